Source: an optimization exercise on an open RTL-to-GDS flow (aim: small area and a short achievable clock period). Production flows keep margins and buffers that such runs may drop.
Function was checked by simulation only, so behaviour that the tests miss may differ from the original.
Runs are listed by start time; runs that overlapped did not see each other's results, and the first one shown may already differ from the original design.
The series may have gaps, and a smaller design here may also do less where the tests do not look.
Power and IR drop assume default switching activity.

==> flow/design.v <==
module mul
    #(parameter Nbits = 8)
    (
    input [Nbits - 1:0] multiplier_u,
    input [Nbits - 1:0] multiplicand_u,
    output [2*Nbits-1:0] mult_out_u
    );
    assign mult_out_u = multiplier_u*multiplicand_u;
endmodule
module mac #(
    parameter Nbits = 8
) (
    input clk,
    input reset,
    input [Nbits-1:0] multiplier,
    input [Nbits-1:0] multiplicand,
    output reg [2*Nbits-1:0] accumulator_out
);
    wire [2*Nbits-1:0] oprod, omux;
    mul #(
        .Nbits(Nbits)
    ) multi (
        .multiplier_u(multiplier),
        .multiplicand_u(multiplicand),
        .mult_out_u(oprod)
    );
    assign omux = reset ? 0 : accumulator_out;
    always @(posedge clk) begin
        accumulator_out <= omux + oprod;
    end
endmodule
module scalar_product_mac #(
    parameter Ndata = 4,
    Nbits = 8
) (
    input [Nbits*Ndata-1:0] A,
    input [Nbits*Ndata-1:0] B,
    input clk,
    input reset,
    output reg [2*Nbits-1:0] out
);
    reg [Nbits*Ndata-1:0] A_reg, B_reg;
    reg [4:0] index;
    reg [Nbits-1:0] multiplier;
    reg [Nbits-1:0] multiplicand;
    wire [2*Nbits-1:0] mac_acc;
    mac #(.Nbits(Nbits)) mac_inst (
    .clk(clk),
    .reset(reset),
    .multiplier(multiplier),
    .multiplicand(multiplicand),
    .accumulator_out(mac_acc)
    );
    always @(posedge clk) begin
        if(reset) begin
            A_reg <= A;
            B_reg <= B;
            multiplier <= 0;
            multiplicand <=0;
            index <= 0;
        end else if (index <= Ndata) begin
            multiplier <= A_reg[Nbits-1:0];
            multiplicand <= B_reg[Nbits-1:0];
            A_reg <= A_reg >> Nbits;
            B_reg <= B_reg >> Nbits;
            index <= index +1;
        end else begin
            out <= mac_acc;
        end
    end
endmodule
module mult_mat_vec_mac #(
    parameter Mdata = 8,
    Ndata = 8,
    Nbits = 8
) (
    input [Mdata*Ndata*Nbits-1:0] M,
    input [Ndata*Nbits-1:0] X,
    input clk,
    input reset,
    output [Mdata*(2*Nbits)-1:0] out
);
    genvar i;
    for (i = 0; i < Mdata; i = i + 1) begin
        scalar_product_mac #(
            .Ndata(Ndata),
            .Nbits(Nbits)
        ) sp (
            .A(M[(i+1)*Ndata*Nbits-1:i*Ndata*Nbits]),
            .B(X[Ndata*Nbits-1:0]),
            .clk(clk),
            .reset(reset),
            .out(out[(i+1)*2*Nbits-1:i*2*Nbits])
        );
    end
endmodule
==> flow/run.sh <==
#!/bin/bash
# synth_recipe.tcl (not shown) runs the flow's synth.tcl, then flattens the netlist and writes it again
# the make line also repeats each setting of config.mk as NAME=value (left out here)
make -C /OpenROAD-flow-scripts/flow DESIGN_CONFIG=/design/flow/config.mk WORK_HOME=/design/flow/orfs CLKGATE_MAP_FILE= SYNTH_SCRIPT=/design/flow/synth_recipe.tcl finish
==> flow/config.mk <==
export PLATFORM = sky130hd
export DESIGN_NAME = mult_mat_vec_mac
export DESIGN_NICKNAME = mult_mat_vec_mac
export VERILOG_FILES = /design/flow/design.v
export SDC_FILE = /design/flow/constraint.sdc
export NUM_CORES = 4
export LEC_CHECK = 0
export CAP_MARGIN = 20
export CORE_MARGIN = 2
export CORE_UTILIZATION = 40
export PLACE_DENSITY = 0.6
export SLEW_MARGIN = 20
==> flow/constraint.sdc <==
create_clock -name core_clock -period 5.0 [get_ports {clk}]
set_input_delay 1.0000 -clock core_clock [delete_from_list [all_inputs] [get_ports {clk}]]
set_output_delay 1.0000 -clock core_clock [all_outputs]
set_load 0.01 [all_outputs]
==> results.ini, run 1 <==
[synth]
synth.area.top_cells = sky130_fd_sc_hd__edfxtp_1 (46%), sky130_fd_sc_hd__fa_1 (11%), sky130_fd_sc_hd__dfxtp_1 (7.9%), sky130_fd_sc_hd__mux2_2 (6.8%), sky130_fd_sc_hd__inv_1 (5.9%)
count_of_flip_flops_with_a_built_in_enable_after_synthesis = 1152
yosys_warnings = 2
synth_nets = 7339
yosys.cell_types.count = 66
ys_seq_elements = 1448
synth_sequential_area_ratio_pct = 54.3
synthDominantCellAreaShare_pct = 46.3
synth_cells = 6065
async_flop_share_pct = 0
post_synth_top_cells = sky130_fd_sc_hd__inv_1 (1178), sky130_fd_sc_hd__edfxtp_1 (1152), sky130_fd_sc_hd__o21ai_0 (476)
yosys_most_used_dff = sky130_fd_sc_hd__edfxtp_1
synthMostInstantiatedCell = sky130_fd_sc_hd__inv_1
syn_avg_cell_area_um2 = 12.3
netlist.top_cell.by_area = sky130_fd_sc_hd__edfxtp_1
post_synth_instance_area_um2 = 74700

[layout]
num-nets-final = 8131
finish.instance_area_um2 = 91100
post_layout_nonfiller_instances = 9491
post_route_cells_drive_above_1_share_pct = 12.7
layout-area-overhead-vs-synth_pct = 22.0

[setup_path]
reg2reg_from = genblk1[5].sp.multiplier[6]$_SDFFE_PP0P_
critical_path_buf_inv_count = 3
cpLargestDelayFamily = adder cells
critPathLaunch = genblk1[5].sp.multiplier[6]$_SDFFE_PP0P_
worst-setup-path-type = flip-flop to flip-flop
cp.arrival_ns = 5.24
critical_path.cell_chain = nand2_1, fa_1, inv_1, fa_1, fa_1, inv_1, fa_1, inv_2, ha_4, or4_1, o21ai_1, a31oi_2, or4b_1, nand4b_1
cp_slowest_stage_delay_ns = 0.58
critical_path.startpoint_type = flip-flop
critical_path_cell_count = 14
endpoint_kind = flip-flop
required_ns = 5.74
timing.rr.end = genblk1[5].sp.mac_inst.accumulator_out[12]$_DFF_P_
critPathMaxFanout = 9
cp_common_cell = sky130_fd_sc_hd__fa_1
endpoint_of_the_most_critical_setup_path = genblk1[5].sp.mac_inst.accumulator_out[12]$_DFF_P_
rr_worst_depth = 14
max_stage_delay_cell_worst_path = sky130_fd_sc_hd__dfxtp_1
setup.reg_to_reg.worst_slack_ns = 0.51

[floorplan]
dieHeight_um = 436
initial_utilization_pct = 40.3
core-area_um2 = 185000
boundaryPins = 706
dieWidth_um = 436
rows = 158
floorplan.die_area_um2 = 190000

[detailed_routing]
antenna_left = 0
drt_pre_antenna_iters = 7
via_per_inst = 4.72
num_vias = 44800
drtIter0Drc = 2657
routed_wire_length_per_instance_um = 19.9
routed_wl_um = 189000
drc = 0

[job]
cap_violations = 0

[cts]
cts-resized-gates = 0
worst_skew_pair.late_latency_ns = 0.82
cts_setup_buffers = 0
h-tree-depth = 4
clk_pin_slew_worst_paths_ns = 0.07
cts-root-buf = sky130_fd_sc_hd__clkbuf_16
clock_tree_from_tritoncts = yes
clockBufferDepth = 3
numClockSinks = 1448
cts-buffers-inserted = 163
ctsHoldBuffers = 0

[pwr]
power_w = 0.0335
leakagePower_nw = 39.5
power_density_nw_per_um2 = 368
vdd.ir_drop.worst_mv = 0.274

[global_routing]
grt_overflow = 0
pin_count_of_the_biggest_net_entering_global_routing = 234
wire_length_of_the_first_global_routing_pass_um = 290000
grt.total_usage_pct = 20.0
first_global_vias = 46400
grt_antenna_before_repair = 26

[sta]
fmax_mhz = 223
worst_slew_pin_slew_ns = 0.988
worst_slew_margin_rel_pct = 34.1
finalWorstSetupSlack_ns = 0.506
timing.clock.skew_ns = 0.0392
hold_viol_final = 0
period_needed_ns = 4.49
fin_crit_sh_pct = 89.9
rsz0062_at_grt = no
setup_tns_ns = 0
report.final.setup_viol = 0
final-max-slew-violation-count = 0

[place]
globalplace.congestion = 0.871
dp_cells = 9172
portBuffers = 705
detailedPlace.worstSlack_ns = -0.118
dp_hpwl_um = 140000
placedInstanceArea_um2 = 85500

[min_path]
holdCritPathClass = flip-flop to flip-flop

[outcome]
run_status = complete, no violations

[stage by stage]
stage	util (%)	hold WS, ns
finish	49.1	0.423
global route	49.1	0.426
CTS	49.1	0.425
detailed placement	46.1	0.412
global placement	46.1	0.407
floorplan	-	0.401
[cells by family after synthesis]
family	after synthesis	synth area share [%]
flip-flops	1448	54.3
multiplexers	579	8.52
buffers and inverters	1392	7.16
adder cells (fa/ha/maj)	696	15.7
XOR/XNOR	106	1.30
AO/OA/AOI/OAI	681	5.11
AND/OR/NAND/NOR	1163	7.96
[where the power goes]
| part | internal [W] | switching (W) | total (W) | leakage [nW] |
|---|---|---|---|---|
| registers | 0.0145 | 0.000937 | 0.0154 | 14.9 |
| clock network | 0.00713 | 0.00507 | 0.0122 | 2.64 |
| logic | 0.00288 | 0.00301 | 0.00589 | 22.0 |
| total | 0.0245 | 0.00902 | 0.0335 | 39.5 |
[cell usage in the layout, fill, tap and decap left out, types with 14 or more instances in the layout]
cell / count
sky130_fd_sc_hd__a21o_1: 18
sky130_fd_sc_hd__fa_1: 398
sky130_fd_sc_hd__buf_12: 17
sky130_fd_sc_hd__o21ai_0: 473
sky130_fd_sc_hd__a21oi_1: 57
sky130_fd_sc_hd__xnor2_1: 78
sky130_fd_sc_hd__o211ai_1: 15
sky130_fd_sc_hd__nor2b_1: 70
sky130_fd_sc_hd__inv_1: 1177
sky130_fd_sc_hd__edfxtp_1: 1152
sky130_fd_sc_hd__dfxtp_1: 296
sky130_fd_sc_hd__nor2_1: 216
sky130_fd_sc_hd__and2_1: 362
sky130_fd_sc_hd__mux2i_1: 130
sky130_fd_sc_hd__ha_4: 14
sky130_fd_sc_hd__xor2_1: 25
sky130_fd_sc_hd__clkbuf_16: 169
sky130_fd_sc_hd__clkinv_2: 21
sky130_fd_sc_hd__nand2b_1: 76
sky130_fd_sc_hd__diode_2: 15
sky130_fd_sc_hd__nand2_1: 319
sky130_fd_sc_hd__buf_4: 119
sky130_fd_sc_hd__clkinv_1: 25
sky130_fd_sc_hd__clkbuf_1: 39
sky130_fd_sc_hd__mux2_2: 449
sky130_fd_sc_hd__clkdlybuf4s50_1: 704
sky130_fd_sc_hd__ha_1: 282
sky130_fd_sc_hd__nor3_1: 23
sky130_fd_sc_hd__bufinv_16: 14
sky130_fd_sc_hd__nand3_1: 22
sky130_fd_sc_hd__o21a_1: 20
[metal layers]
layer | wire [um] | track usage [%] | up-vias | share of wire (%)
met3 | 6100 | 2.61 | 257 | 3.2
li1 | - | - | 21700 | -
met2 | 94100 | 34.0 | 765 | 50
met4 | 5030 | 6.28 | 0 | 2.7
met5 | 0 | 0 | - | 0
met1 | 83500 | 26.5 | 22100 | 44
[how the worst min path moves through the flow]
| stage | end | slack [ns] | cells past startpoint | start |
|---|---|---|---|---|
| 2_1_floorplan | genblk1[0].sp.out[0]$_DFFE_PP_ | 0.40 | 0 | genblk1[0].sp.mac_inst.accumulator_out[0]$_DFF_P_ |
| 3_3_place_gp | genblk1[4].sp.out[8]$_DFFE_PP_ | 0.41 | 0 | genblk1[4].sp.mac_inst.accumulator_out[8]$_DFF_P_ |
| 3_5_place_dp | genblk1[5].sp.out[15]$_DFFE_PP_ | 0.41 | 0 | genblk1[5].sp.mac_inst.accumulator_out[15]$_DFF_P_ |
| 4_1_cts | genblk1[4].sp.out[2]$_DFFE_PP_ | 0.43 | 0 | genblk1[4].sp.mac_inst.accumulator_out[2]$_DFF_P_ |
| 5_1_grt | genblk1[4].sp.out[2]$_DFFE_PP_ | 0.43 | 0 | genblk1[4].sp.mac_inst.accumulator_out[2]$_DFF_P_ |
| 6_report | genblk1[4].sp.out[2]$_DFFE_PP_ | 0.42 | 0 | genblk1[4].sp.mac_inst.accumulator_out[2]$_DFF_P_ |
[final cells by class]
| type | count | area [um2] |
|---|---|---|
| inverters | 1178 | 4420 |
| clock buffers | 218 | 4510 |
| repair buffers | 841 | 8300 |
| flip-flops and latches | 1448 | 40500 |
| multi-input cells | 3225 | 29200 |
| clock inverters | 86 | 972 |
| fillers | 16600 | 94400 |
| well taps | 2480 | 3100 |
| diodes | 15 | 37.5 |
==> run 2, diff against run 1 <==
==> flow/design.v (replaced) <==
module mult_mat_vec_mac #(
    parameter Mdata = 8,
    Ndata = 8,
    Nbits = 8
) (
    input [Mdata*Ndata*Nbits-1:0] M,
    input [Ndata*Nbits-1:0] X,
    input clk,
    input reset,
    output reg [Mdata*(2*Nbits)-1:0] out
);
    reg [511:0] mr;
    reg [63:0] xr;
    reg [35:0] yr;
    reg [8:0] ph;
    reg [87:0] sr, cr;
    wire [7:0] bo;
    wire [87:0] so, co;
    integer e, k, p;
    always @(posedge clk) begin
        for (e = 0; e < 64; e = e + 1) begin
            for (k = 0; k < 7; k = k + 1)
                mr[e*8+k] <= reset ? M[e*8+k] : mr[e*8+k+1];
            mr[e*8+7] <= M[e*8+7];
        end
        if (reset) begin
            xr <= X;
            for (p = 0; p < 4; p = p + 1)
                yr[p*9 +: 9] <= {1'b0, X[(2*p)*8 +: 8]} + {1'b0, X[(2*p+1)*8 +: 8]};
        end
        ph <= reset ? 9'b1 : {ph[7:0], 1'b0};
        sr <= reset ? 88'b0 : so;
        cr <= reset ? 88'b0 : co;
    end
    genvar i, b;
    for (i = 0; i < 8; i = i + 1) begin : row
        wire [7:0] mb;
        for (b = 0; b < 8; b = b + 1) begin : sel
            assign mb[b] = mr[(i*8+b)*8];
        end
        mv_row r (
            .m(mb), .x(xr), .y(yr),
            .s(sr[i*11 +: 11]), .c(cr[i*11 +: 11]),
            .bo(bo[i]), .so(so[i*11 +: 11]), .co(co[i*11 +: 11])
        );
        for (b = 0; b < 8; b = b + 1) begin : lo
            always @(posedge clk)
                if (ph[b]) out[i*16+b] <= bo[i];
        end
        always @(posedge clk)
            if (ph[8]) out[i*16+8 +: 8] <= sr[i*11 +: 8] + cr[i*11 +: 8];
    end
endmodule
module mv_row (
  input  [7:0] m,
  input  [63:0] x,
  input  [35:0] y,
  input  [10:0] s,
  input  [10:0] c,
  output bo,
  output [10:0] so,
  output [10:0] co
);
  wire sa0 = m[0] & ~m[1];
  wire sb0 = ~m[0] & m[1];
  wire sy0 = m[0] & m[1];
  wire [8:0] pp0 = ({9{sa0}} & {1'b0, x[7:0]}) | ({9{sb0}} & {1'b0, x[15:8]}) | ({9{sy0}} & y[8:0]);
  wire sa1 = m[2] & ~m[3];
  wire sb1 = ~m[2] & m[3];
  wire sy1 = m[2] & m[3];
  wire [8:0] pp1 = ({9{sa1}} & {1'b0, x[23:16]}) | ({9{sb1}} & {1'b0, x[31:24]}) | ({9{sy1}} & y[17:9]);
  wire sa2 = m[4] & ~m[5];
  wire sb2 = ~m[4] & m[5];
  wire sy2 = m[4] & m[5];
  wire [8:0] pp2 = ({9{sa2}} & {1'b0, x[39:32]}) | ({9{sb2}} & {1'b0, x[47:40]}) | ({9{sy2}} & y[26:18]);
  wire sa3 = m[6] & ~m[7];
  wire sb3 = ~m[6] & m[7];
  wire sy3 = m[6] & m[7];
  wire [8:0] pp3 = ({9{sa3}} & {1'b0, x[55:48]}) | ({9{sb3}} & {1'b0, x[63:56]}) | ({9{sy3}} & y[35:27]);
  wire t1 = c[0] ^ s[0] ^ pp0[0];
  wire t2 = (c[0] & s[0]) | (c[0] & pp0[0]) | (s[0] & pp0[0]);
  wire t3 = pp1[0] ^ pp2[0] ^ pp3[0];
  wire t4 = (pp1[0] & pp2[0]) | (pp1[0] & pp3[0]) | (pp2[0] & pp3[0]);
  wire t5 = t1 ^ t3;
  wire t6 = t1 & t3;
  wire t7 = c[1] ^ s[1] ^ pp0[1];
  wire t8 = (c[1] & s[1]) | (c[1] & pp0[1]) | (s[1] & pp0[1]);
  wire t9 = pp1[1] ^ pp2[1] ^ pp3[1];
  wire t10 = (pp1[1] & pp2[1]) | (pp1[1] & pp3[1]) | (pp2[1] & pp3[1]);
  wire t11 = t2 ^ t4 ^ t7;
  wire t12 = (t2 & t4) | (t2 & t7) | (t4 & t7);
  wire t13 = t9 ^ t11 ^ t6;
  wire t14 = (t9 & t11) | (t9 & t6) | (t11 & t6);
  wire t15 = c[2] ^ s[2] ^ pp0[2];
  wire t16 = (c[2] & s[2]) | (c[2] & pp0[2]) | (s[2] & pp0[2]);
  wire t17 = pp1[2] ^ pp2[2] ^ pp3[2];
  wire t18 = (pp1[2] & pp2[2]) | (pp1[2] & pp3[2]) | (pp2[2] & pp3[2]);
  wire t19 = t10 ^ t15 ^ t17;
  wire t20 = (t10 & t15) | (t10 & t17) | (t15 & t17);
  wire t21 = t8 ^ t12 ^ t19;
  wire t22 = (t8 & t12) | (t8 & t19) | (t12 & t19);
  wire t23 = c[3] ^ s[3] ^ pp0[3];
  wire t24 = (c[3] & s[3]) | (c[3] & pp0[3]) | (s[3] & pp0[3]);
  wire t25 = pp1[3] ^ pp2[3] ^ pp3[3];
  wire t26 = (pp1[3] & pp2[3]) | (pp1[3] & pp3[3]) | (pp2[3] & pp3[3]);
  wire t27 = t16 ^ t18 ^ t23;
  wire t28 = (t16 & t18) | (t16 & t23) | (t18 & t23);
  wire t29 = t25 ^ t20 ^ t27;
  wire t30 = (t25 & t20) | (t25 & t27) | (t20 & t27);
  wire t31 = c[4] ^ s[4] ^ pp0[4];
  wire t32 = (c[4] & s[4]) | (c[4] & pp0[4]) | (s[4] & pp0[4]);
  wire t33 = pp1[4] ^ pp2[4] ^ pp3[4];
  wire t34 = (pp1[4] & pp2[4]) | (pp1[4] & pp3[4]) | (pp2[4] & pp3[4]);
  wire t35 = t24 ^ t26 ^ t31;
  wire t36 = (t24 & t26) | (t24 & t31) | (t26 & t31);
  wire t37 = t33 ^ t28 ^ t35;
  wire t38 = (t33 & t28) | (t33 & t35) | (t28 & t35);
  wire t39 = c[5] ^ s[5] ^ pp0[5];
  wire t40 = (c[5] & s[5]) | (c[5] & pp0[5]) | (s[5] & pp0[5]);
  wire t41 = pp1[5] ^ pp2[5] ^ pp3[5];
  wire t42 = (pp1[5] & pp2[5]) | (pp1[5] & pp3[5]) | (pp2[5] & pp3[5]);
  wire t43 = t32 ^ t34 ^ t39;
  wire t44 = (t32 & t34) | (t32 & t39) | (t34 & t39);
  wire t45 = t41 ^ t36 ^ t43;
  wire t46 = (t41 & t36) | (t41 & t43) | (t36 & t43);
  wire t47 = c[6] ^ s[6] ^ pp0[6];
  wire t48 = (c[6] & s[6]) | (c[6] & pp0[6]) | (s[6] & pp0[6]);
  wire t49 = pp1[6] ^ pp2[6] ^ pp3[6];
  wire t50 = (pp1[6] & pp2[6]) | (pp1[6] & pp3[6]) | (pp2[6] & pp3[6]);
  wire t51 = t40 ^ t42 ^ t47;
  wire t52 = (t40 & t42) | (t40 & t47) | (t42 & t47);
  wire t53 = t49 ^ t44 ^ t51;
  wire t54 = (t49 & t44) | (t49 & t51) | (t44 & t51);
  wire t55 = c[7] ^ s[7] ^ pp0[7];
  wire t56 = (c[7] & s[7]) | (c[7] & pp0[7]) | (s[7] & pp0[7]);
  wire t57 = pp1[7] ^ pp2[7] ^ pp3[7];
  wire t58 = (pp1[7] & pp2[7]) | (pp1[7] & pp3[7]) | (pp2[7] & pp3[7]);
  wire t59 = t48 ^ t50 ^ t55;
  wire t60 = (t48 & t50) | (t48 & t55) | (t50 & t55);
  wire t61 = t57 ^ t52 ^ t59;
  wire t62 = (t57 & t52) | (t57 & t59) | (t52 & t59);
  wire t63 = c[8] ^ s[8] ^ pp0[8];
  wire t64 = (c[8] & s[8]) | (c[8] & pp0[8]) | (s[8] & pp0[8]);
  wire t65 = pp1[8] ^ pp2[8] ^ pp3[8];
  wire t66 = (pp1[8] & pp2[8]) | (pp1[8] & pp3[8]) | (pp2[8] & pp3[8]);
  wire t67 = t56 ^ t58 ^ t63;
  wire t68 = (t56 & t58) | (t56 & t63) | (t58 & t63);
  wire t69 = t65 ^ t60 ^ t67;
  wire t70 = (t65 & t60) | (t65 & t67) | (t60 & t67);
  wire t71 = c[9] ^ s[9] ^ t64;
  wire t72 = (c[9] & s[9]) | (c[9] & t64) | (s[9] & t64);
  wire t73 = t66 ^ t68 ^ t71;
  wire t74 = (t66 & t68) | (t66 & t71) | (t68 & t71);
  wire t75 = c[10] ^ s[10] ^ t72;
  wire t76 = (c[10] & s[10]) | (c[10] & t72) | (s[10] & t72);
  assign bo = t5;
  assign so[0] = t13;
  assign co[0] = 1'b0;
  assign so[1] = t14;
  assign co[1] = t21;
  assign so[2] = t22;
  assign co[2] = t29;
  assign so[3] = t30;
  assign co[3] = t37;
  assign so[4] = t38;
  assign co[4] = t45;
  assign so[5] = t46;
  assign co[5] = t53;
  assign so[6] = t54;
  assign co[6] = t61;
  assign so[7] = t62;
  assign co[7] = t69;
  assign so[8] = t70;
  assign co[8] = t73;
  assign so[9] = t74;
  assign co[9] = t75;
  assign so[10] = t76;
  assign co[10] = 1'b0;
endmodule
==> run 2 against run 1 <==
Net effect:
- still clean on timing, DRC and antenna
- synthesized cell count shrank 45%
- maximum frequency grew 33%
- sequential share of layout area shrank 7.1 points
- hold slack gained 0.018 ns
- critical path type unchanged
- critical endpoint is now cr[34]$_SDFF_PP0_
==> results.ini, run 2 <==
[layout]
number_of_flip_flops_under_the_largest_register_name = 512
post_route_cells_drive_above_1_share_pct = 21.9  ; was 12.7%
num-nets-final = 4935  ; was 8131
finish.instance_area_um2 = 54700  ; was 91100 um2
mostFrequentLayoutCell = sky130_fd_sc_hd__clkdlybuf4s50_1  ; was sky130_fd_sc_hd__inv_1
final_cell_mix = sky130_fd_sc_hd__clkdlybuf4s50_1 (704), sky130_fd_sc_hd__dfxtp_1 (680), sky130_fd_sc_hd__mux2_2 (624)  ; was sky130_fd_sc_hd__inv_1 (1177), sky130_fd_sc_hd__edfxtp_1 (1152), sky130_fd_sc_hd__clkdlybuf4s50_1 (704)
n_fill_cell = 9614  ; was 16600
layout-area-overhead-vs-synth_pct = 26.5  ; was 22.0%
largest-register = mr

[synth]
synth_nets = 4308  ; was 7339
syn_avg_cell_area_um2 = 13.0  ; was 12.3 um2
netlist.top_cell.by_area = sky130_fd_sc_hd__dfxtp_1  ; was sky130_fd_sc_hd__edfxtp_1
synth_cells = 3326  ; was 6065
async_flop_share_pct = 0  ; unchanged
synth.area.top_cells = sky130_fd_sc_hd__dfxtp_1 (32%), sky130_fd_sc_hd__mux2_2 (16%), sky130_fd_sc_hd__edfxtp_1 (16%), sky130_fd_sc_hd__fa_1 (14%), sky130_fd_sc_hd__a22oi_1 (4.2%)  ; was sky130_fd_sc_hd__edfxtp_1 (46%), sky130_fd_sc_hd__fa_1 (11%), sky130_fd_sc_hd__dfxtp_1 (7.9%), sky130_fd_sc_hd__mux2_2 (6.8%), sky130_fd_sc_hd__inv_1 (5.9%)
post_synth_top_cells = sky130_fd_sc_hd__dfxtp_1 (681), sky130_fd_sc_hd__mux2_2 (624), sky130_fd_sc_hd__inv_1 (385)  ; was sky130_fd_sc_hd__inv_1 (1178), sky130_fd_sc_hd__edfxtp_1 (1152), sky130_fd_sc_hd__o21ai_0 (476)
synthMostInstantiatedCell = sky130_fd_sc_hd__dfxtp_1  ; was sky130_fd_sc_hd__inv_1
ys_seq_elements = 909  ; was 1448
yosys.cell_types.count = 52  ; was 66
yosys_warnings = 1  ; was 2
post_synth_instance_area_um2 = 43300  ; was 74700 um2
yosys_most_used_dff = sky130_fd_sc_hd__dfxtp_1  ; was sky130_fd_sc_hd__edfxtp_1
synthDominantCellAreaShare_pct = 31.5  ; was 46.3%
count_of_flip_flops_with_a_built_in_enable_after_synthesis = 228  ; was 1152
synth_sequential_area_ratio_pct = 47.3  ; was 54.3%

[cts]
cts-buffers-inserted = 99  ; was 163
cts-root-buf = sky130_fd_sc_hd__clkbuf_16  ; unchanged
cts_setup_buffers = 0  ; unchanged
numClockSinks = 909  ; was 1448
cts-resized-gates = 0  ; unchanged
clockBufferDepth = 3  ; unchanged
h-tree-depth = 3  ; was 4
clock_tree_from_tritoncts = yes  ; unchanged
worst_skew_pair.late_latency_ns = 0.69  ; was 0.82 ns
clk_pin_slew_worst_paths_ns = 0.06  ; was 0.07 ns
ctsHoldBuffers = 0  ; unchanged

[place]
detailedPlace.worstSlack_ns = 1.60  ; was -0.118 ns
dp_hpwl_um = 96700  ; was 140000 um
portBuffers = 705  ; unchanged
placedInstanceArea_um2 = 51400  ; was 85500 um2
globalplace.congestion = 0.950  ; was 0.871

[global_routing]
first_global_vias = 28700  ; was 46400
grt_overflow = 0  ; unchanged
grt.total_usage_pct = 23.3  ; was 20.0%
wire_length_of_the_first_global_routing_pass_um = 188000  ; was 290000 um
pin_count_of_the_biggest_net_entering_global_routing = 81  ; was 234
grt_antenna_before_repair = 17  ; was 26

[sta]
worst_slew_pin_slew_ns = 0.924  ; was 0.988 ns
setup_tns_ns = 0  ; unchanged
rsz0062_at_grt = no  ; unchanged
hold_viol_final = 0  ; unchanged
report.final.setup_viol = 0  ; unchanged
finalWorstSetupSlack_ns = 1.63  ; was 0.506 ns
period_needed_ns = 3.37  ; was 4.49 ns
final.hold.worst_slack_ns = 0.441  ; was 0.423 ns
final-max-slew-violation-count = 0  ; unchanged
fmax_mhz = 296  ; was 223 MHz
worst_slew_margin_rel_pct = 38.4  ; was 34.1%
fin_crit_sh_pct = 67.5  ; was 89.9%
timing.clock.skew_ns = 0.0279  ; was 0.0392 ns

[detailed_routing]
detailroute.wirelength.met2_um = 62000  ; was 94100 um
via_per_inst = 5.11  ; was 4.72
drc = 0  ; unchanged
detailroute.wirelength.met3_um = 14300  ; was 6100 um
detailed_routing_wirelength_on_met1_um = 50200  ; was 83500 um
routed_wl_um = 131000  ; was 189000 um
highest-signal-layer = met5  ; was met4
routed_wire_length_per_instance_um = 24.0  ; was 19.9 um
drtIter0Drc = 2112  ; was 2657
antenna_left = 0  ; unchanged
drt_pre_antenna_iters = 6  ; was 7
num_vias = 27800  ; was 44800

[setup_path]
cp.arrival_ns = 3.98  ; was 5.24 ns
worst-setup-path-type = flip-flop to flip-flop  ; unchanged
critical_path.startpoint_type = flip-flop  ; unchanged
critPathMaxFanout = 10  ; was 9
required_ns = 5.60  ; was 5.74 ns
endpoint_kind = flip-flop  ; unchanged

[pwr]
leakagePower_nw = 22.0  ; was 39.5 nW
power_density_nw_per_um2 = 469  ; was 368 nW/um2
vdd.ir_drop.worst_mv = 0.270  ; was 0.274 mV
power_w = 0.0257  ; was 0.0335 W

[floorplan]
initial_utilization_pct = 40.4  ; was 40.3%
dieHeight_um = 333  ; was 436 um
rows = 120  ; was 158
boundaryPins = 706  ; unchanged
floorplan.die_area_um2 = 111000  ; was 190000 um2
core-area_um2 = 107000  ; was 185000 um2
dieWidth_um = 333  ; was 436 um

[min_path]
holdCritPathClass = flip-flop to flip-flop  ; unchanged

[outcome]
run_status = complete, no violations  ; unchanged

[job]
cap_violations = 0  ; unchanged

run 2: cell count changes after synthesis, moves of 240 or more:
cell	before	now
sky130_fd_sc_hd__o21ai_0	476	21
sky130_fd_sc_hd__a22oi_1	0	240
sky130_fd_sc_hd__inv_1	1178	385
sky130_fd_sc_hd__nand2_1	319	6
sky130_fd_sc_hd__dfxtp_1	296	681
sky130_fd_sc_hd__and2_1	363	2
sky130_fd_sc_hd__edfxtp_1	1152	228
run 2: worst paths after layout:
check	start	endpoint	slack, ns	cells after the start
worst max-delay path	mr[224]$_DFF_P_	cr[34]$_SDFF_PP0_	1.63	7
worst min-delay path	mr[106]$_DFF_P_	mr[105]$_DFF_P_	0.44	1
worst max register to register	mr[224]$_DFF_P_	cr[34]$_SDFF_PP0_	1.63	7
worst min register to register	mr[106]$_DFF_P_	mr[105]$_DFF_P_	0.44	1
run 2: kinds of logic after synthesis:
kind of cell	share of synthesized area, %
compound gates	6.14
xor+xnor	1.03
fa+ha+maj	16.7
buf+inv	5.47
flops	47.3
mux	19.0
simple gates	4.27
run 2: through the flow:
stage                     utilization [%]  cells
after CTS                            51.0   5442
after global placement               47.9   5255
after floorplan                         -   3326
after detailed placement             47.9   5255
after global routing                 51.0   5442
final                                51.1   5446
run 2: cell type report:
cell class / instances / area (um2) / share of cell area (%)
multi-input combinational: 1834 / 20400 / 37.3
inverter: 385 / 1450 / 2.64
timing repair buffer: 724 / 7290 / 13.3
sequential: 909 / 20500 / 37.4
clock buffer: 151 / 2910 / 5.32
clock inverter: 36 / 412 / 0.752
tap: 1403 / 1760 / 3.21
antenna: 4 / 10.0 / 0.0183
run 2: worst max-delay path, stage by stage, from the launching register on:
cell,delay (ns)
sky130_fd_sc_hd__dfxtp_1,0.63
sky130_fd_sc_hd__nor2b_1,0.62
sky130_fd_sc_hd__a22oi_1,0.23
sky130_fd_sc_hd__fa_1,0.56
sky130_fd_sc_hd__fa_1,0.55
sky130_fd_sc_hd__inv_1,0.05
sky130_fd_sc_hd__fa_1,0.53
sky130_fd_sc_hd__nor2b_1,0.14
run 2: routing by layer:
| metal | up-vias | GRT usage, % |
|---|---|---|
| met2 | 1238 | 38.1 |
| met4 | 18 | 7.46 |
| li1 | 12600 | - |
| met3 | 282 | 8.54 |
| met1 | 13700 | 28.5 |
| met5 | - | 0 |
run 2: report_power, final:
group	switching (W)	internal (W)	total, W
sequential	0.00101	0.00889	0.00990
clock	0.00308	0.00439	0.00747
combinational	0.00410	0.00421	0.00830
total	0.00818	0.0175	0.0257
==> run 3, diff against run 2 <==
--- a/flow/config.mk
+++ b/flow/config.mk
@@ -5,8 +5,10 @@
 export SDC_FILE = /design/flow/constraint.sdc
 export NUM_CORES = 4
 export LEC_CHECK = 0
+export ABC_CLOCK_PERIOD_IN_PS = 2000
 export CAP_MARGIN = 20
 export CORE_MARGIN = 2
-export CORE_UTILIZATION = 40
-export PLACE_DENSITY = 0.6
+export CORE_UTILIZATION = 55
+export PLACE_DENSITY = 0.7
+export SETUP_SLACK_MARGIN = 3.0
 export SLEW_MARGIN = 20
==> run 3 against run 2 <==
Net effect:
- global-route usage is 11 points higher
- area after synthesis stayed put
- core utilization is 25 points higher
- critical path depth is 1 higher
- clock power is 6.7% lower
- wire length is 9.4% higher
- design area is 8.3% higher
- still clean
- combinational power is 31% higher
- via count is 7.8% higher
==> results.ini, run 3 <==
[pwr]
leakagePower_nw = 24.3  ; was 22.0 nW
vdd.ir_drop.worst_mv = 0.285  ; was 0.270 mV
pwr-share-comb_pct = 39.7  ; was 32.3%
net-switching-power_w = 0.00905  ; was 0.00818 W
power_density_nw_per_um2 = 463  ; was 469 nW/um2
seqPwrFrac_pct = 34.9  ; was 38.6%
relative_contribution_of_the_clock_network_to_total_power_pct = 25.4  ; was 29.1%
power_switching_share_pct = 33.0  ; was 31.9%
internal-power_w = 0.0184  ; was 0.0175 W

[min_path]
whs_path_depth = 1  ; unchanged
hold_path.startpoint = mr[91]$_DFF_P_  ; was mr[106]$_DFF_P_
holdCritPathClass = flip-flop to flip-flop  ; unchanged
worstHoldEndpoint = mr[90]$_DFF_P_  ; was mr[105]$_DFF_P_

[layout]
postLayoutCoreUtil_pct = 76.3  ; was 51.1%
num-nets-final = 5199  ; was 4935
number_of_flip_flops_under_the_largest_register_name = 512  ; unchanged
largest-register = mr  ; unchanged
post_route_cells_drive_above_1_share_pct = 42.9  ; was 21.9%
mostFrequentLayoutCell = sky130_fd_sc_hd__dfxtp_1  ; was sky130_fd_sc_hd__clkdlybuf4s50_1
final_cell_mix = sky130_fd_sc_hd__dfxtp_1 (612), sky130_fd_sc_hd__mux2_2 (540), sky130_fd_sc_hd__clkdlybuf4s50_1 (540)  ; was sky130_fd_sc_hd__clkdlybuf4s50_1 (704), sky130_fd_sc_hd__dfxtp_1 (680), sky130_fd_sc_hd__mux2_2 (624)
layout-area-overhead-vs-synth_pct = 37.0  ; was 26.5%

[synth]
synth_sequential_area_ratio_pct = 47.3  ; unchanged
yosys.cell_types.count = 52  ; unchanged
synthMostInstantiatedCell = sky130_fd_sc_hd__dfxtp_1  ; unchanged
yosys_most_used_dff = sky130_fd_sc_hd__dfxtp_1  ; unchanged
post_synth_instance_area_um2 = 43300  ; unchanged
count_of_flip_flops_with_a_built_in_enable_after_synthesis = 228  ; unchanged
synthDominantCellAreaShare_pct = 31.5  ; unchanged
synth_cells = 3326  ; unchanged
yosys_warnings = 1  ; unchanged
ys_seq_elements = 909  ; unchanged
synth.area.top_cells = sky130_fd_sc_hd__dfxtp_1 (32%), sky130_fd_sc_hd__mux2_2 (16%), sky130_fd_sc_hd__edfxtp_1 (16%), sky130_fd_sc_hd__fa_1 (14%), sky130_fd_sc_hd__a22oi_1 (4.2%)  ; unchanged
syn_avg_cell_area_um2 = 13.0  ; unchanged
async_flop_share_pct = 0  ; unchanged
netlist.top_cell.by_area = sky130_fd_sc_hd__dfxtp_1  ; unchanged
synth_nets = 4308  ; unchanged
post_synth_top_cells = sky130_fd_sc_hd__dfxtp_1 (681), sky130_fd_sc_hd__mux2_2 (624), sky130_fd_sc_hd__inv_1 (385)  ; unchanged

[setup_path]
cp.arrival_ns = 3.57  ; was 3.98 ns
rr_worst_depth = 8  ; was 7
endpoint_kind = flip-flop  ; unchanged
timing.rr.end = cr[17]$_SDFF_PP0_  ; was cr[34]$_SDFF_PP0_
required_ns = 5.58  ; was 5.60 ns
worst-setup-path-type = flip-flop to flip-flop  ; unchanged
critPathMaxFanout = 8  ; was 10
setup.reg_to_reg.worst_slack_ns = 2.01  ; was 1.63 ns
reg2reg_from = xr[15]$_DFFE_PP_  ; was mr[224]$_DFF_P_
critical_path.startpoint_type = flip-flop  ; unchanged

[global_routing]
pin_count_of_the_biggest_net_entering_global_routing = 96  ; was 81
grt_antenna_before_repair = 23  ; was 17
grt_overflow = 0  ; unchanged
wire_length_of_the_first_global_routing_pass_um = 207000  ; was 188000 um
first_global_vias = 31900  ; was 28700
grt.total_usage_pct = 34.8  ; was 23.3%

[sta]
fin_crit_sh_pct = 59.8  ; was 67.5%
fmax_mhz = 334  ; was 296 MHz
report.final.setup_viol = 0  ; unchanged
worst_slew_pin_slew_ns = 0.946  ; was 0.924 ns
setup_tns_ns = 0  ; unchanged
period_needed_ns = 2.99  ; was 3.37 ns
timing.clock.skew_ns = 0.0395  ; was 0.0279 ns
rsz0062_at_grt = yes  ; was no
hold_viol_final = 0  ; unchanged
final-max-slew-violation-count = 0  ; unchanged
worst_slew_margin_rel_pct = 36.9  ; was 38.4%

[floorplan]
floorplan.die_area_um2 = 80900  ; was 111000 um2
rows = 102  ; was 120
dieWidth_um = 284  ; was 333 um
dieHeight_um = 284  ; was 333 um
initial_utilization_pct = 55.7  ; was 40.4%
core-area_um2 = 77700  ; was 107000 um2
boundaryPins = 706  ; unchanged

[cts]
worst_skew_pair.late_latency_ns = 0.68  ; was 0.69 ns
clk_pin_slew_worst_paths_ns = 0.06  ; about the same
clock_tree_from_tritoncts = yes  ; unchanged
cts-root-buf = sky130_fd_sc_hd__clkbuf_16  ; unchanged
cts-buffers-inserted = 95  ; was 99
numClockSinks = 909  ; unchanged
h-tree-depth = 3  ; unchanged
ctsHoldBuffers = 0  ; unchanged
clockBufferDepth = 3  ; unchanged

[place]
dp_hpwl_um = 98000  ; was 96700 um
portBuffers = 705  ; unchanged
globalplace.congestion = 0.941  ; was 0.950

[detailed_routing]
drtIter0Drc = 2409  ; was 2112
num_vias = 30000  ; was 27800
drc = 0  ; unchanged
drt_pre_antenna_iters = 7  ; was 6
via_per_inst = 5.59  ; was 5.11
routed_wire_length_per_instance_um = 26.7  ; was 24.0 um
antenna_left = 0  ; unchanged
routed_wl_um = 143000  ; was 131000 um

[job]
cap_violations = 0  ; unchanged

[outcome]
run_status = complete, no violations  ; unchanged

-- run 3: cell type report --
cell class / count / area, um2
flip-flops and latches: 909 / 20700
fillers: 4720 / 18400
well taps: 1040 / 1300
multi-input cells: 1834 / 22900
clock buffers: 134 / 2670
clock inverters: 44 / 424
diodes: 26 / 65.1
repair buffers: 992 / 9780
inverters: 385 / 1450
-- run 3: how the worst max path moves through the flow --
| stage | from | endpoint | cells past startpoint |
|---|---|---|---|
| 4_1_cts | xr[15]$_DFFE_PP_ | cr[17]$_SDFF_PP0_ | 8 |
| 3_5_place_dp | mr[384]$_DFF_P_ | cr[67]$_SDFF_PP0_ | 7 |
| 3_3_place_gp | mr[384]$_DFF_P_ | cr[72]$_SDFF_PP0_ | 7 |
| 5_1_grt | xr[15]$_DFFE_PP_ | cr[17]$_SDFF_PP0_ | 8 |
| 6_report | xr[15]$_DFFE_PP_ | cr[17]$_SDFF_PP0_ | 8 |
| 2_1_floorplan | mr[320]$_DFF_P_ | cr[56]$_SDFF_PP0_ | 9 |
-- run 3: through the flow --
stage	instances	total power, W	worst slack, ns	hold WS (ns)	area (um2)
2_1_floorplan	3326	0.0159	2.42	0.415	45000
3_3_place_gp	4890	0.0185	1.65	0.436	52100
3_5_place_dp	4890	0.0190	1.56	0.433	52100
4_1_cts	5277	0.0268	2.08	0.444	58100
5_1_grt	5353	0.0290	1.97	0.459	59300
6_report	5364	0.0275	2.01	0.445	59300
-- run 3: metal layers --
metal	vias up	track usage (%)	wire length, um	part of all wire (%)
met3	444	10.0	13300	9.3
met2	1559	56.9	67900	47
met5	-	0	0	0
li1	13200	-	-	-
met4	0	15.8	7660	5.3
met1	14800	42.6	54500	38
-- run 3: what timing repair did --
action                                  CTS  global route
pin swaps                                97            96
setup buffers                           209            61
endpoints found under the setup margin  420           374
gates resized for setup                 907           230
-- run 3: kinds of logic after synthesis --
| logic type | after synthesis | share of synthesized area, % |
|---|---|---|
| compound gates | 368 | 6.14 |
| xor+xnor | 51 | 1.03 |
| mux | 704 | 19.0 |
| simple gates | 307 | 4.27 |
| flops | 909 | 47.3 |
| fa+ha+maj | 404 | 16.7 |
| buf+inv | 583 | 5.47 |
-- run 3: worst max-delay path: stages (launching register included) --
cell	delay [ns]
sky130_fd_sc_hd__edfxtp_1	0.42
sky130_fd_sc_hd__buf_12	0.18
sky130_fd_sc_hd__mux2_4	0.28
sky130_fd_sc_hd__a22oi_2	0.25
sky130_fd_sc_hd__fa_2	0.52
sky130_fd_sc_hd__fa_2	0.57
sky130_fd_sc_hd__inv_2	0.04
sky130_fd_sc_hd__fa_2	0.51
sky130_fd_sc_hd__nor2b_1	0.11
-- run 3: power groups by stage --
| stage | logic, W | registers [W] | clock network, W |
|---|---|---|---|
| after detailed placement | 0.00895 | 0.0101 | 0 |
| after floorplan | 0.00649 | 0.00941 | 0 |
| after global placement | 0.00847 | 0.0100 | 0 |
| after global routing | 0.0120 | 0.00967 | 0.00736 |
| after CTS | 0.0102 | 0.00954 | 0.00703 |
| final | 0.0109 | 0.00958 | 0.00697 |
==> run 4, diff against run 3 <==
--- a/flow/config.mk
+++ b/flow/config.mk
@@ -8,7 +8,7 @@
 export ABC_CLOCK_PERIOD_IN_PS = 2000
 export CAP_MARGIN = 20
 export CORE_MARGIN = 2
-export CORE_UTILIZATION = 55
-export PLACE_DENSITY = 0.7
-export SETUP_SLACK_MARGIN = 3.0
+export CORE_UTILIZATION = 40
+export PLACE_DENSITY = 0.6
+export SETUP_SLACK_MARGIN = 2.6
 export SLEW_MARGIN = 20
==> run 4 against run 3 <==
Net effect:
- still clean
- register-to-register slack gained 0.14 ns
- sequential power shrank 0.5%
- flip-flop and latch count is the same
- first-iteration DRC count shrank 15%
- combinational power shrank about 10%
- synthesized cell count is the same
- setup slack gained 0.14 ns
- total power shrank 3.1%
- non-clock buffer count shrank 83
- largest power group unchanged
- highest routed layer is now met5
==> results.ini, run 4 <==
[synth]
yosys_most_used_dff = sky130_fd_sc_hd__dfxtp_1  ; unchanged
synth_sequential_area_ratio_pct = 47.3  ; unchanged
post_synth_top_cells = sky130_fd_sc_hd__dfxtp_1 (681), sky130_fd_sc_hd__mux2_2 (624), sky130_fd_sc_hd__inv_1 (385)  ; unchanged
yosys.cell_types.count = 52  ; unchanged
async_flop_share_pct = 0  ; unchanged
synth.area.top_cells = sky130_fd_sc_hd__dfxtp_1 (32%), sky130_fd_sc_hd__mux2_2 (16%), sky130_fd_sc_hd__edfxtp_1 (16%), sky130_fd_sc_hd__fa_1 (14%), sky130_fd_sc_hd__a22oi_1 (4.2%)  ; unchanged
ys_seq_elements = 909  ; unchanged
syn_avg_cell_area_um2 = 13.0  ; unchanged
synth_cells = 3326  ; unchanged
yosys_warnings = 1  ; unchanged
post_synth_instance_area_um2 = 43300  ; unchanged
netlist.top_cell.by_area = sky130_fd_sc_hd__dfxtp_1  ; unchanged
synth_nets = 4308  ; unchanged
synthMostInstantiatedCell = sky130_fd_sc_hd__dfxtp_1  ; unchanged
synthDominantCellAreaShare_pct = 31.5  ; unchanged
count_of_flip_flops_with_a_built_in_enable_after_synthesis = 228  ; unchanged

[setup_path]
critPathMaxFanout = 8  ; unchanged
cp.arrival_ns = 3.47  ; was 3.57 ns
max_stage_delay_cell_worst_path = sky130_fd_sc_hd__edfxtp_1  ; was sky130_fd_sc_hd__fa_2
cp_slowest_stage_delay_ns = 0.74  ; was 0.57 ns
critPathLaunch = xr[17]$_DFFE_PP_  ; was xr[15]$_DFFE_PP_
endpoint_kind = flip-flop  ; unchanged
critical_path.cell_chain = a22oi_1, fa_1, fa_1, inv_1, fa_2, nor2b_1  ; was buf_12, mux2_4, a22oi_2, fa_2, fa_2, inv_2, fa_2, nor2b_1
reg2reg_from = xr[17]$_DFFE_PP_  ; was xr[15]$_DFFE_PP_
cp_common_cell = sky130_fd_sc_hd__fa_1  ; was sky130_fd_sc_hd__fa_2
worst-setup-path-type = flip-flop to flip-flop  ; unchanged
critical_path_buf_inv_count = 1  ; was 2
critical_path.startpoint_type = flip-flop  ; unchanged
cpLargestDelayFamily = adder cells  ; unchanged
required_ns = 5.62  ; was 5.58 ns

[floorplan]
initial_utilization_pct = 40.4  ; was 55.7%
floorplan.die_area_um2 = 111000  ; was 80900 um2
dieHeight_um = 333  ; was 284 um
dieWidth_um = 333  ; was 284 um
boundaryPins = 706  ; unchanged
core-area_um2 = 107000  ; was 77700 um2
rows = 120  ; was 102

[layout]
num-nets-final = 5119  ; was 5199
layout-area-overhead-vs-synth_pct = 35.5  ; was 37.0%
post_layout_nonfiller_instances = 5621  ; was 5364
final_cell_mix = sky130_fd_sc_hd__dfxtp_1 (622), sky130_fd_sc_hd__clkdlybuf4s50_1 (572), sky130_fd_sc_hd__mux2_2 (555)  ; was sky130_fd_sc_hd__dfxtp_1 (612), sky130_fd_sc_hd__mux2_2 (540), sky130_fd_sc_hd__clkdlybuf4s50_1 (540)
number_of_flip_flops_under_the_largest_register_name = 512  ; unchanged
post_route_cells_drive_above_1_share_pct = 34.3  ; was 42.9%
largest-register = mr  ; unchanged
mostFrequentLayoutCell = sky130_fd_sc_hd__dfxtp_1  ; unchanged
postLayoutCoreUtil_pct = 54.7  ; was 76.3%
finish.instance_area_um2 = 58600  ; was 59300 um2

[detailed_routing]
drc = 0  ; unchanged
drt_pre_antenna_iters = 6  ; was 7
drtIter0Drc = 2036  ; was 2409
num_vias = 28800  ; was 30000
via_per_inst = 5.12  ; was 5.59
routed_wire_length_per_instance_um = 24.0  ; was 26.7 um
routed_wl_um = 135000  ; was 143000 um
antenna_left = 0  ; unchanged

[place]
portBuffers = 705  ; unchanged
globalplace.congestion = 0.936  ; was 0.941
dp_cells = 5258  ; was 4890
dp_hpwl_um = 97100  ; was 98000 um
placedInstanceArea_um2 = 52200  ; was 52100 um2

[sta]
report.final.setup_viol = 0  ; unchanged
worst_slew_pin_slew_ns = 1.06  ; was 0.946 ns
timing.clock.skew_ns = 0.0272  ; was 0.0395 ns
fin_crit_sh_pct = 57.0  ; was 59.8%
fmax_mhz = 351  ; was 334 MHz
setup_tns_ns = 0  ; unchanged
period_needed_ns = 2.85  ; was 2.99 ns
hold_viol_final = 0  ; unchanged
rsz0062_at_grt = yes  ; unchanged
worst_slew_margin_rel_pct = 29.1  ; was 36.9%
final-max-slew-violation-count = 0  ; unchanged

[cts]
worst_skew_pair.late_latency_ns = 0.69  ; was 0.68 ns
h-tree-depth = 3  ; unchanged
cts-root-buf = sky130_fd_sc_hd__clkbuf_16  ; unchanged
clock_tree_from_tritoncts = yes  ; unchanged
cts-buffers-inserted = 98  ; was 95
numClockSinks = 909  ; unchanged
ctsHoldBuffers = 0  ; unchanged
clockBufferDepth = 3  ; unchanged
clk_pin_slew_worst_paths_ns = 0.06  ; about the same

[pwr]
leakagePower_nw = 23.8  ; was 24.3 nW
power_density_nw_per_um2 = 454  ; was 463 nW/um2
vdd.ir_drop.worst_mv = 0.291  ; was 0.285 mV

[global_routing]
grt_overflow = 0  ; unchanged
pin_count_of_the_biggest_net_entering_global_routing = 98  ; was 96
grt_antenna_before_repair = 14  ; was 23
first_global_vias = 29600  ; was 31900
wire_length_of_the_first_global_routing_pass_um = 194000  ; was 207000 um
grt.total_usage_pct = 24.0  ; was 34.8%

[job]
cap_violations = 0  ; unchanged

[min_path]
hold_path.startpoint = mr[265]$_DFF_P_  ; was mr[91]$_DFF_P_
holdCritPathClass = flip-flop to flip-flop  ; unchanged

[outcome]
run_status = complete, no violations  ; unchanged

run 4: cell counts after synthesis:
Identical to the previous run, type by type.
run 4: cell type report:
class	instances	area [um2]
antenna	2	5.00
clock buffer	147	2860
clock inverter	32	354
fill	9218	48600
inverter	385	1450
multi-input combinational	1834	21900
sequential	909	20700
tap	1403	1760
timing repair buffer	909	9620
run 4: power by group:
part | leakage [nW] | switching [W] | internal (W)
Combinational | 14.4 | 0.00478 | 0.00501
Sequential | 7.88 | 0.000636 | 0.00890
Clock | 1.58 | 0.00305 | 0.00422
run 4: path summary, 6_finish.rpt:
check                 endpoint  slack, ns  cells after the start
min            mr[264]$_DFF_P_       0.44                      1
max          cr[34]$_SDFF_PP0_       2.15                      6
min reg2reg    mr[264]$_DFF_P_       0.44                      1
max reg2reg  cr[34]$_SDFF_PP0_       2.15                      6
run 4: timing repair:
action | 4_1_cts | 5_1_grt
gates cloned | 0 | 0
endpoints found under the setup margin | 344 | 208
pin swaps | 73 | 57
gates resized for setup | 418 | 121
buffers inserted | 167 | 15
hold endpoints to repair | 0 | 0
run 4: through the flow:
step | power (W) | setup WS (ns) | hold WS (ns)
2_1_floorplan | 0.0157 | 2.41 | 0.415
3_3_place_gp | 0.0183 | 1.78 | 0.431
3_5_place_dp | 0.0185 | 1.72 | 0.431
4_1_cts | 0.0265 | 2.20 | 0.445
5_1_grt | 0.0285 | 2.11 | 0.460
6_report | 0.0266 | 2.15 | 0.440
run 4: layer usage:
metal	vias to the layer above	track usage (%)	part of all wire (%)
met5	-	0	0.074
met4	14	7.86	3.2
met3	267	9.08	11
met2	1320	39.4	48
met1	14200	28.9	38
li1	13000	-	-
run 4: cell families after synthesis:
family	share of synthesized area, %
xor gates and xnor gates	1.03
buffers and inverters	5.47
and+or+nand+nor	4.27
muxes	19.0
DFF	47.3
AOI/OAI and AO/OA	6.14
adders and majority gates	16.7
==> run 5, diff against run 4 <==
==> flow/flow/run.sh (new file) <==
#!/bin/bash
# Standard ORFS layout; only the cell used for the port buffers is chosen
# (the smallest plain buffer instead of the resizer's default pick).
set -e
export BUFFER_PORTS_ARGS="-buffer_cell sky130_fd_sc_hd__buf_1"
bash standard.sh > standard.log 2>&1
==> flow/standard.sh (new file) <==
#!/bin/bash
# synth_recipe.tcl (not shown) runs the flow's synth.tcl, then flattens the netlist and writes it again
# the make line also repeats each setting of config.mk as NAME=value (left out here)
make -C /OpenROAD-flow-scripts/flow DESIGN_CONFIG=/design/flow/config.mk WORK_HOME=/design/flow/orfs CLKGATE_MAP_FILE= SYNTH_SCRIPT=/design/flow/synth_recipe.tcl "${@:-finish}"
removed: flow/run.sh
==> run 5 against run 4 <==
Net effect:
- sequential power about the same
- first-iteration DRC count increased by 19%
- area after synthesis stayed put
- combinational power down 3.1%
==> results.ini, run 5 <==
[floorplan]
dieWidth_um = 333  ; unchanged
initial_utilization_pct = 40.4  ; unchanged
rows = 120  ; unchanged
boundaryPins = 706  ; unchanged
floorplan.die_area_um2 = 111000  ; unchanged
dieHeight_um = 333  ; unchanged
core-area_um2 = 107000  ; unchanged

[synth]
synth.area.top_cells = sky130_fd_sc_hd__dfxtp_1 (32%), sky130_fd_sc_hd__mux2_2 (16%), sky130_fd_sc_hd__edfxtp_1 (16%), sky130_fd_sc_hd__fa_1 (14%), sky130_fd_sc_hd__a22oi_1 (4.2%)  ; unchanged
synthDominantCellAreaShare_pct = 31.5  ; unchanged
post_synth_top_cells = sky130_fd_sc_hd__dfxtp_1 (681), sky130_fd_sc_hd__mux2_2 (624), sky130_fd_sc_hd__inv_1 (385)  ; unchanged
synthMostInstantiatedCell = sky130_fd_sc_hd__dfxtp_1  ; unchanged
ys_seq_elements = 909  ; unchanged
synth_cells = 3326  ; unchanged
async_flop_share_pct = 0  ; unchanged
count_of_flip_flops_with_a_built_in_enable_after_synthesis = 228  ; unchanged
yosys_warnings = 1  ; unchanged
synth_nets = 4308  ; unchanged
post_synth_instance_area_um2 = 43300  ; unchanged
yosys.cell_types.count = 52  ; unchanged
yosys_most_used_dff = sky130_fd_sc_hd__dfxtp_1  ; unchanged
synth_sequential_area_ratio_pct = 47.3  ; unchanged
syn_avg_cell_area_um2 = 13.0  ; unchanged
netlist.top_cell.by_area = sky130_fd_sc_hd__dfxtp_1  ; unchanged

[outcome]
run_status = complete, no violations  ; unchanged

[detailed_routing]
routed_wire_length_per_instance_um = 23.5  ; was 24.0 um
drc = 0  ; unchanged
drtIter0Drc = 2424  ; was 2036
antenna_left = 0  ; unchanged
drt_pre_antenna_iters = 5  ; was 6
routed_wl_um = 133000  ; was 135000 um
via_per_inst = 5.12  ; about the same
num_vias = 28900  ; was 28800

[setup_path]
critPathMaxFanout = 8  ; unchanged
required_ns = 5.62  ; about the same
critical_path.cell_chain = buf_12, mux2_4, a22oi_2, fa_1, fa_1, inv_1, fa_2, nor2b_1  ; was a22oi_1, fa_1, fa_1, inv_1, fa_2, nor2b_1
critical_path.startpoint_type = flip-flop  ; unchanged
cp_slowest_stage_delay_ns = 0.51  ; was 0.74 ns
cp_common_cell = sky130_fd_sc_hd__fa_1  ; unchanged
worst-setup-path-type = flip-flop to flip-flop  ; unchanged
max_stage_delay_cell_worst_path = sky130_fd_sc_hd__fa_2  ; was sky130_fd_sc_hd__edfxtp_1
endpoint_kind = flip-flop  ; unchanged
cp.arrival_ns = 3.47  ; about the same

[sta]
timing.clock.skew_ns = 0.0282  ; was 0.0272 ns
worst_slew_pin_slew_ns = 0.909  ; was 1.06 ns
report.final.setup_viol = 0  ; unchanged
setup_tns_ns = 0  ; unchanged
final-max-slew-violation-count = 0  ; unchanged
rsz0062_at_grt = yes  ; unchanged
hold_viol_final = 0  ; unchanged
period_needed_ns = 2.84  ; was 2.85 ns
fin_crit_sh_pct = 56.9  ; was 57.0%
fmax_mhz = 352  ; was 351 MHz
worst_slew_margin_rel_pct = 39.4  ; was 29.1%

[layout]
num-nets-final = 5139  ; was 5119
largest-register = mr  ; unchanged
finish.instance_area_um2 = 54500  ; was 58600 um2
post_route_cells_drive_above_1_share_pct = 34.5  ; was 34.3%
n_fill_cell = 9459  ; was 9218
number_of_flip_flops_under_the_largest_register_name = 512  ; unchanged
final_cell_mix = sky130_fd_sc_hd__buf_1 (704), sky130_fd_sc_hd__dfxtp_1 (618), sky130_fd_sc_hd__mux2_2 (552)  ; was sky130_fd_sc_hd__dfxtp_1 (622), sky130_fd_sc_hd__clkdlybuf4s50_1 (572), sky130_fd_sc_hd__mux2_2 (555)
postLayoutCoreUtil_pct = 50.9  ; was 54.7%
mostFrequentLayoutCell = sky130_fd_sc_hd__buf_1  ; was sky130_fd_sc_hd__dfxtp_1
layout-area-overhead-vs-synth_pct = 26.0  ; was 35.5%

[global_routing]
grt_overflow = 0  ; unchanged
pin_count_of_the_biggest_net_entering_global_routing = 115  ; was 98
grt.total_usage_pct = 23.6  ; was 24.0%
first_global_vias = 29800  ; was 29600
grt_antenna_before_repair = 29  ; was 14
wire_length_of_the_first_global_routing_pass_um = 192000  ; was 194000 um

[pwr]
internal-power_w = 0.0180  ; was 0.0181 W
power_density_nw_per_um2 = 486  ; was 454 nW/um2
seqPwrFrac_pct = 36.0  ; was 35.8%
net-switching-power_w = 0.00853  ; was 0.00847 W
pwr-share-comb_pct = 35.8  ; was 36.8%
relative_contribution_of_the_clock_network_to_total_power_pct = 28.2  ; was 27.3%
vdd.ir_drop.worst_mv = 0.326  ; was 0.291 mV
power_switching_share_pct = 32.2  ; was 31.8%
leakagePower_nw = 21.9  ; was 23.8 nW

[place]
portBuffers = 705  ; unchanged
dp_hpwl_um = 95100  ; was 97100 um
globalplace.congestion = 0.928  ; was 0.936
placedInstanceArea_um2 = 47800  ; was 52200 um2

[cts]
clock_tree_from_tritoncts = yes  ; unchanged
clockBufferDepth = 3  ; unchanged
ctsHoldBuffers = 0  ; unchanged
cts-buffers-inserted = 100  ; was 98
numClockSinks = 909  ; unchanged
cts-root-buf = sky130_fd_sc_hd__clkbuf_16  ; unchanged
worst_skew_pair.late_latency_ns = 0.69  ; about the same
clk_pin_slew_worst_paths_ns = 0.06  ; about the same
h-tree-depth = 3  ; unchanged

[job]
cap_violations = 0  ; unchanged

[min_path]
holdCritPathClass = input pin to flip-flop  ; was flip-flop to flip-flop

==> run 5: cell counts after synthesis <==
No cell type changed its count.
==> run 5: logic make-up (layout without fill, tap and decap cells) <==
| family | Yosys count | after routing | share of synthesized area, % |
|---|---|---|---|
| compound gates | 368 | 368 | 6.14 |
| xor+xnor | 51 | 51 | 1.03 |
| fa+ha+maj | 404 | 404 | 16.7 |
| mux | 704 | 704 | 19.0 |
| flops | 909 | 909 | 47.3 |
| simple gates | 307 | 307 | 4.27 |
| buf+inv | 583 | 1497 | 5.47 |
| other cells | 0 | 5 | 0 |
==> run 5: worst paths after layout <==
path                       endpoint             start  slack (ns)  cells past startpoint
setup / recovery  cr[34]$_SDFF_PP0_  xr[58]$_DFFE_PP_        2.16                      8
hold / removal      mr[439]$_DFF_P_            M[439]        0.39                      1
setup reg to reg  cr[34]$_SDFF_PP0_  xr[58]$_DFFE_PP_        2.16                      8
hold reg to reg     mr[206]$_DFF_P_   mr[207]$_DFF_P_        0.45                      1
==> run 5: layer usage <==
metal  track usage [%]  wire length (um)
met1              28.2             50100
met2              38.5             62400
met3              8.81             14900
met4              9.29              5100
met5                 0               241
==> run 5: power groups by stage <==
stage,sequential [W],clock (W),combinational (W)
after floorplan,0.00941,0,0.00630
after global placement,0.0100,0,0.00794
after detailed placement,0.0100,0,0.00812
after CTS,0.00953,0.00767,0.00914
after global routing,0.00964,0.00797,0.0108
final,0.00953,0.00747,0.00949
==> run 5: final cells by class <==
cell class                      instances  area [um2]  area share (%)
Antenna cell                            5        12.5          0.0230
Clock buffer                          136        2850            5.22
Clock inverter                         49         483           0.886
Inverter                              385        1450            2.65
Multi-Input combinational cell       1834       22000            40.3
Sequential cell                       909       20700            37.9
Tap cell                             1403        1760            3.22
Timing Repair Buffer                  927        5330            9.77
==> run 5: what timing repair did <==
item | CTS | global route
endpoints found under the hold margin | 0 | 0
resized for setup | 248 | 122
pin swaps | 70 | 59
gates cloned | 0 | 0
endpoints found under the setup margin | 214 | 203
setup buffers | 181 | 22
==> run 5: through the flow <==
stage          hold WS, ns  setup slack (ns)  cells  total power (W)
5_1_grt              0.375              2.11   5644           0.0284
6_report             0.394              2.16   5648           0.0265
4_1_cts              0.342              2.20   5621           0.0263
2_1_floorplan        0.415              2.41   3326           0.0157
3_3_place_gp         0.435              1.79   5255           0.0180
3_5_place_dp         0.441              1.74   5255           0.0182
==> run 5: worst max-delay path: cells and delay by family (launching register included) <==
kind / cells / cell delay (ns)
buf+inv: 2 / 0.24
simple gates: 1 / 0.11
flops: 1 / 0.42
mux: 1 / 0.28
fa+ha+maj: 3 / 1.51
compound gates: 1 / 0.21
==> run 6, diff against run 5 <==
==> flow/design.v (replaced) <==
module mult_mat_vec_mac #(
    parameter Mdata = 8,
    Ndata = 8,
    Nbits = 8
) (
    input [Mdata*Ndata*Nbits-1:0] M,
    input [Ndata*Nbits-1:0] X,
    input clk,
    input reset,
    output reg [Mdata*(2*Nbits)-1:0] out
);
    reg [511:0] mr;
    reg [63:0] xr;
    reg [35:0] yr;
    reg [9:0] ph;
    reg [8*19-1:0] qr;
    reg [87:0] sr, cr;
    wire [8*19-1:0] q;
    wire [7:0] bo;
    wire [87:0] so, co;
    integer e, k, p;
    always @(posedge clk) begin
        for (e = 0; e < 64; e = e + 1) begin
            for (k = 0; k < 7; k = k + 1)
                mr[e*8+k] <= reset ? M[e*8+k] : mr[e*8+k+1];
            mr[e*8+7] <= M[e*8+7];
        end
        if (reset) begin
            xr <= X;
            for (p = 0; p < 4; p = p + 1)
                yr[p*9 +: 9] <= {1'b0, X[(2*p)*8 +: 8]} + {1'b0, X[(2*p+1)*8 +: 8]};
        end
        ph <= {ph[8:0] & {9{~reset}}, reset};
        qr <= q;
        sr <= ph[0] ? 88'b0 : so;
        cr <= ph[0] ? 88'b0 : co;
    end
    genvar i, j, b;
    for (i = 0; i < 8; i = i + 1) begin : row
        wire [7:0] mb;
        for (j = 0; j < 8; j = j + 1) begin : sel
            assign mb[j] = mr[(i*8+j)*8];
        end
        mv_pp s1 (.m(mb), .x(xr), .y(yr), .q(q[i*19 +: 19]));
        mv_acc s2 (
            .q(qr[i*19 +: 19]), .s(sr[i*11 +: 11]), .c(cr[i*11 +: 11]),
            .bo(bo[i]), .so(so[i*11 +: 11]), .co(co[i*11 +: 11])
        );
        for (b = 0; b < 8; b = b + 1) begin : lo
            always @(posedge clk)
                if (ph[b+1]) out[i*16+b] <= bo[i];
        end
        always @(posedge clk)
            if (ph[9]) out[i*16+8 +: 8] <= sr[i*11 +: 8] + cr[i*11 +: 8];
    end
endmodule
module mv_pp (
  input  [7:0] m,
  input  [63:0] x,
  input  [35:0] y,
  output [18:0] q
);
  wire sa0 = m[0] & ~m[1];
  wire sb0 = ~m[0] & m[1];
  wire sy0 = m[0] & m[1];
  wire [8:0] pp0 = ({9{sa0}} & {1'b0, x[7:0]}) | ({9{sb0}} & {1'b0, x[15:8]}) | ({9{sy0}} & y[8:0]);
  wire sa1 = m[2] & ~m[3];
  wire sb1 = ~m[2] & m[3];
  wire sy1 = m[2] & m[3];
  wire [8:0] pp1 = ({9{sa1}} & {1'b0, x[23:16]}) | ({9{sb1}} & {1'b0, x[31:24]}) | ({9{sy1}} & y[17:9]);
  wire sa2 = m[4] & ~m[5];
  wire sb2 = ~m[4] & m[5];
  wire sy2 = m[4] & m[5];
  wire [8:0] pp2 = ({9{sa2}} & {1'b0, x[39:32]}) | ({9{sb2}} & {1'b0, x[47:40]}) | ({9{sy2}} & y[26:18]);
  wire sa3 = m[6] & ~m[7];
  wire sb3 = ~m[6] & m[7];
  wire sy3 = m[6] & m[7];
  wire [8:0] pp3 = ({9{sa3}} & {1'b0, x[55:48]}) | ({9{sb3}} & {1'b0, x[63:56]}) | ({9{sy3}} & y[35:27]);
  wire u1 = pp0[0] ^ pp1[0] ^ pp2[0];
  wire u2 = (pp0[0] & pp1[0]) | (pp0[0] & pp2[0]) | (pp1[0] & pp2[0]);
  wire u3 = pp0[1] ^ pp1[1] ^ pp2[1];
  wire u4 = (pp0[1] & pp1[1]) | (pp0[1] & pp2[1]) | (pp1[1] & pp2[1]);
  wire u5 = pp3[1] ^ u2 ^ u3;
  wire u6 = (pp3[1] & u2) | (pp3[1] & u3) | (u2 & u3);
  wire u7 = pp0[2] ^ pp1[2] ^ pp2[2];
  wire u8 = (pp0[2] & pp1[2]) | (pp0[2] & pp2[2]) | (pp1[2] & pp2[2]);
  wire u9 = pp3[2] ^ u4 ^ u7;
  wire u10 = (pp3[2] & u4) | (pp3[2] & u7) | (u4 & u7);
  wire u11 = pp0[3] ^ pp1[3] ^ pp2[3];
  wire u12 = (pp0[3] & pp1[3]) | (pp0[3] & pp2[3]) | (pp1[3] & pp2[3]);
  wire u13 = pp3[3] ^ u11 ^ u8;
  wire u14 = (pp3[3] & u11) | (pp3[3] & u8) | (u11 & u8);
  wire u15 = pp0[4] ^ pp1[4] ^ pp2[4];
  wire u16 = (pp0[4] & pp1[4]) | (pp0[4] & pp2[4]) | (pp1[4] & pp2[4]);
  wire u17 = pp3[4] ^ u12 ^ u15;
  wire u18 = (pp3[4] & u12) | (pp3[4] & u15) | (u12 & u15);
  wire u19 = pp0[5] ^ pp1[5] ^ pp2[5];
  wire u20 = (pp0[5] & pp1[5]) | (pp0[5] & pp2[5]) | (pp1[5] & pp2[5]);
  wire u21 = pp3[5] ^ u16 ^ u19;
  wire u22 = (pp3[5] & u16) | (pp3[5] & u19) | (u16 & u19);
  wire u23 = pp0[6] ^ pp1[6] ^ pp2[6];
  wire u24 = (pp0[6] & pp1[6]) | (pp0[6] & pp2[6]) | (pp1[6] & pp2[6]);
  wire u25 = pp3[6] ^ u20 ^ u23;
  wire u26 = (pp3[6] & u20) | (pp3[6] & u23) | (u20 & u23);
  wire u27 = pp0[7] ^ pp1[7] ^ pp2[7];
  wire u28 = (pp0[7] & pp1[7]) | (pp0[7] & pp2[7]) | (pp1[7] & pp2[7]);
  wire u29 = pp3[7] ^ u24 ^ u27;
  wire u30 = (pp3[7] & u24) | (pp3[7] & u27) | (u24 & u27);
  wire u31 = pp0[8] ^ pp1[8] ^ pp2[8];
  wire u32 = (pp0[8] & pp1[8]) | (pp0[8] & pp2[8]) | (pp1[8] & pp2[8]);
  wire u33 = pp3[8] ^ u28 ^ u31;
  wire u34 = (pp3[8] & u28) | (pp3[8] & u31) | (u28 & u31);
  assign q[0] = pp3[0];   
  assign q[1] = u1;   
  assign q[2] = u5;   
  assign q[3] = u6;   
  assign q[4] = u9;   
  assign q[5] = u10;   
  assign q[6] = u13;   
  assign q[7] = u14;   
  assign q[8] = u17;   
  assign q[9] = u18;   
  assign q[10] = u21;   
  assign q[11] = u22;   
  assign q[12] = u25;   
  assign q[13] = u26;   
  assign q[14] = u29;   
  assign q[15] = u30;   
  assign q[16] = u33;   
  assign q[17] = u32;   
  assign q[18] = u34;   
endmodule
module mv_acc (
  input  [18:0] q,
  input  [10:0] s,
  input  [10:0] c,
  output bo,
  output [10:0] so,
  output [10:0] co
);
  wire v1 = c[0] ^ q[0] ^ q[1];
  wire v2 = (c[0] & q[0]) | (c[0] & q[1]) | (q[0] & q[1]);
  wire v3 = s[0] ^ v1;
  wire v4 = s[0] & v1;
  wire v5 = c[1] ^ q[2] ^ s[1];
  wire v6 = (c[1] & q[2]) | (c[1] & s[1]) | (q[2] & s[1]);
  wire v7 = v2 ^ v5;
  wire v8 = v2 & v5;
  wire v9 = c[2] ^ q[3] ^ q[4];
  wire v10 = (c[2] & q[3]) | (c[2] & q[4]) | (q[3] & q[4]);
  wire v11 = s[2] ^ v6 ^ v9;
  wire v12 = (s[2] & v6) | (s[2] & v9) | (v6 & v9);
  wire v13 = c[3] ^ q[5] ^ q[6];
  wire v14 = (c[3] & q[5]) | (c[3] & q[6]) | (q[5] & q[6]);
  wire v15 = s[3] ^ v10 ^ v13;
  wire v16 = (s[3] & v10) | (s[3] & v13) | (v10 & v13);
  wire v17 = c[4] ^ q[7] ^ q[8];
  wire v18 = (c[4] & q[7]) | (c[4] & q[8]) | (q[7] & q[8]);
  wire v19 = s[4] ^ v14 ^ v17;
  wire v20 = (s[4] & v14) | (s[4] & v17) | (v14 & v17);
  wire v21 = c[5] ^ q[10] ^ q[9];
  wire v22 = (c[5] & q[10]) | (c[5] & q[9]) | (q[10] & q[9]);
  wire v23 = s[5] ^ v18 ^ v21;
  wire v24 = (s[5] & v18) | (s[5] & v21) | (v18 & v21);
  wire v25 = c[6] ^ q[11] ^ q[12];
  wire v26 = (c[6] & q[11]) | (c[6] & q[12]) | (q[11] & q[12]);
  wire v27 = s[6] ^ v22 ^ v25;
  wire v28 = (s[6] & v22) | (s[6] & v25) | (v22 & v25);
  wire v29 = c[7] ^ q[13] ^ q[14];
  wire v30 = (c[7] & q[13]) | (c[7] & q[14]) | (q[13] & q[14]);
  wire v31 = s[7] ^ v26 ^ v29;
  wire v32 = (s[7] & v26) | (s[7] & v29) | (v26 & v29);
  wire v33 = c[8] ^ q[15] ^ q[16];
  wire v34 = (c[8] & q[15]) | (c[8] & q[16]) | (q[15] & q[16]);
  wire v35 = s[8] ^ v30 ^ v33;
  wire v36 = (s[8] & v30) | (s[8] & v33) | (v30 & v33);
  wire v37 = c[9] ^ q[17] ^ q[18];
  wire v38 = (c[9] & q[17]) | (c[9] & q[18]) | (q[17] & q[18]);
  wire v39 = s[9] ^ v34 ^ v37;
  wire v40 = (s[9] & v34) | (s[9] & v37) | (v34 & v37);
  wire v41 = c[10] ^ s[10] ^ v38;
  wire v42 = (c[10] & s[10]) | (c[10] & v38) | (s[10] & v38);
  assign bo = v3;
  assign so[0] = v4;
  assign co[0] = v7;
  assign so[1] = v8;
  assign co[1] = v11;
  assign so[2] = v12;
  assign co[2] = v15;
  assign so[3] = v16;
  assign co[3] = v19;
  assign so[4] = v20;
  assign co[4] = v23;
  assign so[5] = v24;
  assign co[5] = v27;
  assign so[6] = v28;
  assign co[6] = v31;
  assign so[7] = v32;
  assign co[7] = v35;
  assign so[8] = v36;
  assign co[8] = v39;
  assign so[9] = v40;
  assign co[9] = v41;
  assign so[10] = v42;
  assign co[10] = 1'b0;
endmodule
==> run 6 against run 5 <==
Net effect:
- sequential power rose by 28%
- die area rose by 5.2%
- global-route usage fell by 1.6 points
- sequential share of layout area rose by 5.8 points
- setup slack improved by 0.39 ns
- clock power rose by 17%
- largest power group unchanged
==> results.ini, run 6 <==
[cts]
cts-buffers-inserted = 114  ; was 100
clock_tree_from_tritoncts = yes  ; unchanged
clk_pin_slew_worst_paths_ns = 0.06  ; about the same
h-tree-depth = 3  ; unchanged
ctsHoldBuffers = 0  ; unchanged
worst_skew_pair.late_latency_ns = 0.74  ; was 0.69 ns
numClockSinks = 1070  ; was 909
cts-root-buf = sky130_fd_sc_hd__clkbuf_16  ; unchanged
clockBufferDepth = 3  ; unchanged

[synth]
synth.area.top_cells = sky130_fd_sc_hd__dfxtp_1 (37%), sky130_fd_sc_hd__mux2_2 (17%), sky130_fd_sc_hd__edfxtp_1 (15%), sky130_fd_sc_hd__fa_1 (13%), sky130_fd_sc_hd__ha_1 (3.1%)  ; was sky130_fd_sc_hd__dfxtp_1 (32%), sky130_fd_sc_hd__mux2_2 (16%), sky130_fd_sc_hd__edfxtp_1 (16%), sky130_fd_sc_hd__fa_1 (14%), sky130_fd_sc_hd__a22oi_1 (4.2%)
synthMostInstantiatedCell = sky130_fd_sc_hd__dfxtp_1  ; unchanged
synth_nets = 4254  ; was 4308
synth_sequential_area_ratio_pct = 52.0  ; was 47.3%
async_flop_share_pct = 0  ; unchanged
yosys_most_used_dff = sky130_fd_sc_hd__dfxtp_1  ; unchanged
syn_avg_cell_area_um2 = 13.9  ; was 13.0 um2
yosys_warnings = 1  ; unchanged
synthDominantCellAreaShare_pct = 37.0  ; was 31.5%
yosys.cell_types.count = 47  ; was 52
synth_cells = 3272  ; was 3326
post_synth_instance_area_um2 = 45600  ; was 43300 um2
netlist.top_cell.by_area = sky130_fd_sc_hd__dfxtp_1  ; unchanged
count_of_flip_flops_with_a_built_in_enable_after_synthesis = 228  ; unchanged
post_synth_top_cells = sky130_fd_sc_hd__dfxtp_1 (842), sky130_fd_sc_hd__mux2_2 (704), sky130_fd_sc_hd__fa_1 (292)  ; was sky130_fd_sc_hd__dfxtp_1 (681), sky130_fd_sc_hd__mux2_2 (624), sky130_fd_sc_hd__inv_1 (385)
ys_seq_elements = 1070  ; was 909

[setup_path]
critical_path_buf_inv_count = 1  ; was 2
cp_slowest_stage_delay_ns = 0.62  ; was 0.51 ns
critPathMaxFanout = 8  ; unchanged
required_ns = 5.58  ; was 5.62 ns
endpoint_kind = flip-flop  ; unchanged
cpLargestDelayFamily = adder cells  ; unchanged
critical_path.cell_chain = mux2_2, a22oi_1, fa_1, inv_1, fa_1  ; was buf_12, mux2_4, a22oi_2, fa_1, fa_1, inv_1, fa_2, nor2b_1
setup.reg_to_reg.worst_slack_ns = 2.55  ; was 2.16 ns
worst-setup-path-type = flip-flop to flip-flop  ; unchanged
cp.arrival_ns = 3.03  ; was 3.47 ns
critical_path.startpoint_type = flip-flop  ; unchanged
max_stage_delay_cell_worst_path = sky130_fd_sc_hd__edfxtp_1  ; was sky130_fd_sc_hd__fa_2
cp_common_cell = sky130_fd_sc_hd__fa_1  ; unchanged

[detailed_routing]
antenna_left = 0  ; unchanged
routed_wire_length_per_instance_um = 23.4  ; was 23.5 um
via_per_inst = 5.08  ; was 5.12
drtIter0Drc = 2145  ; was 2424
drc = 0  ; unchanged
routed_wl_um = 130000  ; was 133000 um
drt_pre_antenna_iters = 6  ; was 5
num_vias = 28200  ; was 28900

[layout]
n_fill_cell = 10100  ; was 9459
mostFrequentLayoutCell = sky130_fd_sc_hd__dfxtp_1  ; was sky130_fd_sc_hd__buf_1
final_cell_mix = sky130_fd_sc_hd__dfxtp_1 (815), sky130_fd_sc_hd__mux2_2 (704), sky130_fd_sc_hd__buf_1 (703)  ; was sky130_fd_sc_hd__buf_1 (704), sky130_fd_sc_hd__dfxtp_1 (618), sky130_fd_sc_hd__mux2_2 (552)
post_route_cells_drive_above_1_share_pct = 25.2  ; was 34.5%
largest-register = mr  ; unchanged
postLayoutCoreUtil_pct = 48.1  ; was 50.9%
layout-area-overhead-vs-synth_pct = 19.2  ; was 26.0%
num-nets-final = 4938  ; was 5139
number_of_flip_flops_under_the_largest_register_name = 512  ; unchanged

[sta]
worst_slew_margin_rel_pct = 33.2  ; was 39.4%
rsz0062_at_grt = no  ; was yes
period_needed_ns = 2.45  ; was 2.84 ns
setup_tns_ns = 0  ; unchanged
report.final.setup_viol = 0  ; unchanged
fmax_mhz = 408  ; was 352 MHz
worst_slew_pin_slew_ns = 1.00  ; was 0.909 ns
hold_viol_final = 0  ; unchanged
fin_crit_sh_pct = 49.0  ; was 56.9%
final-max-slew-violation-count = 0  ; unchanged
timing.clock.skew_ns = 0.0519  ; was 0.0282 ns

[global_routing]
pin_count_of_the_biggest_net_entering_global_routing = 85  ; was 115
grt_antenna_before_repair = 26  ; was 29
wire_length_of_the_first_global_routing_pass_um = 188000  ; was 192000 um
grt.total_usage_pct = 22.0  ; was 23.6%
grt_overflow = 0  ; unchanged
first_global_vias = 29200  ; was 29800

[job]
cap_violations = 0  ; unchanged

[pwr]
power_density_nw_per_um2 = 515  ; was 486 nW/um2
vdd.ir_drop.worst_mv = 0.333  ; was 0.326 mV
leakagePower_nw = 21.7  ; was 21.9 nW

[outcome]
run_status = complete, no violations  ; unchanged

[place]
dp_hpwl_um = 95000  ; was 95100 um
globalplace.congestion = 0.956  ; was 0.928
portBuffers = 705  ; unchanged

[floorplan]
boundaryPins = 706  ; unchanged
dieWidth_um = 342  ; was 333 um
rows = 123  ; was 120
dieHeight_um = 342  ; was 333 um
floorplan.die_area_um2 = 117000  ; was 111000 um2
initial_utilization_pct = 40.4  ; about the same
core-area_um2 = 113000  ; was 107000 um2

[min_path]
holdCritPathClass = input pin to flip-flop  ; unchanged

[run 6: cell types whose count changed after synthesis, sizes merged, moves of 8 or more]
cell / change
a21o: +9
a22o: +72
a22oi: -72
buf: -12
clkbuf: +11
dfxtp: +161
inv: -254
nand3: -13
nor2: +8
nor3: -9
xnor2: +18
[run 6: what timing repair did]
action | 4_1_cts | 5_1_grt
endpoints found under the setup margin | 120 | 82
gates cloned | 0 | 0
resized for setup | 42 | 22
buffers inserted | 16 | 28
[run 6: cell type report]
type | instances | area, um2 | area share [%]
diodes | 7 | 17.5 | 0.0323
flip-flops and latches | 1070 | 23700 | 43.7
repair buffers | 765 | 3460 | 6.38
multi-input cells | 1874 | 20700 | 38.1
well taps | 1500 | 1880 | 3.46
clock buffers | 152 | 3240 | 5.96
inverters | 131 | 492 | 0.905
clock inverters | 63 | 767 | 1.41
[run 6: metal layers]
layer | share of wire (%) | vias to the layer above | wire, um | GRT usage (%)
met1 | 38 | 13700 | 49000 | 26.1
met4 | 4.3 | 20 | 5630 | 9.56
li1 | - | 12800 | - | -
met5 | 0.095 | - | 124 | 0
met3 | 9.5 | 327 | 12400 | 6.21
met2 | 48 | 1320 | 63200 | 37.4
[run 6: logic make-up after synthesis]
| group | Yosys count | share of synthesized area [%] |
|---|---|---|
| AO/OA/AOI/OAI | 381 | 6.25 |
| XOR/XNOR | 76 | 1.46 |
| adder cells (fa/ha/maj) | 404 | 15.9 |
| buffers and inverters | 328 | 2.93 |
| flip-flops | 1070 | 52.0 |
| multiplexers | 704 | 17.4 |
| AND/OR/NAND/NOR | 309 | 4.05 |
[run 6: through the flow]
stage	hold slack, ns	setup WS (ns)	cell area (um2)	cells	power (W)
after detailed placement	0.441	2.14	49500	5296	0.0193
after CTS	0.289	2.60	53900	5527	0.0282
final	0.347	2.55	54300	5562	0.0280
after global placement	0.436	2.14	49500	5296	0.0191
after floorplan	0.434	2.52	45600	3272	0.0169
after global routing	0.313	2.60	54300	5561	0.0299
[run 6: worst paths after layout]
| path | cells past startpoint | to | startpoint |
|---|---|---|---|
| worst max register to register | 5 | qr[88]$_DFF_P_ | yr[6]$_DFFE_PP_ |
| worst min register to register | 1 | mr[360]$_DFF_P_ | mr[361]$_DFF_P_ |
| worst min-delay path | 1 | mr[335]$_DFF_P_ | M[335] |
| worst max-delay path | 5 | qr[88]$_DFF_P_ | yr[6]$_DFFE_PP_ |
[run 6: where the power goes]
group          internal, W  total (W)  leakage [nW]  switching (W)
clock              0.00508    0.00877          1.94        0.00369
combinational      0.00365    0.00705          10.5        0.00340
sequential          0.0108     0.0122          9.20        0.00140
total               0.0195     0.0280          21.7        0.00848
==> run 7, diff against run 6 <==
--- a/flow/design.v
+++ b/flow/design.v
@@ -10,6 +10,7 @@
     output reg [Mdata*(2*Nbits)-1:0] out
 );
     reg [511:0] mr;
+    reg [31:0] sa, sb, sy;
     reg [63:0] xr;
     reg [35:0] yr;
     reg [9:0] ph;
@@ -21,9 +22,14 @@
     integer e, k, p;
     always @(posedge clk) begin
         for (e = 0; e < 64; e = e + 1) begin
-            for (k = 0; k < 7; k = k + 1)
+            for (k = 1; k < 7; k = k + 1)
                 mr[e*8+k] <= reset ? M[e*8+k] : mr[e*8+k+1];
             mr[e*8+7] <= M[e*8+7];
+        end
+        for (e = 0; e < 32; e = e + 1) begin
+            sa[e] <= reset ? (M[(2*e)*8] & ~M[(2*e+1)*8]) : (mr[(2*e)*8+1] & ~mr[(2*e+1)*8+1]);
+            sb[e] <= reset ? (~M[(2*e)*8] & M[(2*e+1)*8]) : (~mr[(2*e)*8+1] & mr[(2*e+1)*8+1]);
+            sy[e] <= reset ? (M[(2*e)*8] & M[(2*e+1)*8]) : (mr[(2*e)*8+1] & mr[(2*e+1)*8+1]);
         end
         if (reset) begin
             xr <= X;
@@ -35,13 +41,10 @@
         sr <= ph[0] ? 88'b0 : so;
         cr <= ph[0] ? 88'b0 : co;
     end
-    genvar i, j, b;
+    genvar i, b;
     for (i = 0; i < 8; i = i + 1) begin : row
-        wire [7:0] mb;
-        for (j = 0; j < 8; j = j + 1) begin : sel
-            assign mb[j] = mr[(i*8+j)*8];
-        end
-        mv_pp s1 (.m(mb), .x(xr), .y(yr), .q(q[i*19 +: 19]));
+        mv_pp s1 (.sa(sa[i*4 +: 4]), .sb(sb[i*4 +: 4]), .sy(sy[i*4 +: 4]),
+                  .x(xr), .y(yr), .q(q[i*19 +: 19]));
         mv_acc s2 (
             .q(qr[i*19 +: 19]), .s(sr[i*11 +: 11]), .c(cr[i*11 +: 11]),
             .bo(bo[i]), .so(so[i*11 +: 11]), .co(co[i*11 +: 11])
@@ -55,27 +58,17 @@
     end
 endmodule
 module mv_pp (
-  input  [7:0] m,
+  input  [3:0] sa,
+  input  [3:0] sb,
+  input  [3:0] sy,
   input  [63:0] x,
   input  [35:0] y,
   output [18:0] q
 );
-  wire sa0 = m[0] & ~m[1];
-  wire sb0 = ~m[0] & m[1];
-  wire sy0 = m[0] & m[1];
-  wire [8:0] pp0 = ({9{sa0}} & {1'b0, x[7:0]}) | ({9{sb0}} & {1'b0, x[15:8]}) | ({9{sy0}} & y[8:0]);
-  wire sa1 = m[2] & ~m[3];
-  wire sb1 = ~m[2] & m[3];
-  wire sy1 = m[2] & m[3];
-  wire [8:0] pp1 = ({9{sa1}} & {1'b0, x[23:16]}) | ({9{sb1}} & {1'b0, x[31:24]}) | ({9{sy1}} & y[17:9]);
-  wire sa2 = m[4] & ~m[5];
-  wire sb2 = ~m[4] & m[5];
-  wire sy2 = m[4] & m[5];
-  wire [8:0] pp2 = ({9{sa2}} & {1'b0, x[39:32]}) | ({9{sb2}} & {1'b0, x[47:40]}) | ({9{sy2}} & y[26:18]);
-  wire sa3 = m[6] & ~m[7];
-  wire sb3 = ~m[6] & m[7];
-  wire sy3 = m[6] & m[7];
-  wire [8:0] pp3 = ({9{sa3}} & {1'b0, x[55:48]}) | ({9{sb3}} & {1'b0, x[63:56]}) | ({9{sy3}} & y[35:27]);
+  wire [8:0] pp0 = ({9{sa[0]}} & {1'b0, x[7:0]}) | ({9{sb[0]}} & {1'b0, x[15:8]}) | ({9{sy[0]}} & y[8:0]);
+  wire [8:0] pp1 = ({9{sa[1]}} & {1'b0, x[23:16]}) | ({9{sb[1]}} & {1'b0, x[31:24]}) | ({9{sy[1]}} & y[17:9]);
+  wire [8:0] pp2 = ({9{sa[2]}} & {1'b0, x[39:32]}) | ({9{sb[2]}} & {1'b0, x[47:40]}) | ({9{sy[2]}} & y[26:18]);
+  wire [8:0] pp3 = ({9{sa[3]}} & {1'b0, x[55:48]}) | ({9{sb[3]}} & {1'b0, x[63:56]}) | ({9{sy[3]}} & y[35:27]);
   wire u1 = pp0[0] ^ pp1[0] ^ pp2[0];
   wire u2 = (pp0[0] & pp1[0]) | (pp0[0] & pp2[0]) | (pp1[0] & pp2[0]);
   wire u3 = pp0[1] ^ pp1[1] ^ pp2[1];
==> run 7 against run 6 <==
Net effect:
- still clean
- global-route usage fell by 0.23 points
- flip-flop and latch count rose by 32
- synthesized cell count rose by 3.1%
- critical path type unchanged
==> results.ini, run 7 <==
[cts]
clk_pin_slew_worst_paths_ns = 0.06  ; about the same
clockBufferDepth = 3  ; unchanged
h-tree-depth = 3  ; unchanged
cts-buffers-inserted = 114  ; unchanged
clock_tree_from_tritoncts = yes  ; unchanged
numClockSinks = 1102  ; was 1070
worst_skew_pair.late_latency_ns = 0.72  ; was 0.74 ns
cts-root-buf = sky130_fd_sc_hd__clkbuf_16  ; unchanged

[layout]
largest-register = mr  ; unchanged
mostFrequentLayoutCell = sky130_fd_sc_hd__dfxtp_1  ; unchanged
finish.instance_area_um2 = 52800  ; was 54300 um2
post_route_cells_drive_above_1_share_pct = 13.0  ; was 25.2%
final_cell_mix = sky130_fd_sc_hd__dfxtp_1 (872), sky130_fd_sc_hd__buf_1 (704), sky130_fd_sc_hd__fa_1 (289)  ; was sky130_fd_sc_hd__dfxtp_1 (815), sky130_fd_sc_hd__mux2_2 (704), sky130_fd_sc_hd__buf_1 (703)
number_of_flip_flops_under_the_largest_register_name = 448  ; was 512
num-nets-final = 4934  ; was 4938
n_fill_cell = 10200  ; was 10100
layout-area-overhead-vs-synth_pct = 17.1  ; was 19.2%

[synth]
synth_cells = 3373  ; was 3272
post_synth_fa_ha_maj_area_fraction_pct = 16.1  ; was 15.9%
synth_nets = 4355  ; was 4254
dominant_combinational_cell_family_by_area_after_synthesis = adder cells  ; was multiplexers
syn_avg_cell_area_um2 = 13.4  ; was 13.9 um2
yosys_warnings = 1  ; unchanged
synthDominantCellAreaShare_pct = 38.8  ; was 37.0%
ys_seq_elements = 1102  ; was 1070
synth_area_in_xor_xnor_pct = 1.46  ; about the same
yosys.cell_types.count = 50  ; was 47
post_synth_instance_area_um2 = 45100  ; was 45600 um2
compound_cell_area_share_of_the_yosys_netlist_pct = 8.99  ; was 6.25%
synthMostInstantiatedCell = sky130_fd_sc_hd__dfxtp_1  ; unchanged
netlist.top_cell.by_area = sky130_fd_sc_hd__dfxtp_1  ; unchanged
proportion_of_synthesized_area_in_mux_cells_pct = 9.59  ; was 17.4%
yosys_most_used_dff = sky130_fd_sc_hd__dfxtp_1  ; unchanged
synth_sequential_area_ratio_pct = 54.0  ; was 52.0%
post_synth_top_cells = sky130_fd_sc_hd__dfxtp_1 (874), sky130_fd_sc_hd__fa_1 (292), sky130_fd_sc_hd__mux2_2 (284)  ; was sky130_fd_sc_hd__dfxtp_1 (842), sky130_fd_sc_hd__mux2_2 (704), sky130_fd_sc_hd__fa_1 (292)
yosys.area_share.simple_pct = 5.30  ; was 4.05%
synth.area.top_cells = sky130_fd_sc_hd__dfxtp_1 (39%), sky130_fd_sc_hd__edfxtp_1 (15%), sky130_fd_sc_hd__fa_1 (13%), sky130_fd_sc_hd__mux2_2 (7.1%), sky130_fd_sc_hd__a222oi_1 (5.7%)  ; was sky130_fd_sc_hd__dfxtp_1 (37%), sky130_fd_sc_hd__mux2_2 (17%), sky130_fd_sc_hd__edfxtp_1 (15%), sky130_fd_sc_hd__fa_1 (13%), sky130_fd_sc_hd__ha_1 (3.1%)
async_flop_share_pct = 0  ; unchanged
count_of_flip_flops_with_a_built_in_enable_after_synthesis = 228  ; unchanged

[sta]
timing.clock.skew_ns = 0.0520  ; was 0.0519 ns
fin_crit_sh_pct = 48.5  ; was 49.0%
final-max-slew-violation-count = 0  ; unchanged
period_needed_ns = 2.42  ; was 2.45 ns
report.final.setup_viol = 0  ; unchanged
fmax_mhz = 413  ; was 408 MHz
rsz0062_at_grt = yes  ; was no
setup_tns_ns = 0  ; unchanged
worst_slew_pin_slew_ns = 0.839  ; was 1.00 ns
hold_viol_final = 0  ; unchanged
worst_slew_margin_rel_pct = 44.1  ; was 33.2%

[detailed_routing]
num_vias = 28800  ; was 28200
drt_pre_antenna_iters = 17  ; was 6
drc = 0  ; unchanged
routed_wire_length_per_instance_um = 23.1  ; was 23.4 um
drtIter0Drc = 3803  ; was 2145
via_per_inst = 5.18  ; was 5.08
antenna_left = 0  ; unchanged
routed_wl_um = 128000  ; was 130000 um

[global_routing]
globalRouteMet1Util_pct = 26.0  ; was 26.1%
first_global_vias = 29400  ; was 29200
grt_overflow = 0  ; unchanged
pin_count_of_the_biggest_net_entering_global_routing = 117  ; was 85
gr_util_met3_pct = 4.98  ; was 6.21%
wire_length_of_the_first_global_routing_pass_um = 187000  ; was 188000 um
grt.total_usage_pct = 21.8  ; was 22.0%
use_met2_pct = 37.7  ; was 37.4%
grt-busiest-layer = met2  ; unchanged
grt_antenna_before_repair = 21  ; was 26

[setup_path]
worst-setup-path-type = flip-flop to flip-flop  ; unchanged
critical_path.startpoint_type = flip-flop  ; unchanged
timing.rr.end = qr[2]$_DFF_P_  ; was qr[88]$_DFF_P_
cp_common_cell = sky130_fd_sc_hd__fa_1  ; unchanged
cpLargestDelayFamily = adder cells  ; unchanged
required_ns = 5.56  ; was 5.58 ns
cp_slowest_stage_delay_ns = 0.64  ; was 0.62 ns
critical_path_buf_inv_count = 1  ; unchanged
reg2reg_from = yr[1]$_DFFE_PP_  ; was yr[6]$_DFFE_PP_
critPathMaxFanout = 8  ; unchanged
setup.reg_to_reg.worst_slack_ns = 2.58  ; was 2.55 ns
cp.arrival_ns = 2.99  ; was 3.03 ns
endpoint_kind = flip-flop  ; unchanged
rr_worst_depth = 4  ; was 5
critical_path.cell_chain = a222oi_1, fa_1, inv_1, fa_1  ; was mux2_2, a22oi_1, fa_1, inv_1, fa_1
max_stage_delay_cell_worst_path = sky130_fd_sc_hd__a222oi_1  ; was sky130_fd_sc_hd__edfxtp_1

[floorplan]
initial_utilization_pct = 40.2  ; was 40.4%
rows = 123  ; unchanged
floorplan.die_area_um2 = 115000  ; was 117000 um2
core-area_um2 = 112000  ; was 113000 um2
dieWidth_um = 340  ; was 342 um
dieHeight_um = 340  ; was 342 um
boundaryPins = 706  ; unchanged

[min_path]
hold_path.startpoint = M[175]  ; was M[335]
whs_path_depth = 1  ; unchanged
worstHoldEndpoint = mr[175]$_DFF_P_  ; was mr[335]$_DFF_P_
holdCritPathClass = input pin to flip-flop  ; unchanged

[place]
placedInstanceArea_um2 = 48700  ; was 49500 um2
portBuffers = 705  ; unchanged
dp_hpwl_um = 100000  ; was 95000 um
globalplace.congestion = 0.964  ; was 0.956

[job]
cap_violations = 0  ; unchanged

[pwr]
leakagePower_nw = 21.2  ; was 21.7 nW
vdd.ir_drop.worst_mv = 0.327  ; was 0.333 mV
power_density_nw_per_um2 = 521  ; was 515 nW/um2

[outcome]
run_status = complete, no violations  ; unchanged

run 7: repair_timing:
action | CTS | global route
setup endpoints to repair | 1 | 16
gates resized for setup | 0 | 2
pin swaps | 1 | 6
setup buffers | 4 | 7
hold buffers | 0 | 0
run 7: cells by family (layout without fill, tap and decap cells):
logic type,after synthesis,after routing
XOR/XNOR,75,75
flip-flops,1102,1102
AND/OR/NAND/NOR,408,408
adder cells (fa/ha/maj),404,404
buffers and inverters,522,1199
AO/OA/AOI/OAI,478,478
other,0,7
multiplexers,384,384
run 7: metal layers:
metal | vias to the layer above | wire (um)
li1 | 13100 | -
met1 | 13900 | 49700
met2 | 1425 | 63000
met3 | 359 | 10400
met4 | 10 | 5180
met5 | - | 69
run 7: area by class of cell:
cell class | count | area, um2 | share of cell area (%)
diodes | 7 | 17.5 | 0.0332
clock inverters | 56 | 671 | 1.27
well taps | 1500 | 1880 | 3.55
flip-flops and latches | 1102 | 24300 | 46.1
repair buffers | 733 | 2930 | 5.54
clock buffers | 158 | 3310 | 6.26
inverters | 252 | 946 | 1.79
multi-input cells | 1749 | 18700 | 35.4
run 7: worst reg2reg max path, delay by kind of cell (launching register included):
kind	cells	cell delay (ns)
fa+ha+maj	2	0.97
compound gates	1	0.64
flops	1	0.58
buf+inv	1	0.10
run 7: stage by stage:
step | hold slack (ns) | total power [W] | instances | setup WS, ns | utilization, %
after global routing | 0.321 | 0.0294 | 5557 | 2.60 | 47.1
after global placement | 0.415 | 0.0187 | 5325 | 2.04 | 43.4
after detailed placement | 0.417 | 0.0189 | 5325 | 2.02 | 43.4
after CTS | 0.301 | 0.0279 | 5543 | 2.61 | 47.0
after floorplan | 0.410 | 0.0166 | 3373 | 2.52 | -
final | 0.372 | 0.0275 | 5557 | 2.58 | 47.1
run 7: worst max-delay path by stage:
| stage | start | to | slack [ns] | depth (start not counted) |
|---|---|---|---|---|
| after floorplan | X[16] | yr[17]$_DFFE_PP_ | 2.52 | 7 |
| after global placement | X[32] | yr[26]$_DFFE_PP_ | 2.04 | 8 |
| after detailed placement | reset | mr[436]$_DFF_P_ | 2.02 | 3 |
| after CTS | xr[35]$_DFFE_PP_ | qr[120]$_DFF_P_ | 2.61 | 4 |
| after global routing | xr[33]$_DFFE_PP_ | qr[97]$_DFF_P_ | 2.60 | 5 |
| final | yr[1]$_DFFE_PP_ | qr[2]$_DFF_P_ | 2.58 | 4 |
run 7: where the power goes:
group | switching (W) | internal [W] | total [W]
combinational | 0.00317 | 0.00317 | 0.00633
clock | 0.00363 | 0.00517 | 0.00880
sequential | 0.00143 | 0.0110 | 0.0124
total | 0.00823 | 0.0193 | 0.0275
==> run 8, diff against run 7 <==
==> flow/flow/run.sh (replaced) <==
#!/bin/bash
# Standard ORFS layout with two changes: the port buffers use the smallest
# plain buffer, and clock tree synthesis clusters up to 20 sinks per leaf
# buffer without dummy loads (fewer clock buffers).
set -e
export BUFFER_PORTS_ARGS="-buffer_cell sky130_fd_sc_hd__buf_1"
export CTS_ARGS="-sink_clustering_enable -repair_clock_nets -dont_use_dummy_load -sink_clustering_size 20 -sink_clustering_max_diameter 100"
bash standard.sh > standard.log 2>&1
--- a/flow/config.mk
+++ b/flow/config.mk
@@ -5,10 +5,10 @@
 export SDC_FILE = /design/flow/constraint.sdc
 export NUM_CORES = 4
 export LEC_CHECK = 0
-export ABC_CLOCK_PERIOD_IN_PS = 2000
+export ABC_CLOCK_PERIOD_IN_PS = 1500
 export CAP_MARGIN = 20
 export CORE_MARGIN = 2
 export CORE_UTILIZATION = 40
 export PLACE_DENSITY = 0.6
-export SETUP_SLACK_MARGIN = 2.6
+export SETUP_SLACK_MARGIN = 3.0
 export SLEW_MARGIN = 20
==> run 8 against run 7 <==
Net effect:
- still clean on timing, DRC and antenna
- critical path depth grew 1
- clock power shrank about 40%
- setup slack gained 0.11 ns
- count of clock-buffer cells in the layout shrank 91
- non-clock buffer count grew 101
- first-iteration DRC count grew 1.6%
- cell count shrank 0.72%
- wire length shrank 0.14%
- synthesized cell count is the same
- combinational power grew 7.7%
- sequential share of layout area grew 0.72 points
==> results.ini, run 8 <==
[synth]
synthMostInstantiatedCell = sky130_fd_sc_hd__dfxtp_1  ; unchanged
synth.area.top_cells = sky130_fd_sc_hd__dfxtp_1 (39%), sky130_fd_sc_hd__edfxtp_1 (15%), sky130_fd_sc_hd__fa_1 (13%), sky130_fd_sc_hd__mux2_2 (7.1%), sky130_fd_sc_hd__a222oi_1 (5.7%)  ; unchanged
synth_cells = 3373  ; unchanged
synthDominantCellAreaShare_pct = 38.8  ; unchanged
synth_nets = 4355  ; unchanged
ys_seq_elements = 1102  ; unchanged
yosys.cell_types.count = 50  ; unchanged
syn_avg_cell_area_um2 = 13.4  ; unchanged
netlist.top_cell.by_area = sky130_fd_sc_hd__dfxtp_1  ; unchanged
post_synth_instance_area_um2 = 45100  ; unchanged
yosys_most_used_dff = sky130_fd_sc_hd__dfxtp_1  ; unchanged
synth_sequential_area_ratio_pct = 54.0  ; unchanged
async_flop_share_pct = 0  ; unchanged
post_synth_top_cells = sky130_fd_sc_hd__dfxtp_1 (874), sky130_fd_sc_hd__fa_1 (292), sky130_fd_sc_hd__mux2_2 (284)  ; unchanged
yosys_warnings = 1  ; unchanged
count_of_flip_flops_with_a_built_in_enable_after_synthesis = 228  ; unchanged

[setup_path]
critical_path.cell_chain = buf_12, a222oi_1, fa_1, inv_2, fa_2  ; was a222oi_1, fa_1, inv_1, fa_1
critical_path_buf_inv_count = 2  ; was 1
cpLargestDelayFamily = adder cells  ; unchanged
endpoint_kind = flip-flop  ; unchanged
reg2reg_from = xr[18]$_DFFE_PP_  ; was yr[1]$_DFFE_PP_
setup.reg_to_reg.worst_slack_ns = 2.69  ; was 2.58 ns
timing.rr.end = qr[61]$_DFF_P_  ; was qr[2]$_DFF_P_
required_ns = 5.49  ; was 5.56 ns
cp_slowest_stage_delay_ns = 0.53  ; was 0.64 ns
cp.arrival_ns = 2.80  ; was 2.99 ns
max_stage_delay_cell_worst_path = sky130_fd_sc_hd__a222oi_1  ; unchanged
critPathMaxFanout = 7  ; was 8
rr_worst_depth = 5  ; was 4
critical_path.startpoint_type = flip-flop  ; unchanged
worst-setup-path-type = flip-flop to flip-flop  ; unchanged

[pwr]
power_density_nw_per_um2 = 465  ; was 521 nW/um2
net-switching-power_w = 0.00753  ; was 0.00823 W
internal-power_w = 0.0167  ; was 0.0193 W
vdd.ir_drop.worst_mv = 0.248  ; was 0.327 mV
power_switching_share_pct = 31.0  ; was 29.9%
pwr-share-comb_pct = 28.1  ; was 23.0%
seqPwrFrac_pct = 50.3  ; was 45.0%
leakagePower_nw = 21.0  ; was 21.2 nW
relative_contribution_of_the_clock_network_to_total_power_pct = 21.6  ; was 32.0%

[min_path]
holdCritPathClass = flip-flop to flip-flop  ; was input pin to flip-flop
whs_path_depth = 1  ; unchanged
hold_path.startpoint = mr[476]$_DFF_P_  ; was M[175]
worstHoldEndpoint = mr[475]$_DFF_P_  ; was mr[175]$_DFF_P_

[detailed_routing]
drc = 0  ; unchanged
num_vias = 28700  ; was 28800
drtIter0Drc = 3862  ; was 3803
routed_wire_length_per_instance_um = 23.2  ; was 23.1 um
drt_pre_antenna_iters = 14  ; was 17
routed_wl_um = 128000  ; about the same
via_per_inst = 5.20  ; was 5.18
antenna_left = 0  ; unchanged

[job]
cap_violations = 0  ; unchanged

[layout]
post_route_cells_drive_above_1_share_pct = 20.3  ; was 13.0%
finish.instance_area_um2 = 52200  ; was 52800 um2
number_of_flip_flops_under_the_largest_register_name = 448  ; unchanged
num-nets-final = 4988  ; was 4934
final_cell_mix = sky130_fd_sc_hd__dfxtp_1 (807), sky130_fd_sc_hd__buf_1 (584), sky130_fd_sc_hd__mux2_2 (284)  ; was sky130_fd_sc_hd__dfxtp_1 (872), sky130_fd_sc_hd__buf_1 (704), sky130_fd_sc_hd__fa_1 (289)
mostFrequentLayoutCell = sky130_fd_sc_hd__dfxtp_1  ; unchanged
layout-area-overhead-vs-synth_pct = 15.7  ; was 17.1%
largest-register = mr  ; unchanged

[sta]
worst_slew_margin_rel_pct = 39.7  ; was 44.1%
finalWorstSetupSlack_ns = 2.69  ; was 2.58 ns
rsz0062_at_grt = yes  ; unchanged
fin_crit_sh_pct = 46.3  ; was 48.5%
report.final.setup_viol = 0  ; unchanged
hold_viol_final = 0  ; unchanged
period_needed_ns = 2.31  ; was 2.42 ns
final-max-slew-violation-count = 0  ; unchanged
fmax_mhz = 432  ; was 413 MHz
worst_slew_pin_slew_ns = 0.905  ; was 0.839 ns
timing.clock.skew_ns = 0.0864  ; was 0.0520 ns
setup_tns_ns = 0  ; unchanged

[place]
portBuffers = 705  ; unchanged
detailedPlace.worstSlack_ns = 2.07  ; was 2.02 ns
dp_hpwl_um = 101000  ; was 100000 um
placedInstanceArea_um2 = 49000  ; was 48700 um2
globalplace.congestion = 0.942  ; was 0.964

[global_routing]
wire_length_of_the_first_global_routing_pass_um = 185000  ; was 187000 um
pin_count_of_the_biggest_net_entering_global_routing = 101  ; was 117
grt.total_usage_pct = 21.6  ; was 21.8%
grt_overflow = 0  ; unchanged
grt_antenna_before_repair = 35  ; was 21
first_global_vias = 29000  ; was 29400

[cts]
clock_tree_from_tritoncts = yes  ; unchanged
h-tree-depth = 3  ; unchanged
clk_pin_slew_worst_paths_ns = 0.08  ; was 0.06 ns
clockBufferDepth = 3  ; unchanged
cts-buffers-inserted = 67  ; was 114
worst_skew_pair.late_latency_ns = 0.66  ; was 0.72 ns
cts-root-buf = sky130_fd_sc_hd__clkbuf_16  ; unchanged
numClockSinks = 1102  ; unchanged
ctsHoldBuffers = 0  ; unchanged

[floorplan]
dieWidth_um = 340  ; unchanged
core-area_um2 = 112000  ; unchanged
boundaryPins = 706  ; unchanged
rows = 123  ; unchanged
dieHeight_um = 340  ; unchanged
initial_utilization_pct = 40.2  ; unchanged
floorplan.die_area_um2 = 115000  ; unchanged

[outcome]
run_status = complete, no violations  ; unchanged

run 8: per-layer routing:
layer | routed length, um | GRT usage [%] | vias up
met1 | 49200 | 25.9 | 14000
li1 | - | - | 13100
met5 | 98 | 0 | -
met3 | 11200 | 5.35 | 271
met4 | 4430 | 8.11 | 16
met2 | 63200 | 37.5 | 1336
run 8: worst max path at each step:
stage                       from          endpoint  slack, ns  cells past startpoint
2_1_floorplan              X[16]  yr[17]$_DFFE_PP_       2.52                      7
3_3_place_gp               reset   mr[325]$_DFF_P_       2.08                      3
3_5_place_dp               reset   mr[459]$_DFF_P_       2.07                      3
4_1_cts        out[48]$_DFFE_PP_           out[48]       2.74                      1
5_1_grt         yr[10]$_DFFE_PP_     qr[2]$_DFF_P_       2.65                      5
6_report        xr[18]$_DFFE_PP_    qr[61]$_DFF_P_       2.69                      5
run 8: through the flow:
step | power (W) | utilization [%] | instances | hold slack (ns)
after global placement | 0.0188 | 43.6 | 5331 | 0.414
after detailed placement | 0.0190 | 43.6 | 5331 | 0.417
after floorplan | 0.0166 | - | 3373 | 0.410
after CTS | 0.0245 | 46.1 | 5493 | 0.371
final | 0.0243 | 46.5 | 5517 | 0.423
after global routing | 0.0260 | 46.5 | 5514 | 0.395
run 8: repair_timing:
| item | in CTS | in global routing |
|---|---|---|
| pin swaps | 146 | 99 |
| setup buffers | 95 | 11 |
| resized for setup | 136 | 208 |
| endpoints found under the setup margin | 648 | 251 |
run 8: cell type report:
type	count	area, um2
Multi-Input combinational cell	1749	19100
Tap cell	1500	1880
Inverter	252	946
Clock buffer	67	1680
Fill cell	10300	60000
Timing Repair Buffer	834	4120
Antenna cell	13	32.5
Sequential cell	1102	24400
run 8: power by group through the flow:
stage	registers [W]	logic (W)	clock network, W
4_1_cts	0.0122	0.00684	0.00545
3_3_place_gp	0.0126	0.00623	0
3_5_place_dp	0.0126	0.00644	0
2_1_floorplan	0.0118	0.00482	0
6_report	0.0122	0.00682	0.00525
5_1_grt	0.0124	0.00788	0.00574
run 8: logic make-up (layout without fill, tap and decap cells):
family	count (synthesis)	count (layout)	synth area share (%)
buffers and inverters	522	1153	4.59
adders and majority gates	404	404	16.1
and+or+nand+nor	408	408	5.30
muxes	384	384	9.59
AOI/OAI and AO/OA	478	478	8.99
xor gates and xnor gates	75	75	1.46
DFF	1102	1102	54.0
other	0	13	0
==> run 9, diff against run 8 <==
==> flow/flow/run.sh (replaced) <==
#!/bin/bash
# Standard ORFS layout; only the cell used for the port buffers is chosen
# (the smallest plain buffer instead of the resizer's default pick).
set -e
export BUFFER_PORTS_ARGS="-buffer_cell sky130_fd_sc_hd__buf_1"
bash standard.sh > standard.log 2>&1
--- a/flow/config.mk
+++ b/flow/config.mk
@@ -5,7 +5,7 @@
 export SDC_FILE = /design/flow/constraint.sdc
 export NUM_CORES = 4
 export LEC_CHECK = 0
-export ABC_CLOCK_PERIOD_IN_PS = 1500
+export ABC_CLOCK_PERIOD_IN_PS = 2000
 export CAP_MARGIN = 20
 export CORE_MARGIN = 2
 export CORE_UTILIZATION = 40
==> run 9 against run 8 <==
Net effect:
- total power is 14% higher
- highest routed layer unchanged
- register-to-register slack worse by 0.07 ns
- first-iteration DRC count grew 4.2%
- largest cell class unchanged
- wire length rose by 0.95%
- still clean on timing, DRC and antenna
- setup slack got worse by 0.072 ns
- critical path type unchanged
- hold slack lost 0.063 ns
==> results.ini, run 9 <==
[detailed_routing]
drtIter0Drc = 4024  ; was 3862
drt_pre_antenna_iters = 15  ; was 14
routed_wire_length_per_instance_um = 22.8  ; was 23.2 um
num_vias = 29100  ; was 28700
routed_wl_um = 129000  ; was 128000 um
antenna_left = 0  ; unchanged
via_per_inst = 5.13  ; was 5.20
drc = 0  ; unchanged

[min_path]
hold_path.startpoint = M[295]  ; was mr[476]$_DFF_P_
holdCritPathClass = input pin to flip-flop  ; was flip-flop to flip-flop
worstHoldEndpoint = mr[295]$_DFF_P_  ; was mr[475]$_DFF_P_
whs_path_depth = 1  ; unchanged

[setup_path]
reg2reg_from = xr[35]$_DFFE_PP_  ; was xr[18]$_DFFE_PP_
cpLargestDelayFamily = adder cells  ; unchanged
timing.rr.end = qr[25]$_DFF_P_  ; was qr[61]$_DFF_P_
critical_path.startpoint_type = flip-flop  ; unchanged
required_ns = 5.57  ; was 5.49 ns
critical_path.cell_chain = buf_6, a222oi_1, inv_1, fa_2, fa_2  ; was buf_12, a222oi_1, fa_1, inv_2, fa_2
rr_worst_depth = 5  ; unchanged
cp.arrival_ns = 2.96  ; was 2.80 ns
endpoint_kind = flip-flop  ; unchanged
critPathMaxFanout = 3  ; was 7
max_stage_delay_cell_worst_path = sky130_fd_sc_hd__fa_2  ; was sky130_fd_sc_hd__a222oi_1
cp_common_cell = sky130_fd_sc_hd__fa_2
cp_slowest_stage_delay_ns = 0.57  ; was 0.53 ns
setup.reg_to_reg.worst_slack_ns = 2.61  ; was 2.69 ns
critical_path_buf_inv_count = 2  ; unchanged
worst-setup-path-type = flip-flop to flip-flop  ; unchanged

[synth]
ys_seq_elements = 1102  ; unchanged
count_of_flip_flops_with_a_built_in_enable_after_synthesis = 228  ; unchanged
synth.area.top_cells = sky130_fd_sc_hd__dfxtp_1 (39%), sky130_fd_sc_hd__edfxtp_1 (15%), sky130_fd_sc_hd__fa_1 (13%), sky130_fd_sc_hd__mux2_2 (7.1%), sky130_fd_sc_hd__a222oi_1 (5.7%)  ; unchanged
synth_nets = 4355  ; unchanged
yosys_warnings = 1  ; unchanged
synth_cells = 3373  ; unchanged
yosys.cell_types.count = 50  ; unchanged
async_flop_share_pct = 0  ; unchanged
yosys_most_used_dff = sky130_fd_sc_hd__dfxtp_1  ; unchanged
post_synth_top_cells = sky130_fd_sc_hd__dfxtp_1 (874), sky130_fd_sc_hd__fa_1 (292), sky130_fd_sc_hd__mux2_2 (284)  ; unchanged
synth_sequential_area_ratio_pct = 54.0  ; unchanged
synthMostInstantiatedCell = sky130_fd_sc_hd__dfxtp_1  ; unchanged
syn_avg_cell_area_um2 = 13.4  ; unchanged
netlist.top_cell.by_area = sky130_fd_sc_hd__dfxtp_1  ; unchanged
synthDominantCellAreaShare_pct = 38.8  ; unchanged
post_synth_instance_area_um2 = 45100  ; unchanged

[sta]
fin_crit_sh_pct = 47.7  ; was 46.3%
worst_slew_pin_slew_ns = 0.914  ; was 0.905 ns
worst_slew_margin_rel_pct = 39.0  ; was 39.7%
report.final.setup_viol = 0  ; unchanged
finalWorstSetupSlack_ns = 2.61  ; was 2.69 ns
timing.clock.skew_ns = 0.0462  ; was 0.0864 ns
fmax_mhz = 419  ; was 432 MHz
rsz0062_at_grt = yes  ; unchanged
hold_viol_final = 0  ; unchanged
setup_tns_ns = 0  ; unchanged
period_needed_ns = 2.39  ; was 2.31 ns
final-max-slew-violation-count = 0  ; unchanged

[floorplan]
dieWidth_um = 340  ; unchanged
boundaryPins = 706  ; unchanged
initial_utilization_pct = 40.2  ; unchanged
floorplan.die_area_um2 = 115000  ; unchanged
rows = 123  ; unchanged
core-area_um2 = 112000  ; unchanged
dieHeight_um = 340  ; unchanged

[cts]
h-tree-depth = 3  ; unchanged
clockBufferDepth = 3  ; unchanged
worst_skew_pair.late_latency_ns = 0.72  ; was 0.66 ns
cts-buffers-inserted = 115  ; was 67
numClockSinks = 1102  ; unchanged
ctsHoldBuffers = 0  ; unchanged
cts-root-buf = sky130_fd_sc_hd__clkbuf_16  ; unchanged
clock_tree_from_tritoncts = yes  ; unchanged
clk_pin_slew_worst_paths_ns = 0.07  ; was 0.08 ns

[layout]
n_fill_cell = 10000  ; was 10300
post_route_cells_drive_above_1_share_pct = 22.3  ; was 20.3%
final_cell_mix = sky130_fd_sc_hd__dfxtp_1 (806), sky130_fd_sc_hd__buf_1 (590), sky130_fd_sc_hd__mux2_2 (284)  ; was sky130_fd_sc_hd__dfxtp_1 (807), sky130_fd_sc_hd__buf_1 (584), sky130_fd_sc_hd__mux2_2 (284)
multi_input_gate_area_in_the_final_layout_um2 = 19100  ; about the same
layout-area-overhead-vs-synth_pct = 20.4  ; was 15.7%
mostFrequentLayoutCell = sky130_fd_sc_hd__dfxtp_1  ; unchanged
seqCellArea_um2 = 24400  ; about the same
number_of_flip_flops_under_the_largest_register_name = 448  ; unchanged
num-nets-final = 5035  ; was 4988
largest-register = mr  ; unchanged

[job]
cap_violations = 0  ; unchanged

[place]
globalplace.congestion = 0.942  ; unchanged
portBuffers = 705  ; unchanged
dp_hpwl_um = 101000  ; unchanged
detailedPlace.worstSlack_ns = 2.07  ; unchanged

[pwr]
power_density_nw_per_um2 = 509  ; was 465 nW/um2
leakagePower_nw = 22.0  ; was 21.0 nW
vdd.ir_drop.worst_mv = 0.303  ; was 0.248 mV

[global_routing]
pin_count_of_the_biggest_net_entering_global_routing = 101  ; unchanged
grt_antenna_before_repair = 37  ; was 35
wire_length_of_the_first_global_routing_pass_um = 188000  ; was 185000 um
first_global_vias = 29500  ; was 29000
grt_overflow = 0  ; unchanged
grt.total_usage_pct = 21.9  ; was 21.6%

[outcome]
run_status = complete, no violations  ; unchanged

## run 9: final cells by class
type	count	area share, %
flip-flops and latches	1102	45.0
multi-input cells	1749	35.2
repair buffers	833	7.51
clock buffers	161	5.95
well taps	1500	3.46
inverters	252	1.74
clock inverters	56	1.11
diodes	15	0.0691
## run 9: per-layer routing
layer	up-vias	global-route usage (%)	share of wire, %
li1	13300	-	-
met2	1380	37.7	49
met5	-	0.245	0.11
met3	308	6.02	8.9
met1	14100	26.0	38
met4	18	8.00	3.7
## run 9: what timing repair did
item | 4_1_cts | 5_1_grt
resized for setup | 136 | 192
endpoints found under the setup margin | 422 | 249
pin swaps | 134 | 92
setup buffers | 89 | 16
gates cloned | 0 | 0
## run 9: how the worst max path moves through the flow
stage | from | end | cells after the start
floorplan | X[16] | yr[17]$_DFFE_PP_ | 7
global placement | reset | mr[325]$_DFF_P_ | 3
detailed placement | reset | mr[459]$_DFF_P_ | 3
CTS | out[48]$_DFFE_PP_ | out[48] | 1
global route | xr[26]$_DFFE_PP_ | qr[80]$_DFF_P_ | 5
finish | xr[35]$_DFFE_PP_ | qr[25]$_DFF_P_ | 5
## run 9: where the power goes
| part | internal (W) | leakage (nW) | switching [W] | total [W] |
|---|---|---|---|---|
| sequential | 0.0110 | 9.47 | 0.00126 | 0.0122 |
| clock | 0.00492 | 1.89 | 0.00367 | 0.00859 |
| combinational | 0.00340 | 10.6 | 0.00342 | 0.00682 |
| total | 0.0193 | 22.0 | 0.00835 | 0.0276 |
## run 9: cells by family (layout without fill, tap and decap cells)
group | count (synthesis) | after routing | synth area share, %
other cells | 0 | 15 | 0
fa+ha+maj | 404 | 404 | 16.1
mux | 384 | 384 | 9.59
buf+inv | 522 | 1302 | 4.59
xor+xnor | 75 | 75 | 1.46
compound gates | 478 | 478 | 8.99
flops | 1102 | 1102 | 54.0
simple gates | 408 | 408 | 5.30
## run 9: stage by stage
stage          hold WS, ns  power, W  std cells  utilization (%)  cell area (um2)
6_report             0.360    0.0276       5668             48.4            54300
5_1_grt              0.325    0.0294       5664             48.4            54300
4_1_cts              0.312    0.0279       5637             48.0            53800
3_5_place_dp         0.417    0.0190       5331             43.6            49000
3_3_place_gp         0.414    0.0188       5331             43.6            49000
2_1_floorplan        0.410    0.0166       3373                -            45300
==> run 10, diff against run 9 <==
==> flow/flow/run.sh (replaced) <==
#!/bin/bash
# Standard ORFS layout with two changes: the port buffers use the smallest
# plain buffer, and clock tree synthesis clusters up to 24 sinks per leaf
# buffer without dummy loads (fewer clock buffers).
set -e
export BUFFER_PORTS_ARGS="-buffer_cell sky130_fd_sc_hd__buf_1"
export CTS_ARGS="-sink_clustering_enable -repair_clock_nets -dont_use_dummy_load -sink_clustering_size 24 -sink_clustering_max_diameter 100"
bash standard.sh > standard.log 2>&1
--- a/flow/config.mk
+++ b/flow/config.mk
@@ -5,10 +5,10 @@
 export SDC_FILE = /design/flow/constraint.sdc
 export NUM_CORES = 4
 export LEC_CHECK = 0
-export ABC_CLOCK_PERIOD_IN_PS = 2000
+export ABC_CLOCK_PERIOD_IN_PS = 1000
 export CAP_MARGIN = 20
 export CORE_MARGIN = 2
 export CORE_UTILIZATION = 40
 export PLACE_DENSITY = 0.6
-export SETUP_SLACK_MARGIN = 3.0
+export SETUP_SLACK_MARGIN = 3.3
 export SLEW_MARGIN = 20
==> run 10 against run 9 <==
Net effect:
- count of clock-buffer cells in the layout down 108
- clock power down 46%
- design area fell by 1.8%
- wire length rose by 1.3%
- setup slack got worse by 0.20 ns
- hold slack improved by 0.027 ns
- critical endpoint is now qr[4]$_DFF_P_
- area after synthesis did not move
- core utilization down 0.89 points
==> results.ini, run 10 <==
[pwr]
power_switching_share_pct = 31.4  ; was 30.2%
leakagePower_nw = 21.4  ; was 22.0 nW
pwr-share-comb_pct = 30.2  ; was 24.7%
net-switching-power_w = 0.00763  ; was 0.00835 W
relative_contribution_of_the_clock_network_to_total_power_pct = 19.0  ; was 31.1%
seqPwrFrac_pct = 50.8  ; was 44.2%
internal-power_w = 0.0167  ; was 0.0193 W
power_density_nw_per_um2 = 456  ; was 509 nW/um2
power_w = 0.0243  ; was 0.0276 W
vdd.ir_drop.worst_mv = 0.267  ; was 0.303 mV

[sta]
worst_slew_pin_slew_ns = 0.974  ; was 0.914 ns
timing.clock.skew_ns = 0.104  ; was 0.0462 ns
setup_tns_ns = 0  ; unchanged
period_needed_ns = 2.59  ; was 2.39 ns
hold_viol_final = 0  ; unchanged
fmax_mhz = 387  ; was 419 MHz
rsz0062_at_grt = yes  ; unchanged
final-max-slew-violation-count = 0  ; unchanged
fin_crit_sh_pct = 51.7  ; was 47.7%
worst_slew_margin_rel_pct = 34.5  ; was 39.0%
report.final.setup_viol = 0  ; unchanged

[setup_path]
cp.arrival_ns = 3.06  ; was 2.96 ns
required_ns = 5.47  ; was 5.57 ns
critical_path.startpoint_type = flip-flop  ; unchanged
critPathMaxFanout = 4  ; was 3
reg2reg_from = xr[34]$_DFFE_PP_  ; was xr[35]$_DFFE_PP_
timing.rr.end = qr[4]$_DFF_P_  ; was qr[25]$_DFF_P_
setup.reg_to_reg.worst_slack_ns = 2.41  ; was 2.61 ns
worst-setup-path-type = flip-flop to flip-flop  ; unchanged
rr_worst_depth = 5  ; unchanged
endpoint_kind = flip-flop  ; unchanged

[synth]
yosys.cell_types.count = 50  ; unchanged
synthMostInstantiatedCell = sky130_fd_sc_hd__dfxtp_1  ; unchanged
yosys_warnings = 1  ; unchanged
async_flop_share_pct = 0  ; unchanged
synthDominantCellAreaShare_pct = 38.8  ; unchanged
post_synth_instance_area_um2 = 45100  ; unchanged
synth_cells = 3373  ; unchanged
ys_seq_elements = 1102  ; unchanged
post_synth_top_cells = sky130_fd_sc_hd__dfxtp_1 (874), sky130_fd_sc_hd__fa_1 (292), sky130_fd_sc_hd__mux2_2 (284)  ; unchanged
synth_sequential_area_ratio_pct = 54.0  ; unchanged
count_of_flip_flops_with_a_built_in_enable_after_synthesis = 228  ; unchanged
syn_avg_cell_area_um2 = 13.4  ; unchanged
synth_nets = 4355  ; unchanged
yosys_most_used_dff = sky130_fd_sc_hd__dfxtp_1  ; unchanged
synth.area.top_cells = sky130_fd_sc_hd__dfxtp_1 (39%), sky130_fd_sc_hd__edfxtp_1 (15%), sky130_fd_sc_hd__fa_1 (13%), sky130_fd_sc_hd__mux2_2 (7.1%), sky130_fd_sc_hd__a222oi_1 (5.7%)  ; unchanged
netlist.top_cell.by_area = sky130_fd_sc_hd__dfxtp_1  ; unchanged

[cts]
cts-buffers-inserted = 53  ; was 115
clk_pin_slew_worst_paths_ns = 0.10  ; was 0.07 ns
clockBufferDepth = 3  ; unchanged
worst_skew_pair.late_latency_ns = 0.70  ; was 0.72 ns
cts-root-buf = sky130_fd_sc_hd__clkbuf_16  ; unchanged
h-tree-depth = 2  ; was 3
clock_tree_from_tritoncts = yes  ; unchanged
numClockSinks = 1102  ; unchanged

[global_routing]
first_global_vias = 29600  ; was 29500
grt_antenna_before_repair = 17  ; was 37
pin_count_of_the_biggest_net_entering_global_routing = 115  ; was 101
grt_overflow = 0  ; unchanged
grt.total_usage_pct = 22.3  ; was 21.9%
wire_length_of_the_first_global_routing_pass_um = 191000  ; was 188000 um

[min_path]
whs_path_depth = 1  ; unchanged
hold_path.startpoint = M[55]  ; was M[295]
worstHoldEndpoint = mr[55]$_DFF_P_  ; was mr[295]$_DFF_P_
holdCritPathClass = input pin to flip-flop  ; unchanged

[floorplan]
floorplan.die_area_um2 = 115000  ; unchanged
initial_utilization_pct = 40.2  ; unchanged
core-area_um2 = 112000  ; unchanged
boundaryPins = 706  ; unchanged
rows = 123  ; unchanged
dieWidth_um = 340  ; unchanged
dieHeight_um = 340  ; unchanged

[layout]
final_cell_mix = sky130_fd_sc_hd__dfxtp_1 (772), sky130_fd_sc_hd__buf_1 (567), sky130_fd_sc_hd__mux2_2 (284)  ; was sky130_fd_sc_hd__dfxtp_1 (806), sky130_fd_sc_hd__buf_1 (590), sky130_fd_sc_hd__mux2_2 (284)
mostFrequentLayoutCell = sky130_fd_sc_hd__dfxtp_1  ; unchanged
number_of_flip_flops_under_the_largest_register_name = 448  ; unchanged
num-nets-final = 4998  ; was 5035
post_route_cells_drive_above_1_share_pct = 27.7  ; was 22.3%
largest-register = mr  ; unchanged
layout-area-overhead-vs-synth_pct = 18.2  ; was 20.4%
finish.instance_area_um2 = 53300  ; was 54300 um2

[detailed_routing]
drc = 0  ; unchanged
routed_wl_um = 131000  ; was 129000 um
drtIter0Drc = 3660  ; was 4024
drt_pre_antenna_iters = 15  ; unchanged
via_per_inst = 5.21  ; was 5.13
detailroute.wirelength.met3_um = 9930  ; was 11500 um
antenna_left = 0  ; unchanged
detailed_routing_wirelength_on_met1_um = 49300  ; was 49600 um
detailroute.wirelength.met2_um = 64100  ; was 63300 um
highest-signal-layer = met5  ; unchanged
routed_wire_length_per_instance_um = 23.7  ; was 22.8 um
num_vias = 28800  ; was 29100

[place]
portBuffers = 705  ; unchanged
globalplace.congestion = 0.954  ; was 0.942
placedInstanceArea_um2 = 49400  ; was 49000 um2
dp_hpwl_um = 101000  ; about the same

[outcome]
run_status = complete, no violations  ; unchanged

[job]
cap_violations = 0  ; unchanged

-- run 10: cell counts after synthesis --
No cell type changed its count.
-- run 10: power groups by stage --
stage / Clock, W / Sequential [W] / Combinational, W
2_1_floorplan: 0 / 0.0118 / 0.00498
3_3_place_gp: 0 / 0.0126 / 0.00630
3_5_place_dp: 0 / 0.0126 / 0.00648
4_1_cts: 0.00479 / 0.0123 / 0.00709
5_1_grt: 0.00506 / 0.0125 / 0.00841
6_report: 0.00462 / 0.0123 / 0.00733
-- run 10: cell type report --
cell class / count / area [um2]
Timing Repair Buffer: 858 / 4410
Inverter: 252 / 946
Fill cell: 10100 / 58900
Tap cell: 1500 / 1880
Sequential cell: 1102 / 24500
Antenna cell: 10 / 25.0
Multi-Input combinational cell: 1749 / 20200
Clock buffer: 53 / 1330
-- run 10: how the worst max path moves through the flow --
stage                     start               end  slack (ns)  depth (start not counted)
3_3_place_gp              reset   mr[386]$_DFF_P_        1.85                          4
4_1_cts        xr[34]$_DFFE_PP_   qr[137]$_DFF_P_        2.45                          4
6_report       xr[34]$_DFFE_PP_     qr[4]$_DFF_P_        2.41                          5
3_5_place_dp              reset   mr[410]$_DFF_P_        1.80                          4
5_1_grt        xr[34]$_DFFE_PP_   qr[137]$_DFF_P_        2.39                          4
2_1_floorplan             X[16]  yr[17]$_DFFE_PP_        2.52                          7
-- run 10: metrics by stage --
step	setup WS [ns]	instances	hold WS [ns]	utilization [%]
detailed placement	1.80	5323	0.429	44.0
finish	2.41	5524	0.387	47.5
global route	2.39	5522	0.352	47.5
floorplan	2.52	3373	0.411	-
CTS	2.45	5487	0.332	46.7
global placement	1.85	5323	0.426	44.0
-- run 10: cells by family after synthesis --
family	after synthesis	share of synthesized area, %
AOI/OAI and AO/OA	478	8.99
xor gates and xnor gates	75	1.46
adders and majority gates	404	16.1
buffers and inverters	522	4.59
DFF	1102	54.0
muxes	384	9.59
and+or+nand+nor	408	5.30
-- run 10: routing by layer --
metal / GRT usage [%] / vias to the layer above
li1: - / 13100
met1: 25.9 / 13900
met2: 38.6 / 1384
met3: 5.01 / 368
met4: 11.4 / 8
met5: 0 / -
-- run 10: what timing repair did --
item / in CTS / in global routing
pin swaps: 223 / 143
gates resized for setup: 335 / 223
setup buffers: 110 / 27
setup endpoints to repair: 871 / 310
hold buffers: 0 / 0
gates cloned: 1 / 0
endpoints found under the hold margin: 0 / 0
-- run 10: worst max-delay path: stages (launching register included) --
cell	delay (ns)
sky130_fd_sc_hd__edfxtp_1	0.57
sky130_fd_sc_hd__buf_4	0.24
sky130_fd_sc_hd__a222oi_1	0.46
sky130_fd_sc_hd__fa_1	0.55
sky130_fd_sc_hd__inv_1	0.11
sky130_fd_sc_hd__fa_1	0.42
==> run 11, diff against run 10 <==
==> flow/flow/run.sh (replaced) <==
#!/bin/bash
# Standard ORFS layout with two changes: the port buffers use the smallest
# plain buffer, and clock tree synthesis clusters up to 20 sinks per leaf
# buffer without dummy loads (fewer clock buffers).
set -e
export BUFFER_PORTS_ARGS="-buffer_cell sky130_fd_sc_hd__buf_1"
export CTS_ARGS="-sink_clustering_enable -repair_clock_nets -dont_use_dummy_load -sink_clustering_size 20 -sink_clustering_max_diameter 100"
bash standard.sh > standard.log 2>&1
==> run 11 against run 10 <==
Net effect:
- still clean on timing, DRC and antenna
- design area up 0.80%
- critical path depth unchanged
- first-iteration DRC count is 3.5% higher
- non-clock buffer count up 11
- flip-flop and latch count unchanged
- combinational power is 0.7% higher
- hold slack gained 0.033 ns
- register-to-register slack better by 0.07 ns
- core utilization increased by 0.38 points
- total power grew 2.4%
- sequential share of layout area is 0.38 points lower
==> results.ini, run 11 <==
[outcome]
run_status = complete, no violations  ; unchanged

[sta]
worst_slew_pin_slew_ns = 0.971  ; was 0.974 ns
fin_crit_sh_pct = 50.3  ; was 51.7%
fmax_mhz = 397  ; was 387 MHz
timing.clock.skew_ns = 0.0659  ; was 0.104 ns
rsz0062_at_grt = yes  ; unchanged
finalWorstSetupSlack_ns = 2.48  ; was 2.41 ns
final-max-slew-violation-count = 0  ; unchanged
report.final.setup_viol = 0  ; unchanged
hold_viol_final = 0  ; unchanged
setup_tns_ns = 0  ; unchanged
worst_slew_margin_rel_pct = 35.3  ; was 34.5%
period_needed_ns = 2.52  ; was 2.59 ns

[pwr]
power_density_nw_per_um2 = 463  ; was 456 nW/um2
leakagePower_nw = 21.7  ; was 21.4 nW
vdd.ir_drop.worst_mv = 0.298  ; was 0.267 mV

[setup_path]
critPathMaxFanout = 7  ; was 4
critical_path.startpoint_type = flip-flop  ; unchanged
cp.arrival_ns = 3.01  ; was 3.06 ns
critical_path.cell_chain = buf_6, a222oi_1, fa_2, inv_2, fa_2  ; was buf_4, a222oi_1, fa_1, inv_1, fa_1
cp_slowest_stage_delay_ns = 0.69  ; was 0.57 ns
rr_worst_depth = 5  ; unchanged
max_stage_delay_cell_worst_path = sky130_fd_sc_hd__a222oi_1  ; was sky130_fd_sc_hd__edfxtp_1
reg2reg_from = xr[33]$_DFFE_PP_  ; was xr[34]$_DFFE_PP_
cp_common_cell = sky130_fd_sc_hd__fa_2  ; was sky130_fd_sc_hd__fa_1
timing.rr.end = qr[97]$_DFF_P_  ; was qr[4]$_DFF_P_
worst-setup-path-type = flip-flop to flip-flop  ; unchanged
setup.reg_to_reg.worst_slack_ns = 2.48  ; was 2.41 ns
required_ns = 5.49  ; was 5.47 ns
endpoint_kind = flip-flop  ; unchanged

[synth]
post_synth_top_cells = sky130_fd_sc_hd__dfxtp_1 (874), sky130_fd_sc_hd__fa_1 (292), sky130_fd_sc_hd__mux2_2 (284)  ; unchanged
netlist.top_cell.by_area = sky130_fd_sc_hd__dfxtp_1  ; unchanged
synthDominantCellAreaShare_pct = 38.8  ; unchanged
yosys_most_used_dff = sky130_fd_sc_hd__dfxtp_1  ; unchanged
synthMostInstantiatedCell = sky130_fd_sc_hd__dfxtp_1  ; unchanged
yosys_warnings = 1  ; unchanged
post_synth_instance_area_um2 = 45100  ; unchanged
synth_sequential_area_ratio_pct = 54.0  ; unchanged
synth_cells = 3373  ; unchanged
synth.area.top_cells = sky130_fd_sc_hd__dfxtp_1 (39%), sky130_fd_sc_hd__edfxtp_1 (15%), sky130_fd_sc_hd__fa_1 (13%), sky130_fd_sc_hd__mux2_2 (7.1%), sky130_fd_sc_hd__a222oi_1 (5.7%)  ; unchanged
yosys.cell_types.count = 50  ; unchanged
ys_seq_elements = 1102  ; unchanged
synth_nets = 4355  ; unchanged
async_flop_share_pct = 0  ; unchanged
syn_avg_cell_area_um2 = 13.4  ; unchanged
count_of_flip_flops_with_a_built_in_enable_after_synthesis = 228  ; unchanged

[detailed_routing]
antenna_left = 0  ; unchanged
routed_wire_length_per_instance_um = 23.6  ; was 23.7 um
num_vias = 28800  ; about the same
drt_pre_antenna_iters = 15  ; unchanged
routed_wl_um = 131000  ; about the same
drc = 0  ; unchanged
drtIter0Drc = 3789  ; was 3660
via_per_inst = 5.19  ; was 5.21

[layout]
largest-register = mr  ; unchanged
final_cell_mix = sky130_fd_sc_hd__dfxtp_1 (773), sky130_fd_sc_hd__buf_1 (567), sky130_fd_sc_hd__mux2_2 (284)  ; was sky130_fd_sc_hd__dfxtp_1 (772), sky130_fd_sc_hd__buf_1 (567), sky130_fd_sc_hd__mux2_2 (284)
layout-area-overhead-vs-synth_pct = 19.1  ; was 18.2%
post_route_cells_drive_above_1_share_pct = 28.6  ; was 27.7%
num-nets-final = 5023  ; was 4998
number_of_flip_flops_under_the_largest_register_name = 448  ; unchanged
mostFrequentLayoutCell = sky130_fd_sc_hd__dfxtp_1  ; unchanged

[cts]
worst_skew_pair.late_latency_ns = 0.64  ; was 0.70 ns
numClockSinks = 1102  ; unchanged
cts-root-buf = sky130_fd_sc_hd__clkbuf_16  ; unchanged
clockBufferDepth = 3  ; unchanged
clock_tree_from_tritoncts = yes  ; unchanged
h-tree-depth = 3  ; was 2
clk_pin_slew_worst_paths_ns = 0.08  ; was 0.10 ns
cts-buffers-inserted = 67  ; was 53

[min_path]
worstHoldEndpoint = mr[447]$_DFF_P_  ; was mr[55]$_DFF_P_
holdCritPathClass = input pin to flip-flop  ; unchanged
whs_path_depth = 1  ; unchanged
hold_path.startpoint = M[447]  ; was M[55]

[global_routing]
wire_length_of_the_first_global_routing_pass_um = 191000  ; about the same
first_global_vias = 29800  ; was 29600
grt_antenna_before_repair = 15  ; was 17
grt.total_usage_pct = 22.3  ; about the same
pin_count_of_the_biggest_net_entering_global_routing = 115  ; unchanged
grt_overflow = 0  ; unchanged

[floorplan]
floorplan.die_area_um2 = 115000  ; unchanged
dieWidth_um = 340  ; unchanged
core-area_um2 = 112000  ; unchanged
dieHeight_um = 340  ; unchanged
initial_utilization_pct = 40.2  ; unchanged
rows = 123  ; unchanged
boundaryPins = 706  ; unchanged

[place]
globalplace.congestion = 0.954  ; unchanged
detailedPlace.worstSlack_ns = 1.80  ; unchanged
dp_hpwl_um = 101000  ; unchanged
portBuffers = 705  ; unchanged

[job]
cap_violations = 0  ; unchanged

run 11: worst max path at each step:
stage | start | endpoint | slack (ns) | depth (start not counted)
6_report | xr[33]$_DFFE_PP_ | qr[97]$_DFF_P_ | 2.48 | 5
5_1_grt | xr[33]$_DFFE_PP_ | qr[97]$_DFF_P_ | 2.44 | 5
4_1_cts | xr[34]$_DFFE_PP_ | qr[137]$_DFF_P_ | 2.60 | 5
3_5_place_dp | reset | mr[410]$_DFF_P_ | 1.80 | 4
3_3_place_gp | reset | mr[386]$_DFF_P_ | 1.85 | 4
2_1_floorplan | X[16] | yr[17]$_DFFE_PP_ | 2.52 | 7
run 11: cell type report:
cell class / count / area [um2]
Clock buffer: 67 / 1680
Antenna cell: 7 / 17.5
Tap cell: 1500 / 1880
Multi-Input combinational cell: 1749 / 20100
Inverter: 252 / 946
Timing Repair Buffer: 869 / 4550
Fill cell: 10100 / 58500
Sequential cell: 1102 / 24500
run 11: stage by stage:
step	utilization [%]	hold slack, ns	cells	total power (W)	cell area (um2)
CTS	47.3	0.375	5521	0.0249	53100
global route	47.9	0.384	5545	0.0266	53700
global placement	44.0	0.426	5323	0.0189	49400
detailed placement	44.0	0.429	5323	0.0191	49400
floorplan	-	0.411	3373	0.0168	46300
finish	47.9	0.420	5546	0.0249	53700
run 11: where the power goes:
group	leakage, nW	switching [W]	internal, W
sequential	9.49	0.00129	0.0110
combinational	11.3	0.00360	0.00377
clock	0.826	0.00284	0.00239
run 11: metal layers:
metal	wire length [um]	global-route usage, %	share of wire (%)	vias up
li1	-	-	-	13200
met1	49400	26.0	38	13900
met2	64100	38.8	49	1361
met3	9770	5.05	7.5	380
met4	7590	10.8	5.8	8
met5	54	0	0.041	-
run 11: repair_timing:
action | in CTS | in global routing
gates cloned | 1 | 0
endpoints found under the setup margin | 907 | 327
pin swaps | 240 | 141
setup buffers | 130 | 18
hold buffers | 0 | 0
resized for setup | 385 | 189
run 11: kinds of logic after synthesis:
family	synth area share, %
adders and majority gates	16.1
AOI/OAI and AO/OA	8.99
DFF	54.0
muxes	9.59
buffers and inverters	4.59
and+or+nand+nor	5.30
xor gates and xnor gates	1.46
run 11: worst max-delay path, delay by kind of cell (launching register included):
| kind | cells | cell delay [ns] |
|---|---|---|
| adders and majority gates | 2 | 1.03 |
| AOI/OAI and AO/OA | 1 | 0.69 |
| DFF | 1 | 0.39 |
| buffers and inverters | 2 | 0.25 |
==> run 12, diff against run 11 <==
==> flow/config.mk (replaced) <==
export PLATFORM = sky130hd
export DESIGN_NAME = mult_mat_vec_mac
export DESIGN_NICKNAME = mult_mat_vec_mac
export VERILOG_FILES = /design/flow/design.v
export SDC_FILE = /design/flow/constraint.sdc
export NUM_CORES = 4
export LEC_CHECK = 0
export ABC_CLOCK_PERIOD_IN_PS = 1500
export CAP_MARGIN = 20
export CORE_MARGIN = 2
export CORE_UTILIZATION = 50
export PLACE_DENSITY = 0.7
export SETUP_SLACK_MARGIN = 3.0
export SLEW_MARGIN = 20
==> run 12 against run 11 <==
Net effect:
- die area is 20% lower
- count of clock-buffer cells in the layout is 6 lower
- highest routed layer unchanged
- still clean
- critical path type unchanged
- area after synthesis stayed put
==> results.ini, run 12 <==
[outcome]
run_status = complete, no violations  ; unchanged

[detailed_routing]
drt_pre_antenna_iters = 16  ; was 15
num_vias = 28800  ; about the same
via_per_inst = 5.58  ; was 5.19
drtIter0Drc = 4344  ; was 3789
routed_wl_um = 123000  ; was 131000 um
drc = 0  ; unchanged
antenna_left = 0  ; unchanged
routed_wire_length_per_instance_um = 23.8  ; was 23.6 um

[sta]
fmax_mhz = 416  ; was 397 MHz
worst_slew_margin_rel_pct = 40.8  ; was 35.3%
fin_crit_sh_pct = 48.1  ; was 50.3%
hold_viol_final = 0  ; unchanged
timing.clock.skew_ns = 0.0936  ; was 0.0659 ns
setup_tns_ns = 0  ; unchanged
period_needed_ns = 2.40  ; was 2.52 ns
rsz0062_at_grt = yes  ; unchanged
worst_slew_pin_slew_ns = 0.887  ; was 0.971 ns
final-max-slew-violation-count = 0  ; unchanged
final.hold.worst_slack_ns = 0.399  ; was 0.420 ns
report.final.setup_viol = 0  ; unchanged

[setup_path]
critPathMaxFanout = 8  ; was 7
worst-setup-path-type = flip-flop to flip-flop  ; unchanged
critical_path.cell_chain = buf_6, a222oi_1, fa_2, inv_2, fa_2  ; unchanged
cp_slowest_stage_delay_ns = 0.59  ; was 0.69 ns
required_ns = 5.52  ; was 5.49 ns
cp_common_cell = sky130_fd_sc_hd__fa_2  ; unchanged
max_stage_delay_cell_worst_path = sky130_fd_sc_hd__fa_2  ; was sky130_fd_sc_hd__a222oi_1
critical_path.startpoint_type = flip-flop  ; unchanged
endpoint_kind = flip-flop  ; unchanged
reg2reg_from = xr[18]$_DFFE_PP_  ; was xr[33]$_DFFE_PP_
cpLargestDelayFamily = adder cells  ; unchanged
critical_path_buf_inv_count = 2  ; unchanged
cp.arrival_ns = 2.92  ; was 3.01 ns
critPathLaunch = xr[18]$_DFFE_PP_  ; was xr[33]$_DFFE_PP_

[place]
portBuffers = 705  ; unchanged
dp_cells = 4999  ; was 5323
dp_hpwl_um = 96700  ; was 101000 um
globalplace.congestion = 1.01  ; was 0.954

[layout]
post_layout_nonfiller_instances = 5157  ; was 5546
layout-area-overhead-vs-synth_pct = 13.9  ; was 19.1%
post_route_cells_drive_above_1_share_pct = 20.4  ; was 28.6%
mostFrequentLayoutCell = sky130_fd_sc_hd__dfxtp_1  ; unchanged
number_of_flip_flops_under_the_largest_register_name = 448  ; unchanged
n_fill_cell = 7437  ; was 10100
num-nets-final = 4952  ; was 5023
final_cell_mix = sky130_fd_sc_hd__dfxtp_1 (813), sky130_fd_sc_hd__buf_1 (586), sky130_fd_sc_hd__mux2_2 (284)  ; was sky130_fd_sc_hd__dfxtp_1 (773), sky130_fd_sc_hd__buf_1 (567), sky130_fd_sc_hd__mux2_2 (284)
largest-register = mr  ; unchanged

[global_routing]
grt_overflow = 0  ; unchanged
wire_length_of_the_first_global_routing_pass_um = 179000  ; was 191000 um
first_global_vias = 29000  ; was 29800
grt_antenna_before_repair = 25  ; was 15
grt.total_usage_pct = 25.7  ; was 22.3%
pin_count_of_the_biggest_net_entering_global_routing = 144  ; was 115

[synth]
synthMostInstantiatedCell = sky130_fd_sc_hd__dfxtp_1  ; unchanged
count_of_flip_flops_with_a_built_in_enable_after_synthesis = 228  ; unchanged
synth_cells = 3373  ; unchanged
syn_avg_cell_area_um2 = 13.4  ; unchanged
ys_seq_elements = 1102  ; unchanged
yosys_most_used_dff = sky130_fd_sc_hd__dfxtp_1  ; unchanged
synth.area.top_cells = sky130_fd_sc_hd__dfxtp_1 (39%), sky130_fd_sc_hd__edfxtp_1 (15%), sky130_fd_sc_hd__fa_1 (13%), sky130_fd_sc_hd__mux2_2 (7.1%), sky130_fd_sc_hd__a222oi_1 (5.7%)  ; unchanged
synthDominantCellAreaShare_pct = 38.8  ; unchanged
post_synth_top_cells = sky130_fd_sc_hd__dfxtp_1 (874), sky130_fd_sc_hd__fa_1 (292), sky130_fd_sc_hd__mux2_2 (284)  ; unchanged
netlist.top_cell.by_area = sky130_fd_sc_hd__dfxtp_1  ; unchanged
yosys_warnings = 1  ; unchanged
synth_sequential_area_ratio_pct = 54.0  ; unchanged
synth_nets = 4355  ; unchanged
post_synth_instance_area_um2 = 45100  ; unchanged
yosys.cell_types.count = 50  ; unchanged
async_flop_share_pct = 0  ; unchanged

[pwr]
power_switching_share_pct = 31.1  ; about the same
leakagePower_nw = 20.7  ; was 21.7 nW
seqPwrFrac_pct = 50.8  ; was 49.3%
net-switching-power_w = 0.00749  ; was 0.00773 W
vdd.ir_drop.worst_mv = 0.340  ; was 0.298 mV
pwr-share-comb_pct = 28.9  ; was 29.7%
relative_contribution_of_the_clock_network_to_total_power_pct = 20.3  ; was 21.0%
power_density_nw_per_um2 = 468  ; was 463 nW/um2
internal-power_w = 0.0166  ; was 0.0171 W

[floorplan]
dieHeight_um = 304  ; was 340 um
initial_utilization_pct = 50.2  ; was 40.2%
boundaryPins = 706  ; unchanged
floorplan.die_area_um2 = 92600  ; was 115000 um2
dieWidth_um = 304  ; was 340 um
rows = 110  ; was 123
core-area_um2 = 89700  ; was 112000 um2

[cts]
clock_tree_from_tritoncts = yes  ; unchanged
cts-buffers-inserted = 61  ; was 67
h-tree-depth = 2  ; was 3
clk_pin_slew_worst_paths_ns = 0.08  ; about the same
ctsHoldBuffers = 0  ; unchanged
clockBufferDepth = 3  ; unchanged
numClockSinks = 1102  ; unchanged
worst_skew_pair.late_latency_ns = 0.68  ; was 0.64 ns
cts-root-buf = sky130_fd_sc_hd__clkbuf_16  ; unchanged

[min_path]
hold_path.startpoint = M[375]  ; was M[447]
holdCritPathClass = input pin to flip-flop  ; unchanged

[job]
cap_violations = 0  ; unchanged

[run 12: cell counts after synthesis]
Identical to the previous run, type by type.
[run 12: final cells by class]
cell class	count	area, um2	share of cell area (%)
Sequential cell	1102	24400	47.6
Multi-Input combinational cell	1749	19100	37.3
Timing Repair Buffer	804	3820	7.43
Clock buffer	61	1530	2.97
Tap cell	1176	1470	2.87
Inverter	252	946	1.84
Antenna cell	13	32.5	0.0633
[run 12: stage by stage]
| stage | setup WS, ns | util [%] | cell area, um2 | power, W |
|---|---|---|---|---|
| global route | 2.56 | 57.2 | 51300 | 0.0256 |
| global placement | 2.03 | 54.0 | 48500 | 0.0187 |
| CTS | 2.64 | 56.7 | 50900 | 0.0241 |
| floorplan | 2.52 | - | 45300 | 0.0166 |
| detailed placement | 2.01 | 54.0 | 48500 | 0.0191 |
| finish | 2.60 | 57.2 | 51400 | 0.0241 |
[run 12: power groups by stage]
stage / combinational [W] / clock, W / sequential (W)
after global routing: 0.00792 / 0.00531 / 0.0124
after CTS: 0.00691 / 0.00502 / 0.0122
after global placement: 0.00623 / 0 / 0.0125
after floorplan: 0.00482 / 0 / 0.0118
after detailed placement: 0.00653 / 0 / 0.0125
final: 0.00695 / 0.00489 / 0.0122
[run 12: kinds of logic after synthesis]
logic type	count (synthesis)	synth area share [%]
buf+inv	522	4.59
compound gates	478	8.99
simple gates	408	5.30
fa+ha+maj	404	16.1
mux	384	9.59
flops	1102	54.0
xor+xnor	75	1.46
[run 12: worst paths after layout]
check	slack (ns)	cells past startpoint	end
worst max-delay path	2.60	5	qr[23]$_DFF_P_
worst min-delay path	0.40	1	mr[375]$_DFF_P_
worst max register to register	2.60	5	qr[23]$_DFF_P_
worst min register to register	0.43	1	mr[139]$_DFF_P_
[run 12: what timing repair did]
action / in CTS / in global routing
buffers inserted: 76 / 7
gates resized for setup: 165 / 200
cloned: 0 / 1
pin swaps: 155 / 101
setup endpoints to repair: 629 / 344
[run 12: worst register-to-register path: stages (launching register included)]
cell                       delay, ns
sky130_fd_sc_hd__edfxtp_1       0.42
sky130_fd_sc_hd__buf_6          0.17
sky130_fd_sc_hd__a222oi_1       0.59
sky130_fd_sc_hd__fa_2           0.59
sky130_fd_sc_hd__inv_2          0.07
sky130_fd_sc_hd__fa_2           0.41
[run 12: per-layer routing]
| layer | GRT usage, % | routed length (um) |
|---|---|---|
| met5 | 0 | 95 |
| met4 | 10.3 | 5720 |
| met3 | 4.81 | 10100 |
| met2 | 45.2 | 60600 |
| met1 | 31.2 | 46100 |
==> run 13, diff against run 12 <==
--- a/flow/config.mk
+++ b/flow/config.mk
@@ -8,7 +8,7 @@
 export ABC_CLOCK_PERIOD_IN_PS = 1500
 export CAP_MARGIN = 20
 export CORE_MARGIN = 2
-export CORE_UTILIZATION = 50
-export PLACE_DENSITY = 0.7
-export SETUP_SLACK_MARGIN = 3.0
+export CORE_UTILIZATION = 40
+export PLACE_DENSITY = 0.6
+export SETUP_SLACK_MARGIN = 2.8
 export SLEW_MARGIN = 20
==> run 13 against run 12 <==
Net effect:
- still clean
- combinational power decreased by 5.2%
- setup slack gained 0.070 ns
- via count shrank 1.3%
- hold slack better by 0.013 ns
- global-route usage down 4.3 points
- first-iteration DRC count down 20%
- critical path depth stayed put
- count of clock-buffer cells in the layout rose by 7
- area after synthesis did not move
- core utilization shrank 12 points
- sequential share of layout area hardly changed
- register-to-register slack gained 0.07 ns
- critical endpoint is now qr[63]$_DFF_P_
==> results.ini, run 13 <==
[outcome]
run_status = complete, no violations  ; unchanged

[synth]
synth.area.top_cells = sky130_fd_sc_hd__dfxtp_1 (39%), sky130_fd_sc_hd__edfxtp_1 (15%), sky130_fd_sc_hd__fa_1 (13%), sky130_fd_sc_hd__mux2_2 (7.1%), sky130_fd_sc_hd__a222oi_1 (5.7%)  ; unchanged
syn_avg_cell_area_um2 = 13.4  ; unchanged
post_synth_top_cells = sky130_fd_sc_hd__dfxtp_1 (874), sky130_fd_sc_hd__fa_1 (292), sky130_fd_sc_hd__mux2_2 (284)  ; unchanged
netlist.top_cell.by_area = sky130_fd_sc_hd__dfxtp_1  ; unchanged
post_synth_fa_ha_maj_area_fraction_pct = 16.1  ; unchanged
dominant_combinational_cell_family_by_area_after_synthesis = adder cells  ; unchanged
synthDominantCellAreaShare_pct = 38.8  ; unchanged
synthMostInstantiatedCell = sky130_fd_sc_hd__dfxtp_1  ; unchanged
synth_area_in_xor_xnor_pct = 1.46  ; unchanged
proportion_of_synthesized_area_in_mux_cells_pct = 9.59  ; unchanged
ys_seq_elements = 1102  ; unchanged
yosys.cell_types.count = 50  ; unchanged
compound_cell_area_share_of_the_yosys_netlist_pct = 8.99  ; unchanged
synth_sequential_area_ratio_pct = 54.0  ; unchanged
post_synth_instance_area_um2 = 45100  ; unchanged
yosys_most_used_dff = sky130_fd_sc_hd__dfxtp_1  ; unchanged
async_flop_share_pct = 0  ; unchanged
yosys.area_share.simple_pct = 5.30  ; unchanged
yosys_warnings = 1  ; unchanged
count_of_flip_flops_with_a_built_in_enable_after_synthesis = 228  ; unchanged
synth_cells = 3373  ; unchanged
synth_nets = 4355  ; unchanged

[detailed_routing]
via_per_inst = 5.20  ; was 5.58
drc = 0  ; unchanged
drt_pre_antenna_iters = 17  ; was 16
num_vias = 28400  ; was 28800
routed_wire_length_per_instance_um = 23.0  ; was 23.8 um
drtIter0Drc = 3454  ; was 4344
antenna_left = 0  ; unchanged
routed_wl_um = 126000  ; was 123000 um

[pwr]
pwr-share-comb_pct = 27.3  ; was 28.9%
net-switching-power_w = 0.00747  ; was 0.00749 W
seqPwrFrac_pct = 50.7  ; was 50.8%
power_density_nw_per_um2 = 471  ; was 468 nW/um2
internal-power_w = 0.0166  ; about the same
vdd.ir_drop.worst_mv = 0.327  ; was 0.340 mV
power_switching_share_pct = 31.0  ; was 31.1%
relative_contribution_of_the_clock_network_to_total_power_pct = 21.9  ; was 20.3%
leakagePower_nw = 20.5  ; was 20.7 nW

[floorplan]
rows = 123  ; was 110
boundaryPins = 706  ; unchanged
core-area_um2 = 112000  ; was 89700 um2
floorplan.die_area_um2 = 115000  ; was 92600 um2
initial_utilization_pct = 40.2  ; was 50.2%
dieHeight_um = 340  ; was 304 um
dieWidth_um = 340  ; was 304 um

[sta]
hold_viol_final = 0  ; unchanged
rsz0062_at_grt = yes  ; unchanged
report.final.setup_viol = 0  ; unchanged
worst_slew_margin_rel_pct = 52.6  ; was 40.8%
fin_crit_sh_pct = 46.7  ; was 48.1%
fmax_mhz = 428  ; was 416 MHz
timing.clock.skew_ns = 0.0778  ; was 0.0936 ns
worst_slew_pin_slew_ns = 0.711  ; was 0.887 ns
final-max-slew-violation-count = 0  ; unchanged
period_needed_ns = 2.34  ; was 2.40 ns
setup_tns_ns = 0  ; unchanged

[place]
portBuffers = 705  ; unchanged
dp_cells = 5328  ; was 4999
globalplace.congestion = 0.943  ; was 1.01
dp_hpwl_um = 99900  ; was 96700 um

[setup_path]
critPathMaxFanout = 7  ; was 8
cp.arrival_ns = 2.85  ; was 2.92 ns
endpoint_kind = flip-flop  ; unchanged
required_ns = 5.52  ; about the same
critical_path.startpoint_type = flip-flop  ; unchanged
worst-setup-path-type = flip-flop to flip-flop  ; unchanged

[global_routing]
grt.total_usage_pct = 21.4  ; was 25.7%
grt_overflow = 0  ; unchanged
first_global_vias = 29100  ; was 29000
pin_count_of_the_biggest_net_entering_global_routing = 108  ; was 144
wire_length_of_the_first_global_routing_pass_um = 185000  ; was 179000 um
grt_antenna_before_repair = 27  ; was 25

[cts]
clock_tree_from_tritoncts = yes  ; unchanged
clk_pin_slew_worst_paths_ns = 0.08  ; about the same
cts-buffers-inserted = 68  ; was 61
h-tree-depth = 3  ; was 2
numClockSinks = 1102  ; unchanged
clockBufferDepth = 3  ; unchanged
cts-root-buf = sky130_fd_sc_hd__clkbuf_16  ; unchanged
ctsHoldBuffers = 0  ; unchanged
worst_skew_pair.late_latency_ns = 0.67  ; was 0.68 ns

[min_path]
holdCritPathClass = input pin to flip-flop  ; unchanged

[layout]
number_of_flip_flops_under_the_largest_register_name = 448  ; unchanged
layout-area-overhead-vs-synth_pct = 13.6  ; was 13.9%
largest-register = mr  ; unchanged
post_layout_nonfiller_instances = 5458  ; was 5157
post_route_cells_drive_above_1_share_pct = 14.1  ; was 20.4%
mostFrequentLayoutCell = sky130_fd_sc_hd__dfxtp_1  ; unchanged
num-nets-final = 4932  ; was 4952
final_cell_mix = sky130_fd_sc_hd__dfxtp_1 (862), sky130_fd_sc_hd__buf_1 (654), sky130_fd_sc_hd__mux2_2 (284)  ; was sky130_fd_sc_hd__dfxtp_1 (813), sky130_fd_sc_hd__buf_1 (586), sky130_fd_sc_hd__mux2_2 (284)

[job]
cap_violations = 0  ; unchanged

-- run 13: cell families (layout without fill, tap and decap cells) --
kind of cell | count (synthesis) | after routing
xor gates and xnor gates | 75 | 75
DFF | 1102 | 1102
buffers and inverters | 522 | 1097
and+or+nand+nor | 408 | 408
other | 0 | 10
AOI/OAI and AO/OA | 478 | 478
adders and majority gates | 404 | 404
muxes | 384 | 384
-- run 13: per-layer routing --
layer	up-vias	share of wire [%]	GRT usage, %
li1	13000	-	-
met1	13800	39	25.7
met2	1317	49	36.8
met3	258	8.2	5.32
met4	10	3.5	8.49
met5	-	0.051	0
-- run 13: final cells by class --
cell class | count | area, um2
inverters | 252 | 946
repair buffers | 777 | 3410
clock buffers | 68 | 1700
flip-flops and latches | 1102 | 24400
well taps | 1500 | 1880
diodes | 10 | 25.0
fillers | 10300 | 61000
multi-input cells | 1749 | 18900
-- run 13: final timing paths --
kind	startpoint	end	slack, ns	cells past startpoint
worst max register to register	xr[19]$_DFFE_PP_	qr[63]$_DFF_P_	2.66	5
worst min register to register	mr[442]$_DFF_P_	mr[441]$_DFF_P_	0.43	1
worst max-delay path	xr[19]$_DFFE_PP_	qr[63]$_DFF_P_	2.66	5
worst min-delay path	M[367]	mr[367]$_DFF_P_	0.41	1
-- run 13: power groups by stage --
stage	Clock (W)	Sequential [W]	Combinational, W
floorplan	0	0.0118	0.00481
global placement	0	0.0126	0.00625
detailed placement	0	0.0126	0.00642
CTS	0.00549	0.0122	0.00664
global route	0.00578	0.0124	0.00759
finish	0.00529	0.0122	0.00659
-- run 13: critical path, cell delays in order (launching register included) --
cell                       delay, ns
sky130_fd_sc_hd__edfxtp_1       0.39
sky130_fd_sc_hd__buf_6          0.16
sky130_fd_sc_hd__a222oi_1       0.53
sky130_fd_sc_hd__inv_1          0.15
sky130_fd_sc_hd__fa_2           0.60
sky130_fd_sc_hd__fa_1           0.40
-- run 13: timing repair --
| item | 4_1_cts | 5_1_grt |
|---|---|---|
| resized for setup | 33 | 74 |
| pin swaps | 57 | 101 |
| buffers inserted | 48 | 4 |
| hold endpoints to repair | 0 | 0 |
| setup endpoints to repair | 141 | 114 |
-- run 13: through the flow --
step | worst slack [ns] | total power [W] | instance area [um2] | util, % | hold slack [ns]
final | 2.66 | 0.0241 | 51200 | 45.6 | 0.412
after global routing | 2.65 | 0.0258 | 51200 | 45.6 | 0.379
after CTS | 2.71 | 0.0244 | 51100 | 45.5 | 0.364
after detailed placement | 1.97 | 0.0190 | 48900 | 43.6 | 0.417
after global placement | 1.99 | 0.0188 | 48900 | 43.6 | 0.414
after floorplan | 2.52 | 0.0166 | 45300 | - | 0.410

## static timing again, ports no longer ideal
Ports are ideal in the flow. The routed layouts listed here were re-timed in OpenROAD. Step 1 sets driving cells, clkbuf_16 on the clock port and buf_2 on the other inputs (assumed; they add their load-dependent delay and slew). Step 2 times the ports against the registers' clock, not the clock port: input delays grow and output delays shrink by t, the midpoint of the rising clock arrivals with the driver on. Three values: ideal ports, drivers, drivers and shift; two values: the first two.
run	t (ns)	setup WS [ns]	latest minus earliest clock arrival (ns)	worst register clock-pin slew, ns
run 1	0.891	0.506 / 0.506 / -0.165	0.047 / 0.047	0.07 / 0.07
run 2	0.748	1.627 / 1.627 / 1.511	0.030 / 0.030	0.07 / 0.07
run 3	0.734	2.009 / 2.009 / 2.009	0.045 / 0.046	0.07 / 0.07
run 4	0.747	2.150 / 2.150 / 1.927	0.031 / 0.032	0.07 / 0.07
run 5	0.754	2.156 / 2.156 / 2.033	0.035 / 0.035	0.07 / 0.07
run 6	0.787	2.550 / 2.550 / 2.127	0.054 / 0.055	0.07 / 0.07
run 7	0.766	2.577 / 2.577 / 1.893	0.057 / 0.056	0.07 / 0.07
run 8	0.691	2.685 / 2.685 / 2.255	0.087 / 0.087	0.10 / 0.10
run 9	0.772	2.613 / 2.613 / 2.263	0.054 / 0.054	0.07 / 0.07
run 10	0.720	2.414 / 2.414 / 2.411	0.113 / 0.112	0.11 / 0.11
run 11	0.698	2.483 / 2.483 / 2.412	0.092 / 0.092	0.09 / 0.09
run 12	0.707	2.595 / 2.595 / 2.296	0.099 / 0.099	0.09 / 0.09
run 13	0.708	2.665 / 2.665 / 2.149	0.082 / 0.082	0.09 / 0.09
Met with ideal ports but missed after step 2: setup timing in run 1. The setup slack of run 7, which loses most, moves by 0.000 ns with the drivers and by -0.684 ns with both steps.
